From an optimization exercise on the open Yosys and OpenROAD flow, aimed at a short achievable clock period and few clock cycles; shortcuts taken in it are not production practice.
Where RTL was checked, it was by simulation tests only, not by an equivalence proof against the original.
The runs stand in the order in which they began. Some may have run side by side, so a run need not build on the results above it, and the first need not be the original design.
Not every run is shown, and edits may drop behaviour that the tests do not exercise.
For runs 2, 3, 5, 6, 8, 9 and 12, only the layout was checked, not whether the RTL still works.
Power and IR drop assume default switching activity.

==> design/flow/design.v <==
`timescale 1ns / 1ps
module ALU #(
    parameter WIDTH = 32
)(
    input [WIDTH-1:0] a,b,
    input [3:0] f,
    output reg [WIDTH-1:0] y,
    output reg Zero, Less   
);
    always @(*) begin
        casex (f)
            4'b0000: begin
                y = a + b;
                Zero = 0;
                Less = 0;
            end
            4'b1000: begin
                y = a - b;
                Zero = y ? 0 : 1;
                Less = 0;
            end
            4'bx001: begin
                y = a << b;
                Zero = 0;
                Less = 0;
            end
            4'b0010: begin
                y = a - b;
                Zero = y ? 0 : 1;
                Less = ($signed(a) < $signed(b)) ? 1 : 0;
            end
            4'b1010: begin
                y = a - b;
                Zero = y ? 0 : 1;
                Less = (a < b) ? 1 : 0;
            end
            4'bx011: begin
                y = b;
                Zero = 0;
                Less = 0;
            end
            4'bx100: begin
                y = a ^ b;
                Zero = 0;
                Less = 0;
            end
            4'b0101: begin
                y = a >> b;
                Zero = 0;
                Less = 0;
            end
            4'b1101: begin
                y = $signed(a) >>> b;
                Zero = 0;
                Less = 0;
            end
            4'bx110: begin
                y = a | b;
                Zero = 0;
                Less = 0;
            end
            4'bx111: begin
                y = a & b;
                Zero = 0;
                Less = 0;
            end
            default: begin
                y = 0;
                Zero = 0;
                Less = 0;
            end      
        endcase
    end
endmodule
`timescale 1ns / 1ps
module Branch(
    input Zero, Less,
    input [2:0] Branch,
    output reg PCAsrc, PCBsrc
    );
    always @(*) begin
        case (Branch)
            3'b000: begin
                PCAsrc = 1'b0;
                PCBsrc = 1'b0;
            end
            3'b001: begin
                PCBsrc = 1'b0;
                if(Zero) 
                    PCAsrc = 1'b1;
                else 
                    PCAsrc = 1'b0;
            end
            3'b010: begin
                PCBsrc = 1'b0;
                if(Less)
                    PCAsrc = 1'b1;
                else
                    PCAsrc = 1'b0; 
            end
            3'b011: begin
                PCBsrc = 1'b0;
                if(Less)
                    PCAsrc = 1'b1;
                else    
                    PCAsrc = 1'b0;
            end
            3'b100: begin
                PCAsrc = 1'b1;
                PCBsrc = 1'b0;
            end
            3'b101: begin
                PCAsrc = 1'b1;
                PCBsrc = 1'b1;
            end
            default: begin
                PCAsrc = 1'b0;
                PCBsrc = 1'b0;
            end
        endcase
    end
endmodule
`timescale 1ns / 1ps
module Control(
    input [31:0] Instruction,
    output reg ALUAsrc,
    output reg [1:0] ALUBsrc,
    output reg [3:0] ALUop,
    output reg MemRead, MemWrite,
    output reg MemtoReg,
    output reg [2:0] Branch,
    output reg RegWrite
    );
    always @(*) begin
        case (Instruction[6:0])
            7'b0110011: begin
                ALUAsrc = 1'b1;
                ALUBsrc = 2'b00;
                if({Instruction[31:25], Instruction[14:12]} == 10'b0000000000)
                    ALUop = 4'b0000;
                else if({Instruction[31:25], Instruction[14:12]} == 10'b0100000000)
                    ALUop = 4'b1000;
                else if({Instruction[31:25], Instruction[14:12]} == 10'b0000000100)
                    ALUop = 4'b0100;
                else if({Instruction[31:25], Instruction[14:12]} == 10'b0000000110)
                    ALUop = 4'b0110;
                else if({Instruction[31:25], Instruction[14:12]} == 10'b0000000111)
                    ALUop = 4'b0111;
                else    
                    ALUop = 4'b0000;
                MemRead = 1'b0;
                MemWrite = 1'b0;
                MemtoReg = 1'b1;
                Branch = 3'b000;
                RegWrite = 1'b1;
            end
            7'b0010011: begin
                ALUAsrc = 1'b1;
                ALUBsrc = 2'b10;
                if(Instruction[14:12] == 3'b000)
                    ALUop = 4'b0000;
                else if(Instruction[14:12] == 3'b001)
                    ALUop = 4'b0001;
                else if(Instruction[14:12] == 3'b101) begin
                    if(Instruction[31:25] == 7'b0000000)
                        ALUop = 4'b0101;
                    else
                        ALUop = 4'b1101; 
                end
                else
                    ALUop = 4'b0000;
                MemRead = 1'b0;
                MemWrite = 1'b0;
                MemtoReg = 1'b1;
                Branch = 3'b000;
                RegWrite = 1'b1;
            end
            7'b0110111: begin
                ALUAsrc = 1'b0;
                ALUBsrc = 2'b10;
                ALUop = 4'b0011;
                MemRead = 1'b0;
                MemWrite = 1'b0;
                MemtoReg = 1'b1;
                Branch = 3'b000;
                RegWrite = 1'b1;
            end
            7'b0010111: begin
                ALUAsrc = 1'b0;
                ALUBsrc = 2'b10;
                ALUop = 4'b0000;
                MemRead = 1'b0;
                MemWrite = 1'b0;
                MemtoReg = 1'b1;
                Branch = 3'b000;
                RegWrite = 1'b1;
            end
            7'b0000011: begin
                ALUAsrc = 1'b1;
                ALUBsrc = 2'b10;
                ALUop = 4'b0000;
                MemRead = 1'b1;
                MemWrite = 1'b0;
                MemtoReg = 1'b0;
                Branch = 3'b000;
                RegWrite = 1'b1;
            end
            7'b0100011: begin
                ALUAsrc = 1'b1;
                ALUBsrc = 2'b10;
                ALUop = 4'b0000;
                MemRead = 1'b0;
                MemWrite = 1'b1;
                MemtoReg = 1'b0;
                Branch = 3'b000;
                RegWrite = 1'b0;
            end
            7'b1100011: begin
                ALUAsrc = 1'b1;
                ALUBsrc = 2'b00;
                if(Instruction[14:12] == 3'b000) begin
                    ALUop = 4'b1000;
                    Branch = 3'b001;
                end
                else if(Instruction[14:12] == 3'b100) begin
                    ALUop = 4'b0010;
                    Branch = 3'b010;
                end
                else if(Instruction[14:12] == 3'b110) begin
                    ALUop = 4'b1010;
                    Branch = 3'b011;
                end
                else begin
                    ALUop = 4'b0000;
                    Branch = 3'b000;
                end
                MemRead = 1'b0;
                MemWrite = 1'b0;
                MemtoReg = 1'b0;
                RegWrite = 1'b0;
            end
            7'b1101111: begin
                ALUAsrc = 1'b0;
                ALUBsrc = 2'b01;
                ALUop = 4'b0000;
                MemRead = 1'b0;
                MemWrite = 1'b0;
                MemtoReg = 1'b1;
                Branch = 3'b100;
                RegWrite = 1'b1;
            end
            7'b1100111: begin
                ALUAsrc = 1'b0;
                ALUBsrc = 2'b01;
                ALUop = 4'b0000;
                MemRead = 1'b0;
                MemWrite = 1'b0;
                MemtoReg = 1'b1;
                Branch = 3'b101;
                RegWrite = 1'b1;
            end
            default: begin
                ALUAsrc = 1'b1;
                ALUBsrc = 2'b00;
                ALUop = 4'b0000;
                MemRead = 1'b0;
                MemWrite = 1'b0;
                MemtoReg = 1'b0;
                Branch = 3'b000;
                RegWrite = 1'b0;
            end
        endcase
    end
endmodule
module EX_MEM(
    input ID_EX_MemtoReg,
    input ID_EX_RegWrite,
    input ID_EX_MemWrite,
    input [31:0] ALUout,
    input [31:0] ID_EX_RD2,
    input [4:0] ID_EX_RD,
    input clk,
    input rstn,
    output reg EX_MEM_MemtoReg,
    output reg EX_MEM_RegWrite,
    output reg EX_MEM_MemWrite,
    output reg [31:0] EX_MEM_ALUout,
    output reg [31:0] EX_MEM_RD2,
    output reg [4:0] EX_MEM_RD
    );
    always @(posedge clk or negedge rstn) begin
        if(!rstn) begin
            EX_MEM_MemtoReg <= 1'b0;
            EX_MEM_RegWrite <= 1'b0;
            EX_MEM_MemWrite <= 1'b0;
            EX_MEM_ALUout <= 32'b0;
            EX_MEM_RD2 <= 32'b0;
            EX_MEM_RD <= 5'b0;
        end
        else begin
            EX_MEM_MemtoReg <= ID_EX_MemtoReg;
            EX_MEM_RegWrite <= ID_EX_RegWrite;
            EX_MEM_MemWrite <= ID_EX_MemWrite;
            EX_MEM_ALUout <= ALUout;
            EX_MEM_RD2 <= ID_EX_RD2;
            EX_MEM_RD <= ID_EX_RD;
        end
    end
endmodule
`timescale 1ns / 1ps
module Forward(
    input EX_MEM_RegWrite,
    input MEM_WB_RegWrite,
    input [4:0] ID_EX_RS1,
    input [4:0] ID_EX_RS2,
    input [4:0] EX_MEM_RD,
    input [4:0] MEM_WB_RD,
    output reg [1:0] ForwardA,
    output reg [1:0] ForwardB
    );
    always @(*) begin
        if(EX_MEM_RegWrite & (EX_MEM_RD !=0) & (EX_MEM_RD == ID_EX_RS1))
            ForwardA = 2'b10;
        else if(MEM_WB_RegWrite & (MEM_WB_RD !=0) & (MEM_WB_RD == ID_EX_RS1))
            ForwardA = 2'b01;
        else 
            ForwardA = 2'b00;
    end
    always @(*) begin
        if(EX_MEM_RegWrite & (EX_MEM_RD !=0) & (EX_MEM_RD == ID_EX_RS2))
            ForwardB = 2'b10;
        else if(MEM_WB_RegWrite & (MEM_WB_RD !=0) & (MEM_WB_RD == ID_EX_RS2))
            ForwardB = 2'b01;
        else 
            ForwardB = 2'b00;
    end
endmodule
module Hazard_Unit(
    input [4:0] rs1, rs2,
    input ID_EX_MemRead,
    input [4:0] ID_EX_RD,
    input [2:0] ID_EX_Branch,
    input PCAsrc, PCBsrc, 
    output reg stall, IF_ID_Flush, ID_EX_Flush
    );
    always @(*) begin
        if(ID_EX_MemRead & (ID_EX_RD != 5'b0) & ((ID_EX_RD == rs1) | (ID_EX_RD == rs2)))
            stall = 1'b1;
        else
            stall = 1'b0;
    end
    always @(*) begin
        if(ID_EX_Branch == 3'b100 | ID_EX_Branch == 3'b101) begin
            IF_ID_Flush = 1'b1;
            ID_EX_Flush = 1'b1;            
        end
        else if({PCAsrc, PCBsrc} == 2'b10) begin
            IF_ID_Flush = 1'b1;
            ID_EX_Flush = 1'b1; 
        end
        else begin
            IF_ID_Flush = 1'b0;
            ID_EX_Flush = stall ? 1'b1 : 1'b0;
        end
    end
endmodule
module ID_EX(
    input [31:0] IF_ID_PC,
    input ALUAsrc,
    input [1:0] ALUBsrc,
    input [3:0] ALUop,
    input MemRead,
    input MemWrite,
    input MemtoReg,
    input [2:0] Branch,
    input RegWrite,
    input [31:0] RD1, RD2,
    input [4:0] RS1, RS2, RD,
    input [31:0] IMM,
    input ID_EX_Flush,
    input clk,
    input rstn,
    output reg [31:0] ID_EX_PC,
    output reg ID_EX_ALUAsrc,
    output reg [1:0] ID_EX_ALUBsrc,
    output reg [3:0] ID_EX_ALUop,
    output reg ID_EX_MemRead,
    output reg ID_EX_MemWrite,
    output reg ID_EX_MemtoReg,
    output reg [2:0] ID_EX_Branch,
    output reg ID_EX_RegWrite,
    output reg [31:0] ID_EX_RD1,
    output reg [31:0] ID_EX_RD2,
    output reg [4:0] ID_EX_RS1,
    output reg [4:0] ID_EX_RS2,
    output reg [4:0] ID_EX_RD,
    output reg [31:0] ID_EX_IMM
    );
    always @(posedge clk or negedge rstn) begin
        if(!rstn) begin
            ID_EX_PC <= 32'b0;
            ID_EX_ALUAsrc <= 1'b0;
            ID_EX_ALUBsrc <= 2'b0;
            ID_EX_ALUop <= 4'b0;
            ID_EX_MemRead <= 1'b0;
            ID_EX_MemWrite <= 1'b0;
            ID_EX_MemtoReg <= 1'b0;
            ID_EX_Branch <= 3'b0;
            ID_EX_RegWrite <= 1'b0;
            ID_EX_RD1 <= 32'b0;
            ID_EX_RD2 <= 32'b0;
            ID_EX_RS1 <= 5'b0;
            ID_EX_RS2 <= 5'b0;
            ID_EX_RD <= 5'b0;
            ID_EX_IMM <= 32'b0;
        end
        else if(ID_EX_Flush) begin
            ID_EX_PC <= 32'b0;
            ID_EX_ALUAsrc <= 1'b0;
            ID_EX_ALUBsrc <= 2'b0;
            ID_EX_ALUop <= 4'b0;
            ID_EX_MemRead <= 1'b0;
            ID_EX_MemWrite <= 1'b0;
            ID_EX_MemtoReg <= 1'b0;
            ID_EX_Branch <= 3'b0;
            ID_EX_RegWrite <= 1'b0;
            ID_EX_RD1 <= 32'b0;
            ID_EX_RD2 <= 32'b0;
            ID_EX_RS1 <= 5'b0;
            ID_EX_RS2 <= 5'b0;
            ID_EX_RD <= 5'b0;
            ID_EX_IMM <= 32'b0;
        end
        else begin
            ID_EX_PC <= IF_ID_PC;
            ID_EX_ALUAsrc <= ALUAsrc;
            ID_EX_ALUBsrc <= ALUBsrc;
            ID_EX_ALUop <= ALUop;
            ID_EX_MemRead <= MemRead;
            ID_EX_MemWrite <= MemWrite;
            ID_EX_MemtoReg <= MemtoReg;
            ID_EX_Branch <= Branch;
            ID_EX_RegWrite <= RegWrite;
            ID_EX_RD1 <= RD1;
            ID_EX_RD2 <= RD2;
            ID_EX_RS1 <= RS1;
            ID_EX_RS2 <= RS2;
            ID_EX_RD <= RD;
            ID_EX_IMM <= IMM;
        end
    end
endmodule
module IF_ID(
    input [31:0] PC,
    input [31:0] Inst,
    input stall,
    input IF_ID_Flush,
    input clk,
    input rstn,
    output reg [31:0] IF_ID_PC,
    output reg [31:0] IF_ID_Inst
    );
    always @(posedge clk or negedge rstn) begin
        if(!rstn) begin
            IF_ID_PC <= 32'b0;
            IF_ID_Inst <= 32'b0;
        end
        else if(stall) begin
            IF_ID_PC <= IF_ID_PC;
            IF_ID_Inst <= IF_ID_Inst;
        end
        else if(IF_ID_Flush) begin
            IF_ID_PC <= 32'b0;
            IF_ID_Inst <= 32'b0;
        end
        else begin
            IF_ID_PC <= PC;
            IF_ID_Inst <= Inst;
        end
    end
endmodule
module Imm_Gen(
    input [31:0] Instruction,
    output reg [31:0] imm
    );
    always @(*) begin
        case (Instruction[6:0])
            7'b0110011: begin
                imm = 0;
            end
            7'b0010011: begin
                if(Instruction[14:12] == 3'b101)
                    imm = {27'b0, Instruction[24:20]};
                else
                    imm = {{20{Instruction[31]}}, Instruction[31:20]};
            end
            7'b0110111: begin
                imm = {Instruction[31:12], 12'b0};
            end
            7'b0010111: begin
                imm = {Instruction[31:12], 12'b0};
            end
            7'b0000011: begin
                imm = {{20{Instruction[31]}}, Instruction[31:20]};
            end
            7'b0100011: begin
                imm = {{20{Instruction[31]}}, Instruction[31:25],Instruction[11:7]};
            end
            7'b1100011: begin
                imm = {{20{Instruction[31]}}, Instruction[7], Instruction[30:25], Instruction[11:8], 1'b0};
            end
            7'b1101111: begin
                imm = {{12{Instruction[31]}}, Instruction[19:12], Instruction[20], Instruction[30:21], 1'b0};
            end
            7'b1100111: begin
                imm = {{20{Instruction[31]}}, Instruction[31:20]};
            end
            default: begin
                imm = 0;
            end
        endcase
    end
endmodule
module MEM_WB(
    input EX_MEM_MemtoReg,
    input EX_MEM_RegWrite,
    input [31:0] EX_MEM_ALUout,
    input [31:0] MEMout,
    input [4:0] EX_MEM_RD,
    input clk,
    input rstn,
    output reg MEM_WB_MemtoReg,
    output reg MEM_WB_RegWrite,
    output reg [31:0] MEM_WB_ALUout,
    output reg [31:0] MEM_WB_MEMout,
    output reg [4:0] MEM_WB_RD
    );
    always @(posedge clk or negedge rstn) begin
        if(!rstn) begin
            MEM_WB_MemtoReg <= 1'b0;
            MEM_WB_RegWrite <= 1'b0;
            MEM_WB_ALUout <= 32'b0;
            MEM_WB_MEMout <= 32'b0;
            MEM_WB_RD <= 5'b0;
        end 
        else begin
            MEM_WB_MemtoReg <= EX_MEM_MemtoReg;
            MEM_WB_RegWrite <= EX_MEM_RegWrite;
            MEM_WB_ALUout <= EX_MEM_ALUout;
            MEM_WB_MEMout <= MEMout;
            MEM_WB_RD <= EX_MEM_RD;
        end
    end
endmodule
`timescale 1ns / 1ps
module Register_File(
    input clk,
    input [4:0] ra1, ra2,    
    output [31:0] rd1, rd2,  
    input [4:0] wa,          
    input [31:0] wd,         
    input we
    );
    reg [31:0] rf [0:31];    
    assign rd1 = rf[ra1];
    assign rd2 = rf[ra2];
    always @(posedge clk) begin
        rf[0] <= 0;   
        if(we && wa != 5'b0)begin
            rf[wa] <= wd;    
        end   
    end
endmodule
`timescale 1ns / 1ps
module CPU(
    input clk,
    input rstn,
    output [31:0] imem_addr,
    input  [31:0] imem_rdata,
    output [31:0] dmem_addr,
    output [31:0] dmem_wdata,
    output dmem_we,
    input  [31:0] dmem_rdata
    );
    reg [31:0] PC;
    reg [31:0] NPC;
    reg [31:0] NPC_src;
    reg [1:0] cnt;
    wire stall;
    wire PCAsrc;
    wire PCBsrc;
    wire [1:0] ForwardA;
    wire [1:0] ForwardB;
    wire [31:0] IF_ID_PC;
    wire [31:0] IF_ID_Inst;
    wire [31:0] Inst;
    wire IF_ID_Flush;
    wire [31:0] ID_EX_PC;
    wire ID_EX_Flush;
    wire ID_EX_ALUAsrc;
    wire [1:0] ID_EX_ALUBsrc;
    wire [3:0] ID_EX_ALUop;
    wire ID_EX_MemRead;
    wire ID_EX_MemWrite;
    wire ID_EX_MemtoReg;
    wire [2:0] ID_EX_Branch;
    wire ID_EX_RegWrite;
    wire [31:0] ID_EX_RD1;
    wire [31:0] ID_EX_RD2;
    wire [4:0] ID_EX_RS1;
    wire [4:0] ID_EX_RS2;
    wire [4:0] ID_EX_RD;
    wire [31:0] ID_EX_IMM; 
    wire ALUAsrc;
    wire [1:0] ALUBsrc;
    wire [3:0] ALUop;
    wire MemRead;
    wire MemWrite;
    wire MemtoReg;
    wire [2:0] Branch;
    wire RegWrite;
    wire [31:0] rd1;
    wire [31:0] rd2;
    wire [31:0] IMM;
    wire [31:0] EX_MEM_ALUout;
    wire [31:0] EX_MEM_RD2;
    wire EX_MEM_MemtoReg;
    wire EX_MEM_MemWrite;
    wire EX_MEM_RegWrite;
    wire [4:0] EX_MEM_RD;
    wire [31:0] RD1_true;
    wire [31:0] RD2_true;
    wire [31:0] ALUA;
    wire [31:0] ALUB;
    wire Zero;
    wire Less;
    wire [31:0] ALUout;
    wire [31:0] MEMout;
    wire MEM_WB_MemtoReg;
    wire MEM_WB_RegWrite;
    wire [31:0] MEM_WB_ALUout;
    wire [31:0] MEM_WB_MEMout;
    wire [4:0] MEM_WB_RD;
    wire [31:0] MEM_WB_WD;
    always @(posedge clk or negedge rstn) begin
        if(!rstn)
            PC <= 32'h0;
        else if(stall)
            PC <= PC;
        else    
            PC <= NPC;
    end
    always @(*) begin
        case ({PCAsrc, PCBsrc})
            2'b00: begin
                NPC = (PC == 32'h0 | PC == 32'h4) ? (PC + 32'h4) : (NPC_src + 32'h4);
            end
            2'b10: begin
                NPC = ID_EX_IMM + ID_EX_PC;
            end
            2'b11: begin
                NPC = (ID_EX_IMM + ((((ForwardA == 2'b10) ? EX_MEM_ALUout : ((ForwardA == 2'b01) ? MEM_WB_WD : ID_EX_RD1))))) & ~1;
            end
            default: begin
                NPC = 32'h00000000;
            end
        endcase
    end
    reg pre_stall;
    always @(posedge clk or negedge rstn) begin
        if(!rstn)
            pre_stall <= 0;
        else 
            pre_stall <= stall;
    end
    always @(posedge clk or negedge rstn) begin
        if(!rstn) begin
            NPC_src <= 32'b0;
            cnt <= 0;
        end
        else if(ID_EX_Flush & IF_ID_Flush) begin
            NPC_src <= NPC;
            cnt <= 1;
        end
        else if(cnt == 1) begin
            NPC_src <= NPC_src + 32'h4;
            cnt <= 2;
        end
        else if(cnt == 2) begin
            NPC_src <= NPC_src + 32'h4;
            cnt <= 0;
        end
        else begin
            if(stall) begin
                NPC_src <= NPC_src;
                cnt <= cnt;
            end
            else if(pre_stall) begin
                NPC_src <= NPC_src + 4;
                cnt <= cnt;
            end
            else begin
                NPC_src <= NPC;
                cnt <= 0;
            end
        end
    end
    assign imem_addr = PC;
    assign Inst = imem_rdata;
    IF_ID IF_ID_dut(
        .PC(PC),
        .Inst(Inst),
        .stall(stall),
        .IF_ID_Flush(IF_ID_Flush),
        .clk(clk),
        .rstn(rstn),
        .IF_ID_PC(IF_ID_PC),
        .IF_ID_Inst(IF_ID_Inst)
    );
    Control Control_dut(
        .Instruction(IF_ID_Inst),
        .ALUAsrc(ALUAsrc),
        .ALUBsrc(ALUBsrc),
        .ALUop(ALUop),
        .MemRead(MemRead),
        .MemWrite(MemWrite),
        .MemtoReg(MemtoReg),
        .Branch(Branch),
        .RegWrite(RegWrite)
    );
    Register_File Register_File_dut(
        .clk(clk),
        .ra1(IF_ID_Inst[19:15]),
        .ra2(IF_ID_Inst[24:20]),
        .rd1(rd1),
        .rd2(rd2),
        .wa(MEM_WB_RD),
        .wd(MEM_WB_WD),
        .we(MEM_WB_RegWrite)
    );
    Imm_Gen Imm_Gen_dut(
        .Instruction(IF_ID_Inst),
        .imm(IMM)
    );
    wire [31:0] RD1_TRUE, RD2_TRUE;
    assign RD1_TRUE = (MEM_WB_RegWrite && MEM_WB_RD != 5'b0 && IF_ID_Inst[19:15] == MEM_WB_RD) ? MEM_WB_WD : rd1;
    assign RD2_TRUE = (MEM_WB_RegWrite && MEM_WB_RD != 5'b0 && IF_ID_Inst[24:20] == MEM_WB_RD) ? MEM_WB_WD : rd2; 
    ID_EX ID_EX_dut(
        .IF_ID_PC(IF_ID_PC),
        .ALUAsrc(ALUAsrc),
        .ALUBsrc(ALUBsrc),
        .ALUop(ALUop),
        .MemRead(MemRead),
        .MemWrite(MemWrite),
        .MemtoReg(MemtoReg),
        .Branch(Branch),
        .RegWrite(RegWrite),
        .RD1(RD1_TRUE),
        .RD2(RD2_TRUE),
        .RS1(IF_ID_Inst[19:15]),
        .RS2(IF_ID_Inst[24:20]),
        .RD(IF_ID_Inst[11:7]),
        .IMM(IMM),
        .ID_EX_Flush(ID_EX_Flush),
        .clk(clk),
        .rstn(rstn),
        .ID_EX_PC(ID_EX_PC),
        .ID_EX_ALUAsrc(ID_EX_ALUAsrc),
        .ID_EX_ALUBsrc(ID_EX_ALUBsrc),
        .ID_EX_ALUop(ID_EX_ALUop),
        .ID_EX_MemRead(ID_EX_MemRead),
        .ID_EX_MemWrite(ID_EX_MemWrite),
        .ID_EX_MemtoReg(ID_EX_MemtoReg),
        .ID_EX_Branch(ID_EX_Branch),
        .ID_EX_RegWrite(ID_EX_RegWrite),
        .ID_EX_RD1(ID_EX_RD1),
        .ID_EX_RD2(ID_EX_RD2),
        .ID_EX_RS1(ID_EX_RS1),
        .ID_EX_RS2(ID_EX_RS2),
        .ID_EX_RD(ID_EX_RD),
        .ID_EX_IMM(ID_EX_IMM)
    );
    Forward Forward_dut(
        .EX_MEM_RegWrite(EX_MEM_RegWrite),
        .MEM_WB_RegWrite(MEM_WB_RegWrite),
        .ID_EX_RS1(ID_EX_RS1),
        .ID_EX_RS2(ID_EX_RS2),
        .EX_MEM_RD(EX_MEM_RD),
        .MEM_WB_RD(MEM_WB_RD),
        .ForwardA(ForwardA),
        .ForwardB(ForwardB)
    );
    Hazard_Unit Hazard_Unit_dut(
        .rs1(IF_ID_Inst[19:15]),
        .rs2(IF_ID_Inst[24:20]),
        .PCAsrc(PCAsrc),
        .PCBsrc(PCBsrc),
        .ID_EX_MemRead(ID_EX_MemRead),
        .ID_EX_RD(ID_EX_RD),
        .ID_EX_Branch(ID_EX_Branch),
        .stall(stall),
        .IF_ID_Flush(IF_ID_Flush),
        .ID_EX_Flush(ID_EX_Flush)
    );
    assign RD1_true = ((ForwardA == 2'b00) ? ID_EX_RD1 : ((ForwardA == 2'b01) ? MEM_WB_WD : EX_MEM_ALUout));
    assign RD2_true = ((ForwardB == 2'b00) ? ID_EX_RD2 : ((ForwardB == 2'b01) ? MEM_WB_WD : EX_MEM_ALUout));
    assign ALUA = ID_EX_ALUAsrc ? RD1_true : ID_EX_PC;
    assign ALUB = (ID_EX_ALUBsrc == 2'b00) ? RD2_true : ((ID_EX_ALUBsrc == 2'b01) ? 32'h00000004 : ID_EX_IMM);
    ALU ALU_dut(
        .a(ALUA),
        .b(ALUB),
        .f(ID_EX_ALUop),
        .y(ALUout),
        .Zero(Zero),
        .Less(Less)
    );
    Branch Branch_dut(
        .Zero(Zero),
        .Less(Less),
        .Branch(ID_EX_Branch),
        .PCAsrc(PCAsrc),
        .PCBsrc(PCBsrc)
    );
    wire [31:0] RD_DM_TRUE;
    assign RD_DM_TRUE = (ForwardB == 2'b01) ? MEM_WB_WD : ((ForwardB == 2'b10) ? EX_MEM_ALUout : ID_EX_RD2);
    EX_MEM EX_MEM_dut(
        .ID_EX_MemtoReg(ID_EX_MemtoReg),
        .ID_EX_RegWrite(ID_EX_RegWrite),
        .ID_EX_MemWrite(ID_EX_MemWrite),
        .ALUout(ALUout),
        .ID_EX_RD2(RD_DM_TRUE),
        .ID_EX_RD(ID_EX_RD),
        .clk(clk),
        .rstn(rstn),
        .EX_MEM_MemtoReg(EX_MEM_MemtoReg),
        .EX_MEM_RegWrite(EX_MEM_RegWrite),
        .EX_MEM_MemWrite(EX_MEM_MemWrite),
        .EX_MEM_ALUout(EX_MEM_ALUout),
        .EX_MEM_RD2(EX_MEM_RD2),
        .EX_MEM_RD(EX_MEM_RD)
    );
    assign dmem_addr = EX_MEM_ALUout;
    assign dmem_wdata = EX_MEM_RD2;
    assign dmem_we = EX_MEM_MemWrite;
    assign MEMout = dmem_rdata;
    MEM_WB MEM_WB_dut(
        .EX_MEM_MemtoReg(EX_MEM_MemtoReg),
        .EX_MEM_RegWrite(EX_MEM_RegWrite),
        .EX_MEM_ALUout(EX_MEM_ALUout),
        .MEMout(MEMout),
        .EX_MEM_RD(EX_MEM_RD),
        .clk(clk),
        .rstn(rstn),
        .MEM_WB_MemtoReg(MEM_WB_MemtoReg),
        .MEM_WB_RegWrite(MEM_WB_RegWrite),
        .MEM_WB_ALUout(MEM_WB_ALUout),
        .MEM_WB_MEMout(MEM_WB_MEMout),
        .MEM_WB_RD(MEM_WB_RD)
    );
    assign MEM_WB_WD = ((MEM_WB_RD == EX_MEM_RD) && EX_MEM_RegWrite) ? (EX_MEM_MemtoReg ? EX_MEM_ALUout : MEMout) : (MEM_WB_MemtoReg ? MEM_WB_ALUout : MEM_WB_MEMout);
endmodule
==> design/flow/run.sh <==
#!/bin/bash
# synth_recipe.tcl (not shown) runs the flow's synth.tcl, then flattens the netlist and writes it again
# the make line also repeats each setting of config.mk as NAME=value (left out here)
make -C /OpenROAD-flow-scripts/flow DESIGN_CONFIG=/design/flow/config.mk WORK_HOME=/design/flow/orfs CLKGATE_MAP_FILE= SYNTH_SCRIPT=/design/flow/synth_recipe.tcl finish
==> design/flow/config.mk <==
export PLATFORM = sky130hd
export DESIGN_NAME = CPU
export DESIGN_NICKNAME = CPU
export VERILOG_FILES = /design/flow/design.v
export SDC_FILE = /design/flow/constraint.sdc
export NUM_CORES = 4
export LEC_CHECK = 0
export CAP_MARGIN = 20
export CORE_MARGIN = 2
export CORE_UTILIZATION = 40
export SLEW_MARGIN = 20
==> design/flow/constraint.sdc <==
create_clock -name core_clock -period 9.5 [get_ports {clk}]
set_input_delay 1.9000 -clock core_clock [delete_from_list [all_inputs] [get_ports {clk}]]
set_output_delay 1.9000 -clock core_clock [all_outputs]
set_load 0.01 [all_outputs]
==> results of run 1 <==
[placed cells by master, fill, tap and decap left out, types with 72 or more instances in the layout]
cell type and instances:
a211oi_1 153, a21oi_1 301, a31oi_1 93, and2_1 72, buf_4 237, clkbuf_16 162
clkdlybuf4s50_1 161, dfrtp_1 417, edfxtp_1 992, ha_1 165, inv_1 151, mux2i_1 258
mux4_2 640, nand2_1 475, nand3_1 153, nor2_1 383, nor2b_1 87, o21ai_0 263
xnor2_1 107
[critical path, stage by stage, from the launching register on]
cell and delay [ns]:
dfrtp_1 0.69, xnor2_1 0.20, nand4_1 0.62, buf_4 0.43, o21ai_0 0.29, a31oi_1 0.46
a221oi_1 1.10, ha_1 0.57, nor4bb_1 0.74, and3_1 0.28, o211ai_1 0.20, a21boi_1 0.41
nor4_1 0.09, or4_1 0.57, o2111ai_1 0.13, or4_1 0.46, o211ai_1 0.17, buf_4 0.19
nor2_1 0.79, o21ai_0 0.26, o31ai_1 0.13
[area by class of cell]
type,count,area (sq um)
Clock buffer,204,4310
Tap cell,2656,3320
Multi-Input combinational cell,4153,37300
Antenna cell,7,17.5
Clock inverter,92,1130
Inverter,161,604
Sequential cell,1454,41200
Fill cell,17739,108000
Timing Repair Buffer,410,3630
[logic make-up after synthesis]
group,after synthesis,share of synthesized area
xor gates and xnor gates,150,0.0163
and+or+nand+nor,1536,0.0893
adders and majority gates,169,0.0267
muxes,935,0.216
other,1,0.0000466
AOI/OAI and AO/OA,1331,0.109
DFF,1454,0.512
buffers and inverters,614,0.0302
[through the flow]
stage,power [W],util
2_1_floorplan,0.0104,-
3_3_place_gp,0.0126,0.431
3_5_place_dp,0.0126,0.431
4_1_cts,0.0191,0.458
5_1_grt,0.0197,0.458
6_report,0.0191,0.458
[worst max path at each step]
stage | endpoint | depth (start not counted)
4_1_cts | NPC_src[29] | 20
2_1_floorplan | NPC_src[13] | 22
5_1_grt | NPC_src[29] | 20
3_5_place_dp | NPC_src[29] | 19
6_report | NPC_src[27] | 20
3_3_place_gp | NPC_src[13] | 19
[power breakdown]
group          switching [W]  internal (W)  total [W]
logic                0.00288       0.00176    0.00464
clock network        0.00276       0.00374    0.00650
registers           0.000744       0.00726    0.00801
total                0.00638        0.0128     0.0191
[layer usage]
layer  part of all wire  up-vias  GRT usage  wire (microns)
li1                   -    24519          -               -
met3              0.090      776     0.0653           28500
met4              0.065        6      0.170           20600
met5            0.00012        -          0              38
met2               0.46     3264      0.482          147000
met1               0.38    30676      0.396          122000
==> key figures, run 1 <==
Clock network
  • Htree depth: 4
  • Total CTS buffers: 159
  • Clk root buf: clkbuf_16
  • Clk buf depth: 3
  • Resize count post-CTS: 0
  • CTS tree: yes
  • Worst-path clk slew: 0.06 ns
  • CTS Sinks: 1454
  • Worst-skew pair later-pin latency: 0.84 ns
  • Hold buffer count at cts: 0
  • Setup Buffers After CTS: 0

Global routing
  • Vias in the first global route: 58039
  • Remaining Overflow, GRT: 0
  • Largest net degree at the start of global routing: 116
  • Total global-route track usage: 0.307
  • Initial antenna violation count: 15
  • First-pass GRT wire length: 447000 microns

Routing
  • Starting DRC count in detailed routing: 7174
  • Antenna viol nets, final: 0
  • WL final: 318000 microns
  • Vias per cell: 6.48
  • # DRC: 0
  • Via count: 59241
  • DRT Pass-1 Iters: 6
  • Avg WL per Cell: 34.8 microns

Critical path
  • Crit Path Max Fanout: 15
  • WP data arrival: 9.66 ns
  • Critical Path End Type: register
  • Worst setup path startpoint: MEM_WB_dut.MEM_WB_RD[2]
  • R2r endpoint: NPC_src[27]
  • CP required: 10.22 ns
  • Kind of critical path: reg2reg
  • Startpoint types: register
  • Worst R2R Start: MEM_WB_dut.MEM_WB_RD[2]
  • Worst-case reg-to-reg path depth: 20
  • Reg2reg setup slack: 0.56 ns

Placement
  • HPWL after detailed placement: 214000 microns
  • Input/output buffers: 162
  • Placed cell count: 8834
  • Routability cong.: 1.06
  • Placed inst area: 0.0861 sq mm
  • Setup WS pre-CTS: 0.208 ns

Floorplan
  • Core box area: 0.200 sq mm
  • Die width: 452 microns
  • Io pins: 163
  • Die height: 452 microns
  • Core Rows: 164
  • Initial core utilization: 0.403
  • Die ar.: 0.205 sq mm

Layout
  • Final instance area: 0.0916 sq mm
  • Max reg flops: 1024
  • Area Growth Syn to Fin: 13.8%
  • Post-layout nets: 6574
  • Biggest register: Register_File_dut.rf
  • Cell Count, Final, Fillers Out: 9137
  • Share of layout cells above drive strength 1: 0.197

Synthesis
  • Seq/Total Area, Yosys: 0.512
  • Synth Instances: 6190
  • Synth Register Bits: 1454
  • Mapped Area: 0.0805 sq mm
  • EDFF count, synth: 992
  • Top_reg_cell synth: edfxtp_1
  • Fraction of registers with async set/reset: 0.296
  • Synth area leader: edfxtp_1
  • Syn_area_per_cell: 13.0 sq um
  • Largest cells by area after synthesis: edfxtp_1 (37%), mux4_2 (18%), dfrtp_1 (13%), mux2i_1 (3.2%), ha_1 (2.6%)
  • Yosys cell types: 95
  • Top cells by count, synth: edfxtp_1 (992), mux4_2 (640), nand2_1 (475)
  • Total of warnings raised by yosys: 12
  • Top-count cell post-synth: edfxtp_1
  • Synth top area share: 0.370

Power
  • PwrDens: 209 mW/mm^2
  • Lkg Pwr: 32.4 nW
  • Peak supply drop: 0.212 mV

STA
  • Fin worst setup slack: 0.560 ns
  • Final Cycle Share: 0.941
  • Final Skew: 0.0596 ns
  • Slew headroom: 0.132
  • Max Slew Vio Count: 0
  • Max Clk Rate: 0.112 GHz
  • Worst Tran Pin Value: 1.30 ns
  • RSZ-0062 raised after global routing: false
  • Final min period: 8.94 ns
  • Setup TNS: 0 ns
  • Fin. Hold Viols: 0
  • Setup violators final: 0
  • WHS: 0.354 ns

Min path
  • Hold path depth: 0
  • Min-delay src: ID_EX_dut.ID_EX_RegWrite
  • Min-Delay Endpoint: EX_MEM_dut.EX_MEM_RegWrite
  • Worst Hold Class: reg2reg

Status
  • Outcome: timing/DRC/antenna clean

Run
  • Max Cap Violations: 0
Testbench counts, summed over its fixed seeds: cycles 48,352.
==> run 2: changes to the inputs <==
==> design/flow/design.v (replaced) <==
module ks_add32(
    input  [31:0] a,
    input  [31:0] b,
    input         cin,
    output [31:0] s,
    output        cout
    );
    wire [31:0] p0 = a ^ b;
    wire [31:0] g0 = a & b;
    wire [31:0] g1, p1, g2, p2, g3, p3, g4, p4, g5, p5;
    wire [31:0] gi = {g0[31:1], g0[0] | (p0[0] & cin)};
    genvar i;
    generate
        for (i = 0; i < 32; i = i + 1) begin : l1
            if (i >= 1) begin
                assign g1[i] = gi[i] | (p0[i] & gi[i-1]);
                assign p1[i] = p0[i] & p0[i-1];
            end else begin
                assign g1[i] = gi[i];
                assign p1[i] = p0[i];
            end
        end
        for (i = 0; i < 32; i = i + 1) begin : l2
            if (i >= 2) begin
                assign g2[i] = g1[i] | (p1[i] & g1[i-2]);
                assign p2[i] = p1[i] & p1[i-2];
            end else begin
                assign g2[i] = g1[i];
                assign p2[i] = p1[i];
            end
        end
        for (i = 0; i < 32; i = i + 1) begin : l3
            if (i >= 4) begin
                assign g3[i] = g2[i] | (p2[i] & g2[i-4]);
                assign p3[i] = p2[i] & p2[i-4];
            end else begin
                assign g3[i] = g2[i];
                assign p3[i] = p2[i];
            end
        end
        for (i = 0; i < 32; i = i + 1) begin : l4
            if (i >= 8) begin
                assign g4[i] = g3[i] | (p3[i] & g3[i-8]);
                assign p4[i] = p3[i] & p3[i-8];
            end else begin
                assign g4[i] = g3[i];
                assign p4[i] = p3[i];
            end
        end
        for (i = 0; i < 32; i = i + 1) begin : l5
            if (i >= 16) begin
                assign g5[i] = g4[i] | (p4[i] & g4[i-16]);
                assign p5[i] = p4[i] & p4[i-16];
            end else begin
                assign g5[i] = g4[i];
                assign p5[i] = p4[i];
            end
        end
    endgenerate
    wire [32:0] c = {g5, cin};
    assign s = p0 ^ c[31:0];
    assign cout = c[32];
endmodule
module ks_lt32(
    input  [31:0] a,
    input  [31:0] b,
    output        ltu,
    output        lts
    );
    wire [31:0] s;
    wire        cout;
    ks_add32 sub(.a(a), .b(~b), .cin(1'b1), .s(s), .cout(cout));
    assign ltu = ~cout;
    assign lts = ~cout ^ a[31] ^ b[31];
endmodule
module Register_File(
    input         clk,
    input  [4:0]  ra1, ra2,
    output [31:0] rd1, rd2,
    input  [4:0]  wa,
    input  [31:0] wd,
    input         we
    );
    reg [31:0] rf [1:31];
    assign rd1 = (ra1 == 5'd0) ? 32'd0 : rf[ra1];
    assign rd2 = (ra2 == 5'd0) ? 32'd0 : rf[ra2];
    always @(posedge clk) begin
        if (we && wa != 5'd0)
            rf[wa] <= wd;
    end
endmodule
module CPU(
    input clk,
    input rstn,
    output [31:0] imem_addr,
    input  [31:0] imem_rdata,
    output [31:0] dmem_addr,
    output [31:0] dmem_wdata,
    output dmem_we,
    input  [31:0] dmem_rdata
    );
    reg  [31:0] pc_f;
    reg         v_d;
    reg  [31:0] pc_d;
    reg  [31:0] ir_d;
    reg         hit_d;       
    reg         pt_d;        
    reg         wr_e, ld_e, st_e, beq_e, blt_e, bltu_e, jalr_e, cb_e, jal_e;
    reg         pt_e;
    reg  [4:0]  rd_e;
    reg  [31:0] a_e, b_e, sd_e, pre_e, tgt_e, pc4_e, pc_e;
    reg         fa_e, fb_e, fs_e;            
    reg         s_add_e, s_sub_e, s_xor_e, s_or_e, s_and_e, s_sll_e, s_sr_e, s_pre_e;
    reg         sra_e;
    reg  [4:0]  sh_e;
    reg         wr_m, ld_m, st_m;
    reg  [4:0]  rd_m;
    reg  [31:0] res_m, sd_m;
    reg         btb_v  [0:7];
    reg         btb_t  [0:7];
    reg  [27:0] btb_tag[0:7];
    reg  [31:1] btb_tgt[0:7];
    assign dmem_addr  = res_m;
    assign dmem_wdata = sd_m;
    assign dmem_we    = st_m;
    wire [31:0] wb_data = ld_m ? dmem_rdata : res_m;
    wire [6:0] op  = ir_d[6:0];
    wire [4:0] rs1 = ir_d[19:15];
    wire [4:0] rs2 = ir_d[24:20];
    wire [4:0] rd  = ir_d[11:7];
    wire [2:0] f3  = ir_d[14:12];
    wire is_op    = (op[6:2] == 5'b01100);
    wire is_opi   = (op[6:2] == 5'b00100);
    wire is_lui   = (op[6:2] == 5'b01101);
    wire is_auipc = (op[6:2] == 5'b00101);
    wire is_ld    = (op[6:2] == 5'b00000);
    wire is_st    = (op[6:2] == 5'b01000);
    wire is_br    = (op[6:2] == 5'b11000);
    wire is_jal   = (op[6:2] == 5'b11011);
    wire is_jalr  = (op[6:2] == 5'b11001);
    wire use1 = is_op | is_opi | is_ld | is_st | is_br | is_jalr;
    wire use2 = is_op | is_st | is_br;
    wire wrs  = is_op | is_opi | is_lui | is_auipc | is_ld | is_jal | is_jalr;
    wire stall = v_d & ld_e & ((use1 & (rs1 == rd_e)) | (use2 & (rs2 == rd_e)));
    wire [31:0] imm_i = {{20{ir_d[31]}}, ir_d[31:20]};
    wire [31:0] imm_s = {{20{ir_d[31]}}, ir_d[31:25], ir_d[11:7]};
    wire [31:0] imm_b = {{20{ir_d[31]}}, ir_d[7], ir_d[30:25], ir_d[11:8], 1'b0};
    wire [31:0] imm_u = {ir_d[31:12], 12'b0};
    wire [31:0] imm_j = {{12{ir_d[31]}}, ir_d[19:12], ir_d[20], ir_d[30:21], 1'b0};
    wire [31:0] imm_pc = is_br ? imm_b : (is_jal ? imm_j : imm_u);
    wire [31:0] tgt_d;
    ks_add32 tgt_add(.a(pc_d), .b(imm_pc), .cin(1'b0), .s(tgt_d), .cout());
    wire [31:0] pc4_d = pc_d + 32'd4;
    wire [31:0] rf1, rf2;
    Register_File Register_File_dut(
        .clk(clk), .ra1(rs1), .ra2(rs2), .rd1(rf1), .rd2(rf2),
        .wa(rd_m), .wd(wb_data), .we(wr_m)
    );
    wire byp1 = wr_m & (rd_m == rs1);
    wire byp2 = wr_m & (rd_m == rs2);
    wire [31:0] rv1 = byp1 ? wb_data : rf1;
    wire [31:0] rv2 = byp2 ? wb_data : rf2;
    wire use_imm = is_opi | is_ld | is_st | is_jalr;
    wire [31:0] imm_alu = is_st ? imm_s : imm_i;
    wire go_d       = v_d & ~stall;
    wire redirect_d = go_d & ~hit_d & (is_jal | (is_br & ir_d[31]));
    wire pt_dd      = pt_d | redirect_d;
    wire [31:0] A = fa_e ? res_m : a_e;
    wire [31:0] B = fb_e ? res_m : b_e;
    wire [31:0] S = fs_e ? res_m : sd_e;
    wire [31:0] sum, dif;
    ks_add32 add_u(.a(A), .b(B),  .cin(1'b0), .s(sum), .cout());
    ks_add32 sub_u(.a(A), .b(~B), .cin(1'b1), .s(dif), .cout());
    wire ltu, lts;
    ks_lt32 cmp_u(.a(A), .b(B), .ltu(ltu), .lts(lts));
    wire eq = (A == B);
    wire [31:0] shl = A << sh_e;
    wire [31:0] shr = $signed({sra_e & A[31], A}) >>> sh_e;
    wire [31:0] res_e = ({32{s_add_e}} & sum)
                      | ({32{s_sub_e}} & dif)
                      | ({32{s_xor_e}} & (A ^ B))
                      | ({32{s_or_e }} & (A | B))
                      | ({32{s_and_e}} & (A & B))
                      | ({32{s_sll_e}} & shl)
                      | ({32{s_sr_e }} & shr)
                      | ({32{s_pre_e}} & pre_e);
    wire taken_e    = (beq_e & eq) | (blt_e & lts) | (bltu_e & ltu);
    wire redirect_e = (cb_e & (taken_e ^ pt_e)) | jalr_e;
    wire [31:0] rtgt_e = jalr_e ? {sum[31:1], 1'b0} : (pt_e ? pc4_e : tgt_e);
    assign imem_addr = pc_f;
    wire [2:0]  bi      = pc_f[4:2];
    wire [27:0] ftag    = {pc_f[31:5], pc_f[1]};
    wire        btb_hit = btb_v[bi] & (btb_tag[bi] == ftag);
    wire        btb_pt  = btb_hit & btb_t[bi];
    wire [31:0] pc4_f   = pc_f + 32'd4;
    wire [31:0] npc_a   = btb_pt ? {btb_tgt[bi], 1'b0} : pc4_f;
    wire [31:0] npc_b   = redirect_d ? tgt_d : npc_a;
    wire [31:0] npc     = redirect_e ? rtgt_e : (stall ? pc_f : npc_b);
    always @(posedge clk or negedge rstn) begin
        if (!rstn)
            pc_f <= 32'd0;
        else
            pc_f <= npc;
    end
    always @(posedge clk or negedge rstn) begin
        if (!rstn)
            v_d <= 1'b0;
        else if (redirect_e | redirect_d)
            v_d <= 1'b0;
        else if (!stall)
            v_d <= 1'b1;
    end
    always @(posedge clk) begin
        if (!stall) begin
            pc_d  <= pc_f;
            ir_d  <= imem_rdata;
            hit_d <= btb_hit;
            pt_d  <= btb_pt;
        end
    end
    wire go_e = go_d & ~redirect_e;
    always @(posedge clk or negedge rstn) begin
        if (!rstn) begin
            wr_e <= 1'b0; ld_e <= 1'b0; st_e <= 1'b0;
            beq_e <= 1'b0; blt_e <= 1'b0; bltu_e <= 1'b0;
            jalr_e <= 1'b0; cb_e <= 1'b0; jal_e <= 1'b0;
        end else begin
            wr_e   <= go_e & wrs & (rd != 5'd0);
            ld_e   <= go_e & is_ld;
            st_e   <= go_e & is_st;
            beq_e  <= go_e & is_br & (f3 == 3'b000);
            blt_e  <= go_e & is_br & (f3 == 3'b100);
            bltu_e <= go_e & is_br & (f3 == 3'b110);
            cb_e   <= go_e & is_br;
            jalr_e <= go_e & is_jalr;
            jal_e  <= go_e & is_jal;
        end
    end
    always @(posedge clk) begin
        rd_e    <= rd;
        pt_e    <= pt_dd;
        a_e     <= rv1;
        b_e     <= use_imm ? imm_alu : rv2;
        sd_e    <= rv2;
        fa_e    <= wr_e & (rd_e == rs1);
        fb_e    <= ~use_imm & wr_e & (rd_e == rs2);
        fs_e    <= wr_e & (rd_e == rs2);
        pre_e   <= is_lui ? imm_u : (is_auipc ? tgt_d : pc4_d);
        tgt_e   <= tgt_d;
        pc4_e   <= pc4_d;
        pc_e    <= pc_d;
        s_add_e <= (is_op & ~ir_d[30] & (f3 == 3'b000)) | (is_opi & (f3 == 3'b000)) | is_ld | is_st;
        s_sub_e <= is_op & ir_d[30] & (f3 == 3'b000);
        s_xor_e <= (is_op | is_opi) & (f3 == 3'b100);
        s_or_e  <= (is_op | is_opi) & (f3 == 3'b110);
        s_and_e <= (is_op | is_opi) & (f3 == 3'b111);
        s_sll_e <= is_opi & (f3 == 3'b001);
        s_sr_e  <= is_opi & (f3 == 3'b101);
        s_pre_e <= is_lui | is_auipc | is_jal | is_jalr;
        sra_e   <= ir_d[30];
        sh_e    <= ir_d[24:20];
    end
    always @(posedge clk or negedge rstn) begin
        if (!rstn) begin
            wr_m <= 1'b0; ld_m <= 1'b0; st_m <= 1'b0;
        end else begin
            wr_m <= wr_e; ld_m <= ld_e; st_m <= st_e;
        end
    end
    always @(posedge clk) begin
        rd_m  <= rd_e;
        res_m <= res_e;
        sd_m  <= S;
    end
    wire [2:0]  ei   = pc_e[4:2];
    wire [27:0] etag = {pc_e[31:5], pc_e[1]};
    wire        ehit = btb_v[ei] & (btb_tag[ei] == etag);
    wire        e_tk = taken_e | jal_e;
    integer k;
    always @(posedge clk or negedge rstn) begin
        if (!rstn) begin
            for (k = 0; k < 8; k = k + 1) btb_v[k] <= 1'b0;
        end else if ((cb_e | jal_e) & e_tk) begin
            btb_v[ei] <= 1'b1;
        end
    end
    always @(posedge clk) begin
        if ((cb_e | jal_e) & (e_tk | ehit)) begin
            btb_t[ei]   <= e_tk;
            btb_tag[ei] <= etag;
            btb_tgt[ei] <= tgt_e[31:1];
        end
    end
endmodule
--- a/design/flow/config.mk
+++ b/design/flow/config.mk
@@ -7,2 +7,3 @@
 export LEC_CHECK = 0
+export ABC_CLOCK_PERIOD_IN_PS = 2500
 export CAP_MARGIN = 20
@@ -10,2 +11,3 @@
 export CORE_UTILIZATION = 40
+export SETUP_SLACK_MARGIN = 5
 export SLEW_MARGIN = 20
==> run 2 against run 1 <==
Net effect: still clean; area after synthesis up 15%; synthesized cell count grew 0.19%; critical path depth shrank 7; worst hold slack gained 0.029 ns; register-to-register slack better by 4.4 ns; non-clock buffer count is 29 higher; via count up 3.0%; clock power increased by about 20%; largest power group unchanged.
==> key figures, run 2 <==
Status
  • Outcome: timing/DRC/antenna clean

Critical path
  • Reg2reg setup slack: 5.01 ns (+4.45 ns)
  • Critical Path End Type: register
  • Kind of critical path: reg2reg
  • Startpoint types: register
  • WP data arrival: 5.23 ns (-4.43 ns)
  • CP required: 10.24 ns (+0.02 ns)
  • Worst setup path startpoint: fb_e
  • Worst R2R Start: fb_e
  • Crit Path Max Fanout: 16 (+1)

STA
  • Fin worst setup slack: 5.01 ns (+4.45 ns)
  • Setup violators final: 0 (unchanged)
  • Final min period: 4.49 ns (-4.45 ns)
  • Fin. Hold Viols: 0 (unchanged)
  • Setup TNS: 0 ns (unchanged)
  • RSZ-0062 raised after global routing: true
  • Worst Tran Pin Value: 1.06 ns (-0.241 ns)
  • Final Cycle Share: 0.473 (-0.468)
  • Slew headroom: 0.277 (+0.144)
  • Max Clk Rate: 0.222 GHz (+99%)
  • Max Slew Vio Count: 0 (unchanged)
  • Final Skew: 0.0510 ns (-0.00860 ns)

Placement
  • Routability cong.: 0.970 (-8.5%)
  • Input/output buffers: 160 (-1.2%)
  • Setup WS pre-CTS: 3.23 ns (+3.02 ns)
  • HPWL after detailed placement: 207000 microns (-3.4%)

Routing
  • Starting DRC count in detailed routing: 7688 (+7.2%)
  • WL final: 323000 microns (+1.8%)
  • Avg WL per Cell: 33.6 microns (-3.2%)
  • Vias per cell: 6.35 (-2.1%)
  • DRT Pass-1 Iters: 6 (unchanged)
  • Antenna viol nets, final: 0 (unchanged)
  • # DRC: 0 (unchanged)
  • Via count: 61035 (+3.0%)

Synthesis
  • EDFF count, synth: 1536 (+55%)
  • Total of warnings raised by yosys: 3 (-9)
  • Synth top area share: 0.499 (+0.129)
  • Syn_area_per_cell: 14.9 sq um (+15%)
  • Synth Register Bits: 1912 (+31%)
  • Synth Instances: 6202 (+0.19%)
  • Largest cells by area after synthesis: edfxtp_1 (50%), mux4_2 (16%), dfxtp_1 (7.0%), mux2i_1 (4.6%), ha_1 (1.8%)
  • Seq/Total Area, Yosys: 0.583 (+0.0714)
  • Top_reg_cell synth: edfxtp_1
  • Synth area leader: edfxtp_1
  • Yosys cell types: 94 (-1.1%)
  • Mapped Area: 0.0924 sq mm (+15%)
  • Top cells by count, synth: edfxtp_1 (1536), mux4_2 (675), mux2i_1 (422)
  • Top-count cell post-synth: edfxtp_1
  • Fraction of registers with async set/reset: 0.0277 (-0.268)

Power
  • Peak supply drop: 0.202 mV (-4.6%)
  • PwrDens: 246 mW/mm^2 (+18%)
  • Lkg Pwr: 36.6 nW (+13%)

Global routing
  • Initial antenna violation count: 17 (+2)
  • Largest net degree at the start of global routing: 104 (-10%)
  • Total global-route track usage: 0.269 (-0.0373)
  • Remaining Overflow, GRT: 0 (unchanged)
  • First-pass GRT wire length: 453000 microns (+1.4%)
  • Vias in the first global route: 59376 (+2.3%)

Clock network
  • Hold buffer count at cts: 0 (unchanged)
  • Clk root buf: clkbuf_16
  • Worst-path clk slew: 0.07 ns (about the same)
  • CTS Sinks: 1912 (+31%)
  • Total CTS buffers: 197 (+24%)
  • Htree depth: 4 (unchanged)
  • Clk buf depth: 3 (unchanged)
  • Worst-skew pair later-pin latency: 0.87 ns (+0.03 ns)
  • CTS tree: yes

Layout
  • Area Growth Syn to Fin: 16.0%
  • Commonest cells after routing, fill and taps aside: edfxtp_1 (1536), mux4_2 (675), mux2i_1 (368), nor2_1 (317), dfxtp_1 (301)
  • Commonest non-fill, non-tap cell in the layout: edfxtp_1
  • Biggest register: Register_File_dut.rf
  • Share of layout cells above drive strength 1: 0.248 (+0.0512)
  • Filler Cell Count: 19904 (+12%)
  • Max reg flops: 992 (-3.1%)
  • Largest regs: Register_File_dut.rf x992, btb_tgt x248, btb_tag x224
  • Post-layout nets: 6617 (+0.65%)

Floorplan
  • Core Rows: 176 (+7.3%)
  • Die height: 485 microns (+7.1%)
  • Die width: 485 microns (+7.1%)
  • Initial core utilization: 0.402 (-0.000507)
  • Die ar.: 0.235 sq mm (+15%)
  • Io pins: 163 (unchanged)
  • Core box area: 0.230 sq mm (+15%)

Min path
  • Worst Hold Class: reg2reg
  • Min-delay src: wr_e

Run
  • Max Cap Violations: 0 (unchanged)
## run 2: what timing repair did
item,4_1_cts,5_1_grt
setup endpoints to repair,602,548
gates cloned,11,6
buffers inserted,73,44
gates resized for setup,210,134
pin swaps,37,32
## run 2: cell type report
type                       instances  area (sq um)  area share
clock inverter                    95           948     0.00884
timing repair inverter             1          8.76   0.0000817
multi-input combinational       3673         37900       0.354
inverter                         191           741     0.00691
tap                             3026          3790      0.0353
antenna                            5          12.5    0.000117
sequential                      1912         54000       0.503
clock buffer                     275          5470      0.0510
timing repair buffer             439          4370      0.0407
## run 2: cells by family (layout without fill, tap and decap cells)
family,count (synthesis),in the layout,synth area share
muxes,1186,1186,0.221
other,0,5,0
and+or+nand+nor,1034,1044,0.0518
AOI/OAI and AO/OA,1117,1118,0.0809
xor gates and xnor gates,189,189,0.0179
adders and majority gates,136,136,0.0187
buffers and inverters,628,1001,0.0264
DFF,1912,1912,0.583
## run 2: final timing paths
check                           cells after the start       end
worst max-delay path                               13  pc_f[31]
worst min-delay path                                0      wr_m
worst max register to register                     13  pc_f[31]
worst min register to register                      0      wr_m
max in group asynchronous                           1   pc_f[3]
min in group asynchronous                           1  btb_v[6]
## run 2: routing by layer
metal	share of wire	track usage	vias up
li1	-	-	25235
met1	0.39	0.353	31789
met2	0.47	0.429	3284
met3	0.083	0.0501	723
met4	0.060	0.137	4
met5	0.000099	0	-
## run 2: critical path: stages (launching register included)
cell	delay [ns]
dfxtp_4	0.37
buf_12	0.14
mux2i_1	0.50
ha_2	0.51
nand4_1	0.22
nor3_1	0.33
nor4_2	0.13
a2111oi_2	0.51
nand3b_1	0.23
a31oi_2	0.20
o21ai_1	0.37
xnor2_2	0.28
a32o_1	0.28
a211o_1	0.26
## run 2: power breakdown
group	switching [W]	leakage, nW	total (W)	internal, W
Sequential	0.00121	17.5	0.0114	0.0102
Combinational	0.00443	16.0	0.00717	0.00274
Clock	0.00338	3.14	0.00777	0.00439
Total	0.00901	36.6	0.0264	0.0173
## run 2: per-stage QoR
stage                     total power, W  std cells  hold WS, ns  area, sq um  utilization
after floorplan                   0.0150       6202        0.331        92600            -
after global placement            0.0180       9106        0.374        97800        0.425
after detailed placement          0.0181       9107        0.373        97800        0.425
after CTS                         0.0261       9561        0.383       106000        0.461
after global routing              0.0271       9613        0.402       107000        0.466
final                             0.0264       9617        0.383       107000        0.466
==> run 3: changes to the inputs <==
==> design/flow/flow/run.sh (new file) <==
#!/bin/bash
# Standard ORFS layout, with repair_timing asked for extra setup margin so
# that it keeps optimising below the (loose) clock constraint.
set -euo pipefail
MARGIN=${MARGIN:-6.2}
bash standard.sh SETUP_SLACK_MARGIN=$MARGIN finish > standard_flow.log 2>&1
==> design/flow/standard.sh (new file) <==
#!/bin/bash
# synth_recipe.tcl (not shown) runs the flow's synth.tcl, then flattens the netlist and writes it again
# the make line also repeats each setting of config.mk as NAME=value (left out here)
make -C /OpenROAD-flow-scripts/flow DESIGN_CONFIG=/design/flow/config.mk WORK_HOME=/design/flow/orfs CLKGATE_MAP_FILE= SYNTH_SCRIPT=/design/flow/synth_recipe.tcl "${@:-finish}"
--- a/design/flow/config.mk
+++ b/design/flow/config.mk
@@ -11,3 +11,2 @@
 export CORE_UTILIZATION = 40
-export SETUP_SLACK_MARGIN = 5
 export SLEW_MARGIN = 20
removed: design/flow/run.sh
==> run 3 against run 2 <==
Net effect: via count grew 5.5%; count of clock-buffer cells in the layout fell by 21; area after synthesis is the same; total power increased by 8.0%.
==> key figures, run 3 <==
Routing
  • # DRC: 0 (unchanged)
  • WL final: 355000 microns (+9.8%)
  • Vias per cell: 6.43 (+1.3%)
  • DRT Pass-1 Iters: 10 (+4)
  • Sum of routed wire segments on met1: 128000 microns (+2.2%)
  • Starting DRC count in detailed routing: 8374 (+8.9%)
  • Metal3 WL: 34900 microns (+30%)
  • Antenna viol nets, final: 0 (unchanged)
  • Met2 WL: 166000 microns (+8.9%)
  • Via count: 64398 (+5.5%)
  • Max Used Layer: met5
  • Avg WL per Cell: 35.4 microns (+5.3%)

STA
  • Max Slew Vio Count: 0 (unchanged)
  • Setup TNS: 0 ns (unchanged)
  • RSZ-0062 raised after global routing: true
  • Final min period: 4.41 ns (-0.0826 ns)
  • WHS: 0.351 ns (-0.0321 ns)
  • Worst Tran Pin Value: 1.05 ns (-0.00392 ns)
  • Final Skew: 0.0887 ns (+0.0377 ns)
  • Setup violators final: 0 (unchanged)
  • Slew headroom: 0.295 (+0.0185)
  • Fin. Hold Viols: 0 (unchanged)
  • Final Cycle Share: 0.464 (-0.00870)
  • Max Clk Rate: 0.227 GHz (+1.9%)

Placement
  • Input/output buffers: 160 (unchanged)
  • Placed inst area: 0.0982 sq mm (+0.44%)
  • Placed cell count: 9083 (-0.26%)
  • HPWL after detailed placement: 205000 microns (-0.87%)
  • Routability cong.: 0.971 (+0.13%)

Clock network
  • Worst-skew pair later-pin latency: 0.90 ns (+0.03 ns)
  • Htree depth: 4 (unchanged)
  • Hold buffer count at cts: 0 (unchanged)
  • Clk root buf: clkbuf_16
  • Worst-path clk slew: 0.07 ns (about the same)
  • CTS tree: yes
  • Clk buf depth: 3 (unchanged)
  • Total CTS buffers: 200 (+1.5%)
  • CTS Sinks: 1912 (unchanged)

Synthesis
  • Multiplexer area fraction after synthesis: 0.221 (unchanged)
  • Post-synthesis simple-gate area fraction: 0.0518 (unchanged)
  • Yosys cell types: 94 (unchanged)
  • Top cells by count, synth: edfxtp_1 (1536), mux4_2 (675), mux2i_1 (422)
  • Post-Synth XOR/XNOR Area: 0.0179 (unchanged)
  • Synth Instances: 6202 (unchanged)
  • EDFF count, synth: 1536 (unchanged)
  • Top_reg_cell synth: edfxtp_1
  • Top-count cell post-synth: edfxtp_1
  • Synth area leader: edfxtp_1
  • Synth Area in Compound Gates: 0.0809 (unchanged)
  • Synth Register Bits: 1912 (unchanged)
  • Syn_area_per_cell: 14.9 sq um (unchanged)
  • Seq/Total Area, Yosys: 0.583 (unchanged)
  • Mapped Area: 0.0924 sq mm (unchanged)
  • Largest cells by area after synthesis: edfxtp_1 (50%), mux4_2 (16%), dfxtp_1 (7.0%), mux2i_1 (4.6%), ha_1 (1.8%)
  • Post-Synth Adder-Cell Area: 0.0187 (unchanged)
  • Fraction of registers with async set/reset: 0.0277 (unchanged)
  • Total of warnings raised by yosys: 3 (unchanged)
  • Largest family of logic cells by synthesized area: multiplexers
  • Synth top area share: 0.499 (unchanged)

Floorplan
  • Io pins: 163 (unchanged)
  • Die ar.: 0.235 sq mm (unchanged)
  • Initial core utilization: 0.402 (unchanged)
  • Die width: 485 microns (unchanged)
  • Die height: 485 microns (unchanged)
  • Core Rows: 176 (unchanged)
  • Core box area: 0.230 sq mm (unchanged)

Layout
  • Cell Count, Final, Fillers Out: 10020 (+4.2%)
  • Area Growth Syn to Fin: 24.8%
  • Largest regs: Register_File_dut.rf x992, btb_tgt x248, btb_tag x224
  • Commonest cells after routing, fill and taps aside: edfxtp_1 (1536), mux4_2 (675), buf_4 (378), mux2i_1 (322), nor2_1 (312)
  • Max reg flops: 992 (unchanged)
  • Share of layout cells above drive strength 1: 0.355 (+0.107)
  • Biggest register: Register_File_dut.rf
  • Post-layout nets: 7010 (+5.9%)
  • Final instance area: 0.115 sq mm (+7.5%)
  • Commonest non-fill, non-tap cell in the layout: edfxtp_1

Power
  • Total Power: 0.0285 W (+8.0%)
  • PwrDens: 247 mW/mm^2 (+0.41%)
  • Peak supply drop: 0.225 mV (+12%)
  • Lkg Pwr: 39.9 nW (+9.2%)

Run
  • Max Cap Violations: 0 (unchanged)

Global routing
  • Initial antenna violation count: 19 (+2)
  • First-pass GRT wire length: 485000 microns (+7.2%)
  • Remaining Overflow, GRT: 0 (unchanged)
  • Largest net degree at the start of global routing: 86 (-17%)
  • Total global-route track usage: 0.291 (+0.0217)
  • Vias in the first global route: 63010 (+6.1%)

Critical path
  • Startpoint types: register
  • Kind of critical path: reg2reg
  • Cell mode on critical path: buf_6
  • CP required: 10.32 ns (+0.08 ns)
  • Worst path cell trace: buf_12 > mux2i_4 > ha_4 > nor4_4 > and3_4 > o211ai_1 > buf_4 > and2_4 > buf_6 > a21boi_4 > nor4_4 > buf_6 > o31ai_4 > buf_6 > clkinvlp_4 > a222oi_1 > a22o_1
  • Slowest stage delay, CP: 0.50 ns (about the same)
  • Crit Path Max Fanout: 12 (-4)
  • Critical Path End Type: register
  • Reg2reg setup slack: 5.09 ns (+0.08 ns)
  • WP data arrival: 5.23 ns (about the same)
  • Critical-path top delay cell: a222oi_1

Min path
  • Worst Hold Class: reg2reg

Status
  • Outcome: timing/DRC/antenna clean
## run 3: worst paths after layout
kind,start,end,depth (start not counted)
setup / recovery,fa_e,pc_f[18],17
hold / removal,st_e,st_m,0
setup reg to reg,fa_e,pc_f[18],17
hold reg to reg,st_e,st_m,0
max in group asynchronous,rstn,pc_f[29],1
min in group asynchronous,rstn,btb_v[6],1
## run 3: critical path, delay by kind of cell, from the launching register on
kind / cells / cell delay, ns
AND/OR/NAND/NOR: 4 / 0.90
flip-flops: 1 / 0.46
AO/OA/AOI/OAI: 5 / 1.24
multiplexers: 1 / 0.40
adder cells (fa/ha/maj): 1 / 0.32
buffers and inverters: 6 / 0.99
## run 3: logic make-up after synthesis
group,Yosys count
flops,1912
mux,1186
compound gates,1117
simple gates,1034
buf+inv,628
xor+xnor,189
fa+ha+maj,136
## run 3: power by group
group,internal (W),switching (W),total [W]
clock network,0.00436,0.00355,0.00791
logic,0.00383,0.00535,0.00919
registers,0.0103,0.00111,0.0114
## run 3: routing by layer
layer,GRT usage,vias up
li1,-,26028
met1,0.370,33232
met2,0.462,4104
met3,0.0579,1024
met4,0.173,10
met5,0,-
## run 3: area by class of cell
class / instances / area [sq um]
multi-input combinational: 3680 / 40300
clock buffer: 254 / 5340
tap: 3026 / 3790
timing repair inverter: 8 / 65.1
antenna: 9 / 22.5
fill: 18913 / 115000
sequential: 1912 / 54200
timing repair buffer: 815 / 9570
inverter: 191 / 797
clock inverter: 125 / 1240
## run 3: per-stage QoR
| step | util | setup WS (ns) |
|---|---|---|
| detailed placement | 0.427 | 3.29 |
| global placement | 0.427 | 3.31 |
| finish | 0.502 | 5.09 |
| floorplan | - | 5.31 |
| CTS | 0.490 | 5.26 |
| global route | 0.502 | 5.02 |
## run 3: repair_timing
action / 4_1_cts / 5_1_grt
cloned: 60 / 30
gates resized for setup: 1300 / 249
pin swaps: 153 / 112
setup endpoints to repair: 1023 / 970
endpoints found under the hold margin: 0 / 0
setup buffers: 353 / 106
==> run 4: changes to the inputs <==
==> design/flow/design.v (replaced) <==
module ks_add32(
    input  [31:0] a,
    input  [31:0] b,
    input         cin,
    output [31:0] s,
    output        cout
    );
    wire [31:0] p0 = a ^ b;
    wire [31:0] g0 = a & b;
    wire [31:0] g1, p1, g2, p2, g3, p3, g4, p4, g5, p5;
    wire [31:0] gi = {g0[31:1], g0[0] | (p0[0] & cin)};
    genvar i;
    generate
        for (i = 0; i < 32; i = i + 1) begin : l1
            if (i >= 1) begin
                assign g1[i] = gi[i] | (p0[i] & gi[i-1]);
                assign p1[i] = p0[i] & p0[i-1];
            end else begin
                assign g1[i] = gi[i];
                assign p1[i] = p0[i];
            end
        end
        for (i = 0; i < 32; i = i + 1) begin : l2
            if (i >= 2) begin
                assign g2[i] = g1[i] | (p1[i] & g1[i-2]);
                assign p2[i] = p1[i] & p1[i-2];
            end else begin
                assign g2[i] = g1[i];
                assign p2[i] = p1[i];
            end
        end
        for (i = 0; i < 32; i = i + 1) begin : l3
            if (i >= 4) begin
                assign g3[i] = g2[i] | (p2[i] & g2[i-4]);
                assign p3[i] = p2[i] & p2[i-4];
            end else begin
                assign g3[i] = g2[i];
                assign p3[i] = p2[i];
            end
        end
        for (i = 0; i < 32; i = i + 1) begin : l4
            if (i >= 8) begin
                assign g4[i] = g3[i] | (p3[i] & g3[i-8]);
                assign p4[i] = p3[i] & p3[i-8];
            end else begin
                assign g4[i] = g3[i];
                assign p4[i] = p3[i];
            end
        end
        for (i = 0; i < 32; i = i + 1) begin : l5
            if (i >= 16) begin
                assign g5[i] = g4[i] | (p4[i] & g4[i-16]);
                assign p5[i] = p4[i] & p4[i-16];
            end else begin
                assign g5[i] = g4[i];
                assign p5[i] = p4[i];
            end
        end
    endgenerate
    wire [32:0] c = {g5, cin};
    assign s = p0 ^ c[31:0];
    assign cout = c[32];
endmodule
module ks_lt32(
    input  [31:0] a,
    input  [31:0] b,
    output        ltu,
    output        lts
    );
    wire [31:0] s;
    wire        cout;
    ks_add32 sub(.a(a), .b(~b), .cin(1'b1), .s(s), .cout(cout));
    assign ltu = ~cout;
    assign lts = ~cout ^ a[31] ^ b[31];
endmodule
module Register_File(
    input         clk,
    input  [4:0]  ra1, ra2,
    output [31:0] rd1, rd2,
    input  [4:0]  wa,
    input  [31:0] wd,
    input         we
    );
    reg [31:0] rf [1:31];
    assign rd1 = (ra1 == 5'd0) ? 32'd0 : rf[ra1];
    assign rd2 = (ra2 == 5'd0) ? 32'd0 : rf[ra2];
    always @(posedge clk) begin
        if (we && wa != 5'd0)
            rf[wa] <= wd;
    end
endmodule
module CPU(
    input clk,
    input rstn,
    output [31:0] imem_addr,
    input  [31:0] imem_rdata,
    output [31:0] dmem_addr,
    output [31:0] dmem_wdata,
    output dmem_we,
    input  [31:0] dmem_rdata
    );
    reg  [31:0] pc_f;
    reg         wr_e, ld_e, st_e, cb_e, beq_e, blt_e, bltu_e, jalr_e;
    reg         pt_e;
    reg  [4:0]  rd_e;
    reg  [31:0] a_e, b_e, sd_e, pre_e, alt_e;
    reg  [3:0]  bi_e;
    reg         fa_r_e, fa_l_e, fa_n_e;      
    reg         fb_r_e, fb_l_e, fb_n_e;      
    reg         fs_r_e, fs_l_e, fs_n_e;      
    reg         s_add_e, s_sub_e, s_xor_e, s_or_e, s_and_e, s_sll_e, s_sr_e, s_pre_e;
    reg         sra_e;
    reg  [4:0]  sh_e;
    reg         wr_m, ld_m, st_m;
    reg  [4:0]  rd_m;
    reg  [31:0] res_m, sd_m;
    reg         bht_v [0:15];
    reg  [1:0]  bht_c [0:15];
    reg         upd_v, upd_t;
    reg  [3:0]  upd_i;
    assign dmem_addr  = res_m;
    assign dmem_wdata = sd_m;
    assign dmem_we    = st_m;
    wire [31:0] wbd = ld_m ? dmem_rdata : res_m;
    assign imem_addr = pc_f;
    wire [31:0] ir  = imem_rdata;
    wire [6:0]  op  = ir[6:0];
    wire [4:0]  rs1 = ir[19:15];
    wire [4:0]  rs2 = ir[24:20];
    wire [4:0]  rd  = ir[11:7];
    wire [2:0]  f3  = ir[14:12];
    wire is_op    = (op[6:2] == 5'b01100);
    wire is_opi   = (op[6:2] == 5'b00100);
    wire is_lui   = (op[6:2] == 5'b01101);
    wire is_auipc = (op[6:2] == 5'b00101);
    wire is_ld    = (op[6:2] == 5'b00000);
    wire is_st    = (op[6:2] == 5'b01000);
    wire is_br    = (op[6:2] == 5'b11000);
    wire is_jal   = (op[6:2] == 5'b11011);
    wire is_jalr  = (op[6:2] == 5'b11001);
    wire wrs      = is_op | is_opi | is_lui | is_auipc | is_ld | is_jal | is_jalr;
    wire [31:0] imm_i = {{20{ir[31]}}, ir[31:20]};
    wire [31:0] imm_s = {{20{ir[31]}}, ir[31:25], ir[11:7]};
    wire [31:0] imm_b = {{20{ir[31]}}, ir[7], ir[30:25], ir[11:8], 1'b0};
    wire [31:0] imm_u = {ir[31:12], 12'b0};
    wire [31:0] imm_j = {{12{ir[31]}}, ir[19:12], ir[20], ir[30:21], 1'b0};
    wire [31:0] tgt_b, tgt_j, tgt_u;
    ks_add32 add_b(.a(pc_f), .b(imm_b), .cin(1'b0), .s(tgt_b), .cout());
    ks_add32 add_j(.a(pc_f), .b(imm_j), .cin(1'b0), .s(tgt_j), .cout());
    assign tgt_u = {pc_f[31:12] + ir[31:12], pc_f[11:0]};
    wire [31:0] pc4_f = pc_f + 32'd4;
    wire br_nop = ~ir[31] & ~ir[7] & (ir[30:25] == 6'd0) & (ir[11:8] == 4'd2);
    wire cb_f   = is_br & ~br_nop;
    wire [3:0] bi   = pc_f[5:2];
    wire       sdir = (rs1 == rs2) ? (f3 == 3'b000) : ir[31];
    wire       dir  = bht_v[bi] ? bht_c[bi][1] : sdir;
    wire       pt_f = cb_f & dir;
    wire [31:0] rf1, rf2;
    Register_File Register_File_dut(
        .clk(clk), .ra1(rs1), .ra2(rs2), .rd1(rf1), .rd2(rf2),
        .wa(rd_m), .wd(wbd), .we(wr_m)
    );
    wire byp1 = wr_m & (rd_m == rs1);
    wire byp2 = wr_m & (rd_m == rs2);
    wire [31:0] rv1 = byp1 ? wbd : rf1;
    wire [31:0] rv2 = byp2 ? wbd : rf2;
    wire use_imm = is_opi | is_ld | is_st | is_jalr;
    wire [31:0] imm_alu = is_st ? imm_s : imm_i;
    wire m1 = wr_e & (rd_e == rs1);
    wire m2 = wr_e & (rd_e == rs2);
    wire [31:0] A = ({32{fa_r_e}} & res_m) | ({32{fa_l_e}} & dmem_rdata) | ({32{fa_n_e}} & a_e);
    wire [31:0] B = ({32{fb_r_e}} & res_m) | ({32{fb_l_e}} & dmem_rdata) | ({32{fb_n_e}} & b_e);
    wire [31:0] S = ({32{fs_r_e}} & res_m) | ({32{fs_l_e}} & dmem_rdata) | ({32{fs_n_e}} & sd_e);
    wire [31:0] sum, dif;
    ks_add32 add_u(.a(A), .b(B),  .cin(1'b0), .s(sum), .cout());
    ks_add32 sub_u(.a(A), .b(~B), .cin(1'b1), .s(dif), .cout());
    wire ltu, lts;
    ks_lt32 cmp_u(.a(A), .b(B), .ltu(ltu), .lts(lts));
    wire eq = (A == B);
    wire [31:0] shl = A << sh_e;
    wire [31:0] shr = $signed({sra_e & A[31], A}) >>> sh_e;
    wire [31:0] res_e = ({32{s_add_e}} & sum)
                      | ({32{s_sub_e}} & dif)
                      | ({32{s_xor_e}} & (A ^ B))
                      | ({32{s_or_e }} & (A | B))
                      | ({32{s_and_e}} & (A & B))
                      | ({32{s_sll_e}} & shl)
                      | ({32{s_sr_e }} & shr)
                      | ({32{s_pre_e}} & pre_e);
    wire taken_e    = (beq_e & eq) | (blt_e & lts) | (bltu_e & ltu);
    wire redirect_e = (cb_e & (taken_e ^ pt_e)) | jalr_e;
    wire [31:0] rtgt_e = jalr_e ? {sum[31:1], 1'b0} : alt_e;
    wire [31:0] npc_p = is_jal ? tgt_j : (pt_f ? tgt_b : pc4_f);
    wire [31:0] npc   = redirect_e ? rtgt_e : npc_p;
    always @(posedge clk or negedge rstn) begin
        if (!rstn)
            pc_f <= 32'd0;
        else
            pc_f <= npc;
    end
    wire go = ~redirect_e;
    always @(posedge clk or negedge rstn) begin
        if (!rstn) begin
            wr_e <= 1'b0; ld_e <= 1'b0; st_e <= 1'b0; cb_e <= 1'b0;
            beq_e <= 1'b0; blt_e <= 1'b0; bltu_e <= 1'b0; jalr_e <= 1'b0;
        end else begin
            wr_e   <= go & wrs & (rd != 5'd0);
            ld_e   <= go & is_ld;
            st_e   <= go & is_st;
            cb_e   <= go & cb_f;
            beq_e  <= go & cb_f & (f3 == 3'b000);
            blt_e  <= go & cb_f & (f3 == 3'b100);
            bltu_e <= go & cb_f & (f3 == 3'b110);
            jalr_e <= go & is_jalr;
        end
    end
    always @(posedge clk) begin
        rd_e    <= rd;
        pt_e    <= pt_f;
        bi_e    <= bi;
        a_e     <= rv1;
        b_e     <= use_imm ? imm_alu : rv2;
        sd_e    <= rv2;
        alt_e   <= pt_f ? pc4_f : tgt_b;
        fa_r_e  <= m1 & ~ld_e;
        fa_l_e  <= m1 & ld_e;
        fa_n_e  <= ~m1;
        fb_r_e  <= ~use_imm & m2 & ~ld_e;
        fb_l_e  <= ~use_imm & m2 & ld_e;
        fb_n_e  <= use_imm | ~m2;
        fs_r_e  <= m2 & ~ld_e;
        fs_l_e  <= m2 & ld_e;
        fs_n_e  <= ~m2;
        pre_e   <= is_lui ? imm_u : (is_auipc ? tgt_u : pc4_f);
        s_add_e <= (is_op & ~ir[30] & (f3 == 3'b000)) | (is_opi & (f3 == 3'b000)) | is_ld | is_st;
        s_sub_e <= is_op & ir[30] & (f3 == 3'b000);
        s_xor_e <= (is_op | is_opi) & (f3 == 3'b100);
        s_or_e  <= (is_op | is_opi) & (f3 == 3'b110);
        s_and_e <= (is_op | is_opi) & (f3 == 3'b111);
        s_sll_e <= is_opi & (f3 == 3'b001);
        s_sr_e  <= is_opi & (f3 == 3'b101);
        s_pre_e <= is_lui | is_auipc | is_jal | is_jalr;
        sra_e   <= ir[30];
        sh_e    <= ir[24:20];
    end
    always @(posedge clk or negedge rstn) begin
        if (!rstn) begin
            wr_m <= 1'b0; ld_m <= 1'b0; st_m <= 1'b0; upd_v <= 1'b0;
        end else begin
            wr_m <= wr_e; ld_m <= ld_e; st_m <= st_e; upd_v <= cb_e;
        end
    end
    always @(posedge clk) begin
        rd_m  <= rd_e;
        res_m <= res_e;
        sd_m  <= S;
        upd_t <= taken_e;
        upd_i <= bi_e;
    end
    integer k;
    always @(posedge clk or negedge rstn) begin
        if (!rstn) begin
            for (k = 0; k < 16; k = k + 1) bht_v[k] <= 1'b0;
        end else if (upd_v) begin
            bht_v[upd_i] <= 1'b1;
        end
    end
    always @(posedge clk) begin
        if (upd_v) begin
            if (!bht_v[upd_i])
                bht_c[upd_i] <= upd_t ? 2'b11 : 2'b00;
            else if (upd_t && bht_c[upd_i] != 2'b11)
                bht_c[upd_i] <= bht_c[upd_i] + 2'b01;
            else if (!upd_t && bht_c[upd_i] != 2'b00)
                bht_c[upd_i] <= bht_c[upd_i] - 2'b01;
        end
    end
endmodule
==> run 4 against run 3 <==
Net effect: largest power group is now combinational logic; fmax decreased by 14%; critical endpoint is now pc_f[28]; via count is 14% lower; non-clock buffer count is 104 higher; still clean; combinational power down 17%; sequential share of layout area is 6.5 points lower; clock skew down 0.032 ns; final cell count is 16% lower; die area fell by 22%.
==> key figures, run 4 <==
Synthesis
  • Total of warnings raised by yosys: 3 (unchanged)
  • Largest cells by area after synthesis: edfxtp_1 (43%), mux4_2 (18%), dfxtp_1 (7.4%), mux2i_1 (3.7%), ha_1 (2.7%)
  • Top cells by count, synth: edfxtp_1 (1024), mux4_2 (586), nor2_1 (380)
  • Fraction of registers with async set/reset: 0.0444 (+0.0167)
  • Synth Instances: 5290 (-15%)
  • Synth Register Bits: 1351 (-29%)
  • Seq/Total Area, Yosys: 0.523 (-0.0606)
  • Synth top area share: 0.428 (-0.0715)
  • Synth area leader: edfxtp_1
  • Mapped Area: 0.0719 sq mm (-22%)
  • EDFF count, synth: 1024 (-33%)
  • Syn_area_per_cell: 13.6 sq um (-8.8%)
  • Top_reg_cell synth: edfxtp_1
  • Yosys cell types: 84 (-11%)
  • Top-count cell post-synth: edfxtp_1

Critical path
  • CP required: 10.19 ns (-0.13 ns)
  • Kind of critical path: in2reg
  • Crit Path Max Fanout: 6 (-6)
  • CP top delay family: compound AO/OA/AOI/OAI gates
  • Critical Path End Type: register
  • Worst path cell trace: buf_8 > a222oi_1 > buf_4 > inv_4 > ha_4 > inv_4 > a2111oi_4 > a21oi_4 > a211o_4 > a211oi_4 > xnor2_2 > a221oi_4 > buf_12 > mux2i_4 > buf_6 > buf_8 > buf_16 > buf_12 > a21oi_2 > a22oi_1
  • WP data arrival: 5.82 ns (+0.59 ns)
  • Slowest stage delay, CP: 0.39 ns (-0.11 ns)
  • Critical-path top delay cell: a2111oi_4
  • Worst Path Buf+Inv: 9 (+3)
  • Startpoint types: primary input

Clock network
  • Total CTS buffers: 146 (-27%)
  • Clk buf depth: 3 (unchanged)
  • Worst-skew pair later-pin latency: 0.83 ns (-0.07 ns)
  • CTS Sinks: 1351 (-29%)
  • Htree depth: 4 (unchanged)
  • Worst-path clk slew: 0.06 ns (about the same)
  • CTS tree: yes
  • Hold buffer count at cts: 0 (unchanged)
  • Clk root buf: clkbuf_16

Floorplan
  • Die ar.: 0.183 sq mm (-22%)
  • Die height: 428 microns (-12%)
  • Core Rows: 155 (-12%)
  • Initial core utilization: 0.403 (+0.000602)
  • Io pins: 163 (unchanged)
  • Die width: 428 microns (-12%)
  • Core box area: 0.179 sq mm (-22%)

Layout
  • Post-layout nets: 6184 (-12%)
  • Commonest non-fill, non-tap cell in the layout: edfxtp_1
  • Share of layout cells above drive strength 1: 0.403 (+0.0472)
  • Biggest register: Register_File_dut.rf
  • Commonest cells after routing, fill and taps aside: edfxtp_1 (1024), mux4_2 (586), buf_4 (470), nor2_1 (331), a21oi_1 (239)
  • Max reg flops: 992 (unchanged)
  • Area Growth Syn to Fin: 29.9%

Status
  • Outcome: timing/DRC/antenna clean

Placement
  • HPWL after detailed placement: 166000 microns (-19%)
  • Routability cong.: 0.979 (+0.84%)
  • Input/output buffers: 160 (unchanged)

Run
  • Max Cap Violations: 0 (unchanged)

Routing
  • Starting DRC count in detailed routing: 7609 (-9.1%)
  • Avg WL per Cell: 34.5 microns (-2.8%)
  • Via count: 55212 (-14%)
  • # DRC: 0 (unchanged)
  • DRT Pass-1 Iters: 9 (-1)
  • Antenna viol nets, final: 0 (unchanged)
  • WL final: 291000 microns (-18%)
  • Vias per cell: 6.54 (+1.8%)

Global routing
  • First-pass GRT wire length: 404000 microns (-17%)
  • Remaining Overflow, GRT: 0 (unchanged)
  • Largest net degree at the start of global routing: 76 (-12%)
  • Total global-route track usage: 0.308 (+0.0171)
  • Vias in the first global route: 53725 (-15%)
  • Initial antenna violation count: 13 (-6)

STA
  • Worst Tran Pin Value: 1.27 ns (+0.224 ns)
  • Fin. Hold Viols: 0 (unchanged)
  • Final Skew: 0.0565 ns (-0.0322 ns)
  • RSZ-0062 raised after global routing: true
  • Final Cycle Share: 0.540 (+0.0754)
  • Slew headroom: 0.150 (-0.145)
  • WHS: 0.326 ns (-0.0247 ns)
  • Max Clk Rate: 0.195 GHz (-14%)
  • Max Slew Vio Count: 0 (unchanged)
  • Final min period: 5.13 ns (+0.717 ns)
  • Setup TNS: 0 ns (unchanged)
  • Setup violators final: 0 (unchanged)

Power
  • Peak supply drop: 0.211 mV (-6.1%)
  • PwrDens: 221 mW/mm^2 (-10%)
  • Total Power: 0.0207 W (-27%)
  • Lkg Pwr: 33.3 nW (-17%)

Min path
  • Worst Hold Class: reg2reg
-- run 4: cell types whose count changed after synthesis, sizes merged, moves of 20 or more --
cell | previous run | this run
a21oi | 219 | 327
nand2 | 294 | 244
nand4 | 55 | 19
ha | 133 | 156
a211oi | 103 | 56
inv | 187 | 207
xnor2 | 123 | 87
nor2 | 357 | 380
a222oi | 7 | 90
a22oi | 128 | 45
mux4 | 675 | 586
edfxtp | 1536 | 1024
dfxtp | 323 | 267
mux2i | 424 | 267
-- run 4: cell type report --
class / count / area (sq um)
fill: 14566 / 85200
sequential: 1351 / 37800
multi-input combinational: 3328 / 36600
timing repair buffer: 919 / 10600
clock buffer: 196 / 3910
tap: 2355 / 2950
inverter: 211 / 832
clock inverter: 67 / 751
antenna: 14 / 35.0
-- run 4: final timing paths --
check	endpoint	slack (ns)	start	depth (start not counted)
min in group asynchronous	pc_f[23]	1.34	rstn	2
hold reg to reg	upd_i[2]	0.33	bi_e[2]	0
setup / recovery	pc_f[28]	4.37	dmem_rdata[5]	20
max in group asynchronous	pc_f[3]	7.39	rstn	2
setup reg to reg	pc_f[28]	4.71	fb_r_e	20
hold / removal	upd_i[2]	0.33	bi_e[2]	0
-- run 4: power by group --
group	leakage [nW]	internal [W]	switching, W
combinational	18.7	0.00329	0.00434
sequential	12.4	0.00705	0.000343
clock	2.24	0.00312	0.00250
-- run 4: timing repair --
action | CTS | global route
setup endpoints to repair | 628 | 352
resized for setup | 1523 | 317
gates cloned | 71 | 17
pin swaps | 263 | 194
setup buffers | 424 | 124
-- run 4: logic make-up after synthesis --
logic type / synth area share
adders and majority gates: 0.0285
muxes: 0.232
and+or+nand+nor: 0.0591
buffers and inverters: 0.0324
xor gates and xnor gates: 0.0178
AOI/OAI and AO/OA: 0.107
DFF: 0.523
-- run 4: per-layer routing --
metal / track usage / up-vias / wire (microns)
li1: - / 22494 / -
met2: 0.489 / 3449 / 135000
met1: 0.384 / 28375 / 104000
met4: 0.200 / 6 / 23400
met5: 0 / - / 47
met3: 0.0623 / 888 / 29000
-- run 4: stage by stage --
step	std cells	setup WS (ns)	instance area, sq um	utilization
floorplan	5290	4.02	73600	-
global placement	7526	1.79	76900	0.430
detailed placement	7527	1.78	76900	0.430
CTS	8285	4.60	90800	0.508
global route	8437	4.32	93400	0.523
finish	8441	4.37	93400	0.523
Testbench counts for the RTL of run 4, summed over its fixed seeds: cycles 37,683.
==> run 5: changes to the inputs <==
--- a/design/flow/design.v
+++ b/design/flow/design.v
@@ -75,2 +75,26 @@
 endmodule
+module cmp32(
+    input  [31:0] a,
+    input  [31:0] b,
+    output        eq,
+    output        ltu,
+    output        lts
+    );
+    assign eq = (a == b);
+    ks_lt32 lt(.a(a), .b(b), .ltu(ltu), .lts(lts));
+endmodule
+module pc_add #(
+    parameter W = 13
+)(
+    input  [31:0]  pc,
+    input  [W-1:0] imm,
+    output [31:0]  s
+    );
+    wire [W:0] lo = {1'b0, pc[W-1:0]} + {1'b0, imm};
+    wire [31-W:0] hi   = pc[31:W];
+    wire [31-W:0] hi_p = hi + 1'b1;
+    wire [31-W:0] hi_m = hi - 1'b1;
+    assign s[W-1:0] = lo[W-1:0];
+    assign s[31:W]  = (imm[W-1] == lo[W]) ? hi : (lo[W] ? hi_p : hi_m);
+endmodule
 module Register_File(
@@ -107,4 +131,4 @@
     reg  [3:0]  bi_e;
-    reg         fa_r_e, fa_l_e, fa_n_e;      
-    reg         fb_r_e, fb_l_e, fb_n_e;      
+    reg         fa_r_e, fa_l_e;      
+    reg         fb_r_e, fb_l_e;      
     reg         fs_r_e, fs_l_e, fs_n_e;      
@@ -115,3 +139,4 @@
     reg  [4:0]  rd_m;
-    reg  [31:0] res_m, sd_m;
+    reg  [31:0] res_m, sd_m, addr_m;
+    reg  [31:0] pc_o;            
     reg         bht_v [0:15];
@@ -120,3 +145,3 @@
     reg  [3:0]  upd_i;
-    assign dmem_addr  = res_m;
+    assign dmem_addr  = addr_m;
     assign dmem_wdata = sd_m;
@@ -124,3 +149,3 @@
     wire [31:0] wbd = ld_m ? dmem_rdata : res_m;
-    assign imem_addr = pc_f;
+    assign imem_addr = pc_o;
     wire [31:0] ir  = imem_rdata;
@@ -147,4 +172,4 @@
     wire [31:0] tgt_b, tgt_j, tgt_u;
-    ks_add32 add_b(.a(pc_f), .b(imm_b), .cin(1'b0), .s(tgt_b), .cout());
-    ks_add32 add_j(.a(pc_f), .b(imm_j), .cin(1'b0), .s(tgt_j), .cout());
+    pc_add #(.W(13)) add_b(.pc(pc_f), .imm(imm_b[12:0]), .s(tgt_b));
+    pc_add #(.W(21)) add_j(.pc(pc_f), .imm(imm_j[20:0]), .s(tgt_j));
     assign tgt_u = {pc_f[31:12] + ir[31:12], pc_f[11:0]};
@@ -170,5 +195,8 @@
     wire m2 = wr_e & (rd_e == rs2);
-    wire [31:0] A = ({32{fa_r_e}} & res_m) | ({32{fa_l_e}} & dmem_rdata) | ({32{fa_n_e}} & a_e);
-    wire [31:0] B = ({32{fb_r_e}} & res_m) | ({32{fb_l_e}} & dmem_rdata) | ({32{fb_n_e}} & b_e);
-    wire [31:0] S = ({32{fs_r_e}} & res_m) | ({32{fs_l_e}} & dmem_rdata) | ({32{fs_n_e}} & sd_e);
+    wire [31:0] D  = dmem_rdata;
+    wire [31:0] Ae = fa_r_e ? res_m : a_e;
+    wire [31:0] Be = fb_r_e ? res_m : b_e;
+    wire [31:0] A  = fa_l_e ? D : Ae;
+    wire [31:0] B  = fb_l_e ? D : Be;
+    wire [31:0] S  = ({32{fs_r_e}} & res_m) | ({32{fs_l_e}} & D) | ({32{fs_n_e}} & sd_e);
     wire [31:0] sum, dif;
@@ -176,5 +204,13 @@
     ks_add32 sub_u(.a(A), .b(~B), .cin(1'b1), .s(dif), .cout());
-    wire ltu, lts;
-    ks_lt32 cmp_u(.a(A), .b(B), .ltu(ltu), .lts(lts));
-    wire eq = (A == B);
+    wire eq_ee, ltu_ee, lts_ee, eq_de, ltu_de, lts_de, eq_ed, ltu_ed, lts_ed;
+    cmp32 c_ee(.a(Ae), .b(Be), .eq(eq_ee), .ltu(ltu_ee), .lts(lts_ee));
+    cmp32 c_de(.a(D),  .b(Be), .eq(eq_de), .ltu(ltu_de), .lts(lts_de));
+    cmp32 c_ed(.a(Ae), .b(D),  .eq(eq_ed), .ltu(ltu_ed), .lts(lts_ed));
+    wire eq  = (~fa_l_e & ~fb_l_e & eq_ee)  | (fa_l_e & ~fb_l_e & eq_de)  | (~fa_l_e & fb_l_e & eq_ed)  | (fa_l_e & fb_l_e);
+    wire ltu = (~fa_l_e & ~fb_l_e & ltu_ee) | (fa_l_e & ~fb_l_e & ltu_de) | (~fa_l_e & fb_l_e & ltu_ed);
+    wire lts = (~fa_l_e & ~fb_l_e & lts_ee) | (fa_l_e & ~fb_l_e & lts_de) | (~fa_l_e & fb_l_e & lts_ed);
+    wire [31:0] jt_e, jt_d;
+    ks_add32 add_je(.a(Ae), .b(b_e), .cin(1'b0), .s(jt_e), .cout());
+    ks_add32 add_jd(.a(D),  .b(b_e), .cin(1'b0), .s(jt_d), .cout());
+    wire [31:0] jt = fa_l_e ? jt_d : jt_e;
     wire [31:0] shl = A << sh_e;
@@ -191,5 +227,5 @@
     wire redirect_e = (cb_e & (taken_e ^ pt_e)) | jalr_e;
-    wire [31:0] rtgt_e = jalr_e ? {sum[31:1], 1'b0} : alt_e;
+    wire [31:0] rtgt_e = jalr_e ? {jt[31:1], 1'b0} : alt_e;
     wire [31:0] npc_p = is_jal ? tgt_j : (pt_f ? tgt_b : pc4_f);
-    wire [31:0] npc   = redirect_e ? rtgt_e : npc_p;
+    wire [31:0] npc   = ({32{redirect_e}} & rtgt_e) | ({32{~redirect_e}} & npc_p);
     always @(posedge clk or negedge rstn) begin
@@ -200,2 +236,4 @@
     end
+    always @(posedge clk)
+        pc_o <= {32{rstn}} & npc;
     wire go = ~redirect_e;
@@ -226,6 +264,4 @@
         fa_l_e  <= m1 & ld_e;
-        fa_n_e  <= ~m1;
         fb_r_e  <= ~use_imm & m2 & ~ld_e;
         fb_l_e  <= ~use_imm & m2 & ld_e;
-        fb_n_e  <= use_imm | ~m2;
         fs_r_e  <= m2 & ~ld_e;
@@ -247,5 +283,5 @@
         if (!rstn) begin
-            wr_m <= 1'b0; ld_m <= 1'b0; st_m <= 1'b0; upd_v <= 1'b0;
+            wr_m <= 1'b0; ld_m <= 1'b0; upd_v <= 1'b0;
         end else begin
-            wr_m <= wr_e; ld_m <= ld_e; st_m <= st_e; upd_v <= cb_e;
+            wr_m <= wr_e; ld_m <= ld_e; upd_v <= cb_e;
         end
@@ -253,2 +289,4 @@
     always @(posedge clk) begin
+        st_m  <= st_e;           
+        addr_m <= sum;
         rd_m  <= rd_e;
==> design/flow/flow/run.sh (replaced) <==
#!/bin/bash
# Standard ORFS layout with two changes:
#  - no adder-cell mapping in synthesis (the adders are written as
#    parallel-prefix logic and are left to ABC);
#  - repair_timing asked for extra setup margin, so that it keeps optimising
#    below the (loose) clock constraint.
set -euo pipefail
MARGIN=${MARGIN:-6.0}
bash standard.sh ADDER_MAP_FILE= SETUP_SLACK_MARGIN=$MARGIN finish > standard_flow.log 2>&1
==> run 5 against run 4 <==
Net effect: still clean on timing, DRC and antenna; worst hold slack worse by 0.0059 ns; utilization is 1.2 points lower; sequential cell count is 62 higher; non-clock buffer count down 135; sequential share of layout area fell by 2.0 points; global-route usage is 0.84 points lower; total power rose by 2.2%; synthesized cell count increased by 23%; fmax is 9.5% higher; wire length rose by 8.3%; clock power rose by 12%; largest cell class is now multi-input gates.
==> key figures, run 5 <==
Layout
  • Commonest cells after routing, fill and taps aside: edfxtp_1 (1024), mux4_2 (527), nor2_1 (428), buf_4 (377), nand2_1 (355)
  • Cell Count, Final, Fillers Out: 9693 (+15%)
  • Max reg flops: 992 (unchanged)
  • Commonest non-fill, non-tap cell in the layout: edfxtp_1
  • Post-layout nets: 6987 (+13%)
  • Biggest register: Register_File_dut.rf
  • Area Growth Syn to Fin: 27.0%
  • Share of layout cells above drive strength 1: 0.337 (-0.0660)
  • Filler Cell Count: 16465 (+13%)

STA
  • Setup violators final: 0 (unchanged)
  • Max Slew Vio Count: 0 (unchanged)
  • Setup TNS: 0 ns (unchanged)
  • WHS: 0.320 ns (-0.00591 ns)
  • Worst Tran Pin Value: 1.25 ns (-0.0240 ns)
  • RSZ-0062 raised after global routing: true
  • Fin. Hold Viols: 0 (unchanged)
  • Slew headroom: 0.158 (+0.00829)
  • Max Clk Rate: 0.213 GHz (+9.5%)
  • Final Skew: 0.0607 ns (+0.00414 ns)
  • Final Cycle Share: 0.493 (-0.0467)
  • Final min period: 4.68 ns (-0.444 ns)

Floorplan
  • Die height: 450 microns (+5.2%)
  • Die ar.: 0.203 sq mm (+11%)
  • Core box area: 0.198 sq mm (+11%)
  • Core Rows: 163 (+5.2%)
  • Io pins: 163 (unchanged)
  • Die width: 450 microns (+5.2%)
  • Initial core utilization: 0.403 (about the same)

Critical path
  • R2r endpoint: pc_o[27]
  • WP data arrival: 5.39 ns (-0.43 ns)
  • Kind of critical path: in2reg
  • CP required: 10.21 ns (+0.02 ns)
  • Crit Path Max Fanout: 7 (+1)
  • Worst R2R Start: fa_r_e
  • Critical Path End Type: register
  • Startpoint types: primary input
  • Worst-case reg-to-reg path depth: 16 (-20%)
  • Reg2reg setup slack: 4.93 ns (+0.22 ns)

Clock network
  • Worst-path clk slew: 0.06 ns (about the same)
  • Worst-skew pair later-pin latency: 0.85 ns (+0.02 ns)
  • CTS Sinks: 1413 (+4.6%)
  • Total CTS buffers: 155 (+6.2%)
  • Clk buf depth: 3 (unchanged)
  • CTS tree: yes
  • Clk root buf: clkbuf_16
  • Htree depth: 4 (unchanged)

Status
  • Outcome: timing/DRC/antenna clean

Routing
  • # DRC: 0 (unchanged)
  • Avg WL per Cell: 32.5 microns (-5.7%)
  • Starting DRC count in detailed routing: 7757 (+1.9%)
  • DRT Pass-1 Iters: 6 (-3)
  • Vias per cell: 6.45 (-1.3%)
  • WL final: 315000 microns (+8.3%)
  • Via count: 62566 (+13%)
  • Antenna viol nets, final: 0 (unchanged)

Global routing
  • Remaining Overflow, GRT: 0 (unchanged)
  • Initial antenna violation count: 13 (unchanged)
  • Vias in the first global route: 59691 (+11%)
  • Total global-route track usage: 0.300 (-0.00840)
  • First-pass GRT wire length: 440000 microns (+8.8%)
  • Largest net degree at the start of global routing: 102 (+34%)

Synthesis
  • Top cells by count, synth: edfxtp_1 (1024), mux4_2 (527), nor2_1 (510)
  • Synth top area share: 0.386 (-0.0413)
  • Total of warnings raised by yosys: 3 (unchanged)
  • Mapped Area: 0.0796 sq mm (+11%)
  • Synth Register Bits: 1413 (+4.6%)
  • Synth area leader: edfxtp_1
  • Synth Instances: 6495 (+23%)
  • EDFF count, synth: 1024 (unchanged)
  • Top_reg_cell synth: edfxtp_1
  • Fraction of registers with async set/reset: 0.0418 (-0.00266)
  • Syn_area_per_cell: 12.3 sq um (-9.8%)
  • Seq/Total Area, Yosys: 0.488 (-0.0350)
  • Largest cells by area after synthesis: edfxtp_1 (39%), mux4_2 (15%), dfxtp_1 (8.3%), mux2i_1 (5.4%), xnor2_1 (3.3%)
  • Yosys cell types: 105 (+25%)
  • Top-count cell post-synth: edfxtp_1

Placement
  • Input/output buffers: 160 (unchanged)
  • Placed cell count: 8925 (+19%)
  • HPWL after detailed placement: 191000 microns (+15%)
  • Routability cong.: 0.979 (about the same)

Run
  • Max Cap Violations: 0 (unchanged)

Power
  • Peak supply drop: 0.198 mV (-6.1%)
  • Lkg Pwr: 35.1 nW (+5.3%)
  • PwrDens: 209 mW/mm^2 (-5.6%)
  • Total Power: 0.0211 W (+2.2%)

Min path
  • Min-Delay Endpoint: upd_i[2]
  • Min-delay src: bi_e[2]
  • Worst Hold Class: reg2reg
  • Hold path depth: 0 (unchanged)
-- run 5: metrics by stage --
| step | utilization | area, sq um | worst slack (ns) |
|---|---|---|---|
| floorplan | - | 82300 | 4.64 |
| global placement | 0.431 | 85100 | 2.43 |
| detailed placement | 0.431 | 85100 | 2.40 |
| CTS | 0.494 | 97700 | 4.82 |
| global route | 0.511 | 101000 | 4.71 |
| finish | 0.512 | 101000 | 4.82 |
-- run 5: repair_timing --
action | CTS | global route
pin swaps | 225 | 188
cloned | 53 | 16
gates resized for setup | 1113 | 382
endpoints found under the setup margin | 624 | 278
hold buffers | 0 | 0
setup buffers | 257 | 153
-- run 5: how the worst max path moves through the flow --
stage	start	endpoint	slack, ns	cells past startpoint
after global routing	imem_rdata[30]	pc_o[30]	4.71	18
after CTS	dmem_rdata[4]	pc_o[19]	4.82	16
after global placement	dmem_rdata[17]	pc_o[17]	2.43	14
final	dmem_rdata[4]	pc_o[28]	4.82	17
after floorplan	dmem_rdata[11]	pc_o[28]	4.64	15
after detailed placement	dmem_rdata[17]	pc_o[17]	2.40	14
-- run 5: cells by family after synthesis --
kind of cell	count (synthesis)	synth area share
AO/OA/AOI/OAI	1466	0.122
XOR/XNOR	426	0.0471
adder cells (fa/ha/maj)	114	0.0144
buffers and inverters	675	0.0339
flip-flops	1413	0.488
multiplexers	1061	0.219
AND/OR/NAND/NOR	1340	0.0761
-- run 5: cell type report --
| class | count | area, sq um | area share |
|---|---|---|---|
| antenna | 4 | 10.0 | 0.0000990 |
| multi-input combinational | 4409 | 43500 | 0.430 |
| clock inverter | 75 | 953 | 0.00943 |
| clock buffer | 210 | 4370 | 0.0433 |
| timing repair buffer | 784 | 9390 | 0.0929 |
| timing repair inverter | 3 | 45.0 | 0.000446 |
| tap | 2640 | 3300 | 0.0327 |
| sequential | 1413 | 38900 | 0.384 |
| inverter | 155 | 658 | 0.00651 |
-- run 5: where the power goes --
part / internal [W] / total, W / switching (W)
Combinational: 0.00293 / 0.00672 / 0.00379
Sequential: 0.00726 / 0.00806 / 0.000801
Clock: 0.00360 / 0.00633 / 0.00272
Total: 0.0138 / 0.0211 / 0.00732
-- run 5: routing by layer --
layer	part of all wire	wire length (microns)	global-route usage	up-vias
met1	0.38	120000	0.395	32035
met5	0.00013	40	0	-
met2	0.46	145000	0.469	3594
met4	0.065	20400	0.162	6
met3	0.094	29500	0.0554	751
li1	-	-	-	26180
-- run 5: critical path: stages --
cell and delay, ns:
buf_6 0.10, buf_12 0.14, a31oi_4 0.15, nor4_2 0.07
maj3_2 0.30, maj3_2 0.36, o21ai_4 0.24, a31oi_4 0.16
a211oi_4 0.31, maj3_2 0.30, a221oi_2 0.08, or4b_4 0.48
o211a_1 0.15, xnor2_1 0.14, buf_4 0.24, mux2i_4 0.10
and2_4 0.15
==> run 6: changes to the inputs <==
--- a/design/flow/design.v
+++ b/design/flow/design.v
@@ -139,3 +139,4 @@
     reg  [4:0]  rd_m;
-    reg  [31:0] res_m, sd_m, addr_m;
+    reg  [31:0] res_m, sd_m, addr_m, alt_m;
+    reg         late_m, tk_m, pt_m;
     reg  [31:0] pc_o;            
@@ -195,2 +196,3 @@
     wire m2 = wr_e & (rd_e == rs2);
+    wire stall = is_jalr & m1 & ld_e;
     wire [31:0] D  = dmem_rdata;
@@ -208,9 +210,10 @@
     cmp32 c_ed(.a(Ae), .b(D),  .eq(eq_ed), .ltu(ltu_ed), .lts(lts_ed));
-    wire eq  = (~fa_l_e & ~fb_l_e & eq_ee)  | (fa_l_e & ~fb_l_e & eq_de)  | (~fa_l_e & fb_l_e & eq_ed)  | (fa_l_e & fb_l_e);
-    wire ltu = (~fa_l_e & ~fb_l_e & ltu_ee) | (fa_l_e & ~fb_l_e & ltu_de) | (~fa_l_e & fb_l_e & ltu_ed);
-    wire lts = (~fa_l_e & ~fb_l_e & lts_ee) | (fa_l_e & ~fb_l_e & lts_de) | (~fa_l_e & fb_l_e & lts_ed);
-    wire [31:0] jt_e, jt_d;
-    ks_add32 add_je(.a(Ae), .b(b_e), .cin(1'b0), .s(jt_e), .cout());
-    ks_add32 add_jd(.a(D),  .b(b_e), .cin(1'b0), .s(jt_d), .cout());
-    wire [31:0] jt = fa_l_e ? jt_d : jt_e;
+    wire late_e  = cb_e & (fa_l_e | fb_l_e);
+    wire taken_ee = (beq_e & eq_ee) | (blt_e & lts_ee) | (bltu_e & ltu_ee);
+    wire eq_l  = (fa_l_e & ~fb_l_e & eq_de)  | (~fa_l_e & fb_l_e & eq_ed)  | (fa_l_e & fb_l_e);
+    wire ltu_l = (fa_l_e & ~fb_l_e & ltu_de) | (~fa_l_e & fb_l_e & ltu_ed);
+    wire lts_l = (fa_l_e & ~fb_l_e & lts_de) | (~fa_l_e & fb_l_e & lts_ed);
+    wire taken_l  = (beq_e & eq_l) | (blt_e & lts_l) | (bltu_e & ltu_l);
+    wire [31:0] jt;
+    ks_add32 add_je(.a(Ae), .b(b_e), .cin(1'b0), .s(jt), .cout());
     wire [31:0] shl = A << sh_e;
@@ -225,7 +228,9 @@
                       | ({32{s_pre_e}} & pre_e);
-    wire taken_e    = (beq_e & eq) | (blt_e & lts) | (bltu_e & ltu);
-    wire redirect_e = (cb_e & (taken_e ^ pt_e)) | jalr_e;
+    wire taken_e    = late_e ? taken_l : taken_ee;
+    wire redirect_l = late_m & (tk_m ^ pt_m);
+    wire redirect_e = ~redirect_l & ((cb_e & ~late_e & (taken_ee ^ pt_e)) | jalr_e);
     wire [31:0] rtgt_e = jalr_e ? {jt[31:1], 1'b0} : alt_e;
     wire [31:0] npc_p = is_jal ? tgt_j : (pt_f ? tgt_b : pc4_f);
-    wire [31:0] npc   = ({32{redirect_e}} & rtgt_e) | ({32{~redirect_e}} & npc_p);
+    wire [31:0] npc_s = stall ? pc_f : npc_p;
+    wire [31:0] npc   = ({32{redirect_l}} & alt_m) | ({32{redirect_e}} & rtgt_e) | ({32{~redirect_l & ~redirect_e}} & npc_s);
     always @(posedge clk or negedge rstn) begin
@@ -238,3 +243,3 @@
         pc_o <= {32{rstn}} & npc;
-    wire go = ~redirect_e;
+    wire go = ~redirect_e & ~redirect_l & ~stall;
     always @(posedge clk or negedge rstn) begin
@@ -283,5 +288,6 @@
         if (!rstn) begin
-            wr_m <= 1'b0; ld_m <= 1'b0; upd_v <= 1'b0;
+            wr_m <= 1'b0; ld_m <= 1'b0; upd_v <= 1'b0; late_m <= 1'b0;
         end else begin
-            wr_m <= wr_e; ld_m <= ld_e; upd_v <= cb_e;
+            wr_m <= wr_e & ~redirect_l; ld_m <= ld_e & ~redirect_l;
+            upd_v <= cb_e & ~redirect_l; late_m <= late_e & ~redirect_l;
         end
@@ -289,3 +295,6 @@
     always @(posedge clk) begin
-        st_m  <= st_e;           
+        st_m  <= st_e & ~redirect_l;     
+        tk_m  <= taken_l;
+        pt_m  <= pt_e;
+        alt_m <= alt_e;
         addr_m <= sum;
--- a/design/flow/flow/run.sh
+++ b/design/flow/flow/run.sh
@@ -8,2 +8,2 @@
 MARGIN=${MARGIN:-6.0}
-bash standard.sh ADDER_MAP_FILE= SETUP_SLACK_MARGIN=$MARGIN finish > standard_flow.log 2>&1
+bash standard.sh ADDER_MAP_FILE= MATCH_CELL_FOOTPRINT=0 SETUP_SLACK_MARGIN=$MARGIN finish > standard_flow.log 2>&1
==> run 6 against run 5 <==
Net effect: utilization rose by 0.51 points; fmax rose by 7.5%; critical path depth fell by 3; area after synthesis barely moved; highest routed layer unchanged; non-clock buffer count rose by 84; clock skew rose by 0.026 ns.
==> key figures, run 6 <==
Status
  • Outcome: timing/DRC/antenna clean

Clock network
  • Total CTS buffers: 158 (+1.9%)
  • CTS Sinks: 1448 (+2.5%)
  • CTS tree: yes
  • Clk root buf: clkbuf_16
  • Clk buf depth: 3 (unchanged)
  • Worst-path clk slew: 0.06 ns (about the same)
  • Worst-skew pair later-pin latency: 0.88 ns (+0.03 ns)
  • Htree depth: 4 (unchanged)

Layout
  • Multi-input logic area: 0.0432 sq mm (-0.57%)
  • Max reg flops: 992 (unchanged)
  • Biggest register: Register_File_dut.rf
  • Post-layout nets: 6992 (+0.072%)
  • Commonest non-fill, non-tap cell in the layout: edfxtp_1
  • Area Growth Syn to Fin: 28.3%
  • Filler Cell Count: 16392 (-0.44%)
  • Share of layout cells above drive strength 1: 0.358 (+0.0212)
  • Register area: 0.0396 sq mm (+1.8%)
  • Commonest cells after routing, fill and taps aside: edfxtp_1 (1024), mux4_2 (544), buf_4 (453), nor2_1 (419), nand2_1 (395)

Routing
  • # DRC: 0 (unchanged)
  • Starting DRC count in detailed routing: 8172 (+5.4%)
  • Via count: 63274 (+1.1%)
  • WL final: 330000 microns (+4.7%)
  • DRT Pass-1 Iters: 9 (+3)
  • Antenna viol nets, final: 0 (unchanged)
  • Avg WL per Cell: 34.0 microns (+4.7%)
  • Vias per cell: 6.53 (+1.1%)

Global routing
  • Remaining Overflow, GRT: 0 (unchanged)
  • GR Util met2: 0.492 (+0.0225)
  • Total global-route track usage: 0.314 (+0.0148)
  • First-pass GRT wire length: 458000 microns (+4.1%)
  • Vias in the first global route: 61093 (+2.3%)
  • Largest net degree at the start of global routing: 83 (-19%)
  • Initial antenna violation count: 17 (+4)
  • GRT met3 Usage: 0.0743 (+0.0189)
  • Most used routing layer: met2
  • GRT met1 Usage: 0.396 (+0.00146)

Power
  • Seq pwr share: 0.385 (+0.003)
  • Clk network pwr share: 0.295 (-0.005)
  • Pint: 0.0140 W (+1.3%)
  • Total Power: 0.0213 W (+1.1%)
  • Comb pwr share: 0.319 (about the same)
  • Sw Ratio: 0.346 (-0.00107)
  • PwrDens: 209 mW/mm^2 (+0.13%)
  • Peak supply drop: 0.206 mV (+3.8%)
  • Net Sw Power: 0.00738 W (+0.82%)
  • Lkg Pwr: 36.7 nW (+4.4%)

STA
  • Final min period: 4.36 ns (-0.327 ns)
  • RSZ-0062 raised after global routing: true
  • Final Cycle Share: 0.459 (-0.0345)
  • Max Slew Vio Count: 0 (unchanged)
  • Worst Tran Pin Value: 1.18 ns (-0.0714 ns)
  • Fin. Hold Viols: 0 (unchanged)
  • WHS: 0.313 ns (-0.00693 ns)
  • Final Skew: 0.0868 ns (+0.0261 ns)
  • Slew headroom: 0.208 (+0.0496)
  • Max Clk Rate: 0.230 GHz (+7.5%)
  • Setup TNS: 0 ns (unchanged)
  • Setup violators final: 0 (unchanged)

Synthesis
  • Top cells by count, synth: edfxtp_1 (1024), mux4_2 (544), nor2_1 (492)
  • Largest cells by area after synthesis: edfxtp_1 (39%), mux4_2 (15%), dfxtp_1 (9.2%), mux2i_1 (5.0%), xnor2_1 (2.8%)
  • Fraction of registers with async set/reset: 0.0414 (-0.000319)
  • Mapped Area: 0.0796 sq mm (about the same)
  • EDFF count, synth: 1024 (unchanged)
  • Synth Register Bits: 1448 (+2.5%)
  • Synth top area share: 0.386 (about the same)
  • Total of warnings raised by yosys: 3 (unchanged)
  • Yosys cell types: 108 (+2.9%)
  • Synth Instances: 6411 (-1.3%)
  • Seq/Total Area, Yosys: 0.497 (+0.00901)
  • Synth area leader: edfxtp_1
  • Syn_area_per_cell: 12.4 sq um (+1.3%)
  • Top-count cell post-synth: edfxtp_1
  • Top_reg_cell synth: edfxtp_1

Critical path
  • Cell mode on critical path: maj3_2
  • CP required: 10.24 ns (+0.03 ns)
  • Worst path cell trace: clkbuf_2 > buf_6 > a31oi_4 > o31ai_4 > o2111ai_4 > o2111ai_2 > a221oi_2 > o31ai_2 > maj3_2 > maj3_2 > maj3_2 > xnor2_2 > or3_4 > a31oi_4
  • Reg2reg setup slack: 5.16 ns (+0.23 ns)
  • R2r endpoint: pc_o[20]
  • Slowest stage delay, CP: 0.36 ns (-0.12 ns)
  • WP data arrival: 5.10 ns (-0.29 ns)
  • Worst R2R Start: fa_r_e
  • Kind of critical path: in2reg
  • Critical-path top delay cell: a221oi_2
  • Worst-case reg-to-reg path depth: 19 (+3)
  • Startpoint types: primary input
  • Critical Path End Type: register
  • Crit Path Max Fanout: 4 (-3)

Min path
  • Min-delay src: alt_e[15]
  • Hold path depth: 0 (unchanged)
  • Min-Delay Endpoint: alt_m[15]
  • Worst Hold Class: reg2reg

Floorplan
  • Core Rows: 163 (unchanged)
  • Initial core utilization: 0.403 (about the same)
  • Io pins: 163 (unchanged)
  • Die ar.: 0.203 sq mm (about the same)
  • Core box area: 0.198 sq mm (unchanged)
  • Die width: 450 microns (about the same)
  • Die height: 450 microns (about the same)

Placement
  • Input/output buffers: 160 (unchanged)
  • Routability cong.: 0.993 (+1.4%)
  • HPWL after detailed placement: 197000 microns (+3.4%)

Run
  • Max Cap Violations: 0 (unchanged)
==> run 6: worst max-delay path by stage <==
stage | to | start | slack [ns] | cells after the start
finish | pre_e[30] | imem_rdata[13] | 5.14 | 14
global route | res_m[29] | fa_r_e | 5.11 | 16
CTS | pre_e[30] | imem_rdata[12] | 5.11 | 14
detailed placement | res_m[31] | dmem_rdata[19] | 3.15 | 12
global placement | res_m[31] | dmem_rdata[19] | 3.16 | 12
floorplan | res_m[29] | dmem_rdata[0] | 4.82 | 13
==> run 6: repair_timing <==
| action | in CTS | in global routing |
|---|---|---|
| gates resized for setup | 1187 | 293 |
| hold buffers | 0 | 0 |
| cloned | 64 | 12 |
| endpoints found under the setup margin | 569 | 260 |
| pin swaps | 257 | 172 |
| buffers inserted | 358 | 124 |
==> run 6: metal layers <==
| layer | wire length, microns | vias to the layer above |
|---|---|---|
| li1 | - | 26087 |
| met5 | 36 | - |
| met4 | 24700 | 6 |
| met1 | 119000 | 32168 |
| met2 | 150000 | 4031 |
| met3 | 35900 | 982 |
==> run 6: power groups by stage <==
| stage | combinational [W] | clock (W) | sequential (W) |
|---|---|---|---|
| floorplan | 0.00370 | 0 | 0.00786 |
| global placement | 0.00513 | 0 | 0.00827 |
| detailed placement | 0.00517 | 0 | 0.00829 |
| CTS | 0.00623 | 0.00634 | 0.00818 |
| global route | 0.00711 | 0.00659 | 0.00827 |
| finish | 0.00682 | 0.00630 | 0.00822 |
==> run 6: stage by stage <==
step | cells | utilization | worst slack (ns) | cell area [sq um]
floorplan | 6411 | - | 4.82 | 82200
global placement | 8844 | 0.431 | 3.16 | 85200
detailed placement | 8846 | 0.431 | 3.15 | 85200
CTS | 9550 | 0.502 | 5.11 | 99300
global route | 9693 | 0.517 | 5.11 | 102000
finish | 9697 | 0.517 | 5.14 | 102000
==> run 6: critical path: cells and delay by family <==
kind                       cells  cell delay, ns
xor gates and xnor gates       1            0.16
adders and majority gates      3            1.02
and+or+nand+nor                1            0.35
AOI/OAI and AO/OA              7            1.46
buffers and inverters          2            0.21
==> run 6: kinds of logic after synthesis <==
logic type               synth area share
AO/OA/AOI/OAI                       0.116
XOR/XNOR                           0.0407
adder cells (fa/ha/maj)            0.0123
buffers and inverters              0.0341
flip-flops                          0.497
multiplexers                        0.221
AND/OR/NAND/NOR                    0.0796
==> run 6: cell type report <==
class	count	area share
diodes	9	0.000221
clock buffers	200	0.0411
clock inverters	82	0.0101
inverters	166	0.00673
multi-input cells	4282	0.423
flip-flops and latches	1448	0.388
well taps	2640	0.0324
repair buffers	868	0.0983
repair inverters	2	0.000159
==> run 7: changes to the inputs <==
--- a/design/flow/design.v
+++ b/design/flow/design.v
@@ -139,4 +139,3 @@
     reg  [4:0]  rd_m;
-    reg  [31:0] res_m, sd_m, addr_m, alt_m;
-    reg         late_m, tk_m, pt_m;
+    reg  [31:0] res_m, sd_m, addr_m;
     reg  [31:0] pc_o;            
@@ -210,8 +209,5 @@
     cmp32 c_ed(.a(Ae), .b(D),  .eq(eq_ed), .ltu(ltu_ed), .lts(lts_ed));
-    wire late_e  = cb_e & (fa_l_e | fb_l_e);
-    wire taken_ee = (beq_e & eq_ee) | (blt_e & lts_ee) | (bltu_e & ltu_ee);
-    wire eq_l  = (fa_l_e & ~fb_l_e & eq_de)  | (~fa_l_e & fb_l_e & eq_ed)  | (fa_l_e & fb_l_e);
-    wire ltu_l = (fa_l_e & ~fb_l_e & ltu_de) | (~fa_l_e & fb_l_e & ltu_ed);
-    wire lts_l = (fa_l_e & ~fb_l_e & lts_de) | (~fa_l_e & fb_l_e & lts_ed);
-    wire taken_l  = (beq_e & eq_l) | (blt_e & lts_l) | (bltu_e & ltu_l);
+    wire eq  = (~fa_l_e & ~fb_l_e & eq_ee)  | (fa_l_e & ~fb_l_e & eq_de)  | (~fa_l_e & fb_l_e & eq_ed)  | (fa_l_e & fb_l_e);
+    wire ltu = (~fa_l_e & ~fb_l_e & ltu_ee) | (fa_l_e & ~fb_l_e & ltu_de) | (~fa_l_e & fb_l_e & ltu_ed);
+    wire lts = (~fa_l_e & ~fb_l_e & lts_ee) | (fa_l_e & ~fb_l_e & lts_de) | (~fa_l_e & fb_l_e & lts_ed);
     wire [31:0] jt;
@@ -228,5 +224,4 @@
                       | ({32{s_pre_e}} & pre_e);
-    wire taken_e    = late_e ? taken_l : taken_ee;
-    wire redirect_l = late_m & (tk_m ^ pt_m);
-    wire redirect_e = ~redirect_l & ((cb_e & ~late_e & (taken_ee ^ pt_e)) | jalr_e);
+    wire taken_e    = (beq_e & eq) | (blt_e & lts) | (bltu_e & ltu);
+    wire redirect_e = (cb_e & (taken_e ^ pt_e)) | jalr_e;
     wire [31:0] rtgt_e = jalr_e ? {jt[31:1], 1'b0} : alt_e;
@@ -234,3 +229,3 @@
     wire [31:0] npc_s = stall ? pc_f : npc_p;
-    wire [31:0] npc   = ({32{redirect_l}} & alt_m) | ({32{redirect_e}} & rtgt_e) | ({32{~redirect_l & ~redirect_e}} & npc_s);
+    wire [31:0] npc   = ({32{redirect_e}} & rtgt_e) | ({32{~redirect_e}} & npc_s);
     always @(posedge clk or negedge rstn) begin
@@ -243,3 +238,3 @@
         pc_o <= {32{rstn}} & npc;
-    wire go = ~redirect_e & ~redirect_l & ~stall;
+    wire go = ~redirect_e & ~stall;
     always @(posedge clk or negedge rstn) begin
@@ -288,6 +283,5 @@
         if (!rstn) begin
-            wr_m <= 1'b0; ld_m <= 1'b0; upd_v <= 1'b0; late_m <= 1'b0;
+            wr_m <= 1'b0; ld_m <= 1'b0; upd_v <= 1'b0;
         end else begin
-            wr_m <= wr_e & ~redirect_l; ld_m <= ld_e & ~redirect_l;
-            upd_v <= cb_e & ~redirect_l; late_m <= late_e & ~redirect_l;
+            wr_m <= wr_e; ld_m <= ld_e; upd_v <= cb_e;
         end
@@ -295,6 +289,3 @@
     always @(posedge clk) begin
-        st_m  <= st_e & ~redirect_l;     
-        tk_m  <= taken_l;
-        pt_m  <= pt_e;
-        alt_m <= alt_e;
+        st_m  <= st_e;           
         addr_m <= sum;
==> run 7 against run 6 <==
Net effect: still clean; worst setup slack got worse by 0.18 ns; non-clock buffer count decreased by 184; utilization decreased by 1.3 points; via count decreased by 3.4%; critical endpoint is now res_m[19].
==> key figures, run 7 <==
Status
  • Outcome: timing/DRC/antenna clean

Layout
  • Share of layout cells above drive strength 1: 0.320 (-0.0378)
  • Commonest non-fill, non-tap cell in the layout: edfxtp_1
  • Filler Cell Count: 16569 (+1.1%)
  • Cell Count, Final, Fillers Out: 9417 (-2.9%)
  • Area Growth Syn to Fin: 25.2%
  • Post-layout nets: 6713 (-4.0%)
  • Commonest cells after routing, fill and taps aside: edfxtp_1 (1024), mux4_2 (522), nor2_1 (396), nand2_1 (369), buf_4 (329)
  • Biggest register: Register_File_dut.rf
  • Max reg flops: 992 (unchanged)

Routing
  • Via count: 61113 (-3.4%)
  • Avg WL per Cell: 33.1 microns (-2.7%)
  • # DRC: 0 (unchanged)
  • Antenna viol nets, final: 0 (unchanged)
  • Starting DRC count in detailed routing: 8116 (-0.69%)
  • WL final: 312000 microns (-5.5%)
  • DRT Pass-1 Iters: 17 (+8)
  • Vias per cell: 6.49 (-0.54%)

Global routing
  • First-pass GRT wire length: 435000 microns (-5.0%)
  • Vias in the first global route: 58240 (-4.7%)
  • Remaining Overflow, GRT: 0 (unchanged)
  • Initial antenna violation count: 22 (+5)
  • Largest net degree at the start of global routing: 82 (-1.2%)
  • Total global-route track usage: 0.305 (-0.00933)

Synthesis
  • Top cells by count, synth: edfxtp_1 (1024), mux4_2 (522), nor2_1 (460)
  • Top_reg_cell synth: edfxtp_1
  • Total of warnings raised by yosys: 3 (unchanged)
  • Synth Register Bits: 1413 (-2.4%)
  • Synth area leader: edfxtp_1
  • Seq/Total Area, Yosys: 0.496 (-0.000954)
  • Synth Instances: 6307 (-1.6%)
  • Synth top area share: 0.393 (+0.00627)
  • Fraction of registers with async set/reset: 0.0418 (+0.000319)
  • Top-count cell post-synth: edfxtp_1
  • Largest cells by area after synthesis: edfxtp_1 (39%), mux4_2 (15%), dfxtp_1 (8.4%), mux2i_1 (5.4%), xnor2_1 (2.9%)
  • EDFF count, synth: 1024 (unchanged)
  • Mapped Area: 0.0783 sq mm (-1.6%)
  • Yosys cell types: 108 (unchanged)
  • Syn_area_per_cell: 12.4 sq um (about the same)

Floorplan
  • Core Rows: 162 (-0.61%)
  • Initial core utilization: 0.402 (-0.000661)
  • Die height: 446 microns (-0.79%)
  • Io pins: 163 (unchanged)
  • Core box area: 0.195 sq mm (-1.4%)
  • Die width: 446 microns (-0.79%)
  • Die ar.: 0.199 sq mm (-1.6%)

Critical path
  • Critical-path top delay cell: or3_4
  • CP required: 10.18 ns (-0.06 ns)
  • Kind of critical path: in2reg
  • Cell mode on critical path: buf_12
  • Critical Path End Type: register
  • R2r endpoint: pc_f[29]
  • Worst-case reg-to-reg path depth: 18 (-1)
  • Reg2reg setup slack: 4.99 ns (-0.17 ns)
  • Slowest stage delay, CP: 0.39 ns (+0.03 ns)
  • Worst Path Buf+Inv: 4 (+2)
  • Startpoint types: primary input
  • Worst path cell trace: buf_12 > inv_6 > mux2_4 > buf_12 > xnor2_4 > a211oi_2 > o31a_2 > a211o_4 > a21oi_4 > buf_12 > o41ai_4 > a311o_1 > nand2_2 > or3_4 > and3_4 > or3_1
  • Crit Path Max Fanout: 4 (unchanged)
  • Worst R2R Start: fa_r_e
  • CP top delay family: compound AO/OA/AOI/OAI gates
  • WP data arrival: 5.21 ns (+0.11 ns)

STA
  • Worst Tran Pin Value: 1.32 ns (+0.141 ns)
  • Max Slew Vio Count: 0 (unchanged)
  • Final Cycle Share: 0.477 (+0.0186)
  • Max Clk Rate: 0.221 GHz (-3.9%)
  • Final min period: 4.53 ns (+0.177 ns)
  • Fin. Hold Viols: 0 (unchanged)
  • Slew headroom: 0.0948 (-0.113)
  • Final Skew: 0.0473 ns (-0.0395 ns)
  • Setup violators final: 0 (unchanged)
  • RSZ-0062 raised after global routing: true
  • Setup TNS: 0 ns (unchanged)

Power
  • Total Power: 0.0206 W (-3.5%)
  • PwrDens: 210 mW/mm^2 (+0.47%)
  • Lkg Pwr: 34.7 nW (-5.4%)
  • Peak supply drop: 0.210 mV (+2.0%)

Clock network
  • CTS Sinks: 1413 (-2.4%)
  • Clk buf depth: 3 (unchanged)
  • CTS tree: yes
  • Worst-skew pair later-pin latency: 0.84 ns (-0.04 ns)
  • Total CTS buffers: 158 (unchanged)
  • Htree depth: 4 (unchanged)
  • Worst-path clk slew: 0.06 ns (about the same)
  • Clk root buf: clkbuf_16

Placement
  • HPWL after detailed placement: 192000 microns (-2.8%)
  • Input/output buffers: 160 (unchanged)
  • Routability cong.: 0.963 (-3.0%)
  • Placed cell count: 8728 (-1.3%)

Min path
  • Hold path depth: 0 (unchanged)
  • Min-delay src: bi_e[0]
  • Worst Hold Class: reg2reg
  • Min-Delay Endpoint: upd_i[0]

Run
  • Max Cap Violations: 0 (unchanged)
## run 7: per-stage QoR
stage	utilization	setup WS [ns]	hold slack, ns	area (sq um)
3_5_place_dp	0.430	2.58	0.312	83700
4_1_cts	0.490	5.10	0.325	95400
6_report	0.503	4.97	0.324	98000
5_1_grt	0.503	4.95	0.329	98000
2_1_floorplan	-	4.76	0.310	80800
3_3_place_gp	0.430	2.52	0.310	83700
## run 7: cell type report
type                       count  area [sq um]  area share
multi-input combinational   4231         41800       0.427
sequential                  1413         38900       0.396
timing repair buffer         684          8170      0.0834
clock buffer                 216          4400      0.0449
tap                         2624          3280      0.0335
inverter                     157           722     0.00736
clock inverter                77           709     0.00724
antenna                       13          32.5    0.000332
timing repair inverter         2          22.5    0.000230
## run 7: cell families after synthesis
kind of cell,after synthesis,share of synthesized area
and+or+nand+nor,1308,0.0758
AOI/OAI and AO/OA,1403,0.118
buffers and inverters,664,0.0342
xor gates and xnor gates,358,0.0401
adders and majority gates,92,0.0119
muxes,1069,0.224
DFF,1413,0.496
## run 7: what timing repair did
action	in CTS	in global routing
resized for setup	972	307
hold buffers	0	0
setup endpoints to repair	551	233
buffers inserted	228	95
pin swaps	179	143
gates cloned	49	11
## run 7: worst max path at each step
| stage | from | end | slack (ns) | cells after the start |
|---|---|---|---|---|
| global route | dmem_rdata[24] | pc_f[29] | 4.95 | 17 |
| finish | dmem_rdata[2] | res_m[19] | 4.97 | 16 |
| floorplan | dmem_rdata[24] | pc_o[27] | 4.76 | 15 |
| CTS | dmem_rdata[6] | addr_m[28] | 5.10 | 13 |
| detailed placement | dmem_rdata[6] | addr_m[28] | 2.58 | 13 |
| global placement | dmem_rdata[6] | addr_m[28] | 2.52 | 13 |
## run 7: metal layers
metal  vias up  track usage  wire [microns]
met5         -            0              48
met4         8        0.186           22500
met3       794       0.0637           31200
met2      3797        0.471          141000
met1     31141        0.394          117000
li1      25373            -               -
## run 7: where the power goes
part           switching (W)  internal, W  total (W)
combinational        0.00371      0.00279    0.00649
sequential          0.000754      0.00723    0.00799
clock                0.00267      0.00343    0.00611
Testbench counts for the RTL of run 7, summed over its fixed seeds: cycles 37,683.
==> run 8: changes to the inputs <==
--- a/design/flow/design.v
+++ b/design/flow/design.v
@@ -130,2 +130,4 @@
     reg  [31:0] a_e, b_e, sd_e, pre_e, alt_e;
+    reg  [19:0] pch_e;           
+    reg         aui_e;
     reg  [3:0]  bi_e;
@@ -139,3 +141,4 @@
     reg  [4:0]  rd_m;
-    reg  [31:0] res_m, sd_m, addr_m;
+    reg  [31:0] res_m, sd_m, addr_m, alt_m;
+    reg         late_m, tk_m, pt_m;
     reg  [31:0] pc_o;            
@@ -171,6 +174,5 @@
     wire [31:0] imm_j = {{12{ir[31]}}, ir[19:12], ir[20], ir[30:21], 1'b0};
-    wire [31:0] tgt_b, tgt_j, tgt_u;
+    wire [31:0] tgt_b, tgt_j;
     pc_add #(.W(13)) add_b(.pc(pc_f), .imm(imm_b[12:0]), .s(tgt_b));
     pc_add #(.W(21)) add_j(.pc(pc_f), .imm(imm_j[20:0]), .s(tgt_j));
-    assign tgt_u = {pc_f[31:12] + ir[31:12], pc_f[11:0]};
     wire [31:0] pc4_f = pc_f + 32'd4;
@@ -209,5 +211,8 @@
     cmp32 c_ed(.a(Ae), .b(D),  .eq(eq_ed), .ltu(ltu_ed), .lts(lts_ed));
-    wire eq  = (~fa_l_e & ~fb_l_e & eq_ee)  | (fa_l_e & ~fb_l_e & eq_de)  | (~fa_l_e & fb_l_e & eq_ed)  | (fa_l_e & fb_l_e);
-    wire ltu = (~fa_l_e & ~fb_l_e & ltu_ee) | (fa_l_e & ~fb_l_e & ltu_de) | (~fa_l_e & fb_l_e & ltu_ed);
-    wire lts = (~fa_l_e & ~fb_l_e & lts_ee) | (fa_l_e & ~fb_l_e & lts_de) | (~fa_l_e & fb_l_e & lts_ed);
+    wire late_e  = cb_e & (fa_l_e | fb_l_e);
+    wire taken_ee = (beq_e & eq_ee) | (blt_e & lts_ee) | (bltu_e & ltu_ee);
+    wire eq_l  = (fa_l_e & ~fb_l_e & eq_de)  | (~fa_l_e & fb_l_e & eq_ed)  | (fa_l_e & fb_l_e);
+    wire ltu_l = (fa_l_e & ~fb_l_e & ltu_de) | (~fa_l_e & fb_l_e & ltu_ed);
+    wire lts_l = (fa_l_e & ~fb_l_e & lts_de) | (~fa_l_e & fb_l_e & lts_ed);
+    wire taken_l  = (beq_e & eq_l) | (blt_e & lts_l) | (bltu_e & ltu_l);
     wire [31:0] jt;
@@ -216,2 +221,3 @@
     wire [31:0] shr = $signed({sra_e & A[31], A}) >>> sh_e;
+    wire [31:0] pre_v = {aui_e ? pre_e[31:12] + pch_e : pre_e[31:12], pre_e[11:0]};
     wire [31:0] res_e = ({32{s_add_e}} & sum)
@@ -223,5 +229,6 @@
                       | ({32{s_sr_e }} & shr)
-                      | ({32{s_pre_e}} & pre_e);
-    wire taken_e    = (beq_e & eq) | (blt_e & lts) | (bltu_e & ltu);
-    wire redirect_e = (cb_e & (taken_e ^ pt_e)) | jalr_e;
+                      | ({32{s_pre_e}} & pre_v);
+    wire taken_e    = late_e ? taken_l : taken_ee;
+    wire redirect_l = late_m & (tk_m ^ pt_m);
+    wire redirect_e = ~redirect_l & ((cb_e & ~late_e & (taken_ee ^ pt_e)) | jalr_e);
     wire [31:0] rtgt_e = jalr_e ? {jt[31:1], 1'b0} : alt_e;
@@ -229,3 +236,3 @@
     wire [31:0] npc_s = stall ? pc_f : npc_p;
-    wire [31:0] npc   = ({32{redirect_e}} & rtgt_e) | ({32{~redirect_e}} & npc_s);
+    wire [31:0] npc   = ({32{redirect_l}} & alt_m) | ({32{redirect_e}} & rtgt_e) | ({32{~redirect_l & ~redirect_e}} & npc_s);
     always @(posedge clk or negedge rstn) begin
@@ -238,17 +245,13 @@
         pc_o <= {32{rstn}} & npc;
-    wire go = ~redirect_e & ~stall;
-    always @(posedge clk or negedge rstn) begin
-        if (!rstn) begin
-            wr_e <= 1'b0; ld_e <= 1'b0; st_e <= 1'b0; cb_e <= 1'b0;
-            beq_e <= 1'b0; blt_e <= 1'b0; bltu_e <= 1'b0; jalr_e <= 1'b0;
-        end else begin
-            wr_e   <= go & wrs & (rd != 5'd0);
-            ld_e   <= go & is_ld;
-            st_e   <= go & is_st;
-            cb_e   <= go & cb_f;
-            beq_e  <= go & cb_f & (f3 == 3'b000);
-            blt_e  <= go & cb_f & (f3 == 3'b100);
-            bltu_e <= go & cb_f & (f3 == 3'b110);
-            jalr_e <= go & is_jalr;
-        end
+    wire go = ~redirect_e & ~redirect_l & ~stall;
+    wire gor = go & rstn;
+    always @(posedge clk) begin
+        wr_e   <= gor & wrs & (rd != 5'd0);
+        ld_e   <= gor & is_ld;
+        st_e   <= gor & is_st;
+        cb_e   <= gor & cb_f;
+        beq_e  <= gor & cb_f & (f3 == 3'b000);
+        blt_e  <= gor & cb_f & (f3 == 3'b100);
+        bltu_e <= gor & cb_f & (f3 == 3'b110);
+        jalr_e <= gor & is_jalr;
     end
@@ -269,3 +272,5 @@
         fs_n_e  <= ~m2;
-        pre_e   <= is_lui ? imm_u : (is_auipc ? tgt_u : pc4_f);
+        pre_e   <= is_lui ? imm_u : (is_auipc ? {ir[31:12], pc_f[11:0]} : pc4_f);
+        pch_e   <= pc_f[31:12];
+        aui_e   <= is_auipc;
         s_add_e <= (is_op & ~ir[30] & (f3 == 3'b000)) | (is_opi & (f3 == 3'b000)) | is_ld | is_st;
@@ -283,5 +288,6 @@
         if (!rstn) begin
-            wr_m <= 1'b0; ld_m <= 1'b0; upd_v <= 1'b0;
+            wr_m <= 1'b0; ld_m <= 1'b0; upd_v <= 1'b0; late_m <= 1'b0;
         end else begin
-            wr_m <= wr_e; ld_m <= ld_e; upd_v <= cb_e;
+            wr_m <= wr_e & ~redirect_l; ld_m <= ld_e & ~redirect_l;
+            upd_v <= cb_e & ~redirect_l; late_m <= late_e & ~redirect_l;
         end
@@ -289,3 +295,6 @@
     always @(posedge clk) begin
-        st_m  <= st_e;           
+        st_m  <= st_e & ~redirect_l;     
+        tk_m  <= taken_l;
+        pt_m  <= pt_e;
+        alt_m <= alt_e;
         addr_m <= sum;
==> run 8 against run 7 <==
Net effect: first-iteration DRC count fell by 1.8%; still clean on timing, DRC and antenna; wire length about the same; total power grew 3.1%; non-clock buffer count is 52 higher; critical endpoint is now res_m[30]; final cell count up 2.3%; utilization increased by 0.44 points; worst setup slack worse by 0.095 ns; count of clock-buffer cells in the layout is 19 lower; critical path type unchanged; worst hold slack gained 0.0015 ns; critical path depth down 2; via count rose by 0.98%; largest cell class unchanged; highest routed layer unchanged; combinational power about the same.
==> key figures, run 8 <==
Layout
  • Biggest register: Register_File_dut.rf
  • Area Growth Syn to Fin: 26.1%
  • Commonest cells after routing, fill and taps aside: edfxtp_1 (1024), mux4_2 (557), nand2_1 (437), nor2_1 (436), dfxtp_1 (387)
  • Final instance area: 0.100 sq mm (+2.3%)
  • Commonest non-fill, non-tap cell in the layout: edfxtp_1
  • Post-layout nets: 6909 (+2.9%)
  • Cell Count, Final, Fillers Out: 9630 (+2.3%)
  • Max reg flops: 992 (unchanged)
  • Share of layout cells above drive strength 1: 0.326 (+0.00653)

Critical path
  • Crit Path Max Fanout: 4 (unchanged)
  • CP required: 10.25 ns (+0.07 ns)
  • Startpoint types: primary input
  • WP data arrival: 5.37 ns (+0.16 ns)
  • Kind of critical path: in2reg
  • Critical Path End Type: register

STA
  • Setup violators final: 0 (unchanged)
  • Fin. Hold Viols: 0 (unchanged)
  • Slew headroom: 0.140 (+0.0455)
  • Final min period: 4.63 ns (+0.0953 ns)
  • Fin worst setup slack: 4.87 ns (-0.0953 ns)
  • Max Slew Vio Count: 0 (unchanged)
  • Setup TNS: 0 ns (unchanged)
  • Final Skew: 0.0705 ns (+0.0232 ns)
  • Worst Tran Pin Value: 1.29 ns (-0.0305 ns)
  • RSZ-0062 raised after global routing: true
  • Final Cycle Share: 0.487 (+0.0100)
  • Max Clk Rate: 0.216 GHz (-2.1%)

Placement
  • Placed inst area: 0.0852 sq mm (+1.8%)
  • Setup WS pre-CTS: 2.53 ns (-0.0530 ns)
  • HPWL after detailed placement: 195000 microns (+1.5%)
  • Placed cell count: 8886 (+1.8%)
  • Input/output buffers: 160 (unchanged)
  • Routability cong.: 0.968 (+0.52%)

Global routing
  • First-pass GRT wire length: 436000 microns (+0.27%)
  • Largest net degree at the start of global routing: 103 (+26%)
  • Remaining Overflow, GRT: 0 (unchanged)
  • Initial antenna violation count: 26 (+18%)
  • Vias in the first global route: 59445 (+2.1%)
  • GRT met3 Usage: 0.0608 (-0.00297)
  • GR Util met2: 0.472 (+0.000586)
  • GRT met1 Usage: 0.379 (-0.0151)
  • Most used routing layer: met2
  • Total global-route track usage: 0.297 (-0.00821)

Synthesis
  • Top-count cell post-synth: edfxtp_1
  • EDFF count, synth: 1024 (unchanged)
  • Total of warnings raised by yosys: 3 (unchanged)
  • Top_reg_cell synth: edfxtp_1
  • Synth Instances: 6425 (+1.9%)
  • Synth top area share: 0.386 (-0.00625)
  • Syn_area_per_cell: 12.4 sq um (-0.25%)
  • Yosys cell types: 88 (-19%)
  • Largest cells by area after synthesis: edfxtp_1 (39%), mux4_2 (16%), dfxtp_1 (9.9%), mux2i_1 (4.9%), xnor2_1 (2.6%)
  • Top cells by count, synth: edfxtp_1 (1024), mux4_2 (557), nor2_1 (511)
  • Synth area leader: edfxtp_1
  • Fraction of registers with async set/reset: 0.0354 (-0.00636)
  • Seq/Total Area, Yosys: 0.502 (+0.00575)
  • Mapped Area: 0.0796 sq mm (+1.6%)
  • Synth Register Bits: 1469 (+4.0%)

Routing
  • Avg WL per Cell: 32.4 microns (-2.2%)
  • # DRC: 0 (unchanged)
  • Vias per cell: 6.41 (-1.3%)
  • WL final: 312000 microns (about the same)
  • DRT Pass-1 Iters: 9 (-8)
  • Starting DRC count in detailed routing: 7972 (-1.8%)
  • Via count: 61710 (+0.98%)
  • Antenna viol nets, final: 0 (unchanged)

Power
  • Net Sw Power: 0.00730 W (+2.3%)
  • Seq pwr share: 0.392 (+0.004)
  • Sw Ratio: 0.344 (-0.00276)
  • Total Power: 0.0212 W (+3.1%)
  • Comb pwr share: 0.306 (-0.009)
  • Lkg Pwr: 35.9 nW (+3.5%)
  • Pint: 0.0139 W (+3.6%)
  • PwrDens: 212 mW/mm^2 (+0.76%)
  • Clk network pwr share: 0.302 (+0.005)
  • Peak supply drop: 0.218 mV (+3.8%)

Run
  • Max Cap Violations: 0 (unchanged)

Clock network
  • CTS tree: yes
  • Worst-skew pair later-pin latency: 0.86 ns (+0.02 ns)
  • Worst-path clk slew: 0.06 ns (about the same)
  • Clk buf depth: 3 (unchanged)
  • Clk root buf: clkbuf_16
  • CTS Sinks: 1469 (+4.0%)
  • Htree depth: 4 (unchanged)
  • Total CTS buffers: 159 (+0.63%)

Floorplan
  • Die width: 450 microns (+0.80%)
  • Core box area: 0.198 sq mm (+1.5%)
  • Die ar.: 0.203 sq mm (+1.6%)
  • Io pins: 163 (unchanged)
  • Die height: 450 microns (+0.80%)
  • Initial core utilization: 0.403 (+0.000648)
  • Core Rows: 163 (+0.62%)

Min path
  • Worst Hold Class: reg2reg

Status
  • Outcome: timing/DRC/antenna clean
## run 8: cell count changes in the layout (fill, tap and decap cells not counted), moves of 29 or more
cell,delta
mux4_2,+35
mux2i_1,-41
dfxtp_1,+69
a21oi_1,-29
nor2_1,+40
nand2_1,+68
a211oi_1,-45
and2_1,+34
## run 8: cells by family after synthesis
kind of cell             Yosys count  synth area share
multiplexers                    1056             0.223
buffers and inverters            644            0.0311
adder cells (fa/ha/maj)           94            0.0118
AND/OR/NAND/NOR                 1468            0.0828
XOR/XNOR                         351            0.0386
flip-flops                      1469             0.502
AO/OA/AOI/OAI                   1343             0.111
## run 8: timing repair
action / in CTS / in global routing
resized for setup: 969 / 364
endpoints found under the setup margin: 554 / 217
pin swaps: 156 / 188
cloned: 38 / 18
buffers inserted: 224 / 153
hold buffers: 0 / 0
## run 8: metrics by stage
| step | utilization | hold slack, ns |
|---|---|---|
| floorplan | - | 0.310 |
| global placement | 0.431 | 0.310 |
| detailed placement | 0.431 | 0.312 |
| CTS | 0.491 | 0.324 |
| global route | 0.508 | 0.329 |
| finish | 0.508 | 0.326 |
## run 8: layout make-up
cell class / instances / area [sq um]
Fill cell: 16653 / 97300
Multi-Input combinational cell: 4312 / 42400
Sequential cell: 1469 / 39900
Timing Repair Buffer: 736 / 8610
Clock buffer: 197 / 4180
Tap cell: 2640 / 3300
Clock inverter: 90 / 1160
Inverter: 164 / 676
Antenna cell: 21 / 52.6
Timing Repair inverter: 1 / 11.3
## run 8: worst paths after layout
path	depth (start not counted)	end	slack, ns	from
setup reg to reg	16	res_m[30]	4.96	fb_l_e
min in group asynchronous	1	pc_f[0]	1.01	rstn
hold reg to reg	0	upd_i[0]	0.33	bi_e[0]
setup / recovery	14	res_m[30]	4.87	dmem_rdata[11]
hold / removal	0	upd_i[0]	0.33	bi_e[0]
max in group asynchronous	2	pc_f[13]	7.29	rstn
## run 8: critical path, cell delays in order
cell	delay [ns]
buf_12	0.11
mux2_4	0.30
xnor2_4	0.14
or4_4	0.55
or3_4	0.35
o211a_4	0.28
o31a_1	0.31
a221oi_2	0.35
nor3_4	0.12
o31ai_4	0.24
buf_4	0.16
mux2i_2	0.22
a2111oi_2	0.06
a211o_1	0.27
## run 8: layer usage
layer  vias to the layer above  wire, microns  part of all wire
li1                      25911              -                 -
met1                     31358         116000              0.37
met2                      3596         146000              0.47
met3                       833          29600             0.095
met4                        12          20600             0.066
met5                         -             75           0.00024
## run 8: power by group through the flow
stage / Combinational, W / Clock [W] / Sequential (W)
floorplan: 0.00362 / 0 / 0.00804
global placement: 0.00516 / 0 / 0.00840
detailed placement: 0.00518 / 0 / 0.00841
CTS: 0.00592 / 0.00648 / 0.00829
global route: 0.00683 / 0.00673 / 0.00839
finish: 0.00649 / 0.00642 / 0.00833
==> run 9: changes to the inputs <==
--- a/design/flow/config.mk
+++ b/design/flow/config.mk
@@ -12 +12,2 @@
 export SLEW_MARGIN = 20
+export SYNTH_HIERARCHICAL = 1
==> run 9 against run 8 <==
Net effect: sequential cell count unchanged; register-to-register slack got worse by 0.80 ns; clock power decreased by 0.9%; worst hold slack got worse by 0.012 ns; first-iteration DRC count up 11%; critical path type unchanged; sequential power up 0.5%; still clean; global-route usage grew 0.29 points; utilization down 0.50 points; combinational power up 9.2%.
==> key figures, run 9 <==
Status
  • Outcome: timing/DRC/antenna clean

Floorplan
  • Die width: 459 microns (+1.9%)
  • Core box area: 0.205 sq mm (+3.7%)
  • Die height: 459 microns (+1.9%)
  • Io pins: 163 (unchanged)
  • Core Rows: 166 (+1.8%)
  • Die ar.: 0.210 sq mm (+3.9%)
  • Initial core utilization: 0.403 (+0.000752)

Critical path
  • CP required: 10.21 ns (-0.04 ns)
  • CP top delay family: compound AO/OA/AOI/OAI gates
  • Crit Path Max Fanout: 3 (-1)
  • WP data arrival: 6.14 ns (+0.77 ns)
  • Critical Path End Type: register
  • Cell mode on critical path: buf_4
  • Critical-path top delay cell: or4b_4
  • Kind of critical path: in2reg
  • Worst path cell trace: clkbuf_2 > buf_12 > mux2i_2 > buf_4 > buf_4 > buf_4 > xnor2_4 > a211oi_4 > or4b_4 > o21a_1 > a21oi_4 > a31oi_4 > a221o_1 > a222oi_1 > nor3_2 > xnor2_1 > a222oi_1 > nand4_1 > a221oi_2 > o221ai_1
  • Slowest stage delay, CP: 0.53 ns (-0.02 ns)
  • Startpoint types: primary input
  • Worst Path Buf+Inv: 5 (+3)

Power
  • Pint: 0.0142 W (+2.0%)
  • Lkg Pwr: 38.5 nW (+7.1%)
  • Clk network pwr share: 0.291 (-0.011)
  • Peak supply drop: 0.206 mV (-5.8%)
  • PwrDens: 212 mW/mm^2 (about the same)
  • Comb pwr share: 0.325 (+0.019)
  • Sw Ratio: 0.349 (+0.00483)
  • Net Sw Power: 0.00761 W (+4.2%)
  • Seq pwr share: 0.384 (-0.008)

Layout
  • Filler Cell Count: 17446 (+4.8%)
  • Final Core Density: 0.503 (-0.00501)
  • Multi-input logic area: 0.0434 sq mm (+2.2%)
  • Commonest cells after routing, fill and taps aside: edfxtp_1 (1024), mux2i_1 (521), buf_4 (434), mux4_2 (394), nor2_1 (391)
  • Register area: 0.0399 sq mm (about the same)
  • Post-layout nets: 7552 (+9.3%)
  • Max reg flops: 992 (unchanged)
  • Share of layout cells above drive strength 1: 0.284 (-0.0429)
  • Biggest register: Register_File_dut.rf
  • Commonest non-fill, non-tap cell in the layout: edfxtp_1
  • Area Growth Syn to Fin: 24.6%
  • Cell Count, Final, Fillers Out: 10317 (+7.1%)
  • Final instance area: 0.103 sq mm (+2.7%)

Global routing
  • Largest net degree at the start of global routing: 72 (-30%)
  • Total global-route track usage: 0.300 (+0.00290)
  • Vias in the first global route: 62685 (+5.5%)
  • Initial antenna violation count: 19 (-27%)
  • First-pass GRT wire length: 455000 microns (+4.3%)
  • Remaining Overflow, GRT: 0 (unchanged)

Routing
  • Starting DRC count in detailed routing: 8813 (+11%)
  • # DRC: 0 (unchanged)
  • WL final: 332000 microns (+6.3%)
  • Vias per cell: 6.37 (-0.60%)
  • Avg WL per Cell: 32.2 microns (-0.73%)
  • DRT Pass-1 Iters: 7 (-2)
  • Via count: 65713 (+6.5%)
  • Antenna viol nets, final: 0 (unchanged)

STA
  • Worst Tran Pin Value: 1.29 ns (-0.000805 ns)
  • Setup TNS: 0 ns (unchanged)
  • Fin. Hold Viols: 0 (unchanged)
  • Slew headroom: 0.138 (-0.00264)
  • Final Skew: 0.0417 ns (-0.0288 ns)
  • Final Cycle Share: 0.572 (+0.0851)
  • RSZ-0062 raised after global routing: true
  • Final min period: 5.44 ns (+0.808 ns)
  • WHS: 0.314 ns (-0.0117 ns)
  • Setup violators final: 0 (unchanged)
  • Max Slew Vio Count: 0 (unchanged)
  • Max Clk Rate: 0.184 GHz (-15%)

Placement
  • Placed cell count: 9503 (+6.9%)
  • Placed inst area: 0.0878 sq mm (+3.1%)
  • HPWL after detailed placement: 200000 microns (+2.5%)
  • Input/output buffers: 160 (unchanged)
  • Routability cong.: 1.01 (+4.0%)

Clock network
  • Total CTS buffers: 161 (+1.3%)
  • Clk root buf: clkbuf_16
  • Clk buf depth: 3 (unchanged)
  • Worst-skew pair later-pin latency: 0.85 ns (about the same)
  • CTS tree: yes
  • Worst-path clk slew: 0.06 ns (about the same)
  • CTS Sinks: 1469 (unchanged)
  • Htree depth: 4 (unchanged)

Synthesis
  • Mapped Area: 0.0827 sq mm (+3.9%)
  • Synth Instances: 6931 (+7.9%)
  • Total of warnings raised by yosys: 9 (+6)
  • Syn_area_per_cell: 11.9 sq um (-3.7%)

Run
  • Max Cap Violations: 0 (unchanged)

Min path
  • Worst Hold Class: reg2reg
[run 9: per-stage QoR]
| stage | total power (W) | setup WS [ns] |
|---|---|---|
| final | 0.0218 | 4.06 |
| after global routing | 0.0225 | 4.01 |
| after CTS | 0.0212 | 4.08 |
| after detailed placement | 0.0142 | 2.07 |
| after global placement | 0.0141 | 2.11 |
| after floorplan | 0.0121 | 4.14 |
[run 9: final timing paths]
| path | start | end | slack [ns] | depth (start not counted) |
|---|---|---|---|---|
| max | dmem_rdata[5] | res_m[29] | 4.06 | 20 |
| min | bi_e[0] | upd_i[0] | 0.31 | 0 |
| max reg2reg | fa_l_e | res_m[29] | 4.16 | 17 |
| min reg2reg | bi_e[0] | upd_i[0] | 0.31 | 0 |
| max in group asynchronous | rstn | bht_v[4] | 7.47 | 2 |
| min in group asynchronous | rstn | pc_f[24] | 1.01 | 1 |
[run 9: repair_timing]
item	4_1_cts	5_1_grt
pin swaps	160	188
buffers inserted	275	156
setup endpoints to repair	703	245
resized for setup	874	319
hold endpoints to repair	0	0
hold buffers	0	0
gates cloned	51	23
[run 9: cell type report]
| type | count | area share |
|---|---|---|
| multi-input combinational | 4680 | 0.421 |
| timing repair buffer | 836 | 0.0939 |
| inverter | 335 | 0.0133 |
| tap | 2688 | 0.0326 |
| clock buffer | 210 | 0.0425 |
| sequential | 1469 | 0.388 |
| clock inverter | 85 | 0.00889 |
| timing repair inverter | 3 | 0.000146 |
| antenna | 11 | 0.000267 |
[run 9: power groups by stage]
stage,logic (W),clock network (W),registers (W)
2_1_floorplan,0.00392,0,0.00816
3_3_place_gp,0.00566,0,0.00844
3_5_place_dp,0.00573,0,0.00845
4_1_cts,0.00651,0.00641,0.00833
5_1_grt,0.00742,0.00666,0.00842
6_report,0.00709,0.00636,0.00837
[run 9: routing by layer]
metal / vias up / routed length (microns) / GRT usage / share of wire
met5: - / 55 / 0 / 0.00017
met4: 8 / 22700 / 0.176 / 0.069
met3: 893 / 37300 / 0.0655 / 0.11
met2: 4176 / 148000 / 0.461 / 0.45
met1: 33034 / 124000 / 0.389 / 0.37
li1: 27602 / - / - / -
==> run 10: changes to the inputs <==
--- a/design/flow/design.v
+++ b/design/flow/design.v
@@ -132,3 +132,3 @@
     reg         aui_e;
-    reg  [3:0]  bi_e;
+    reg  [5:0]  bi_e;
     reg         fa_r_e, fa_l_e;      
@@ -136,3 +136,3 @@
     reg         fs_r_e, fs_l_e, fs_n_e;      
-    reg         s_add_e, s_sub_e, s_xor_e, s_or_e, s_and_e, s_sll_e, s_sr_e, s_pre_e;
+    reg         s_addi_e, s_add_e, s_sub_e, s_xor_e, s_or_e, s_and_e, s_sll_e, s_sr_e, s_pre_e;
     reg         sra_e;
@@ -144,6 +144,6 @@
     reg  [31:0] pc_o;            
-    reg         bht_v [0:15];
-    reg  [1:0]  bht_c [0:15];
+    reg         bht_v [0:63];
+    reg  [1:0]  bht_c [0:63];
     reg         upd_v, upd_t;
-    reg  [3:0]  upd_i;
+    reg  [5:0]  upd_i;
     assign dmem_addr  = addr_m;
@@ -180,3 +180,3 @@
     wire cb_f   = is_br & ~br_nop;
-    wire [3:0] bi   = pc_f[5:2];
+    wire [5:0] bi   = pc_f[7:2];
     wire       sdir = (rs1 == rs2) ? (f3 == 3'b000) : ir[31];
@@ -197,3 +197,3 @@
     wire m2 = wr_e & (rd_e == rs2);
-    wire stall = is_jalr & m1 & ld_e;
+    wire stall = ld_e & ((m1 & (is_op | is_opi | is_ld | is_st | is_jalr)) | (m2 & is_op));
     wire [31:0] D  = dmem_rdata;
@@ -201,4 +201,4 @@
     wire [31:0] Be = fb_r_e ? res_m : b_e;
-    wire [31:0] A  = fa_l_e ? D : Ae;
-    wire [31:0] B  = fb_l_e ? D : Be;
+    wire [31:0] A  = Ae;         
+    wire [31:0] B  = Be;
     wire [31:0] S  = ({32{fs_r_e}} & res_m) | ({32{fs_l_e}} & D) | ({32{fs_n_e}} & sd_e);
@@ -218,3 +218,5 @@
     wire [31:0] jt;
-    ks_add32 add_je(.a(Ae), .b(b_e), .cin(1'b0), .s(jt), .cout());
+    pc_add #(.W(12)) add_je(.pc(Ae), .imm(b_e[11:0]), .s(jt));
+    wire [31:0] sum_i;
+    pc_add #(.W(12)) add_i(.pc(A), .imm(b_e[11:0]), .s(sum_i));
     wire [31:0] shl = A << sh_e;
@@ -223,2 +225,3 @@
     wire [31:0] res_e = ({32{s_add_e}} & sum)
+                      | ({32{s_addi_e}} & sum_i)
                       | ({32{s_sub_e}} & dif)
@@ -275,3 +278,4 @@
         aui_e   <= is_auipc;
-        s_add_e <= (is_op & ~ir[30] & (f3 == 3'b000)) | (is_opi & (f3 == 3'b000)) | is_ld | is_st;
+        s_add_e <= is_op & ~ir[30] & (f3 == 3'b000);
+        s_addi_e <= (is_opi & (f3 == 3'b000)) | is_ld | is_st;
         s_sub_e <= is_op & ir[30] & (f3 == 3'b000);
@@ -299,3 +303,3 @@
         alt_m <= alt_e;
-        addr_m <= sum;
+        addr_m <= sum_i;
         rd_m  <= rd_e;
@@ -309,3 +313,3 @@
         if (!rstn) begin
-            for (k = 0; k < 16; k = k + 1) bht_v[k] <= 1'b0;
+            for (k = 0; k < 64; k = k + 1) bht_v[k] <= 1'b0;
         end else if (upd_v) begin
--- a/design/flow/config.mk
+++ b/design/flow/config.mk
@@ -10,4 +10,3 @@
 export CORE_MARGIN = 2
-export CORE_UTILIZATION = 40
+export CORE_UTILIZATION = 55
 export SLEW_MARGIN = 20
-export SYNTH_HIERARCHICAL = 1
==> run 10 against run 9 <==
Net effect: still clean on timing, DRC and antenna; sequential power up 9.2%; global-route usage increased by 13 points; via count increased by 4.5%; final cell count down 7.7%; die area decreased by 25%; critical path type unchanged.
==> key figures, run 10 <==
Status
  • Outcome: timing/DRC/antenna clean

Critical path
  • CP required: 10.20 ns (about the same)
  • WP data arrival: 5.01 ns (-1.13 ns)
  • Crit Path Max Fanout: 6 (+3)
  • Startpoint types: primary input
  • Critical Path End Type: register
  • Kind of critical path: in2reg

Synthesis
  • Fraction of registers with async set/reset: 0.0618
  • Top-count cell post-synth: edfxtp_1
  • Yosys cell types: 116
  • Total of warnings raised by yosys: 3 (-6)
  • Mapped Area: 0.0856 sq mm (+3.5%)
  • EDFF count, synth: 1120
  • Seq/Total Area, Yosys: 0.515
  • Synth Register Bits: 1618
  • Largest cells by area after synthesis: edfxtp_1 (39%), mux4_2 (16%), dfxtp_1 (9.3%), mux2i_1 (3.9%), dfrtp_1 (2.9%)
  • Synth area leader: edfxtp_1
  • Synth top area share: 0.393
  • Top cells by count, synth: edfxtp_1 (1120), mux4_2 (616), nor2_1 (547)
  • Synth Instances: 6642 (-4.2%)
  • Top_reg_cell synth: edfxtp_1
  • Syn_area_per_cell: 12.9 sq um (+8.0%)

Power
  • Lkg Pwr: 40.4 nW (+5.0%)
  • Total Power: 0.0237 W (+8.7%)
  • PwrDens: 215 mW/mm^2 (+1.6%)
  • Peak supply drop: 0.215 mV (+4.7%)

Global routing
  • GR Util met2: 0.633 (+0.172)
  • Most used routing layer: met2
  • GRT met1 Usage: 0.570 (+0.180)
  • Largest net degree at the start of global routing: 101 (+40%)
  • Vias in the first global route: 64174 (+2.4%)
  • Total global-route track usage: 0.430 (+0.130)
  • Remaining Overflow, GRT: 0 (unchanged)
  • First-pass GRT wire length: 480000 microns (+5.6%)
  • GRT met3 Usage: 0.133 (+0.0679)
  • Initial antenna violation count: 36 (+17)

Placement
  • HPWL after detailed placement: 202000 microns (+1.1%)
  • Input/output buffers: 160 (unchanged)
  • Routability cong.: 1.00 (-0.31%)

Clock network
  • CTS Sinks: 1618 (+10%)
  • Worst-path clk slew: 0.06 ns (about the same)
  • Worst-skew pair later-pin latency: 0.85 ns (about the same)
  • CTS tree: yes
  • Total CTS buffers: 172 (+6.8%)
  • Htree depth: 4 (unchanged)
  • Clk root buf: clkbuf_16
  • Clk buf depth: 3 (unchanged)

STA
  • Worst Tran Pin Value: 1.29 ns (-0.00330 ns)
  • Slew headroom: 0.119 (-0.0191)
  • Setup TNS: 0 ns (unchanged)
  • Max Slew Vio Count: 0 (unchanged)
  • Final Cycle Share: 0.454 (-0.119)
  • Fin. Hold Viols: 0 (unchanged)
  • Setup violators final: 0 (unchanged)
  • RSZ-0062 raised after global routing: true
  • Final Skew: 0.0782 ns (+0.0365 ns)
  • Final min period: 4.31 ns (-1.13 ns)
  • Max Clk Rate: 0.232 GHz (+26%)

Layout
  • Final Core Density: 0.715 (+0.212)
  • Area Growth Syn to Fin: 28.8%
  • Largest regs: Register_File_dut.rf x992, bht_c x128, bht_v x64
  • Max reg flops: 992 (unchanged)
  • Biggest register: Register_File_dut.rf
  • Register area: 0.0442 sq mm (+11%)
  • Multi-input logic area: 0.0449 sq mm (+3.5%)
  • Share of layout cells above drive strength 1: 0.370 (+0.0867)
  • Post-layout nets: 7386 (-2.2%)
  • Filler Cell Count: 10325 (-41%)
  • Commonest cells after routing, fill and taps aside: edfxtp_1 (1120), mux4_2 (616), buf_4 (541), nor2_1 (400), nand2_1 (399)
  • Commonest non-fill, non-tap cell in the layout: edfxtp_1

Routing
  • # DRC: 0 (unchanged)
  • Vias per cell: 7.21 (+13%)
  • DRT Pass-1 Iters: 10 (+3)
  • Avg WL per Cell: 37.0 microns (+15%)
  • Starting DRC count in detailed routing: 10500 (+19%)
  • WL final: 352000 microns (+6.1%)
  • Antenna viol nets, final: 0 (unchanged)
  • Via count: 68641 (+4.5%)

Floorplan
  • Die height: 398 microns (-13%)
  • Die ar.: 0.159 sq mm (-25%)
  • Initial core utilization: 0.555 (+0.152)
  • Die width: 398 microns (-13%)
  • Io pins: 163 (unchanged)
  • Core Rows: 144 (-13%)
  • Core box area: 0.154 sq mm (-25%)

Min path
  • Worst Hold Class: reg2reg

Run
  • Max Cap Violations: 0 (unchanged)
## run 10: logic make-up after synthesis
kind of cell	Yosys count	share of synthesized area
buffers and inverters	663	0.0316
adders and majority gates	69	0.00811
and+or+nand+nor	1461	0.0783
DFF	1618	0.515
muxes	1049	0.216
AOI/OAI and AO/OA	1419	0.113
xor gates and xnor gates	363	0.0373
## run 10: where the power goes
| group | internal, W | leakage, nW | switching (W) |
|---|---|---|---|
| Sequential | 0.00825 | 15.2 | 0.000894 |
| Clock | 0.00398 | 2.87 | 0.00305 |
| Combinational | 0.00330 | 22.4 | 0.00423 |
| Total | 0.0155 | 40.4 | 0.00818 |
## run 10: critical path, cell delays in order
cell and delay, ns:
dlymetal6s2s_1 0.44, xor2_1 0.43, nand2_4 0.14, a211oi_4 0.30, o32ai_4 0.19, nor2_1 0.29, a31oi_1 0.16, or2_1 0.30
o31a_1 0.26, o211a_1 0.22, o221ai_2 0.26, a21oi_1 0.11
## run 10: final cells by class
class / instances / share of cell area
Multi-Input combinational cell: 4370 / 0.407
Sequential cell: 1618 / 0.401
Timing Repair Buffer: 1029 / 0.111
Clock buffer: 223 / 0.0426
Tap cell: 2044 / 0.0232
Clock inverter: 101 / 0.0111
Inverter: 128 / 0.00473
Antenna cell: 9 / 0.000204
Timing Repair inverter: 1 / 0.000102
## run 10: path summary, 6_finish.rpt
check / from / end / slack (ns) / cells past startpoint
setup / recovery: imem_rdata[7] / pc_o[28] / 5.19 / 12
hold / removal: alt_e[13] / alt_m[13] / 0.31 / 0
setup reg to reg: fa_r_e / pc_f[20] / 5.46 / 18
hold reg to reg: alt_e[13] / alt_m[13] / 0.31 / 0
max in group asynchronous: rstn / pc_f[5] / 6.56 / 3
min in group asynchronous: rstn / pc_f[21] / 0.99 / 1
## run 10: routing by layer
layer / vias up / wire length (microns)
met1: 34589 / 123000
li1: 27587 / -
met3: 1241 / 50600
met5: - / 221
met2: 5188 / 153000
met4: 36 / 25300
## run 10: what timing repair did
action | CTS | global route
pin swaps | 244 | 242
gates resized for setup | 1247 | 453
cloned | 94 | 27
hold buffers | 0 | 0
hold endpoints to repair | 0 | 0
setup buffers | 369 | 212
setup endpoints to repair | 804 | 482
## run 10: through the flow
step / cell area [sq um] / hold WS [ns] / cells / worst slack [ns]
after global placement: 89700 / 0.310 / 8486 / 3.22
final: 110000 / 0.308 / 9523 / 5.19
after CTS: 106000 / 0.297 / 9275 / 5.32
after global routing: 110000 / 0.314 / 9515 / 5.16
after detailed placement: 89700 / 0.314 / 8488 / 3.14
after floorplan: 87200 / 0.310 / 6642 / 4.77
Testbench counts for the RTL of run 10, summed over its fixed seeds: cycles 38,470.
==> run 11: changes to the inputs <==
--- a/design/flow/config.mk
+++ b/design/flow/config.mk
@@ -10,3 +10,3 @@
 export CORE_MARGIN = 2
-export CORE_UTILIZATION = 55
+export CORE_UTILIZATION = 40
 export SLEW_MARGIN = 20
==> run 11 against run 10 <==
Net effect: still clean on timing, DRC and antenna; clock skew decreased by 0.044 ns; cell area decreased by 0.78%; global-route usage decreased by 13 points; die area increased by 37%; critical path type unchanged; critical endpoint is now pc_o[25]; highest routed layer unchanged.
==> key figures, run 11 <==
Critical path
  • Crit Path Max Fanout: 3 (-3)
  • Critical Path End Type: register
  • CP required: 10.26 ns (+0.06 ns)
  • R2r endpoint: bltu_e
  • Kind of critical path: in2reg
  • Worst R2R Start: fa_r_e
  • WP data arrival: 4.98 ns (-0.03 ns)
  • Reg2reg setup slack: 5.41 ns (-0.05 ns)
  • Worst-case reg-to-reg path depth: 19 (+1)
  • Worst setup path startpoint: imem_rdata[29]
  • Startpoint types: primary input

STA
  • Final min period: 4.22 ns (-0.0884 ns)
  • Setup violators final: 0 (unchanged)
  • Worst Tran Pin Value: 1.23 ns (-0.0506 ns)
  • Slew headroom: 0.177 (+0.0582)
  • WHS: 0.324 ns (+0.0157 ns)
  • Setup TNS: 0 ns (unchanged)
  • RSZ-0062 raised after global routing: true
  • Final Cycle Share: 0.444 (-0.00931)
  • Max Clk Rate: 0.237 GHz (+2.1%)
  • Final Skew: 0.0338 ns (-0.0443 ns)
  • Max Slew Vio Count: 0 (unchanged)
  • Fin. Hold Viols: 0 (unchanged)

Synthesis
  • Synth Instances: 6642 (unchanged)
  • Synth Register Bits: 1618 (unchanged)
  • EDFF count, synth: 1120 (unchanged)
  • Syn_area_per_cell: 12.9 sq um (unchanged)
  • Fraction of registers with async set/reset: 0.0618 (unchanged)
  • Largest cells by area after synthesis: edfxtp_1 (39%), mux4_2 (16%), dfxtp_1 (9.3%), mux2i_1 (3.9%), dfrtp_1 (2.9%)
  • Synth area leader: edfxtp_1
  • Seq/Total Area, Yosys: 0.515 (unchanged)
  • Top cells by count, synth: edfxtp_1 (1120), mux4_2 (616), nor2_1 (547)
  • Synth top area share: 0.393 (unchanged)
  • Mapped Area: 0.0856 sq mm (unchanged)
  • Yosys cell types: 116 (unchanged)
  • Top_reg_cell synth: edfxtp_1
  • Top-count cell post-synth: edfxtp_1
  • Total of warnings raised by yosys: 3 (unchanged)

Floorplan
  • Die ar.: 0.218 sq mm (+37%)
  • Initial core utilization: 0.403 (-0.152)
  • Core box area: 0.212 sq mm (+38%)
  • Io pins: 163 (unchanged)
  • Core Rows: 169 (+17%)
  • Die height: 467 microns (+17%)
  • Die width: 467 microns (+17%)

Routing
  • Antenna viol nets, final: 0 (unchanged)
  • Vias per cell: 6.59 (-8.5%)
  • Max Used Layer: met5
  • # DRC: 0 (unchanged)
  • WL final: 343000 microns (-2.6%)
  • Starting DRC count in detailed routing: 9891 (-5.8%)
  • DRT Pass-1 Iters: 9 (-1)
  • Avg WL per Cell: 33.7 microns (-8.9%)
  • Met2 WL: 154000 microns (+0.66%)
  • Via count: 67120 (-2.2%)
  • Sum of routed wire segments on met1: 126000 microns (+2.2%)
  • Metal3 WL: 38800 microns (-23%)

Min path
  • Min-Delay Endpoint: upd_i[3]
  • Hold path depth: 0 (unchanged)
  • Worst Hold Class: reg2reg
  • Min-delay src: bi_e[3]

Global routing
  • Remaining Overflow, GRT: 0 (unchanged)
  • Initial antenna violation count: 31 (-14%)
  • Vias in the first global route: 64030 (-0.22%)
  • First-pass GRT wire length: 470000 microns (-2.2%)
  • Largest net degree at the start of global routing: 101 (unchanged)
  • Total global-route track usage: 0.299 (-0.131)

Layout
  • Largest regs: Register_File_dut.rf x992, bht_c x128, bht_v x64
  • Biggest register: Register_File_dut.rf
  • Filler Cell Count: 17662 (+71%)
  • Register area: 0.0442 sq mm (about the same)
  • Max reg flops: 992 (unchanged)
  • Multi-input logic area: 0.0447 sq mm (-0.42%)
  • Commonest cells after routing, fill and taps aside: edfxtp_1 (1120), mux4_2 (616), buf_4 (445), nor2_1 (421), nand2_1 (396)
  • Area Growth Syn to Fin: 27.8%
  • Post-layout nets: 7263 (-1.7%)
  • Commonest non-fill, non-tap cell in the layout: edfxtp_1
  • Share of layout cells above drive strength 1: 0.355 (-0.0151)
  • Final instance area: 0.109 sq mm (-0.78%)

Power
  • Peak supply drop: 0.209 mV (-3.0%)
  • Lkg Pwr: 39.4 nW (-2.5%)
  • PwrDens: 213 mW/mm^2 (-0.85%)
  • Total Power: 0.0233 W (-1.6%)

Clock network
  • Total CTS buffers: 169 (-1.7%)
  • Hold buffer count at cts: 0 (unchanged)
  • Worst-path clk slew: 0.06 ns (about the same)
  • CTS tree: yes
  • Clk root buf: clkbuf_16
  • Clk buf depth: 3 (unchanged)
  • Worst-skew pair later-pin latency: 0.87 ns (+0.02 ns)
  • Htree depth: 4 (unchanged)
  • CTS Sinks: 1618 (unchanged)

Placement
  • Input/output buffers: 160 (unchanged)
  • Placed inst area: 0.0906 sq mm (+0.95%)
  • HPWL after detailed placement: 200000 microns (-0.81%)
  • Routability cong.: 0.983 (-2.0%)

Run
  • Max Cap Violations: 0 (unchanged)

Status
  • Outcome: timing/DRC/antenna clean
[run 11: cell types whose count changed in the layout (fill, tap and decap cells not counted), sizes merged, moves of 3 or more]
cell | previous run | this run
clkbuf | 314 | 294
buf | 819 | 707
diode | 9 | 16
clkinvlp | 12 | 9
bufinv | 16 | 13
clkdlybuf4s50 | 3 | 7
inv | 128 | 138
dlymetal6s2s | 116 | 113
[run 11: layout make-up]
class,instances,share of cell area
multi-input cells,4369,0.408
flip-flops and latches,1618,0.404
repair buffers,910,0.100
clock buffers,211,0.0403
well taps,2821,0.0323
clock inverters,106,0.0100
inverters,128,0.00487
diodes,16,0.000366
repair inverters,1,0.000103
[run 11: worst max-delay path by stage]
stage               depth (start not counted)       end
floorplan                                  12  pc_o[28]
global placement                           11  pc_o[27]
detailed placement                         11  pc_o[27]
CTS                                        13  pc_o[28]
global route                               14  pc_o[25]
finish                                     14  pc_o[25]
[run 11: kinds of logic after synthesis]
kind of cell	Yosys count	synth area share
compound gates	1419	0.113
mux	1049	0.216
fa+ha+maj	69	0.00811
xor+xnor	363	0.0373
simple gates	1461	0.0783
flops	1618	0.515
buf+inv	663	0.0316
[run 11: report_power, final]
group | leakage (nW) | switching [W] | internal [W]
combinational | 21.6 | 0.00418 | 0.00331
sequential | 15.2 | 0.000849 | 0.00824
clock | 2.67 | 0.00303 | 0.00370
total | 39.4 | 0.00807 | 0.0153
[run 11: timing repair]
item / 4_1_cts / 5_1_grt
setup endpoints to repair: 686 / 515
cloned: 60 / 46
gates resized for setup: 1166 / 430
pin swaps: 237 / 183
buffers inserted: 325 / 164
[run 11: worst max-delay path, stage by stage]
cell,delay (ns)
buf_12,0.10
and2_4,0.13
maj3_2,0.32
maj3_2,0.35
and2_4,0.18
o32ai_4,0.38
buf_4,0.19
a21oi_4,0.06
o211ai_1,0.25
mux2i_1,0.12
a211oi_2,0.37
nor4_2,0.11
a211o_1,0.31
nor3_2,0.19
[run 11: layer usage]
metal	global-route usage	vias up
met3	0.0686	1103
met2	0.462	4530
met5	0	-
met1	0.388	34198
li1	-	27279
met4	0.172	10
[run 11: per-stage QoR]
| stage | worst slack [ns] | util | cells |
|---|---|---|---|
| 3_3_place_gp | 3.37 | 0.427 | 9252 |
| 6_report | 5.28 | 0.515 | 10180 |
| 3_5_place_dp | 3.29 | 0.427 | 9252 |
| 2_1_floorplan | 4.77 | - | 6642 |
| 4_1_cts | 5.38 | 0.495 | 9954 |
| 5_1_grt | 5.20 | 0.515 | 10174 |
==> run 12: changes to the inputs <==
--- a/design/flow/design.v
+++ b/design/flow/design.v
@@ -126,3 +126,4 @@
     reg  [31:0] pc_f;
-    reg         wr_e, ld_e, st_e, cb_e, beq_e, blt_e, bltu_e, jalr_e;
+    reg         wr_e, ld_e, st_e, cb_e, beq_e, blt_e, bltu_e, jalr_e, jf_e;
+    reg         k_e;             
     reg         pt_e;
@@ -152,2 +153,8 @@
     wire [31:0] wbd = ld_m ? dmem_rdata : res_m;
+    wire wr_x   = wr_e   & ~k_e;
+    wire ld_x   = ld_e   & ~k_e;
+    wire st_x   = st_e   & ~k_e;
+    wire cb_x   = cb_e   & ~k_e;
+    wire jalr_x = jalr_e & ~k_e;
+    wire jf_x   = jf_e   & ~k_e;
     assign imem_addr = pc_o;
@@ -177,2 +184,5 @@
     pc_add #(.W(21)) add_j(.pc(pc_f), .imm(imm_j[20:0]), .s(tgt_j));
+    wire jal_n = is_jal & (ir[19:12] == {8{ir[31]}});
+    wire [31:0] tgt_jn;
+    pc_add #(.W(13)) add_jn(.pc(pc_f), .imm(imm_j[12:0]), .s(tgt_jn));
     wire [31:0] pc4_f = pc_f + 32'd4;
@@ -195,5 +205,5 @@
     wire [31:0] imm_alu = is_st ? imm_s : imm_i;
-    wire m1 = wr_e & (rd_e == rs1);
-    wire m2 = wr_e & (rd_e == rs2);
-    wire stall = ld_e & ((m1 & (is_op | is_opi | is_ld | is_st | is_jalr)) | (m2 & is_op));
+    wire m1 = wr_x & (rd_e == rs1);
+    wire m2 = wr_x & (rd_e == rs2);
+    wire stall = ld_x & ((m1 & (is_op | is_opi | is_ld | is_st | is_jalr)) | (m2 & is_op));
     wire [31:0] D  = dmem_rdata;
@@ -211,3 +221,3 @@
     cmp32 c_ed(.a(Ae), .b(D),  .eq(eq_ed), .ltu(ltu_ed), .lts(lts_ed));
-    wire late_e  = cb_e & (fa_l_e | fb_l_e);
+    wire late_e  = cb_x & (fa_l_e | fb_l_e);
     wire taken_ee = (beq_e & eq_ee) | (blt_e & lts_ee) | (bltu_e & ltu_ee);
@@ -235,5 +245,5 @@
     wire redirect_l = late_m & (tk_m ^ pt_m);
-    wire redirect_e = ~redirect_l & ((cb_e & ~late_e & (taken_ee ^ pt_e)) | jalr_e);
+    wire redirect_e = ~redirect_l & ((cb_x & ~late_e & (taken_ee ^ pt_e)) | jalr_x | jf_x);
     wire [31:0] rtgt_e = jalr_e ? {jt[31:1], 1'b0} : alt_e;
-    wire [31:0] npc_p = is_jal ? tgt_j : (pt_f ? tgt_b : pc4_f);
+    wire [31:0] npc_p = jal_n ? tgt_jn : (pt_f ? tgt_b : pc4_f);
     wire [31:0] npc_s = stall ? pc_f : npc_p;
@@ -248,4 +258,3 @@
         pc_o <= {32{rstn}} & npc;
-    wire go = ~redirect_e & ~redirect_l & ~stall;
-    wire gor = go & rstn;
+    wire gor = ~stall & rstn;
     always @(posedge clk) begin
@@ -259,2 +268,4 @@
         jalr_e <= gor & is_jalr;
+        jf_e   <= gor & is_jal & ~jal_n;
+        k_e    <= redirect_e | redirect_l;
     end
@@ -267,3 +278,3 @@
         sd_e    <= rv2;
-        alt_e   <= pt_f ? pc4_f : tgt_b;
+        alt_e   <= is_jal ? tgt_j : (pt_f ? pc4_f : tgt_b);
         fa_r_e  <= m1 & ~ld_e;
@@ -294,4 +305,4 @@
         end else begin
-            wr_m <= wr_e & ~redirect_l; ld_m <= ld_e & ~redirect_l;
-            upd_v <= cb_e & ~redirect_l; late_m <= late_e & ~redirect_l;
+            wr_m <= wr_x & ~redirect_l; ld_m <= ld_x & ~redirect_l;
+            upd_v <= cb_x & ~redirect_l; late_m <= late_e & ~redirect_l;
         end
@@ -299,3 +310,3 @@
     always @(posedge clk) begin
-        st_m  <= st_e & ~redirect_l;     
+        st_m  <= st_x & ~redirect_l;     
         tk_m  <= taken_l;
==> run 12 against run 11 <==
Net effect: wire length decreased by 1.3%; sequential cell count up 2; first-iteration DRC count decreased by 8.6%; total power about the same; final cell count increased by 1.2%; largest power group unchanged; highest routed layer unchanged.
==> key figures, run 12 <==
Status
  • Outcome: timing/DRC/antenna clean

Critical path
  • WP data arrival: 5.00 ns (+0.02 ns)
  • Worst R2R Start: fa_r_e
  • Slowest stage delay, CP: 0.47 ns (+0.09 ns)
  • Worst path cell trace: buf_12 > clkbuf_16 > buf_6 > mux2_2 > xnor2_1 > o22ai_1 > buf_4 > nor2_1 > a31oi_2 > a31oi_2 > a21o_1 > a311o_1 > buf_4 > o211ai_4 > buf_12 > buf_12 > nor4b_4 > or3_1
  • Worst setup path startpoint: fa_r_e
  • Critical-path top delay cell: mux2_2
  • Critical Path End Type: register
  • CP required: 10.22 ns (-0.04 ns)
  • Cell mode on critical path: buf_12
  • Reg2reg setup slack: 5.22 ns (-0.19 ns)
  • Kind of critical path: reg2reg
  • Startpoint types: register
  • Crit Path Max Fanout: 8 (+5)

Floorplan
  • Core Rows: 170 (+0.59%)
  • Io pins: 163 (unchanged)
  • Initial core utilization: 0.403 (-0.000641)
  • Die height: 469 microns (+0.51%)
  • Die width: 469 microns (+0.51%)
  • Die ar.: 0.220 sq mm (+1.0%)
  • Core box area: 0.215 sq mm (+1.2%)

Layout
  • Max reg flops: 992 (unchanged)
  • Area Growth Syn to Fin: 26.7%
  • Cell Count, Final, Fillers Out: 10300 (+1.2%)
  • Share of layout cells above drive strength 1: 0.349 (-0.00585)
  • Commonest non-fill, non-tap cell in the layout: edfxtp_1
  • Largest regs: Register_File_dut.rf x992, bht_c x128, bht_v x64
  • Commonest cells after routing, fill and taps aside: edfxtp_1 (1120), mux4_2 (617), buf_4 (451), nand2_1 (423), dfxtp_1 (382)
  • Filler Cell Count: 17867 (+1.2%)
  • Final Core Density: 0.510 (-0.00535)
  • Post-layout nets: 7369 (+1.5%)
  • Biggest register: Register_File_dut.rf

Synthesis
  • Seq/Total Area, Yosys: 0.510 (-0.00480)
  • Yosys cell types: 108 (-6.9%)
  • Top-count cell post-synth: edfxtp_1
  • Fraction of registers with async set/reset: 0.0617 (-0.0000763)
  • Largest cells by area after synthesis: edfxtp_1 (39%), mux4_2 (16%), dfxtp_1 (9.3%), mux2i_1 (3.9%), dfrtp_1 (2.9%)
  • Synth top area share: 0.389 (-0.00401)
  • Syn_area_per_cell: 12.7 sq um (-1.3%)
  • Synth Instances: 6800 (+2.4%)
  • EDFF count, synth: 1120 (unchanged)
  • Mapped Area: 0.0865 sq mm (+1.0%)
  • Synth area leader: edfxtp_1
  • Top_reg_cell synth: edfxtp_1
  • Top cells by count, synth: edfxtp_1 (1120), mux4_2 (617), nor2_1 (508)
  • Synth Register Bits: 1620 (+0.12%)
  • Total of warnings raised by yosys: 3 (unchanged)

Placement
  • Placed cell count: 9415 (+1.8%)
  • Input/output buffers: 160 (unchanged)
  • HPWL after detailed placement: 204000 microns (+1.9%)
  • Routability cong.: 1.03 (+4.5%)

Routing
  • Starting DRC count in detailed routing: 9037 (-8.6%)
  • Antenna viol nets, final: 0 (unchanged)
  • Vias per cell: 6.57 (-0.40%)
  • DRT Pass-1 Iters: 9 (unchanged)
  • WL final: 339000 microns (-1.3%)
  • # DRC: 0 (unchanged)
  • Via count: 67642 (+0.78%)
  • Avg WL per Cell: 32.9 microns (-2.5%)

Power
  • Comb pwr share: 0.327 (+0.006)
  • Total Power: 0.0233 W (about the same)
  • Seq pwr share: 0.383 (-0.007)
  • Sw Ratio: 0.349 (+0.00325)
  • Peak supply drop: 0.156 mV (-25%)
  • Clk network pwr share: 0.290 (about the same)
  • Net Sw Power: 0.00814 W (+0.95%)
  • Lkg Pwr: 39.1 nW (-0.74%)
  • PwrDens: 213 mW/mm^2 (-0.13%)
  • Pint: 0.0152 W (-0.48%)

STA
  • Final Skew: 0.0557 ns (+0.0218 ns)
  • Worst Tran Pin Value: 1.27 ns (+0.0304 ns)
  • Slew headroom: 0.157 (-0.0202)
  • Setup TNS: 0 ns (unchanged)
  • Final min period: 4.28 ns (+0.0649 ns)
  • Max Clk Rate: 0.233 GHz (-1.5%)
  • Setup violators final: 0 (unchanged)
  • RSZ-0062 raised after global routing: true
  • Fin. Hold Viols: 0 (unchanged)
  • Final Cycle Share: 0.451 (+0.00683)
  • Max Slew Vio Count: 0 (unchanged)

Clock network
  • CTS Sinks: 1620 (+0.12%)
  • Hold buffer count at cts: 0 (unchanged)
  • CTS tree: yes
  • Worst-skew pair later-pin latency: 0.87 ns (about the same)
  • Clk root buf: clkbuf_16
  • Clk buf depth: 3 (unchanged)
  • Htree depth: 4 (unchanged)
  • Total CTS buffers: 169 (unchanged)
  • Worst-path clk slew: 0.07 ns (about the same)

Min path
  • Worst Hold Class: reg2reg
  • Min-delay src: bi_e[2]

Global routing
  • Remaining Overflow, GRT: 0 (unchanged)
  • First-pass GRT wire length: 472000 microns (+0.57%)
  • Largest net degree at the start of global routing: 82 (-19%)
  • Initial antenna violation count: 34 (+9.7%)
  • Total global-route track usage: 0.297 (-0.00219)
  • Vias in the first global route: 64723 (+1.1%)

Run
  • Max Cap Violations: 0 (unchanged)
## run 12: area by class of cell
type                    count  area, sq um  share of cell area
repair buffers            877        10300              0.0937
diodes                     16         40.0            0.000365
well taps                2838         3550              0.0324
repair inverters            5          104            0.000948
multi-input cells        4515        45300               0.414
flip-flops and latches   1620        44200               0.403
inverters                 115          475             0.00434
clock inverters           101         1100              0.0101
clock buffers             213         4480              0.0409
## run 12: cells by family (layout without fill, tap and decap cells)
family	count (synthesis)	count (layout)	synth area share
other	0	16	0
flip-flops	1620	1620	0.510
AND/OR/NAND/NOR	1537	1540	0.0816
adder cells (fa/ha/maj)	63	63	0.00734
XOR/XNOR	343	343	0.0348
buffers and inverters	669	1311	0.0308
AO/OA/AOI/OAI	1464	1465	0.115
multiplexers	1104	1104	0.220
## run 12: timing repair
item	in CTS	in global routing
cloned	64	17
resized for setup	1021	511
pin swaps	188	198
endpoints found under the setup margin	658	521
buffers inserted	309	164
## run 12: through the flow
step / hold slack, ns / setup WS (ns) / area, sq um
after global placement: 0.311 / 2.91 / 91900
final: 0.328 / 5.22 / 110000
after global routing: 0.331 / 5.21 / 110000
after floorplan: 0.310 / 4.99 / 88700
after CTS: 0.329 / 5.38 / 105000
after detailed placement: 0.315 / 2.91 / 91900
## run 12: final timing paths
check,to,cells past startpoint
setup / recovery,pc_f[11],18
hold / removal,upd_i[2],0
setup reg to reg,pc_f[11],18
hold reg to reg,upd_i[2],0
max in group asynchronous,pc_f[2],2
min in group asynchronous,pc_f[27],1
## run 12: critical path: cells and delay by family (launching register included)
| kind | cells | cell delay (ns) |
|---|---|---|
| xor gates and xnor gates | 1 | 0.17 |
| and+or+nand+nor | 3 | 0.51 |
| AOI/OAI and AO/OA | 6 | 1.39 |
| muxes | 1 | 0.47 |
| DFF | 1 | 0.39 |
| buffers and inverters | 7 | 1.18 |
## run 12: power groups by stage
stage / combinational, W / clock, W / sequential, W
after global placement: 0.00561 / 0 / 0.00901
after floorplan: 0.00399 / 0 / 0.00865
final: 0.00762 / 0.00675 / 0.00894
after detailed placement: 0.00566 / 0 / 0.00903
after CTS: 0.00674 / 0.00682 / 0.00889
after global routing: 0.00793 / 0.00708 / 0.00898
## run 12: layer usage
metal / global-route usage / wire length, microns / vias to the layer above / part of all wire
met5: 0 / 92 / - / 0.00027
met3: 0.0595 / 34800 / 991 / 0.10
met1: 0.388 / 126000 / 34495 / 0.37
li1: - / - / 27835 / -
met4: 0.163 / 22300 / 14 / 0.066
met2: 0.465 / 155000 / 4307 / 0.46
==> run 13: changes to the inputs <==
--- a/design/flow/design.v
+++ b/design/flow/design.v
@@ -217,4 +217,3 @@
     ks_add32 sub_u(.a(A), .b(~B), .cin(1'b1), .s(dif), .cout());
-    wire eq_ee, ltu_ee, lts_ee, eq_de, ltu_de, lts_de, eq_ed, ltu_ed, lts_ed;
-    cmp32 c_ee(.a(Ae), .b(Be), .eq(eq_ee), .ltu(ltu_ee), .lts(lts_ee));
+    wire eq_de, ltu_de, lts_de, eq_ed, ltu_ed, lts_ed;
     cmp32 c_de(.a(D),  .b(Be), .eq(eq_de), .ltu(ltu_de), .lts(lts_de));
@@ -222,3 +221,12 @@
     wire late_e  = cb_x & (fa_l_e | fb_l_e);
-    wire taken_ee = (beq_e & eq_ee) | (blt_e & lts_ee) | (bltu_e & ltu_ee);
+    wire eq_nn, ltu_nn, lts_nn, eq_rn, ltu_rn, lts_rn, eq_nr, ltu_nr, lts_nr;
+    cmp32 c_nn(.a(a_e),   .b(b_e),   .eq(eq_nn), .ltu(ltu_nn), .lts(lts_nn));
+    cmp32 c_rn(.a(res_m), .b(b_e),   .eq(eq_rn), .ltu(ltu_rn), .lts(lts_rn));
+    cmp32 c_nr(.a(a_e),   .b(res_m), .eq(eq_nr), .ltu(ltu_nr), .lts(lts_nr));
+    wire t_nn = (beq_e & eq_nn) | (blt_e & lts_nn) | (bltu_e & ltu_nn);
+    wire t_rn = (beq_e & eq_rn) | (blt_e & lts_rn) | (bltu_e & ltu_rn);
+    wire t_nr = (beq_e & eq_nr) | (blt_e & lts_nr) | (bltu_e & ltu_nr);
+    wire t_rr = beq_e;           
+    wire taken_ee = (~fa_r_e & ~fb_r_e & t_nn) | (fa_r_e & ~fb_r_e & t_rn)
+                  | (~fa_r_e & fb_r_e & t_nr) | (fa_r_e & fb_r_e & t_rr);
     wire eq_l  = (fa_l_e & ~fb_l_e & eq_de)  | (~fa_l_e & fb_l_e & eq_ed)  | (fa_l_e & fb_l_e);
@@ -227,4 +235,6 @@
     wire taken_l  = (beq_e & eq_l) | (blt_e & lts_l) | (bltu_e & ltu_l);
-    wire [31:0] jt;
-    pc_add #(.W(12)) add_je(.pc(Ae), .imm(b_e[11:0]), .s(jt));
+    wire [31:0] jt_n, jt_r;
+    pc_add #(.W(12)) add_jrn(.pc(a_e),   .imm(b_e[11:0]), .s(jt_n));
+    pc_add #(.W(12)) add_jrr(.pc(res_m), .imm(b_e[11:0]), .s(jt_r));
+    wire [31:0] jt = fa_r_e ? jt_r : jt_n;
     wire [31:0] sum_i;
==> run 13 against run 12 <==
Net effect: still clean; fmax up 3.5%; die area up 2.6%; register-to-register slack better by 0.15 ns; count of clock-buffer cells in the layout up 2; critical path type unchanged; largest cell class unchanged; highest routed layer unchanged.
==> key figures, run 13 <==
Synthesis
  • Mapped Area: 0.0887 sq mm (+2.6%)
  • Synth Register Bits: 1620 (unchanged)
  • Seq/Total Area, Yosys: 0.497 (-0.0130)
  • Synth top area share: 0.379 (-0.00989)
  • Yosys cell types: 129 (+19%)
  • Largest cells by area after synthesis: edfxtp_1 (38%), mux4_2 (16%), dfxtp_1 (9.0%), mux2i_1 (3.7%), dfrtp_1 (2.8%)
  • Total of warnings raised by yosys: 3 (unchanged)
  • Top-count cell post-synth: edfxtp_1
  • Synth Instances: 7175 (+5.5%)
  • Syn_area_per_cell: 12.4 sq um (-2.8%)
  • Fraction of registers with async set/reset: 0.0617 (unchanged)
  • EDFF count, synth: 1120 (unchanged)
  • Top_reg_cell synth: edfxtp_1
  • Synth area leader: edfxtp_1
  • Top cells by count, synth: edfxtp_1 (1120), mux4_2 (625), nor2_1 (597)

Floorplan
  • Core Rows: 172 (+1.2%)
  • Io pins: 163 (unchanged)
  • Die ar.: 0.226 sq mm (+2.6%)
  • Die height: 475 microns (+1.3%)
  • Core box area: 0.220 sq mm (+2.5%)
  • Die width: 475 microns (+1.3%)
  • Initial core utilization: 0.403 (+0.000517)

Power
  • Peak supply drop: 0.173 mV (+11%)
  • PwrDens: 220 mW/mm^2 (+3.2%)
  • Lkg Pwr: 39.5 nW (+1.0%)

Layout
  • Post-layout nets: 7637 (+3.6%)
  • Commonest non-fill, non-tap cell in the layout: edfxtp_1
  • Biggest register: Register_File_dut.rf
  • Cell Count, Final, Fillers Out: 10705 (+3.9%)
  • Commonest cells after routing, fill and taps aside: edfxtp_1 (1120), mux4_2 (625), nor2_1 (469), nand2_1 (449), buf_4 (413)
  • Share of layout cells above drive strength 1: 0.333 (-0.0166)
  • Max reg flops: 992 (unchanged)
  • Area Growth Syn to Fin: 24.6%
  • Largest regs: Register_File_dut.rf x992, bht_c x128, bht_v x64

Clock network
  • Worst-skew pair later-pin latency: 0.88 ns (about the same)
  • Hold buffer count at cts: 0 (unchanged)
  • Worst-path clk slew: 0.07 ns (about the same)
  • Total CTS buffers: 171 (+1.2%)
  • CTS tree: yes
  • Clk root buf: clkbuf_16
  • Htree depth: 4 (unchanged)
  • Clk buf depth: 3 (unchanged)
  • CTS Sinks: 1620 (unchanged)

Routing
  • Starting DRC count in detailed routing: 9681 (+7.1%)
  • # DRC: 0 (unchanged)
  • WL final: 353000 microns (+4.4%)
  • Antenna viol nets, final: 0 (unchanged)
  • Avg WL per Cell: 33.0 microns (+0.41%)
  • Via count: 70033 (+3.5%)
  • DRT Pass-1 Iters: 7 (-2)
  • Vias per cell: 6.54 (-0.38%)

Critical path
  • Worst R2R Start: res_m[23]
  • Critical Path End Type: register
  • WP data arrival: 4.96 ns (-0.04 ns)
  • Slowest stage delay, CP: 0.54 ns (+0.07 ns)
  • Worst Setup EP: pc_o[18]
  • CP required: 10.32 ns (+0.10 ns)
  • Startpoint types: register
  • Crit Path Max Fanout: 12 (+4)
  • Critical-path top delay cell: dfxtp_2
  • Worst setup path startpoint: res_m[23]
  • Reg2reg setup slack: 5.36 ns (+0.15 ns)
  • Worst-case reg-to-reg path depth: 14 (-4)
  • R2r endpoint: pc_o[18]
  • Kind of critical path: reg2reg
  • Worst path cell trace: xor2_1 > or3_1 > nor4bb_4 > nand2b_4 > nor3b_1 > a211oi_1 > a22o_1 > a221oi_4 > nand2_4 > buf_12 > nor2_4 > clkinv_4 > o31ai_4 > and2_1

STA
  • Max Clk Rate: 0.242 GHz (+3.5%)
  • Slew headroom: 0.181 (+0.0242)
  • Fin. Hold Viols: 0 (unchanged)
  • Setup violators final: 0 (unchanged)
  • Worst Tran Pin Value: 1.22 ns (-0.0404 ns)
  • Setup TNS: 0 ns (unchanged)
  • Final Skew: 0.0469 ns (-0.00873 ns)
  • RSZ-0062 raised after global routing: true
  • Max Slew Vio Count: 0 (unchanged)
  • Final Cycle Share: 0.436 (-0.0153)
  • Final min period: 4.14 ns (-0.146 ns)

Placement
  • Routability cong.: 0.996 (-3.1%)
  • HPWL after detailed placement: 209000 microns (+2.3%)
  • Placed cell count: 9863 (+4.8%)
  • Input/output buffers: 160 (unchanged)

Min path
  • Worst Hold Class: reg2reg
  • Hold path depth: 0 (unchanged)

Run
  • Max Cap Violations: 0 (unchanged)

Global routing
  • Initial antenna violation count: 33 (-2.9%)
  • First-pass GRT wire length: 486000 microns (+2.8%)
  • Largest net degree at the start of global routing: 100 (+22%)
  • Vias in the first global route: 66532 (+2.8%)
  • Remaining Overflow, GRT: 0 (unchanged)
  • Total global-route track usage: 0.300 (+0.00277)

Status
  • Outcome: timing/DRC/antenna clean
[run 13: logic make-up after synthesis]
group / share of synthesized area
compound gates: 0.109
xor+xnor: 0.0400
fa+ha+maj: 0.0129
buf+inv: 0.0353
flops: 0.497
mux: 0.212
simple gates: 0.0936
[run 13: final cells by class]
cell class,count,area (sq um)
antenna,28,70.1
clock buffer,215,4660
clock inverter,106,1270
fill,18553,110000
inverter,166,683
multi-input combinational,4803,46500
sequential,1620,44300
tap,2958,3700
timing repair buffer,803,9150
timing repair inverter,6,106
[run 13: worst max-delay path: cells and delay by family, from the launching register on]
| kind | cells | cell delay (ns) |
|---|---|---|
| AO/OA/AOI/OAI | 4 | 1.23 |
| XOR/XNOR | 1 | 0.15 |
| buffers and inverters | 2 | 0.36 |
| flip-flops | 1 | 0.54 |
| AND/OR/NAND/NOR | 7 | 1.77 |
[run 13: timing repair]
item	in CTS	in global routing
resized for setup	1014	512
endpoints found under the hold margin	0	0
cloned	56	21
pin swaps	153	183
endpoints found under the setup margin	686	441
setup buffers	231	185
[run 13: layer usage]
metal / global-route usage / share of wire / vias to the layer above
met3: 0.0591 / 0.10 / 1206
met1: 0.382 / 0.37 / 35578
met4: 0.197 / 0.079 / 4
met2: 0.465 / 0.45 / 4586
li1: - / - / 28659
met5: 0 / 0.000076 / -
[run 13: through the flow]
stage	setup WS [ns]	hold slack [ns]	area, sq um	total power, W	util
after floorplan	5.04	0.310	90600	0.0131	-
after global placement	3.26	0.310	93800	0.0151	0.426
after detailed placement	3.21	0.314	93900	0.0152	0.426
after CTS	5.47	0.322	106000	0.0234	0.483
after global routing	5.21	0.328	111000	0.0250	0.502
final	5.36	0.317	111000	0.0243	0.502
[run 13: power by group]
group	switching [W]	internal, W
clock	0.00303	0.00407
sequential	0.000906	0.00825
combinational	0.00456	0.00348
total	0.00849	0.0158
[run 13: worst min-delay path by stage]
stage,start,slack [ns],to
after global routing,alt_e[23],0.33,alt_m[23]
final,alt_e[23],0.32,alt_m[23]
after global placement,bi_e[0],0.31,upd_i[0]
after CTS,alt_e[23],0.32,alt_m[23]
after detailed placement,bi_e[1],0.31,upd_i[1]
after floorplan,bi_e[0],0.31,upd_i[0]
Testbench counts for the RTL of run 13, summed over its fixed seeds: cycles 38,470.
==> run 14: changes to the inputs <==
--- a/design/flow/flow/run.sh
+++ b/design/flow/flow/run.sh
@@ -7,3 +7,3 @@
 set -euo pipefail
-MARGIN=${MARGIN:-6.0}
+MARGIN=${MARGIN:-6.6}
 bash standard.sh ADDER_MAP_FILE= MATCH_CELL_FOOTPRINT=0 SETUP_SLACK_MARGIN=$MARGIN finish > standard_flow.log 2>&1
==> run 14 against run 13 <==
Net effect: clock power is 2% lower; count of clock-buffer cells in the layout is 8 higher; fmax grew 0.36%; worst hold slack gained 0.0080 ns; first-iteration DRC count is 5.0% higher; highest routed layer unchanged; utilization grew 3.4 points; area after synthesis is the same; still clean on timing, DRC and antenna; critical path type is now in2reg.
==> key figures, run 14 <==
STA
  • Final Skew: 0.0552 ns (+0.00823 ns)
  • RSZ-0062 raised after global routing: true
  • Fin worst setup slack: 5.38 ns (+0.0150 ns)
  • Final Cycle Share: 0.434 (-0.00157)
  • Final min period: 4.12 ns (-0.0150 ns)
  • Max Clk Rate: 0.242 GHz (+0.36%)
  • Setup violators final: 0 (unchanged)
  • Fin. Hold Viols: 0 (unchanged)
  • Worst Tran Pin Value: 1.27 ns (+0.0455 ns)
  • Setup TNS: 0 ns (unchanged)
  • Slew headroom: 0.153 (-0.0276)
  • Max Slew Vio Count: 0 (unchanged)

Layout
  • Biggest register: Register_File_dut.rf
  • Largest regs: Register_File_dut.rf x992, bht_c x128, bht_v x64
  • Area Growth Syn to Fin: 33.0%
  • Share of layout cells above drive strength 1: 0.419 (+0.0864)
  • Commonest non-fill, non-tap cell in the layout: edfxtp_1
  • Commonest cells after routing, fill and taps aside: edfxtp_1 (1120), mux4_2 (625), buf_4 (540), nor2_1 (449), nand2_1 (431)
  • Post-layout nets: 8009 (+4.9%)
  • Max reg flops: 992 (unchanged)

Placement
  • Input/output buffers: 160 (unchanged)
  • HPWL after detailed placement: 212000 microns (+1.5%)
  • Routability cong.: 0.974 (-2.2%)
  • Setup WS pre-CTS: 3.24 ns (+0.0240 ns)

Global routing
  • Largest net degree at the start of global routing: 75 (-25%)
  • Total global-route track usage: 0.330 (+0.0304)
  • Initial antenna violation count: 34 (+3.0%)
  • Remaining Overflow, GRT: 0 (unchanged)
  • Vias in the first global route: 69947 (+5.1%)
  • First-pass GRT wire length: 528000 microns (+8.8%)

Routing
  • Avg WL per Cell: 34.8 microns (+5.4%)
  • WL final: 385000 microns (+9.0%)
  • # DRC: 0 (unchanged)
  • Vias per cell: 6.56 (+0.33%)
  • Antenna viol nets, final: 0 (unchanged)
  • DRT Pass-1 Iters: 8 (+1)
  • Via count: 72673 (+3.8%)
  • Starting DRC count in detailed routing: 10164 (+5.0%)

Clock network
  • Clk buf depth: 3 (unchanged)
  • Htree depth: 4 (unchanged)
  • Total CTS buffers: 173 (+1.2%)
  • CTS tree: yes
  • Hold buffer count at cts: 0 (unchanged)
  • Worst-path clk slew: 0.06 ns (about the same)
  • CTS Sinks: 1620 (unchanged)
  • Worst-skew pair later-pin latency: 0.88 ns (about the same)
  • Clk root buf: clkbuf_16

Synthesis
  • Top cells by count, synth: edfxtp_1 (1120), mux4_2 (625), nor2_1 (597)
  • Synth Register Bits: 1620 (unchanged)
  • Mapped Area: 0.0887 sq mm (unchanged)
  • Syn_area_per_cell: 12.4 sq um (unchanged)
  • Top-count cell post-synth: edfxtp_1
  • Largest cells by area after synthesis: edfxtp_1 (38%), mux4_2 (16%), dfxtp_1 (9.0%), mux2i_1 (3.7%), dfrtp_1 (2.8%)
  • Yosys cell types: 129 (unchanged)
  • Synth top area share: 0.379 (unchanged)
  • Total of warnings raised by yosys: 3 (unchanged)
  • Synth area leader: edfxtp_1
  • Seq/Total Area, Yosys: 0.497 (unchanged)
  • EDFF count, synth: 1120 (unchanged)
  • Synth Instances: 7175 (unchanged)
  • Top_reg_cell synth: edfxtp_1
  • Fraction of registers with async set/reset: 0.0617 (unchanged)

Critical path
  • WP data arrival: 4.87 ns (-0.09 ns)
  • Startpoint types: primary input
  • Crit Path Max Fanout: 6 (-6)
  • Slowest stage delay, CP: 0.35 ns (-0.19 ns)
  • Critical Path End Type: register
  • Worst path cell trace: buf_16 > buf_16 > a21oi_4 > a221oi_4 > a31o_4 > o211ai_1 > a31oi_1 > o211ai_1 > buf_4 > o21ai_4 > buf_6 > mux2i_4 > buf_6 > buf_12 > nand2_4 > xor2_1 > a21oi_1
  • Critical-path top delay cell: a221oi_4
  • Kind of critical path: in2reg
  • CP required: 10.25 ns (-0.07 ns)

Floorplan
  • Initial core utilization: 0.403 (unchanged)
  • Core box area: 0.220 sq mm (unchanged)
  • Die width: 475 microns (unchanged)
  • Die height: 475 microns (unchanged)
  • Io pins: 163 (unchanged)
  • Core Rows: 172 (unchanged)
  • Die ar.: 0.226 sq mm (unchanged)

Power
  • Lkg Pwr: 41.9 nW (+6.0%)
  • PwrDens: 213 mW/mm^2 (-3.1%)
  • Peak supply drop: 0.231 mV (+34%)

Run
  • Max Cap Violations: 0 (unchanged)

Min path
  • Worst Hold Class: reg2reg

Status
  • Outcome: timing/DRC/antenna clean
==> run 14: cell count changes in the layout (fill, tap and decap cells not counted), moves of 62 or more <==
cell and delta:
mux2i_1 -62, dlymetal6s2s_1 -86, buf_6 +145, dfxtp_1 -71
buf_4 +127, buf_12 +79
==> run 14: where the power goes <==
group	switching [W]	internal, W	total [W]
registers	0.000904	0.00827	0.00917
logic	0.00502	0.00397	0.00900
clock network	0.00311	0.00383	0.00695
total	0.00904	0.0161	0.0251
==> run 14: what timing repair did <==
item                                     CTS  global route
pin swaps                                259           261
gates resized for setup                 1777           537
endpoints found under the setup margin  1242          1005
endpoints found under the hold margin      0             0
cloned                                   156            23
buffers inserted                         495           193
==> run 14: per-stage QoR <==
| stage | hold slack (ns) | util | instance area [sq um] | power, W | std cells |
|---|---|---|---|---|---|
| after floorplan | 0.310 | - | 91900 | 0.0133 | 7175 |
| after global placement | 0.312 | 0.430 | 94800 | 0.0153 | 9857 |
| after detailed placement | 0.314 | 0.430 | 94800 | 0.0154 | 9857 |
| after CTS | 0.327 | 0.515 | 113000 | 0.0241 | 10826 |
| after global routing | 0.330 | 0.536 | 118000 | 0.0258 | 11070 |
| final | 0.325 | 0.536 | 118000 | 0.0251 | 11072 |
==> run 14: kinds of logic (layout without fill, tap and decap cells) <==
| logic type | count (synthesis) | in the layout | share of synthesized area |
|---|---|---|---|
| buffers and inverters | 761 | 1667 | 0.0353 |
| AOI/OAI and AO/OA | 1439 | 1441 | 0.109 |
| other | 0 | 28 | 0 |
| xor gates and xnor gates | 404 | 404 | 0.0400 |
| muxes | 1069 | 1069 | 0.212 |
| and+or+nand+nor | 1768 | 1771 | 0.0936 |
| DFF | 1620 | 1620 | 0.497 |
| adders and majority gates | 114 | 114 | 0.0129 |
==> run 14: path summary, 6_finish.rpt <==
kind                             end            from  slack, ns  cells after the start
min                         upd_i[2]         bi_e[2]       0.33                      0
min reg2reg                 upd_i[2]         bi_e[2]       0.33                      0
min in group asynchronous   pc_f[24]            rstn       0.98                      1
max in group asynchronous    pc_f[7]            rstn       7.00                      3
max reg2reg                 pc_o[14]         pc_f[4]       5.41                     16
max                        alt_e[30]  imem_rdata[22]       5.38                     17
==> run 14: per-layer routing <==
metal,up-vias,part of all wire,global-route usage
met2,4974,0.45,0.511
met5,-,0.00047,0.00433
met1,36874,0.35,0.407
li1,29451,-,-
met4,8,0.092,0.248
met3,1366,0.10,0.0688
==> run 14: cell type report <==
class / count / area, sq um
sequential: 1620 / 44500
tap: 2958 / 3700
multi-input combinational: 4799 / 48700
inverter: 166 / 722
timing repair inverter: 13 / 170
clock buffer: 223 / 4670
antenna: 28 / 70.1
fill: 17859 / 102000
timing repair buffer: 1170 / 14300
clock inverter: 95 / 1130
==> run 14: worst max-delay path: cells and delay by family <==
family                    cells  cell delay (ns)
AOI/OAI and AO/OA             8             1.72
buffers and inverters         6             0.79
muxes                         1             0.24
xor gates and xnor gates      1             0.14
and+or+nand+nor               1             0.05
==> run 15: changes to the inputs <==
--- a/design/flow/design.v
+++ b/design/flow/design.v
@@ -131,2 +131,4 @@
     reg  [31:0] a_e, b_e, sd_e, pre_e, alt_e;
+    reg  [31:0] pcx_e;             
+    reg  [20:0] jimm_e;
     reg  [19:0] pch_e;           
@@ -181,5 +183,4 @@
     wire [31:0] imm_j = {{12{ir[31]}}, ir[19:12], ir[20], ir[30:21], 1'b0};
-    wire [31:0] tgt_b, tgt_j;
+    wire [31:0] tgt_b;
     pc_add #(.W(13)) add_b(.pc(pc_f), .imm(imm_b[12:0]), .s(tgt_b));
-    pc_add #(.W(21)) add_j(.pc(pc_f), .imm(imm_j[20:0]), .s(tgt_j));
     wire jal_n = is_jal & (ir[19:12] == {8{ir[31]}});
@@ -255,3 +256,5 @@
     wire redirect_l = late_m & (tk_m ^ pt_m);
-    wire redirect_e = ~redirect_l & ((cb_x & ~late_e & (taken_ee ^ pt_e)) | jalr_x | jf_x);
+    wire redirect_e = ~redirect_l & ((cb_x & ~late_e & (taken_ee ^ pt_e)) | jalr_x);
+    wire [31:0] jft;
+    pc_add #(.W(21)) add_jf(.pc(pcx_e), .imm(jimm_e), .s(jft));
     wire [31:0] rtgt_e = jalr_e ? {jt[31:1], 1'b0} : alt_e;
@@ -288,3 +291,5 @@
         sd_e    <= rv2;
-        alt_e   <= is_jal ? tgt_j : (pt_f ? pc4_f : tgt_b);
+        alt_e   <= pt_f ? pc4_f : tgt_b;
+        pcx_e   <= pc_f;
+        jimm_e  <= imm_j[20:0];
         fa_r_e  <= m1 & ~ld_e;
@@ -316,3 +321,3 @@
             wr_m <= wr_x & ~redirect_l; ld_m <= ld_x & ~redirect_l;
-            upd_v <= cb_x & ~redirect_l; late_m <= late_e & ~redirect_l;
+            upd_v <= cb_x & ~redirect_l; late_m <= (late_e | jf_x) & ~redirect_l;
         end
@@ -321,5 +326,5 @@
         st_m  <= st_x & ~redirect_l;     
-        tk_m  <= taken_l;
-        pt_m  <= pt_e;
-        alt_m <= alt_e;
+        tk_m  <= taken_l | jf_x;
+        pt_m  <= pt_e & ~jf_x;
+        alt_m <= jf_x ? jft : alt_e;
         addr_m <= sum_i;
--- a/design/flow/flow/run.sh
+++ b/design/flow/flow/run.sh
@@ -7,3 +7,3 @@
 set -euo pipefail
-MARGIN=${MARGIN:-6.6}
+MARGIN=${MARGIN:-6.0}
 bash standard.sh ADDER_MAP_FILE= MATCH_CELL_FOOTPRINT=0 SETUP_SLACK_MARGIN=$MARGIN finish > standard_flow.log 2>&1
==> run 15 against run 14 <==
Net effect: still clean; utilization fell by 2.8 points; area after synthesis grew 0.88%; sequential cell count is 19 higher; fmax fell by 0.95%; wire length shrank 6.2%; clock power down 0.6%; clock skew grew 0.0015 ns; critical endpoint is now pc_o[18]; largest power group unchanged.
==> key figures, run 15 <==
Status
  • Outcome: timing/DRC/antenna clean

STA
  • Worst Tran Pin Value: 1.39 ns (+0.117 ns)
  • Max Slew Vio Count: 0 (unchanged)
  • RSZ-0062 raised after global routing: true
  • Final Cycle Share: 0.438 (+0.00415)
  • Final Skew: 0.0566 ns (+0.00146 ns)
  • Fin. Hold Viols: 0 (unchanged)
  • Setup TNS: 0 ns (unchanged)
  • WHS: 0.374 ns (+0.0490 ns)
  • Final min period: 4.16 ns (+0.0394 ns)
  • Slew headroom: 0.0750 (-0.0782)
  • Setup violators final: 0 (unchanged)
  • Max Clk Rate: 0.240 GHz (-0.95%)

Routing
  • Vias per cell: 6.56 (about the same)
  • Via count: 71078 (-2.2%)
  • DRT Pass-1 Iters: 10 (+2)
  • Avg WL per Cell: 33.4 microns (-4.1%)
  • # DRC: 0 (unchanged)
  • Antenna viol nets, final: 0 (unchanged)
  • WL final: 362000 microns (-6.2%)
  • Starting DRC count in detailed routing: 10227 (+0.62%)

Synthesis
  • Yosys cell types: 128 (-0.78%)
  • Synth top area share: 0.376 (-0.00329)
  • Synth Register Bits: 1639 (+1.2%)
  • Fraction of registers with async set/reset: 0.0610 (-0.000716)
  • Largest cells by area after synthesis: edfxtp_1 (38%), mux4_2 (16%), dfxtp_1 (9.4%), mux2i_1 (3.8%), xnor2_1 (2.9%)
  • Synth area leader: edfxtp_1
  • Synth Area in Compound Gates: 0.111 (+0.00242)
  • Syn_area_per_cell: 12.5 sq um (+0.74%)
  • Mapped Area: 0.0895 sq mm (+0.88%)
  • Total of warnings raised by yosys: 3 (unchanged)
  • Seq/Total Area, Yosys: 0.497 (about the same)
  • Largest family of logic cells by synthesized area: multiplexers
  • Synth Instances: 7185 (+0.14%)
  • Post-Synth XOR/XNOR Area: 0.0412 (+0.00112)
  • Top cells by count, synth: edfxtp_1 (1120), mux4_2 (644), nor2_1 (587)
  • Post-Synth Adder-Cell Area: 0.0108 (-0.00215)
  • Post-synthesis simple-gate area fraction: 0.0887 (-0.00496)
  • EDFF count, synth: 1120 (unchanged)
  • Top_reg_cell synth: edfxtp_1
  • Top-count cell post-synth: edfxtp_1
  • Multiplexer area fraction after synthesis: 0.216 (+0.00448)

Power
  • Sw Ratio: 0.349 (-0.0111)
  • Clk network pwr share: 0.289 (+0.012)
  • Lkg Pwr: 40.0 nW (-4.5%)
  • Comb pwr share: 0.327 (-0.031)
  • Net Sw Power: 0.00835 W (-7.7%)
  • Pint: 0.0156 W (-3.1%)
  • Seq pwr share: 0.384 (+0.019)
  • Peak supply drop: 0.171 mV (-26%)
  • Total Power: 0.0239 W (-4.7%)
  • PwrDens: 212 mW/mm^2 (-0.48%)

Floorplan
  • Die height: 477 microns (+0.43%)
  • Die width: 477 microns (+0.43%)
  • Io pins: 163 (unchanged)
  • Core box area: 0.222 sq mm (+0.97%)
  • Die ar.: 0.228 sq mm (+0.87%)
  • Core Rows: 173 (+0.58%)
  • Initial core utilization: 0.403 (about the same)

Clock network
  • Worst-skew pair later-pin latency: 0.88 ns (about the same)
  • CTS Sinks: 1639 (+1.2%)
  • Worst-path clk slew: 0.06 ns (about the same)
  • Hold buffer count at cts: 0 (unchanged)
  • CTS tree: yes
  • Total CTS buffers: 173 (unchanged)
  • Clk root buf: clkbuf_16
  • Htree depth: 4 (unchanged)
  • Clk buf depth: 3 (unchanged)

Global routing
  • Remaining Overflow, GRT: 0 (unchanged)
  • Initial antenna violation count: 34 (unchanged)
  • Largest net degree at the start of global routing: 93 (+24%)
  • First-pass GRT wire length: 500000 microns (-5.4%)
  • Vias in the first global route: 68029 (-2.7%)
  • Total global-route track usage: 0.303 (-0.0275)

Critical path
  • WP data arrival: 4.94 ns (+0.07 ns)
  • Reg2reg setup slack: 5.43 ns (+0.02 ns)
  • Crit Path Max Fanout: 9 (+3)
  • CP required: 10.27 ns (+0.02 ns)
  • Startpoint types: primary input
  • Critical Path End Type: register
  • Kind of critical path: in2reg

Min path
  • Worst Hold Class: reg2reg

Layout
  • Biggest register: Register_File_dut.rf
  • Area Growth Syn to Fin: 26.2%
  • Cell Count, Final, Fillers Out: 10831 (-2.2%)
  • Max reg flops: 992 (unchanged)
  • Filler Cell Count: 18626 (+4.3%)
  • Largest regs: Register_File_dut.rf x992, bht_c x128, bht_v x64
  • Final instance area: 0.113 sq mm (-4.3%)
  • Commonest cells after routing, fill and taps aside: edfxtp_1 (1120), mux4_2 (644), buf_4 (469), nand2_1 (450), nor2_1 (442)
  • Share of layout cells above drive strength 1: 0.344 (-0.0748)
  • Post-layout nets: 7753 (-3.2%)
  • Commonest non-fill, non-tap cell in the layout: edfxtp_1

Placement
  • Placed cell count: 9896 (+0.40%)
  • Routability cong.: 0.987 (+1.3%)
  • HPWL after detailed placement: 219000 microns (+3.3%)
  • Input/output buffers: 160 (unchanged)
  • Placed inst area: 0.0945 sq mm (-0.30%)

Run
  • Max Cap Violations: 0 (unchanged)
run 15: cell count changes after synthesis, sizes merged, moves of 27 or more:
cell	change
xnor2	+59
a21o	-62
a21oi	-36
xor2	-44
nor2b	-27
o21bai	+69
run 15: power by group through the flow:
stage	clock network [W]	registers (W)	logic, W
final	0.00691	0.00919	0.00782
after global routing	0.00721	0.00923	0.00815
after CTS	0.00693	0.00911	0.00693
after detailed placement	0	0.00924	0.00572
after global placement	0	0.00923	0.00567
after floorplan	0	0.00869	0.00425
run 15: layer usage:
metal	part of all wire	global-route usage	routed length, microns	vias to the layer above
li1	-	-	-	29052
met1	0.37	0.390	132000	36032
met2	0.46	0.469	165000	4809
met3	0.11	0.0648	38900	1163
met4	0.071	0.181	25600	22
met5	0.00049	0	177	-
run 15: critical path, stage by stage:
cell and delay (ns):
buf_8 0.13, nor2_1 0.05, o31a_1 0.30, maj3_2 0.38, o221ai_4 0.32, buf_6 0.16, a21oi_4 0.08, nor4_4 0.35
buf_4 0.18, or2_4 0.21, buf_4 0.14, nand3_1 0.10, a311oi_2 0.33, a2111oi_4 0.06, a211oi_1 0.24
run 15: through the flow:
step	utilization	setup slack [ns]
floorplan	-	4.90
global route	0.508	5.28
finish	0.508	5.34
detailed placement	0.425	2.67
CTS	0.490	5.51
global placement	0.425	2.73
run 15: logic make-up (layout without fill, tap and decap cells):
kind of cell,count (synthesis),count (layout)
AO/OA/AOI/OAI,1459,1460
XOR/XNOR,419,419
adder cells (fa/ha/maj),95,95
buffers and inverters,770,1410
flip-flops,1639,1639
multiplexers,1099,1100
other,0,23
AND/OR/NAND/NOR,1704,1710
run 15: layout make-up:
| class | instances | area, sq um | share of cell area |
|---|---|---|---|
| multi-input cells | 4784 | 47400 | 0.419 |
| repair inverters | 4 | 56.3 | 0.000499 |
| inverters | 178 | 731 | 0.00647 |
| repair buffers | 907 | 10600 | 0.0934 |
| well taps | 2975 | 3720 | 0.0330 |
| diodes | 23 | 57.6 | 0.000510 |
| clock inverters | 86 | 920 | 0.00814 |
| flip-flops and latches | 1639 | 44800 | 0.396 |
| clock buffers | 235 | 4780 | 0.0423 |
run 15: timing repair:
action                                   CTS  global route
cloned                                    69            23
endpoints found under the setup margin   676           453
pin swaps                                196           225
gates resized for setup                 1211           437
buffers inserted                         320           176
run 15: path summary, 6_finish.rpt:
check,depth (start not counted),start,endpoint
max in group asynchronous,2,rstn,ld_m
max reg2reg,17,pc_f[2],pc_o[15]
min in group asynchronous,1,rstn,bht_v[50]
max,15,imem_rdata[10],pc_o[18]
min reg2reg,0,pcx_e[0],alt_m[0]
min,0,pcx_e[0],alt_m[0]
Testbench counts for the RTL of run 15, summed over its fixed seeds: cycles 38,470.

## re-timing with driven ports
In the flow no input, the clock included, has a driving cell. The finished layouts below were timed again as built, in two steps. Step 1 sets driving cells, clkbuf_16 on the clock port and buf_2 on the other inputs (assumed; they add their load-dependent delay and slew). Step 2 times the ports against the registers' clock, not the clock port: input delays grow and output delays shrink by t, the midpoint of the rising clock arrivals with the driver on. Slacks: ideal ports / drivers / drivers and shift; pairs: ideal ports / drivers.
run	t (ns)	slack for setup (ns)	latest minus earliest clock arrival (ns)	worst register clock-pin slew, ns	pins driven straight from the clock port
run 1	0.897	0.560 / 0.560 / 0.035	0.063 / 0.063	0.07 / 0.07	1
run 2	0.932	5.005 / 5.005 / 4.992	0.054 / 0.054	0.07 / 0.07	1
run 3	0.953	5.088 / 5.088 / 5.088	0.089 / 0.089	0.07 / 0.07	1
run 4	0.893	4.371 / 4.366 / 3.473	0.056 / 0.056	0.07 / 0.07	1
run 5	0.908	4.815 / 4.815 / 3.907	0.067 / 0.067	0.07 / 0.07	1
run 6	0.920	5.143 / 5.094 / 4.174	0.088 / 0.088	0.07 / 0.07	1
run 7	0.909	4.966 / 4.937 / 4.027	0.049 / 0.049	0.07 / 0.07	1
run 8	0.917	4.871 / 4.821 / 3.904	0.090 / 0.089	0.07 / 0.07	1
run 9	0.909	4.063 / 4.088 / 3.180	0.053 / 0.053	0.07 / 0.07	1
run 10	0.898	5.192 / 5.225 / 4.326	0.081 / 0.081	0.07 / 0.07	1
run 11	0.948	5.280 / 5.251 / 4.303	0.042 / 0.042	0.08 / 0.08	1
run 12	0.936	5.215 / 5.093 / 4.157	0.057 / 0.056	0.07 / 0.07	1
run 13	0.965	5.361 / 5.118 / 4.153	0.049 / 0.048	0.07 / 0.07	1
run 14	0.951	5.376 / 5.118 / 4.167	0.071 / 0.072	0.08 / 0.08	1
run 15	0.956	5.336 / 5.217 / 4.261	0.061 / 0.060	0.07 / 0.07	1
After both steps setup and hold are still met in every run listed. The setup slack of run 14, which loses most, moves by -0.258 ns with the drivers and by -1.209 ns with both steps.
